Source: an optimization exercise on an open RTL-to-GDS flow (aim: small area). Production flows keep margins and buffers that such runs may drop.
RTL that was checked went through simulation tests only; none was proved equivalent to the original.
Runs are listed by start time; runs that overlapped did not see each other's results, and the first one shown may already differ from the original design.
The series may have gaps, and a smaller design here may also do less where the tests do not look.
No functional check of the RTL was part of runs 2 to 4, 7 and 15.
The clock port is modelled as an ideal driver; clocking choices that lean on that would not hold on a real chip.
Power and IR drop assume default switching activity.

## design/flow/constraint.sdc

```tcl
create_clock -name core_clock -period 5.0 [get_ports {clk_50M}]
set_input_delay 1.0000 -clock core_clock [delete_from_list [all_inputs] [get_ports {clk_50M}]]
set_output_delay 1.0000 -clock core_clock [all_outputs]
set_load 0.01 [all_outputs]
```

## design/flow/design.v

```verilog
`timescale 1ns / 1ps
module Clock(clk, reset, en1);
input clk, reset;
output en1;
reg clk1;
reg [24:0] counter1;
assign en1 = (counter1 == 10) && (clk1 == 1'b0);
always@(posedge reset or posedge clk)
begin
    if (reset == 1'b1)
        begin
            clk1 <= 0;
            counter1 <= 0;
        end
    else
        begin
            counter1 <= counter1 + 1;
            if ( counter1 == 10)
                begin
                    counter1 <= 0;
                    clk1 <= ~clk1;
                end
        end
end
endmodule
`timescale 1ns / 1ps
module tm1638 (clk, en1, reset, stb, dio, sclk, data_check, light_chuc1, light_dv1, light_chuc2, light_dv2, light1, light2);
input clk, en1, reset;
output reg stb, dio, sclk;
output reg [7:0] data_check;
input [3:0] light_chuc1, light_dv1, light_chuc2, light_dv2;
input [1:0] light1, light2;
wire [7:0] sseg1, sseg2, sseg3, sseg4, sseg5, sseg6;
function [7:0] decode_sseg;
	input [3:0] hex;
		case(hex)
			4'd0: decode_sseg = 8'h3f;
			4'd1: decode_sseg = 8'h06;
			4'd2: decode_sseg = 8'h5b;
			4'd3: decode_sseg = 8'h4f;
			4'd4: decode_sseg = 8'h66;
			4'd5: decode_sseg = 8'h6d;
			4'd6: decode_sseg = 8'h7d;
			4'd7: decode_sseg = 8'h07;
			4'd8: decode_sseg = 8'h7f;
			4'd9: decode_sseg = 8'h6f;
			default: decode_sseg = 8'h00;
        endcase
endfunction
assign sseg1 = decode_sseg(light_chuc1);
assign sseg2 = decode_sseg(light_dv1);
assign sseg4 = decode_sseg(light_chuc2);
assign sseg5 = decode_sseg(light_dv2);
function [7:0] traffic_light;
	input [3:0] hex;
		case(hex)
			4'd1: traffic_light = 8'h01;
			4'd2: traffic_light = 8'h40;
			4'd3: traffic_light = 8'h08;
			default: traffic_light = 8'h00;
		endcase
endfunction
assign sseg3 = traffic_light(light1);
assign sseg6 = traffic_light(light2);
wire [47:0]data;
assign data[0*8+7:0*8+0]=sseg1;
assign data[1*8+7:1*8+0]=sseg2;
assign data[2*8+7:2*8+0]=sseg3;
assign data[3*8+7:3*8+0]=sseg4;
assign data[4*8+7:4*8+0]=sseg5;
assign data[5*8+7:5*8+0]=sseg6;
reg [47:0] data_hold;
reg [7:0] command_activate;  
reg [7:0] command_mode;  
reg [7:0] command_addr1;  
reg [7:0] command_addr2;  
reg [7:0] command_addr3;  
reg [7:0] command_addr4;  
reg [7:0] command_addr5;  
reg [7:0] command_addr6;  
integer cnt;
always @ (posedge clk or posedge reset) begin
if (reset) begin
	sclk = 1;
	stb = 1; 
	dio = 0;
	cnt = 0;
	data_check = 0;
	command_mode = 8'h44; command_activate = 8'h8f; command_addr1 = 8'hc0; command_addr2 = 8'hc2; command_addr3 = 8'hc4; command_addr4 = 8'hc6; command_addr5 = 8'hc8; command_addr6 = 8'hca;
	data_hold = 0;
end
else if (en1) begin
	if (cnt == 0) begin 
		command_mode = 8'h44; command_activate = 8'h8f; command_addr1 = 8'hc0; command_addr2 = 8'hc2; command_addr3 = 8'hc4; command_addr4 = 8'hc6; command_addr5 = 8'hc8; command_addr6 = 8'hca;
		data_hold = data;
		stb = 0;
	end
	else if ((cnt >= 1) && (cnt <= 16)) begin  
		data_check = 8'h44;
		dio = command_mode[0];
		sclk = ~sclk;
		if (sclk) begin command_mode=command_mode>>1; end
	end
	else if (cnt == 17) begin  
		data_check = 0;
		stb = 1;
	end
	else if (cnt == 18) begin  
		stb = 0;
	end
	else if ((cnt>=19) && (cnt<=34)) begin  
		data_check = 8'hc0;
		dio = command_addr1[0];
		sclk = ~sclk;
		if (sclk) begin command_addr1 = command_addr1>>1; end
	end
	else if ((cnt>=35) && (cnt<=50)) begin  
		data_check = sseg1;
		dio = data_hold[0];
		sclk = ~ sclk;
		if (sclk) begin data_hold = data_hold >>1; end
	end
	else if (cnt == 51) begin  
		data_check = 0;
		stb = 1;
	end
	else if (cnt == 52) begin  
		stb = 0;
	end
	else if ((cnt>=53) && (cnt<=68)) begin  
		data_check = 8'hc2;
		dio = command_addr2[0];
		sclk = ~sclk;
		if (sclk) begin command_addr2 = command_addr2>>1; end
	end
	else if ((cnt>=69) && (cnt<=84)) begin  
		data_check = sseg2;
		dio = data_hold[0];
		sclk = ~ sclk;
		if (sclk) begin data_hold = data_hold >>1; end
	end
	else if (cnt == 85) begin  
		data_check = 0;
		stb = 1;
	end
	else if (cnt == 86) begin  
		stb = 0;
	end
	else if ((cnt>=87) && (cnt<=102)) begin  
		data_check = 8'hc4;
		dio = command_addr3[0];
		sclk = ~sclk;
		if (sclk) begin command_addr3 = command_addr3>>1; end
	end
	else if ((cnt>=103) && (cnt<=118)) begin  
		data_check = sseg3;
		dio = data_hold[0];
		sclk = ~ sclk;
		if (sclk) begin data_hold = data_hold >>1; end
	end
	else if (cnt == 119) begin  
		data_check = 0;
		stb = 1;
	end
	else if (cnt == 120) begin  
		stb = 0;
	end
	else if ((cnt>=121) && (cnt<=136)) begin  
		data_check = 8'hc6;
		dio = command_addr4[0];
		sclk = ~sclk;
		if (sclk) begin command_addr4 = command_addr4>>1; end
	end
	else if ((cnt>=137) && (cnt<=152)) begin  
		data_check = sseg4;
		dio = data_hold[0];
		sclk = ~ sclk;
		if (sclk) begin data_hold = data_hold >>1; end
	end
	else if (cnt == 153) begin  
		data_check = 0;
		stb = 1;
	end
	else if (cnt == 154) begin  
		stb = 0;
	end
	else if ((cnt>=155) && (cnt<=170)) begin  
		data_check = 8'hc8;
		dio = command_addr5[0];
		sclk = ~sclk;
		if (sclk) begin command_addr5 = command_addr5>>1; end
	end
	else if ((cnt>=171) && (cnt<=186)) begin  
		data_check = sseg5;
		dio = data_hold[0];
		sclk = ~ sclk;
		if (sclk) begin data_hold = data_hold >>1; end
	end
	else if (cnt == 187) begin  
		data_check = 0;
		stb = 1;
	end
	else if (cnt == 188) begin  
		stb = 0;
	end
	else if ((cnt>=189) && (cnt<=204)) begin  
		data_check = 8'hca;
		dio = command_addr6[0];
		sclk = ~sclk;
		if (sclk) begin command_addr6 = command_addr6>>1; end
	end
	else if ((cnt>=205) && (cnt<=220)) begin  
		data_check = sseg6;
		dio = data_hold[0];
		sclk = ~ sclk;
		if (sclk) begin data_hold = data_hold >>1; end
	end
	else if (cnt == 221) begin  
		data_check = 0;
		stb = 1;
	end
	else if (cnt == 222) begin  
		stb = 0;
	end
	else if ((cnt>=223) && (cnt<=238)) begin  
		data_check = 8'h8f;
		dio = command_activate[0];
		sclk = ~sclk;
		if (sclk) begin command_activate = command_activate>>1; end
	end
	else if (cnt == 239) begin  
		data_check = 0;
		stb = 1;
	end
	else if (cnt == 240) begin  
		cnt = -1;
		sclk = 1;
		dio = 0;
	end
	cnt = cnt +1;
end
end
endmodule 
`timescale 1ns / 1ps
module mainblock(clk_50M, reset, dio, sclk, stb, data_check, light_chuc1, light_dv1, light_chuc2, light_dv2,light1, light2);
input clk_50M, reset;
wire en1;
input wire [3:0] light_chuc1, light_dv1, light_chuc2, light_dv2;
output wire dio, stb, sclk;
output wire [7:0] data_check;
input wire [1:0] light1, light2;
Clock Clock(clk_50M, reset, en1);
tm1638 tm1638(clk_50M, en1, reset, stb, dio, sclk, data_check, light_chuc1, light_dv1, light_chuc2, light_dv2, light1, light2);
endmodule
```

## design/flow/run.sh

```bash
#!/bin/bash
# synth_recipe.tcl (not shown) runs the flow's synth.tcl, then flattens the netlist and writes it again
# the make line also repeats each setting of config.mk as NAME=value (left out here)
make -C /OpenROAD-flow-scripts/flow DESIGN_CONFIG=/design/flow/config.mk WORK_HOME=/design/flow/orfs CLKGATE_MAP_FILE= SYNTH_SCRIPT=/design/flow/synth_recipe.tcl finish
```

## design/flow/config.mk

```make
export PLATFORM = sky130hd
export DESIGN_NAME = mainblock
export DESIGN_NICKNAME = mainblock
export VERILOG_FILES = /design/flow/design.v
export SDC_FILE = /design/flow/constraint.sdc
export NUM_CORES = 4
export LEC_CHECK = 0
export CAP_MARGIN = 20
export CORE_MARGIN = 2
export CORE_UTILIZATION = 40
export SLEW_MARGIN = 20
```

==> summary.txt, run 1 <==
clock share of power 0.456; clock root buffer clkbuf_16; Die H between 150 and 200 um; max incr delay on CP between 1 and 1.5 ns; YS warnings 2; post-synth cell types roughly 90; Final Slew Violations 0; # IOs 33; overall die area 28500 um2; FF+latch area ~4500 um2; post-synth net total approximately 1300; Leakage Power roughly 0.005 uW; pre-CTS setup slack 1.28 ns; Cells after Synth 1213; Max FO, Critical Path 31; WP data required roughly 5.4 ns; WL/cell between 15 and 20 um; Multi-input gate area 5760 um2; Routed WL between 20000 and 30000 um; Clk Latency, worst-skew pair between 0.4 and 0.5 ns; Worst Skew between 0.01 and 0.015 ns; GRT Util Overall 0.201; critical path's most frequent cell nand3_1; critical-path cell list nand4_1, nor2_1, nand3_1, buf_4, nand2b_1, ha_1, o21ai_1, or4b_1, or4_1, nand3_1; synthesized flop and latch total ~180; Die Span X between 150 and 200 um; Worst Tran Pin Value slightly above 1 ns; Rel. slew slack 0.319; hold_ws around 0.47 ns; core area about 27000 um2; vias in the first global route 8691; Final period util 0.758; GRT Residual Overflow 0; Row Count 60; Critical Path Source Type flip-flop; Detailed Routing Iterations Pass 1 5; Final WS setup approximately 1.2 ns; number of antenna repair diodes 0; Max clock buf depth 2; gp weighted congestion about 0.95; Setup Fix Bufs, Post-CTS 0; # clock sinks roughly 180; # H-tree levels 4; P&R area growth vs syn 10.4%; layout cells sized above 1 0.123; Final Hold Viols 0; Crit path arrival time about 4.2 ns; Starting Density 0.405; Avg Cell Area, Syn around 8.9 um2; P_sw roughly 760 uW; post-cts resize count 0; Reg power frac 0.494; Layout Nets between 1000 and 1500; peak supply drop around 0.00021 V; setup tns final 0 ns; Main synth FF type dfrtp_1; max_cap viols 0; Combinational Power Share 0.050; R2R Path Start tm1638.cnt[7]; initial detailed-routing violation count a little over 900; Post-route DRC 0; CTS tree yes; Cell Area, Placed between 10000 and 15000 um2; largest net degree at the start of global routing 93; initial antenna violation count 0; Buffers on Ports 32; origin of the worst min-delay path tm1638.command_addr2[1]; crit path from tm1638.cnt[7]; min-delay worst type reg -> reg; Seq/Total Area, Yosys 0.416; placed wire-length estimate slightly below 20000 um; number of buffers created by CTS 17; Sw Ratio 0.253; Int Power about 2200 uW; Buf/Inv on CP 1; Post-synth ARST share 1.00; global-route wire length before repair 46000 um; Layout fillers ~2600; power per cell area ~250 nW/um2; post-synthesis cell area 10900 um2; unrepaired setup endpoints after global routing no; Tmin final approximately 3.8 ns; CP max stage cell dfrtp_1; Vias ~9000; achievable frequency ~260 MHz; final instance area 12000 um2; DR vias/cell between 5 and 6; clock-pin slew on the worst setup and hold paths 0.08 ns; post-route ant nets 0; endpoint class of the critical path flip-flop; Post-synth EDFFs 0; # hold bufs at CTS 0; Setup Viol. Count Final 0; delay-heaviest family, CP simple AND/OR/NAND/NOR gates; critical path type reg -> reg; status complete, no violations
[kinds of logic after synthesis]
family          Yosys count  synth area share
compound gates          331             0.206
xor+xnor                 41            0.0331
fa+ha+maj                23            0.0265
buf+inv                 125            0.0550
flops                   179             0.416
mux                      33            0.0315
simple gates            481             0.232
[power by group through the flow]
stage	combinational (uW)	clock, uW	sequential (uW)
2_1_floorplan	96.3	0	1510
3_3_place_gp	150	0	1510
3_5_place_dp	153	0	1510
4_1_cts	153	1400	1480
5_1_grt	174	1460	1490
6_report	150	1370	1480
[final cells by class]
| cell class | instances | share of cell area |
|---|---|---|
| inverters | 49 | 0.0157 |
| well taps | 341 | 0.0356 |
| multi-input cells | 909 | 0.481 |
| clock buffers | 18 | 0.0358 |
| repair buffers | 54 | 0.0426 |
| flip-flops and latches | 179 | 0.377 |
| clock inverters | 14 | 0.0129 |
[metal layers]
| layer | part of all wire | wire length (um) | vias up | track usage |
|---|---|---|---|---|
| li1 | - | - | 4382 | - |
| met1 | 0.47 | 13100 | 4322 | 0.289 |
| met2 | 0.44 | 12200 | 270 | 0.301 |
| met3 | 0.057 | 1570 | 52 | 0.0379 |
| met4 | 0.028 | 778 | 0 | 0.0742 |
| met5 | 0 | 0 | - | 0 |
[synth_stat cells, drive strengths merged (6+ instances only)]
library cell / instances / share of area
o31ai: 10 / 0.0078
dfstp: 28 / 0.068
mux2i: 24 / 0.022
a21oi: 57 / 0.026
nor2: 88 / 0.030
o22a: 7 / 0.0056
ha: 23 / 0.027
or2: 10 / 0.0060
nand3: 40 / 0.018
a31oi: 12 / 0.0069
nand4: 20 / 0.012
a2111oi: 6 / 0.0067
nor3: 18 / 0.0088
a211oi: 8 / 0.0076
a211o: 10 / 0.0081
xor2: 11 / 0.0089
and2: 8 / 0.0046
nand2b: 18 / 0.010
dfrtp: 151 / 0.35
o21ai: 131 / 0.068
mux2: 9 / 0.0093
nor4: 27 / 0.021
clkbuf: 30 / 0.010
o22ai: 14 / 0.0081
xnor2: 30 / 0.024
buf: 46 / 0.028
nor2b: 7 / 0.0040
a21o: 9 / 0.0062
a22o: 16 / 0.013
inv: 49 / 0.017
or3: 15 / 0.0091
and4: 11 / 0.0089
or4: 6 / 0.0045
nand2: 165 / 0.057
and3: 20 / 0.012
[metrics by stage]
stage                     total power, uW  cells   util
after floorplan                      1600   1213      -
after global placement               1660   1532  0.425
after detailed placement             1660   1532  0.425
after CTS                            3040   1564  0.447
after global routing                 3120   1564  0.447
final                                3000   1564  0.447
[sequential cells by signal, summed over array words and instances, names as in the netlist]
register and flops:
tm1638.command_activate 8, tm1638.command_mode 7, tm1638.command_addr4 8, Clock.counter1 25, tm1638.stb 1, tm1638.command_addr2 8
tm1638.command_addr6 8, tm1638.data_check 8, tm1638.sclk 1, tm1638.command_addr5 8, tm1638.data_hold 47, tm1638.command_addr3 8
tm1638.command_addr1 8, tm1638.dio 1, Clock.clk1 1, tm1638.cnt 32
[worst register-to-register path: cells and delay by family (launching register included)]
family,cells,cell delay [ns]
AO/OA/AOI/OAI,1,0.12
flip-flops,1,1.02
buffers and inverters,1,0.23
AND/OR/NAND/NOR,7,2.14
adder cells (fa/ha/maj),1,0.21
[cells in the final DEF, fill, tap and decap left out, types with 6 or more instances in the layout]
master,instances
a21oi_1,57
a22o_1,16
nor3_1,17
o22ai_1,14
inv_1,48
or2_2,9
mux2i_1,24
nand2b_1,18
nand3_1,40
dfstp_2,28
and4_1,11
nor2_1,88
nand2_1,164
nor4_1,21
a21o_1,9
a211o_1,10
clkdlybuf4s50_1,32
a31oi_1,12
o22a_1,7
o21ai_2,21
o21ai_1,31
o31ai_1,7
o21ai_0,79
buf_4,20
or3_1,14
xor2_1,11
mux2_2,7
dfrtp_1,151
nand4_1,20
and3_1,20
nor2b_1,7
ha_1,23
inv_6,6
and2_1,8
clkbuf_16,17
xnor2_1,30
[final timing paths]
kind | slack (ns) | cells after the start | endpoint
setup / recovery | 1.21 | 10 | tm1638.cnt[28]
hold / removal | 0.47 | 2 | tm1638.command_addr2[1]
setup reg to reg | 1.21 | 10 | tm1638.cnt[28]
hold reg to reg | 0.47 | 2 | tm1638.command_addr2[1]
max in group asynchronous | 3.18 | 3 | tm1638.command_addr2[1]
min in group asynchronous | 0.94 | 2 | tm1638.cnt[25]
==> run 2, diff against run 1 <==
==> design/flow/design.v (replaced) <==
`timescale 1ns / 1ps
module Clock(clk, reset, en1);
input clk, reset;
output en1;
reg [4:0] p;
assign en1 = (p == 5'd10);
always @(posedge clk or posedge reset)
    if (reset)
        p <= 5'd0;
    else if (p == 5'd21)
        p <= 5'd0;
    else
        p <= p + 5'd1;
endmodule
`timescale 1ns / 1ps
module tm1638 (clk, en1, reset, stb, dio, sclk, data_check, light_chuc1, light_dv1, light_chuc2, light_dv2, light1, light2);
input clk, en1, reset;
output reg stb, dio, sclk;
output reg [7:0] data_check;
input [3:0] light_chuc1, light_dv1, light_chuc2, light_dv2;
input [1:0] light1, light2;
function [7:0] decode_sseg;
	input [3:0] hex;
	if (hex == 4'd0) decode_sseg = 8'h3f;
	else if (hex == 4'd1) decode_sseg = 8'h06;
	else if (hex == 4'd2) decode_sseg = 8'h5b;
	else if (hex == 4'd3) decode_sseg = 8'h4f;
	else if (hex == 4'd4) decode_sseg = 8'h66;
	else if (hex == 4'd5) decode_sseg = 8'h6d;
	else if (hex == 4'd6) decode_sseg = 8'h7d;
	else if (hex == 4'd7) decode_sseg = 8'h07;
	else if (hex == 4'd8) decode_sseg = 8'h7f;
	else if (hex == 4'd9) decode_sseg = 8'h6f;
	else decode_sseg = 8'h00;
endfunction
function [7:0] traffic_light;
	input [1:0] hex;
	if (hex == 2'd1) traffic_light = 8'h01;
	else if (hex == 2'd2) traffic_light = 8'h40;
	else if (hex == 2'd3) traffic_light = 8'h08;
	else traffic_light = 8'h00;
endfunction
reg [2:0] g;
reg [1:0] slot;
reg [3:0] i;
reg [19:0] hold;    
reg [3:0] cur;      
wire cmdg = g[2] & g[1];
wire byte_slot = (slot == 2'd1) | (slot == 2'd2 & ~cmdg);
always @(posedge clk or posedge reset)
	if (reset) begin
		g <= 3'd7;
		slot <= 2'd3;
		i <= 4'd0;
	end else if (en1) begin
		if (byte_slot)
			i <= i + 4'd1;
		if (~byte_slot | (i == 4'd15)) begin
			if (slot == 2'd3 | (slot == 2'd2 & g == 3'd6)) begin
				slot <= 2'd0;
				case (g)
					3'd5: g <= 3'd7;
					3'd6: g <= 3'd0;
					3'd7: g <= 3'd6;
					default: g <= g + 3'd1;
				endcase
			end else
				slot <= slot + 2'd1;
		end
	end
always @(posedge clk)
	if (en1 && g == 3'd7 && slot == 2'd3)
		hold <= {light2, light_dv2, light_chuc2, light1, light_dv1, light_chuc1};
always @(posedge clk)
	if (en1)
		case (g)
			3'd0: cur <= light_chuc1;
			3'd1: cur <= light_dv1;
			3'd2: cur <= {2'b00, light1};
			3'd3: cur <= light_chuc2;
			3'd4: cur <= light_dv2;
			default: cur <= {2'b00, light2};
		endcase
reg [3:0] hsel;
always @(*)
	case (g)
		3'd0: hsel = hold[3:0];
		3'd1: hsel = hold[7:4];
		3'd2: hsel = {2'b00, hold[9:8]};
		3'd3: hsel = hold[13:10];
		3'd4: hsel = hold[17:14];
		default: hsel = {2'b00, hold[19:18]};
	endcase
wire light_pos = (g == 3'd2) | (g == 3'd5);
wire [7:0] cur_b = light_pos ? traffic_light(cur[1:0]) : decode_sseg(cur);
wire [7:0] hold_b = light_pos ? traffic_light(hsel[1:0]) : decode_sseg(hsel);
reg [7:0] sbyte, hbyte;
always @(*) begin
	if (cmdg) begin
		sbyte = g[0] ? 8'h8f : 8'h44;
		hbyte = sbyte;
	end else if (slot == 2'd1) begin
		sbyte = {4'hc, g, 1'b0};
		hbyte = sbyte;
	end else begin
		sbyte = cur_b;
		hbyte = hold_b;
	end
	sclk = byte_slot ? i[0] : 1'b1;
	data_check = byte_slot ? sbyte : 8'h00;
	dio = byte_slot ? hbyte[i[3:1]] : (g == 3'd7 && slot == 2'd2);
	stb = (slot == 2'd3) | (slot == 2'd2 & cmdg);
end
endmodule
`timescale 1ns / 1ps
module mainblock(clk_50M, reset, dio, sclk, stb, data_check, light_chuc1, light_dv1, light_chuc2, light_dv2,light1, light2);
input clk_50M, reset;
wire en1;
input wire [3:0] light_chuc1, light_dv1, light_chuc2, light_dv2;
output wire dio, stb, sclk;
output wire [7:0] data_check;
input wire [1:0] light1, light2;
Clock Clock(clk_50M, reset, en1);
tm1638 tm1638(clk_50M, en1, reset, stb, dio, sclk, data_check, light_chuc1, light_dv1, light_chuc2, light_dv2, light1, light2);
endmodule
==> run 2 against run 1 <==
Hold slack better by 0.031 ns. Via count fell by 76%. Fmax decreased by 21%. Largest cell class unchanged. Final area decreased by 74%. Core utilization grew 4.8 points. Critical path depth rose by 1. Critical path type is now reg -> out. Still clean.
==> summary.txt, run 2 <==
Setup Viol. Count Final 0; initial detailed-routing violation count 104; cell taking the most area after synthesis edfxtp_1; final instance area a little over 3000 um2; # clock sinks 38; Final Slew Violations 0; Starting Density 0.407; commonest non-fill, non-tap cell in the layout clkdlybuf4s50_1; WL/cell between 15 and 20 um; min-delay worst type reg -> reg; most frequent cells in the layout clkdlybuf4s50_1 (32), edfxtp_1 (24), o21ai_0 (22); Seq/Total Area, Yosys 0.424; status complete, no violations; global-route wire length before repair around 9700 um; top cells by area, synth edfxtp_1 (28%), dfrtp_1 (8.9%), ha_1 (5.4%), dfstp_2 (5.2%), o21ai_0 (4.3%); Tmin final between 4 and 5 ns; Die H between 80 and 90 um; synthesized flop and latch total 38; overall die area ~7000 um2; clock root buffer clkbuf_8; core area between 6000 and 7000 um2; # hold bufs at CTS 0; achievable frequency around 210 MHz; flop2flop setup slack 2.40 ns; YS warnings 2; Cells after Synth ~260; Max clock buf depth 2; post-route ant nets 0; post-synth cell types 63; largest net degree at the start of global routing 33; DP Cell Count about 360; Buffers on Ports 32; Final Non-Filler Cells around 370; P&R area growth vs syn 21.5%; max_cap viols 0; Crit path arrival time between 3 and 4 ns; vias in the first global route between 2000 and 2500; pre-CTS setup slack about 0.35 ns; Routed WL 5780 um; Clk Latency, worst-skew pair approximately 0.29 ns; WP data required roughly 4.0 ns; Post-synth ARST share 0.368; layout cells sized above 1 0.141; Final Hold Viols 0; Detailed Routing Iterations Pass 1 5; CP max stage cell dfstp_2; endpoint class of the critical path primary output; Final WS setup ~0.17 ns; top cells by count, synth edfxtp_1 (24), o21ai_0 (22), nand2_1 (19); clock-pin slew on the worst setup and hold paths 0.08 ns; critical-path cell list clkinv_1, ha_2, nor4_4, o32ai_1, or2_1, maj3_2, mux2_2, o311ai_1, nand4b_1, nand2_1, clkdlybuf4s50_1; CTS tree yes; gp weighted congestion between 0.8 and 0.9; placed wire-length estimate ~4300 um; # H-tree levels 2; GRT Util Overall 0.169; area fraction of the dominant cell type after synthesis 0.283; number of buffers created by CTS 5; Vias around 2100; Final period util 0.966; most frequent cell after synthesis edfxtp_1; critical path type reg -> out; Critical Path Source Type flip-flop; Worst Skew approximately 0.0042 ns; Worst Tran Pin Value between 0.8 and 0.9 ns; Die Span X 83.7 um; Avg Cell Area, Syn 9.89 um2; GRT Residual Overflow 0; number of antenna repair diodes 0; Post-route DRC 0; Layout Nets between 300 and 400; hold_ws approximately 0.50 ns; initial antenna violation count 0; Rel. slew slack 0.423; Main synth FF type edfxtp_1; # IOs 33; max incr delay on CP roughly 0.65 ns; post-synthesis cell area 2540 um2; Cell Area, Placed around 2900 um2; post-synth net total 290; DR vias/cell slightly below 6; number of flip-flops in the largest register 20; Max FO, Critical Path 14; Post-synth EDFFs 24; Row Count 29
run 2: cell types whose count changed after synthesis, moves of 22 or more:
| cell | change |
|---|---|
| nand2_1 | -145 |
| dfrtp_1 | -142 |
| nor2_1 | -73 |
| o21ai_0 | -57 |
| a21oi_1 | -44 |
| inv_1 | -37 |
| nand3_1 | -30 |
| o21ai_1 | -30 |
| xnor2_1 | -26 |
| edfxtp_1 | +24 |
| buf_2 | -23 |
| dfstp_2 | -23 |
| clkbuf_1 | -22 |
run 2: layout make-up:
cell class              instances  area (um2)
fillers                       595        3150
multi-input cells             189        1350
flip-flops and latches         38        1080
repair buffers                 42         395
well taps                      77        96.3
clock buffers                   5        68.8
inverters                      14        56.3
clock inverters                 3        45.0
run 2: repair_timing:
| action | in CTS | in global routing |
|---|---|---|
| buffers inserted | 0 | 3 |
| resized for setup | 0 | 7 |
| setup endpoints to repair | 0 | 1 |
run 2: path summary, 6_finish.rpt:
path / start / to / cells past startpoint
worst min-delay path: tm1638.slot[1] / tm1638.slot[1] / 2
worst max register to register: flip-flop / tm1638.g[0] / 6
worst min register to register: tm1638.slot[1] / tm1638.slot[1] / 2
max in group asynchronous: reset / asynchronous set/reset pin / 2
min in group asynchronous: reset / Clock.p[4] / 2
worst max-delay path: tm1638.g[1] / dio / 11
run 2: cell families (layout without fill, tap and decap cells):
kind of cell	after synthesis	in the layout	share of synthesized area
AO/OA/AOI/OAI	93	93	0.259
AND/OR/NAND/NOR	71	71	0.148
flip-flops	38	38	0.424
buffers and inverters	30	64	0.0610
adder cells (fa/ha/maj)	12	12	0.0586
multiplexers	8	8	0.0330
XOR/XNOR	5	5	0.0172
run 2: worst max-delay path, delay by kind of cell, from the launching register on:
kind,cells,cell delay (ns)
AO/OA/AOI/OAI,2,0.45
adder cells (fa/ha/maj),2,0.62
buffers and inverters,2,0.72
flip-flops,1,0.65
multiplexers,1,0.26
AND/OR/NAND/NOR,4,0.84
run 2: metrics by stage:
stage,setup TNS (ns),utilization
2_1_floorplan,0,-
3_3_place_gp,0,0.467
3_5_place_dp,0,0.467
4_1_cts,0,0.485
5_1_grt,-0.0102,0.495
6_report,0,0.495
run 2: per-layer routing:
| metal | vias to the layer above | GRT usage | share of wire |
|---|---|---|---|
| met3 | 6 | 0.0218 | 0.042 |
| li1 | 1056 | - | - |
| met2 | 54 | 0.271 | 0.48 |
| met5 | - | 0 | 0 |
| met1 | 1027 | 0.233 | 0.47 |
| met4 | 0 | 0.0660 | 0.017 |
Power of run 2 is not shown: the default activity estimate is doubtful for this run.
==> run 3, diff against run 2 <==
==> design/flow/flow/run.sh (new file) <==
#!/bin/bash
# Standard synthesis, then the standard layout with small port buffers and
# a lighter clock tree.
set -euo pipefail
bash standard.sh synth > synth.log 2>&1
bash standard.sh \
  'BUFFER_PORTS_ARGS=-buffer_cell sky130_fd_sc_hd__buf_1' \
  finish > layout.log 2>&1
==> design/flow/standard.sh (new file) <==
#!/bin/bash
# synth_recipe.tcl (not shown) runs the flow's synth.tcl, then flattens the netlist and writes it again
# the make line also repeats each setting of config.mk as NAME=value (left out here)
make -C /OpenROAD-flow-scripts/flow DESIGN_CONFIG=/design/flow/config.mk WORK_HOME=/design/flow/orfs CLKGATE_MAP_FILE= SYNTH_SCRIPT=/design/flow/synth_recipe.tcl "${@:-finish}"
removed: design/flow/run.sh
==> run 3 against run 2 <==
Die area unchanged. Hold slack better by 0.0033 ns. Fmax up 3.8%.
==> summary.txt, run 3 <==
CP max stage cell dfstp_2; Layout fillers between 600 and 700; met3 usage 0.0326; Post-synth EDFFs 24; # hold bufs at CTS 0; initial antenna violation count 0; GRT Util Overall 0.169; Cells after Synth about 260; synthesized flop and latch total 38; Hold EP tm1638.slot[1]; commonest non-fill, non-tap cell in the layout buf_1; origin of the worst min-delay path tm1638.slot[1]; YS warnings 2; Tmin final approximately 4.7 ns; max_cap viols 0; post-synth net total a little under 300; most frequent cells in the layout buf_1 (32), edfxtp_1 (24), o21ai_0 (22); Die Span X ~84 um; # clock sinks 38; worst r2r path cells 6; Setup Viol. Count Final 0; Vias 2168; overall die area approximately 7000 um2; Final period util 0.931; post-cts resize count 0; Die H about 84 um; Worst Tran Pin Value approximately 0.85 ns; Crit path arrival time 3.66 ns; Layout Nets approximately 320; Avg Cell Area, Syn about 9.9 um2; Detailed Routing Iterations Pass 1 7; post-route ant nets 0; routing usage on met1 0.238; post-synth cell types 63; WL/cell approximately 16 um; endpoint class of the critical path primary output; P&R area growth vs syn 10.9%; initial detailed-routing violation count roughly 290; Buffers on Ports 32; unrepaired setup endpoints after global routing no; DR vias/cell 6.01; most frequent cell after synthesis edfxtp_1; global-route wire length before repair around 9600 um; core area 6240 um2; critical path type reg -> out; status complete, no violations; top cells by area, synth edfxtp_1 (28%), dfrtp_1 (8.9%), ha_1 (5.4%), dfstp_2 (5.2%), o21ai_0 (4.3%); Post-route DRC 0; achievable frequency about 210 MHz; CTS tree yes; # H-tree levels 2; min-delay worst type reg -> reg; Setup Fix Bufs, Post-CTS 0; placed wire-length estimate between 4000 and 5000 um; Worst Skew about 0.0075 ns; Max clock buf depth 2; Max FO, Critical Path 14; # IOs 33; clock-pin slew on the worst setup and hold paths around 0.070 ns; Row Count 29; WP data required 4.00 ns; Clk Latency, worst-skew pair 0.29 ns; clock root buffer clkbuf_8; flop2flop setup slack between 2 and 2.5 ns; Post-synth ARST share 0.368; max incr delay on CP between 0.6 and 0.7 ns; area fraction of the dominant cell type after synthesis 0.283; Critical Path Source Type flip-flop; Seq/Total Area, Yosys 0.424; number of flip-flops in the largest register 20; Routed WL 5780 um; top cells by count, synth edfxtp_1 (24), o21ai_0 (22), nand2_1 (19); vias in the first global route just under 2000; Final Slew Violations 0; met2 Use GR 0.265; largest net degree at the start of global routing 33; layout cells sized above 1 0.106; Rel. slew slack 0.435; Starting Density 0.407; Main synth FF type edfxtp_1; cell taking the most area after synthesis edfxtp_1; gp weighted congestion 0.842; number of buffers created by CTS 5; reg2reg end tm1638.g[0]; number of antenna repair diodes 0; post-synthesis cell area 2540 um2; GRT Residual Overflow 0; Final Hold Viols 0; critical-path cell list clkinv_1, ha_2, nor4_4, o32ai_1, or2_1, maj3_2, mux2_2, o311ai_1, nand4b_1, nand2_1, buf_1; setup tns final 0 ns; worst hold stages 2; GRT busiest layer met2
## run 3: worst max-delay path, delay by kind of cell, from the launching register on
kind                     cells  cell delay, ns
multiplexers                 1            0.25
flip-flops                   1            0.63
adder cells (fa/ha/maj)      2            0.71
AND/OR/NAND/NOR              4            0.93
buffers and inverters        2            0.40
AO/OA/AOI/OAI                2            0.44
## run 3: stage by stage
stage               setup WS, ns  std cells  area (um2)  hold WS, ns   util
finish                     0.345        361        2820        0.504  0.452
global route              0.0308        361        2820        0.547  0.452
CTS                        0.189        361        2810        0.509  0.450
detailed placement         0.508        353        2680        0.488  0.429
global placement           0.628        353        2680        0.488  0.429
floorplan                  0.845        257        2540        0.471      -
## run 3: area by class of cell
| class | instances | area (um2) | area share |
|---|---|---|---|
| clock inverters | 3 | 63.8 | 0.0226 |
| repair buffers | 35 | 143 | 0.0506 |
| well taps | 77 | 96.3 | 0.0342 |
| inverters | 14 | 56.3 | 0.0200 |
| clock buffers | 5 | 68.8 | 0.0244 |
| flip-flops and latches | 38 | 1080 | 0.382 |
| multi-input cells | 189 | 1320 | 0.466 |
## run 3: logic make-up (layout without fill, tap and decap cells)
family                   Yosys count  in the layout  share of synthesized area
multiplexers                       8              8                     0.0330
AND/OR/NAND/NOR                   71             71                      0.148
XOR/XNOR                           5              5                     0.0172
adder cells (fa/ha/maj)           12             12                     0.0586
flip-flops                        38             38                      0.424
buffers and inverters             30             57                     0.0610
AO/OA/AOI/OAI                     93             93                      0.259
## run 3: worst max-delay path by stage
stage,start,slack (ns),endpoint,depth (start not counted)
after detailed placement,tm1638.g[0],0.51,dio,11
after global placement,tm1638.g[1],0.63,dio,11
after CTS,tm1638.g[0],0.19,dio,11
after global routing,tm1638.g[0],0.03,dio,11
after floorplan,tm1638.g[1],0.84,dio,13
final,tm1638.g[1],0.34,dio,11
## run 3: per-layer routing
layer	routed length [um]	vias to the layer above	share of wire
li1	-	1050	-
met1	2730	1028	0.47
met2	2700	84	0.47
met3	280	6	0.048
met4	77	0	0.013
met5	0	-	0
Power of run 3 is not shown: the default activity estimate is doubtful for this run.
==> run 4, diff against run 3 <==
==> design/flow/flow/run.sh (replaced) <==
#!/bin/bash
# Standard synthesis and layout, except: the ports get the smallest buffer
# (buf_1), and the clock tree is a few clock buffers fed by the clock port,
# each driving a group of nearby registers (flow/clock.tcl).
set -euo pipefail
PORTBUF='BUFFER_PORTS_ARGS=-buffer_cell sky130_fd_sc_hd__buf_1'
bash standard.sh synth > synth.log 2>&1
bash standard.sh "$PORTBUF" place > place.log 2>&1
export RES=orfs/results/$FLOW_PLATFORM/mainblock/base
export LIB=$FLOW_HOME/platforms/sky130hd/lib/sky130_fd_sc_hd__tt_025C_1v80.lib
export SETRC=$FLOW_HOME/platforms/sky130hd/setRC.tcl
export CLKPORT=clk_50M
cp $RES/3_place.odb $RES/3_place_saved.odb
ok=0
for cfg in "2 clkbuf_8" "3 clkbuf_8" "4 clkbuf_8" "4 clkbuf_16"; do
  set -- $cfg
  CLK_GROUPS=$1 CLKBUF=sky130_fd_sc_hd__$2 openroad -no_init -exit flow/clock.tcl > clock_$1_$2.log 2>&1
  s=$(sed -n 's/^max clk slew //p' clock_$1_$2.log)
  if awk -v s="$s" 'BEGIN{exit !(s < 0.115)}'; then ok=1; break; fi
done
[[ $ok == 1 ]]
bash standard.sh "$PORTBUF" finish > finish.log 2>&1
==> design/flow/flow/clock.tcl (new file) <==
# Clock distribution: the register clock pins are split into K groups by
# position; one clock buffer, fed by the clock port, drives each group.
set res $::env(RES)
set K $::env(CLK_GROUPS)
set cell $::env(CLKBUF)
read_db $res/3_place.odb
read_liberty $::env(LIB)
read_sdc $res/3_place.sdc
source $::env(SETRC)
set block [ord::get_db_block]
set clknet [$block findNet $::env(CLKPORT)]
set pins {}
foreach it [$clknet getITerms] {
  set b [[$it getInst] getBBox]
  lappend pins [list $it [expr ([$b xMin]+[$b xMax])/2] [expr ([$b yMin]+[$b yMax])/2]]
}
set n [llength $pins]
# k-means, seeded with pins spread along the sort by x+y
set sorted [lsort -real -index 0 [lmap p $pins {list [expr [lindex $p 1]+[lindex $p 2]] $p}]]
set cx {}; set cy {}
for {set k 0} {$k < $K} {incr k} {
  set p [lindex [lindex $sorted [expr int(($k+0.5)*$n/$K)]] 1]
  lappend cx [lindex $p 1]; lappend cy [lindex $p 2]
}
for {set it 0} {$it < 50} {incr it} {
  set asg {}
  foreach p $pins {
    set best 0; set bd 1e30
    for {set k 0} {$k < $K} {incr k} {
      set d [expr abs([lindex $p 1]-[lindex $cx $k]) + abs([lindex $p 2]-[lindex $cy $k])]
      if {$d < $bd} {set bd $d; set best $k}
    }
    lappend asg $best
  }
  set sx [lrepeat $K 0.0]; set sy [lrepeat $K 0.0]; set sc [lrepeat $K 0]
  foreach p $pins a $asg {
    lset sx $a [expr [lindex $sx $a]+[lindex $p 1]]
    lset sy $a [expr [lindex $sy $a]+[lindex $p 2]]
    lset sc $a [expr [lindex $sc $a]+1]
  }
  for {set k 0} {$k < $K} {incr k} {
    if {[lindex $sc $k] > 0} {
      lset cx $k [expr [lindex $sx $k]/[lindex $sc $k]]
      lset cy $k [expr [lindex $sy $k]/[lindex $sc $k]]
    }
  }
}
for {set k 0} {$k < $K} {incr k} {
  set loads {}
  foreach p $pins a $asg {
    if {$a == $k} {
      set it [lindex $p 0]
      lappend loads [get_pins [[$it getInst] getName]/[[$it getMTerm] getName]]
    }
  }
  if {[llength $loads] == 0} continue
  insert_buffer -buffer_cell $cell -net $::env(CLKPORT) -load_pins $loads \
    -location [list [expr [lindex $cx $k]/1000.0] [expr [lindex $cy $k]/1000.0]] \
    -buffer_name clkbuf_g$k -net_name clknet_g$k
}
set_propagated_clock [all_clocks]
detailed_placement
check_placement -verbose
estimate_parasitics -placement
report_clock_skew
set m 0
foreach p [get_pins -hierarchical */CLK] { set s [get_property $p slew_max] ; if {$s > $m} {set m $s} }
puts "max clk slew $m"
report_checks -format end
report_worst_slack -max
report_worst_slack -min
write_db $res/4_1_cts.odb
write_sdc $res/4_cts.sdc
==> run 4 against run 3 <==
Still clean on timing, DRC and antenna. Synthesized cell count unchanged. Final area fell by 3.5%. Register-to-register slack hardly changed. Die area stayed put. Global-route usage down 1.1 points. Via count shrank 1.4%. Count of clock-buffer cells in the layout down 2. Core utilization down 1.6 points. Hold slack got worse by 0.0025 ns. Cell count is 1.4% lower. Worst setup slack better by 0.0093 ns. Largest cell class unchanged.
==> summary.txt, run 4 <==
status complete, no violations; YS warnings 2; post-route ant nets 0; Starting Density 0.407; Final WS setup around 0.35 ns; Crit path arrival time 3.65 ns; Worst Skew around 0.016 ns; crit path from tm1638.g[1]; Tmin final ~4.6 ns; largest net degree at the start of global routing 33; Setup Viol. Count Final 0; vias in the first global route roughly 1900; Cells after Synth 257; cell taking the most area after synthesis edfxtp_1; Final Hold Viols 0; adder and majority gate portion of the synthesized area 0.0586; post-synth net total just under 300; Max FO, Critical Path 14; Die H roughly 84 um; achievable frequency approximately 220 MHz; Buffers on Ports 32; Worst Tran Pin Value between 0.8 and 0.9 ns; Die Span X between 80 and 90 um; Final Slew Violations 0; Routed WL 5720 um; overall die area about 7000 um2; most frequent cell after synthesis edfxtp_1; simple-gate portion of the synthesized area 0.148; Compound-Gate Fraction of Synth Area 0.259; critical path type reg -> out; area fraction of the dominant cell type after synthesis 0.283; largest family of logic cells by synthesized area compound AO/OA/AOI/OAI gates; Layout fillers roughly 630; pre-CTS setup slack between 0.5 and 0.6 ns; Post-route DRC 0; global-route wire length before repair ~9400 um; setup tns final 0 ns; clock-pin slew on the worst setup and hold paths 0.09 ns; Rel. slew slack 0.434; post-synthesis cell area around 2500 um2; origin of the worst min-delay path tm1638.slot[1]; initial detailed-routing violation count roughly 230; Critical Path Source Type flip-flop; WL/cell approximately 16 um; Vias between 2000 and 2500; post-synth cell types 63; Layout Nets ~310; min-delay worst type reg -> reg; Detailed Routing Iterations Pass 1 5; Main synth FF type edfxtp_1; synthesized flop and latch total 38; Row Count 29; top cells by count, synth edfxtp_1 (24), o21ai_0 (22), nand2_1 (19); Post-synth EDFFs 24; Clk Latency, worst-skew pair 0.15 ns; GRT Residual Overflow 0; Final period util 0.929; unrepaired setup endpoints after global routing no; core area 6240 um2; initial antenna violation count 0; GRT Util Overall 0.158; commonest non-fill, non-tap cell in the layout buf_1; DR vias/cell between 6 and 7; max_cap viols 0; post-synthesis mux area share 0.0330; Seq/Total Area, Yosys 0.424; endpoint class of the critical path primary output; placed wire-length estimate 4280 um; number of flip-flops in the largest register 20; Post-synth ARST share 0.368; layout cells sized above 1 0.0860; WP data required ~4 ns; top cells by area, synth edfxtp_1 (28%), dfrtp_1 (8.9%), ha_1 (5.4%), dfstp_2 (5.2%), o21ai_0 (4.3%); gp weighted congestion 0.842; XOR/XNOR share of the synthesized area 0.0172; number of antenna repair diodes 0; Avg Cell Area, Syn roughly 9.9 um2; # IOs 33; most frequent cells in the layout buf_1 (32), edfxtp_1 (24), o21ai_0 (22); P&R area growth vs syn 7.09%
[run 4: logic make-up (layout without fill, tap and decap cells)]
group           Yosys count  after routing
flops                    38             38
buf+inv                  30             52
xor+xnor                  5              5
mux                       8              8
fa+ha+maj                12             12
compound gates           93             93
simple gates             71             71
[run 4: path summary, 6_finish.rpt]
check | slack (ns) | cells after the start | endpoint
max | 0.35 | 11 | dio
min | 0.50 | 2 | tm1638.slot[1]
max reg2reg | 2.39 | 6 | tm1638.g[0]
min reg2reg | 0.50 | 2 | tm1638.slot[1]
max in group asynchronous | 3.77 | 2 | Clock.p[0]
min in group asynchronous | 0.85 | 2 | Clock.p[3]
[run 4: worst max-delay path, cell delays in order, from the launching register on]
cell,delay [ns]
dfstp_2,0.64
clkinv_1,0.24
ha_1,0.45
nor4_4,0.35
o32ai_1,0.17
or2_1,0.38
maj3_2,0.35
mux2_2,0.25
o311ai_1,0.27
nand4b_1,0.14
nand2_1,0.10
buf_1,0.15
[run 4: metrics by stage]
step                std cells  area, um2   util  hold WS [ns]
floorplan                 257       2540      -         0.471
global placement          353       2680  0.429         0.488
detailed placement        353       2680  0.429         0.488
global route              356       2720  0.436         0.552
finish                    356       2720  0.436         0.501
[run 4: metal layers]
layer / routed length (um) / global-route usage / vias to the layer above / part of all wire
met3: 239 / 0.0119 / 3 / 0.042
met4: 55 / 0.0147 / 0 / 0.0096
li1: - / - / 1039 / -
met1: 2750 / 0.237 / 1039 / 0.48
met5: 0 / 0 / - / 0
met2: 2670 / 0.260 / 57 / 0.47
[run 4: final cells by class]
type	instances	area (um2)	area share
multi-input combinational	189	1310	0.482
inverter	14	52.6	0.0193
sequential	38	1080	0.396
timing repair buffer	35	143	0.0524
tap	77	96.3	0.0354
clock buffer	3	41.3	0.0152
Power of run 4 is not shown: the default activity estimate is doubtful for this run.
==> run 5, diff against run 4 <==
==> design/flow/design.v (replaced) <==
`timescale 1ns / 1ps
module Clock(clk, reset, en1);
input clk, reset;
output en1;
reg [4:0] p;
localparam [15:0] F = 16'b0010000011011111;
assign en1 = ~p[2] & ~p[3] & ~p[4];
always @(posedge clk or posedge reset)
    if (reset)
        p <= 5'b10010;
    else
        p <= {p[3:0], F[{p[4], p[2], p[1], p[0]}]};
endmodule
`timescale 1ns / 1ps
module tm1638 (clk, en1, reset, stb, dio, sclk, data_check, light_chuc1, light_dv1, light_chuc2, light_dv2, light1, light2);
input clk, en1, reset;
output reg stb, dio, sclk;
output reg [7:0] data_check;
input [3:0] light_chuc1, light_dv1, light_chuc2, light_dv2;
input [1:0] light1, light2;
localparam [127:0] SSEG = {48'h0, 8'h6f, 8'h7f, 8'h07, 8'h7d, 8'h6d, 8'h66, 8'h4f, 8'h5b, 8'h06, 8'h3f};
localparam [31:0] TLIGHT = {8'h08, 8'h40, 8'h01, 8'h00};
reg [2:0] g;
reg [1:0] slot;
reg [3:0] i;
reg [19:0] hold;    
reg [3:0] cur;      
wire cmdg = g[2] & g[1];
wire byte_slot = (slot == 2'd1) | (slot == 2'd2 & ~cmdg);
wire frame_end = (g == 3'd7) & (slot == 2'd3);
always @(posedge clk or posedge reset)
	if (reset) begin
		g <= 3'd7;
		slot <= 2'd3;
	end else if (en1 & (~byte_slot | (i == 4'd15))) begin
		if (slot == 2'd3 | (slot == 2'd2 & g == 3'd6)) begin
			slot <= 2'd0;
			case (g)
				3'd5: g <= 3'd7;
				3'd6: g <= 3'd0;
				3'd7: g <= 3'd6;
				default: g <= g + 3'd1;
			endcase
		end else
			slot <= slot + 2'd1;
	end
always @(posedge clk)
	if (frame_end)
		i <= 4'd0;
	else if (en1 & byte_slot)
		i <= i + 4'd1;
always @(posedge clk)
	if (en1 & frame_end)
		hold <= {light2, light_dv2, light_chuc2, light1, light_dv1, light_chuc1};
always @(posedge clk)
	if (en1)
		case (g)
			3'd0: cur <= light_chuc1;
			3'd1: cur <= light_dv1;
			3'd2: cur <= {2'b00, light1};
			3'd3: cur <= light_chuc2;
			3'd4: cur <= light_dv2;
			default: cur <= {2'b00, light2};
		endcase
reg [3:0] hsel;
always @(*)
	case (g)
		3'd0: hsel = hold[3:0];
		3'd1: hsel = hold[7:4];
		3'd2: hsel = {2'b00, hold[9:8]};
		3'd3: hsel = hold[13:10];
		3'd4: hsel = hold[17:14];
		default: hsel = {2'b00, hold[19:18]};
	endcase
wire light_pos = (g == 3'd2) | (g == 3'd5);
wire [7:0] cur_b;
genvar k;
generate for (k = 0; k < 8; k = k + 1) begin : dc
	assign cur_b[k] = light_pos ? TLIGHT[{cur[1:0], k[2:0]}] : SSEG[{cur, k[2:0]}];
end endgenerate
wire hold_bit = light_pos ? TLIGHT[{hsel[1:0], i[3:1]}] : SSEG[{hsel, i[3:1]}];
reg [7:0] cbyte;
always @(*) begin
	if (cmdg)
		cbyte = g[0] ? 8'h8f : 8'h44;
	else
		cbyte = {4'hc, g, 1'b0};
	sclk = byte_slot ? i[0] : 1'b1;
	data_check = ~byte_slot ? 8'h00 : (slot == 2'd1) ? cbyte : cur_b;
	dio = ~byte_slot ? (g == 3'd7 && slot == 2'd2) : (slot == 2'd1) ? cbyte[i[3:1]] : hold_bit;
	stb = (slot == 2'd3) | (slot == 2'd2 & cmdg);
end
endmodule
`timescale 1ns / 1ps
module mainblock(clk_50M, reset, dio, sclk, stb, data_check, light_chuc1, light_dv1, light_chuc2, light_dv2,light1, light2);
input clk_50M, reset;
wire en1;
input wire [3:0] light_chuc1, light_dv1, light_chuc2, light_dv2;
output wire dio, stb, sclk;
output wire [7:0] data_check;
input wire [1:0] light1, light2;
Clock Clock(clk_50M, reset, en1);
tm1638 tm1638(clk_50M, en1, reset, stb, dio, sclk, data_check, light_chuc1, light_dv1, light_chuc2, light_dv2, light1, light2);
endmodule
==> design/flow/flow/run.sh (replaced) <==
#!/bin/bash
# Layout flow:
#  1. the standard synthesis, then a second synthesis (flow/synth.tcl) that
#     differs only in its combinational mapping; the second is kept only if
#     it has exactly the same registers (names and cell types).
#  2. the standard placement, with the smallest buffer (buf_1) on the ports.
#  3. clock tree: a few clock buffers fed by the clock port, each driving a
#     group of nearby registers (flow/clock.tcl).
#  4. the standard routing and finishing.
set -euo pipefail
RES=orfs/results/$FLOW_PLATFORM/mainblock/base
PORTBUF='BUFFER_PORTS_ARGS=-buffer_cell sky130_fd_sc_hd__buf_1'
bash standard.sh synth > synth_standard.log 2>&1
mkdir -p keep
cp $RES/1_2_yosys.v $RES/1_2_yosys.sdc $RES/1_synth.odb $RES/1_synth.sdc keep/
python3 flow/regs.py keep/1_2_yosys.v > regs_standard.txt
rm -f $RES/1_2_yosys.v $RES/1_2_yosys.sdc $RES/1_synth.odb $RES/1_synth.sdc
if bash standard.sh SYNTH_SCRIPT=$PWD/flow/synth.tcl synth > synth_own.log 2>&1 \
   && python3 flow/regs.py $RES/1_2_yosys.v > regs_own.txt \
   && cmp -s regs_standard.txt regs_own.txt; then
  echo "own synthesis kept" > synth_choice.log
else
  echo "own synthesis dropped, standard synthesis used" > synth_choice.log
  cp keep/* $RES/
fi
bash standard.sh "$PORTBUF" place > place.log 2>&1
export RES
export LIB=$FLOW_HOME/platforms/sky130hd/lib/sky130_fd_sc_hd__tt_025C_1v80.lib
export SETRC=$FLOW_HOME/platforms/sky130hd/setRC.tcl
export CLKPORT=clk_50M
ok=0
for cfg in "2 clkbuf_8" "3 clkbuf_8" "4 clkbuf_8" "4 clkbuf_16"; do
  set -- $cfg
  CLK_GROUPS=$1 CLKBUF=sky130_fd_sc_hd__$2 openroad -no_init -exit flow/clock.tcl > clock_$1_$2.log 2>&1
  s=$(sed -n 's/^max clk slew //p' clock_$1_$2.log)
  if awk -v s="$s" 'BEGIN{exit !(s < 0.115)}'; then ok=1; break; fi
done
[[ $ok == 1 ]]
bash standard.sh "$PORTBUF" finish > finish.log 2>&1
==> design/flow/flow/abc.script (new file) <==
strash
&get -n
&deepsyn -T 20
&put
dch -f
map -a
topo
stime -c
==> design/flow/flow/regs.py (new file) <==
# print "name type" of every flip-flop in a Yosys netlist, sorted
import re, sys
t = open(sys.argv[1]).read()
out = []
for m in re.finditer(r'^\s*(sky130_fd_sc_hd__(\w+?)_\d+)\s+(\\\S+|\S+)\s*\(', t, re.M):
    base = m.group(2)
    if re.match(r'(e|s|se)?df', base):
        out.append('%s %s' % (m.group(3), base))
print('\n'.join(sorted(out)))
==> design/flow/flow/synth.tcl (new file) <==
# The standard flow's synthesis (synth_recipe.tcl) with two changes: no adder extraction
# (extract_fa), and an area-oriented ABC script (flow/abc.script). Registers
# are mapped exactly as in the standard synthesis.
set flowdir [file dirname [file normalize [info script]]]
proc synth {args} { yosys synth -nofsm -noshare {*}$args }
proc extract_fa {args} { puts "extract_fa skipped" }
proc abc {args} {
  set i [lsearch -exact $args -script]
  if { $i >= 0 } {
    set args [lreplace $args [expr {$i + 1}] [expr {$i + 1}] $::flowdir/abc.script]
  }
  yosys abc {*}$args
}
source $::env(SCRIPTS_DIR)/synth.tcl
# left out here: clear keep_hierarchy, flatten, clean up, hide names made inside functions, write 1_2_yosys.v
==> run 5 against run 4 <==
Count of clock-buffer cells in the layout unchanged. Synthesized cell count shrank 9.3%. Clock skew down 0.00087 ns. Worst setup slack improved by 0.45 ns. Synthesized area shrank 5.8%. Via count shrank 13%. Routed wire length is 7.3% lower. Cell count down 6.2%. First-iteration DRC count is 46% lower. Flip-flop and latch count unchanged. Register-to-register slack lost 0.02 ns. Hold slack lost 0.12 ns. Critical path type unchanged.
==> summary.txt, run 5 <==
commonest non-fill, non-tap cell in the layout buf_1; Avg Cell Area, Syn slightly above 10 um2; Rel. slew slack 0.333; met3 usage 0.0111; GRT Util Overall 0.164; Vias around 1900; Buffers on Ports 32; GRT Residual Overflow 0; P&R area growth vs syn 8.83%; overall die area ~6600 um2; vias in the first global route ~1700; Die H around 81 um; WL/cell between 15 and 20 um; post-synthesis cell area between 2000 and 2500 um2; Worst Skew 0.0146 ns; endpoint class of the critical path primary output; WP data required 4.00 ns; max_cap viols 0; Tmin final ~4.2 ns; critical path type reg -> out; Final Hold Viols 0; Row Count 28; YS warnings 2; unrepaired setup endpoints after global routing no; placed wire-length estimate a little over 4000 um; DR vias/cell approximately 5.6; Detailed Routing Iterations Pass 1 4; Die Span X roughly 81 um; number of flip-flops in the largest register 20; Cell Area, Placed ~2600 um2; Cells after Synth 233; Starting Density 0.410; Routed WL around 5300 um; layout cells sized above 1 0.0695; clock-pin slew on the worst setup and hold paths about 0.090 ns; Final Slew Violations 0; routing usage on met1 0.243; Setup Viol. Count Final 0; Worst Tran Pin Value approximately 1 ns; post-route ant nets 0; worst hold stages 0; setup tns final 0 ns; Max FO, Critical Path 18; pre-CTS setup slack between 0.9 and 1 ns; worst r2r path cells 3; Layout Nets around 300; Clk Latency, worst-skew pair around 0.15 ns; final instance area between 2000 and 3000 um2; Final WS setup approximately 0.81 ns; # IOs 33; post-synth net total between 200 and 300; core area 5850 um2; most frequent cells in the layout buf_1 (32), edfxtp_1 (24), nand2_1 (23); achievable frequency around 240 MHz; Critical Path Source Type flip-flop; initial detailed-routing violation count ~130; global-route wire length before repair between 8000 and 9000 um; Crit path arrival time 3.19 ns; Final period util 0.838; min-delay worst type reg -> reg; gp weighted congestion roughly 0.82; Post-route DRC 0; GRT busiest layer met2; number of antenna repair diodes 0; initial antenna violation count 0; largest net degree at the start of global routing 28; status complete, no violations; met2 Use GR 0.267
## run 5: cell types whose count changed in the layout (fill, tap and decap cells not counted), moves of 4 or more
cell / previous run / this run
o21ai_0: 22 / 15
ha_1: 10 / 21
dfrtp_1: 9 / 3
a21oi_1: 13 / 8
inv_1: 12 / 19
a221oi_1: 4 / 0
nand2_1: 19 / 23
nand3_1: 10 / 6
dfxtp_1: 0 / 4
## run 5: final cells by class
class | instances | area, um2
clock buffers | 3 | 41.3
repair buffers | 32 | 120
well taps | 75 | 93.8
flip-flops and latches | 38 | 1060
inverters | 19 | 71.3
multi-input cells | 167 | 1220
fillers | 569 | 3240
## run 5: final timing paths
check | endpoint | slack, ns | from
max | dio | 0.81 | tm1638.g[0]
max reg2reg | tm1638.hold[16] | 2.37 | tm1638.g[1]
max in group asynchronous | tm1638.slot[0] | 3.92 | reset
min reg2reg | Clock.p[1] | 0.38 | Clock.p[0]
min | Clock.p[1] | 0.38 | Clock.p[0]
min in group asynchronous | Clock.p[3] | 0.78 | reset
## run 5: per-layer routing
metal  wire, um  vias to the layer above
li1           -                      922
met1       2600                      909
met2       2500                       29
met3        143                        3
met4         54                        0
met5          0                        -
## run 5: worst max-delay path: stages (launching register included)
cell      delay, ns
dfstp_2        0.62
inv_1          0.13
ha_1           0.42
or4_4          0.51
a32oi_1        0.48
mux2_2         0.40
a211oi_1       0.28
a221oi_2       0.06
buf_1          0.15
## run 5: through the flow
stage	std cells	util	hold WS, ns
detailed placement	331	0.439	0.365
global route	334	0.446	0.407
floorplan	233	-	0.355
finish	334	0.446	0.382
global placement	331	0.439	0.363
Power of run 5 is not shown: the default activity estimate is doubtful for this run.
==> run 6, diff against run 5 <==
--- a/design/flow/flow/run.sh
+++ b/design/flow/flow/run.sh
@@ -13,10 +13,13 @@
 bash standard.sh synth > synth_standard.log 2>&1
 mkdir -p keep
 cp $RES/1_2_yosys.v $RES/1_2_yosys.sdc $RES/1_synth.odb $RES/1_synth.sdc keep/
-python3 flow/regs.py keep/1_2_yosys.v > regs_standard.txt
+python3 flow/regs.py list keep/1_2_yosys.v > regs_standard.txt
 rm -f $RES/1_2_yosys.v $RES/1_2_yosys.sdc $RES/1_synth.odb $RES/1_synth.sdc
 if bash standard.sh SYNTH_SCRIPT=$PWD/flow/synth.tcl synth > synth_own.log 2>&1 \
-   && python3 flow/regs.py $RES/1_2_yosys.v > regs_own.txt \
+   && python3 flow/regs.py rename keep/1_2_yosys.v $RES/1_2_yosys.v own_renamed.v \
+   && cp own_renamed.v $RES/1_2_yosys.v && rm -f $RES/1_synth.odb $RES/1_synth.sdc \
+   && bash standard.sh synth > synth_own_odb.log 2>&1 \
+   && python3 flow/regs.py list $RES/1_2_yosys.v > regs_own.txt \
    && cmp -s regs_standard.txt regs_own.txt; then
   echo "own synthesis kept" > synth_choice.log
 else
==> design/flow/flow/regs.py (replaced) <==
# Flip-flops of a Yosys netlist.
#   regs.py list NETLIST          print "name type" of every flip-flop, sorted
#   regs.py rename STD OWN OUT    write OWN to OUT with each flip-flop named as
#                                 the flip-flop of STD that drives the same Q net
import re, sys

INST = re.compile(r'^(\s*)(sky130_fd_sc_hd__(\w+?)_\d+)\s+(\\\S+|\S+)(\s*\()', re.M)

def is_ff(base):
    return re.match(r'(e|s|se)?df', base) is not None

def flops(text):
    out = {}
    for m in INST.finditer(text):
        if not is_ff(m.group(3)):
            continue
        body = text[m.end():text.index(');', m.end())]
        q = re.search(r'\.Q\(\s*(\\\S+|[^\s)]+)\s*\)', body)
        out[m.group(4)] = (m.group(3), q.group(1) if q else None)
    return out

if sys.argv[1] == 'list':
    f = flops(open(sys.argv[2]).read())
    print('\n'.join(sorted('%s %s' % (n, t) for n, (t, q) in f.items())))
else:
    std = flops(open(sys.argv[2]).read())
    text = open(sys.argv[3]).read()
    own = flops(text)
    want = {}
    byq = {q: n for n, (t, q) in std.items()}
    for n, (t, q) in own.items():
        if q in byq and byq[q] != n:
            want[n] = byq[q]
    names = set(m.group(4) for m in INST.finditer(text))
    taken = set(want.values())
    def sub(m):
        n = m.group(4)
        if n in want:
            n = want[n]
        elif n in taken:
            k = 0
            while '%s_%d' % (n.rstrip(), k) in names:
                k += 1
            n = '%s_%d' % (n.rstrip(), k)
            names.add(n)
        sep = ' ' if n.startswith('\\') else ''
        return m.group(1) + m.group(2) + ' ' + n + sep + m.group(5)
    open(sys.argv[4], 'w').write(INST.sub(sub, text))
==> run 6 against run 5 <==
Count of clock-buffer cells in the layout unchanged. Routed wire length shrank 15%. Sequential share of layout area up 8.0 points. Final area decreased by 16%. Hold slack improved by 0.0020 ns. Non-clock buffer count is 1 higher. Fmax up 6.6%. Synthesized cell count decreased by 5.2%. Critical path type unchanged.
==> summary.txt, run 6 <==
largest net degree at the start of global routing 21; post-synth cell types 26; layout cells sized above 1 0.0700; Hold EP Clock.p[4]; origin of the worst min-delay path Clock.p[3]; reg2reg end tm1638.i[2]; synthesized flop and latch total 38; Crit path arrival time 2.93 ns; post-synthesis cell area ~2000 um2; Setup Viol. Count Final 0; placed wire-length estimate ~3400 um; Die Span X about 74 um; Clk Latency, worst-skew pair 0.15 ns; Post-synth EDFFs 24; P&R area growth vs syn 12.2%; Final Hold Viols 0; initial detailed-routing violation count 74; flop2flop setup slack between 2 and 2.5 ns; worst hold stages 0; Post-synth ARST share 0.263; overall die area between 5000 and 6000 um2; unrepaired setup endpoints after global routing no; achievable frequency around 250 MHz; GRT Util Overall 0.179; crit path from tm1638.g[0]; Final period util 0.787; most frequent cells in the layout nor2_1 (37), clkinv_1 (36), nand2_1 (33); post-synth net total 243; Avg Cell Area, Syn between 8 and 9 um2; max_cap viols 0; WP data required 4.00 ns; gp weighted congestion around 0.86; final instance area ~2200 um2; vias in the first global route 1648; Cells after Synth roughly 220; endpoint class of the critical path primary output; Seq/Total Area, Yosys 0.545; core area 4690 um2; Layout Nets 281; cell taking the most area after synthesis edfxtp_1; # IOs 33; YS warnings 2; GRT Residual Overflow 0; area fraction of the dominant cell type after synthesis 0.371; critical path type reg -> out; critical path's most frequent cell clkinv_1; post-route ant nets 0; Post-route DRC 0; Starting Density 0.414; Tmin final 3.93 ns; Worst Skew 0.0181 ns; Die H 73.7 um; number of flip-flops in the largest register 20; status complete, no violations; critical-path cell list clkinv_1, a221o_2, o21ai_0, clkinv_1, o31ai_1, a21oi_1, a211oi_1, o22ai_1, buf_1; Final Slew Violations 0; Main synth FF type edfxtp_1; top cells by area, synth edfxtp_1 (37%), dfstp_2 (9.5%), nor2_1 (7.1%), clkinv_1 (7.0%), nand2_1 (6.4%); initial antenna violation count 0; max incr delay on CP 0.57 ns; top cells by count, synth nor2_1 (37), clkinv_1 (36), nand2_1 (33); setup tns final 0 ns; DR vias/cell 5.50; Critical Path Source Type flip-flop; Detailed Routing Iterations Pass 1 4; Vias approximately 1700; Worst Tran Pin Value 0.869 ns; commonest non-fill, non-tap cell in the layout nor2_1; Buffers on Ports 32; min-delay worst type reg -> reg; CP max stage cell dfstp_2; Cell Area, Placed around 2100 um2; global-route wire length before repair ~7700 um; most frequent cell after synthesis nor2_1; number of antenna repair diodes 0; Rel. slew slack 0.416; WL/cell 14.4 um; Row Count 25; clock-pin slew on the worst setup and hold paths approximately 0.09 ns; Routed WL roughly 4500 um; Max FO, Critical Path 15; worst r2r path cells 10; Layout fillers about 480
[run 6: cell count changes in the layout (fill, tap and decap cells not counted), sizes merged, moves of 5 or more]
cell and delta:
clkinv +36, nor2 +22, ha -21, inv -19
nand2 +10, nor3 +7, a222oi -5, o21ai -5
o22ai +5
[run 6: per-stage QoR]
stage                     hold slack, ns   util  worst slack, ns  instances
after floorplan                    0.355      -             1.65        221
after global placement             0.360  0.456             1.34        308
after detailed placement           0.368  0.456             1.23        308
after global routing               0.403  0.465            0.734        311
final                              0.384  0.465             1.07        311
[run 6: final cells by class]
class | instances | area (um2) | area share
clock buffer | 3 | 41.3 | 0.0189
timing repair buffer | 33 | 128 | 0.0586
sequential | 38 | 1060 | 0.486
tap | 54 | 67.6 | 0.0310
inverter | 36 | 135 | 0.0620
multi-input combinational | 147 | 748 | 0.343
[run 6: cells by family after synthesis]
logic type             after synthesis  synth area share
AND/OR/NAND/NOR                     90             0.187
AO/OA/AOI/OAI                       56             0.193
flip-flops                          38             0.545
buffers and inverters               36            0.0695
XOR/XNOR                             1           0.00451
[run 6: how the worst max path moves through the flow]
stage / end / slack, ns / cells past startpoint
after floorplan: dio / 1.65 / 8
after global placement: dio / 1.34 / 9
after detailed placement: dio / 1.23 / 9
after global routing: dio / 0.73 / 9
final: dio / 1.07 / 9
[run 6: worst max-delay path: cells and delay by family (launching register included)]
kind            cells  cell delay, ns
compound gates      6            1.58
buf+inv             3            0.65
flops               1            0.57
[run 6: layer usage]
metal	routed length (um)	vias to the layer above	track usage
met4	53	0	0.0242
li1	-	850	-
met5	0	-	0
met3	191	6	0.0137
met1	2010	814	0.253
met2	2230	40	0.310
Power of run 6 is not shown: the default activity estimate is doubtful for this run.
==> run 7, diff against run 6 <==
--- a/design/flow/design.v
+++ b/design/flow/design.v
@@ -20,8 +20,10 @@
 input [1:0] light1, light2;
 localparam [127:0] SSEG = {48'h0, 8'h6f, 8'h7f, 8'h07, 8'h7d, 8'h6d, 8'h66, 8'h4f, 8'h5b, 8'h06, 8'h3f};
 localparam [31:0] TLIGHT = {8'h08, 8'h40, 8'h01, 8'h00};
-reg [2:0] g;
-reg [1:0] slot;
+reg [2:0] ng;       
+reg [1:0] nslot;    
+wire [2:0] g = ~ng;
+wire [1:0] slot = ~nslot;
 reg [3:0] i;
 reg [19:0] hold;    
 reg [3:0] cur;      
@@ -30,19 +32,19 @@
 wire frame_end = (g == 3'd7) & (slot == 2'd3);
 always @(posedge clk or posedge reset)
 	if (reset) begin
-		g <= 3'd7;
-		slot <= 2'd3;
+		ng <= 3'd0;
+		nslot <= 2'd0;
 	end else if (en1 & (~byte_slot | (i == 4'd15))) begin
 		if (slot == 2'd3 | (slot == 2'd2 & g == 3'd6)) begin
-			slot <= 2'd0;
+			nslot <= 2'd3;
 			case (g)
-				3'd5: g <= 3'd7;
-				3'd6: g <= 3'd0;
-				3'd7: g <= 3'd6;
-				default: g <= g + 3'd1;
+				3'd5: ng <= 3'd0;
+				3'd6: ng <= 3'd7;
+				3'd7: ng <= 3'd1;
+				default: ng <= ~(g + 3'd1);
 			endcase
 		end else
-			slot <= slot + 2'd1;
+			nslot <= ~(slot + 2'd1);
 	end
 always @(posedge clk)
 	if (frame_end)
--- a/design/flow/flow/run.sh
+++ b/design/flow/flow/run.sh
@@ -32,11 +32,11 @@
 export SETRC=$FLOW_HOME/platforms/sky130hd/setRC.tcl
 export CLKPORT=clk_50M
 ok=0
-for cfg in "2 clkbuf_8" "3 clkbuf_8" "4 clkbuf_8" "4 clkbuf_16"; do
+for cfg in "3 clkbuf_4" "1 clkbuf_16" "2 clkbuf_8" "4 clkbuf_4" "3 clkbuf_8" "4 clkbuf_8" "4 clkbuf_16"; do
   set -- $cfg
   CLK_GROUPS=$1 CLKBUF=sky130_fd_sc_hd__$2 openroad -no_init -exit flow/clock.tcl > clock_$1_$2.log 2>&1
   s=$(sed -n 's/^max clk slew //p' clock_$1_$2.log)
-  if awk -v s="$s" 'BEGIN{exit !(s < 0.115)}'; then ok=1; break; fi
+  if awk -v s="$s" 'BEGIN{exit !(s < 0.118)}'; then ok=1; break; fi
 done
 [[ $ok == 1 ]]
 bash standard.sh "$PORTBUF" finish > finish.log 2>&1
==> design/flow/flow/abc.script (replaced) <==
strash
&get -n
&deepsyn -T 20
&put
dch -f
amap
topo
stime -c
--- a/design/flow/config.mk
+++ b/design/flow/config.mk
@@ -7,5 +7,5 @@
 export LEC_CHECK = 0
 export CAP_MARGIN = 20
 export CORE_MARGIN = 2
-export CORE_UTILIZATION = 40
+export CORE_UTILIZATION = 70
 export SLEW_MARGIN = 20
==> run 7 against run 6 <==
Still clean on timing, DRC and antenna. Via count up 4.6%. Final area decreased by 0.98%. Hold slack hardly changed. Fmax decreased by 13%. Synthesized area fell by 0.64%. Highest routed layer unchanged.
==> summary.txt, run 7 <==
worst hold stages 0; Setup Viol. Count Final 0; max_cap viols 0; Rel. slew slack 0.575; post-route ant nets 0; initial detailed-routing violation count roughly 190; Clk Latency, worst-skew pair roughly 0.15 ns; placed wire-length estimate approximately 3500 um; origin of the worst min-delay path Clock.p[3]; endpoint class of the critical path primary output; Post-synth EDFFs 24; most frequent cell after synthesis nor2_1; Max FO, Critical Path 7; GRT Util Overall 0.298; Die H roughly 57 um; number of flip-flops in the largest register 20; post-synth cell types 36; Layout fillers ~180; cell taking the most area after synthesis edfxtp_1; Routed WL 4540 um; top cells by count, synth nor2_1 (38), clkinv_1 (32), edfxtp_1 (24); unrepaired setup endpoints after global routing no; Setup crit end dio; Final Hold Viols 0; WP data required around 4.0 ns; Main synth FF type edfxtp_1; number of antenna repair diodes 0; Tmin final roughly 4.5 ns; FF+latch area about 1100 um2; Cells after Synth about 200; area fraction of the dominant cell type after synthesis 0.373; Buffers on Ports 32; commonest non-fill, non-tap cell in the layout nor2_1; min-delay worst type reg -> reg; Seq/Total Area, Yosys 0.546; flop2flop setup slack 2.77 ns; WL/cell roughly 17 um; most frequent cells in the layout nor2_1 (38), clkinv_1 (32), buf_1 (32); critical path type reg -> out; setup tns final 0 ns; Critical Path Source Type flip-flop; Row Count 19; Detailed Routing Iterations Pass 1 5; Crit path arrival time ~3.5 ns; Final period util 0.900; core area around 2700 um2; gp weighted congestion ~1.1; Post-route DRC 0; top cells by area, synth edfxtp_1 (37%), dfrtp_1 (10%), nor2_1 (7.4%), clkinv_1 (6.2%), dfxtp_1 (4.1%); DR vias/cell roughly 6.6; Worst Skew approximately 0.014 ns; # IOs 33; overall die area 3190 um2; status complete, no violations; R2R Path Start tm1638.i[1]; largest net degree at the start of global routing 21; post-synthesis cell area between 1500 and 2000 um2; global-route wire length before repair roughly 7700 um; GRT Residual Overflow 0; P&R area growth vs syn 11.8%; worst r2r path cells 7; final instance area 2160 um2; Avg Cell Area, Syn 9.51 um2; Worst Tran Pin Value about 0.63 ns; Starting Density 0.719; Layout Nets about 270; synthesized flop and latch total 38; Vias 1788; Final Slew Violations 0; Cell Area, Placed about 2100 um2; Post-synth ARST share 0.263; initial antenna violation count 0; YS warnings 2; Die Span X between 50 and 60 um; layout cells sized above 1 0.0373; clock-pin slew on the worst setup and hold paths about 0.080 ns; crit path from tm1638.ng[0]; vias in the first global route about 1700; Multi-input gate area about 760 um2; achievable frequency 222 MHz; post-synth net total around 230
-- run 7: layer usage --
| metal | track usage | wire [um] | share of wire | vias to the layer above |
|---|---|---|---|---|
| met5 | 0 | 0 | 0 | - |
| li1 | - | - | - | 837 |
| met1 | 0.415 | 1870 | 0.41 | 833 |
| met4 | 0.0748 | 110 | 0.024 | 0 |
| met3 | 0.0138 | 297 | 0.065 | 13 |
| met2 | 0.517 | 2260 | 0.50 | 105 |
-- run 7: layout make-up --
cell class / count / area share
multi-input cells: 133 / 0.353
well taps: 31 / 0.0180
flip-flops and latches: 38 / 0.488
inverters: 32 / 0.0557
clock buffers: 3 / 0.0191
repair buffers: 35 / 0.0661
-- run 7: worst max-delay path, stage by stage (launching register included) --
cell	delay, ns
dfrtp_1	0.46
clkinv_1	0.17
nor2_1	0.40
clkinv_1	0.22
nand2_1	0.19
o21ai_0	0.12
o32ai_1	0.60
clkinv_1	0.21
o221a_1	0.16
a31oi_1	0.16
o2111ai_1	0.12
o311ai_0	0.14
nand3_1	0.14
o211ai_1	0.10
buf_1	0.17
-- run 7: worst min path at each step --
stage | endpoint | slack [ns]
after global routing | Clock.p[4] | 0.40
final | Clock.p[4] | 0.38
after detailed placement | Clock.p[4] | 0.36
after global placement | Clock.p[4] | 0.36
after floorplan | Clock.p[1] | 0.35
-- run 7: logic make-up (layout without fill, tap and decap cells) --
| kind of cell | Yosys count | in the layout | share of synthesized area |
|---|---|---|---|
| AOI/OAI and AO/OA | 58 | 58 | 0.224 |
| buffers and inverters | 32 | 70 | 0.0622 |
| DFF | 38 | 38 | 0.546 |
| and+or+nand+nor | 75 | 75 | 0.169 |
-- run 7: through the flow --
step	setup slack (ns)	hold WS (ns)	instances	util
floorplan	1.44	0.355	203	-
global placement	1.05	0.364	269	0.788
detailed placement	0.780	0.361	269	0.788
global route	0.143	0.401	272	0.803
finish	0.502	0.384	272	0.803
Power of run 7 is not shown: the default activity estimate is doubtful for this run.
==> run 8, diff against run 7 <==
--- a/design/flow/design.v
+++ b/design/flow/design.v
@@ -47,9 +47,9 @@
 			nslot <= ~(slot + 2'd1);
 	end
 always @(posedge clk)
-	if (frame_end)
+	if (~byte_slot)
 		i <= 4'd0;
-	else if (en1 & byte_slot)
+	else if (en1)
 		i <= i + 4'd1;
 always @(posedge clk)
 	if (en1 & frame_end)
==> design/flow/flow/abc.script (replaced) <==
strash
&get -n
&deepsyn -T 10 -S @SEED@
&put
dch -f
amap
topo
stime -c
==> design/flow/flow/synth.tcl (replaced) <==
# The standard flow's synthesis (synth_recipe.tcl) with two changes: no adder extraction
# (extract_fa), and an area-oriented ABC script (flow/abc.script, run with a
# few random seeds; the smallest result is kept). Registers are mapped exactly
# as in the standard synthesis.
set flowdir [file dirname [file normalize [info script]]]
proc synth {args} { yosys synth -nofsm -noshare {*}$args }
proc extract_fa {args} { puts "extract_fa skipped" }
proc design_area {} {
  set s [tee -q -s result.string stat {*}$::lib_args]
  regexp {Chip area for module[^:]*:\s*([0-9.]+)} $s -> a
  return $a
}
proc abc {args} {
  set i [lsearch -exact $args -script]
  if { $i < 0 } {
    yosys abc {*}$args
    return
  }
  set f [open $::flowdir/abc.script]
  set script [read $f]
  close $f
  yosys design -save abc_in
  set best -1
  foreach seed {0 1 2 3} {
    set fn $::env(OBJECTS_DIR)/abc_seed$seed.script
    set f [open $fn w]
    puts $f [string map [list @SEED@ $seed] $script]
    close $f
    yosys design -load abc_in
    yosys abc {*}[lreplace $args [expr {$i + 1}] [expr {$i + 1}] $fn]
    set a [design_area]
    puts "abc seed $seed: area $a"
    if { $best < 0 || $a < $best } {
      set best $a
      yosys design -save abc_best
    }
  }
  yosys design -load abc_best
  puts "abc kept area $best"
}
source $::env(SCRIPTS_DIR)/synth.tcl
# left out here: clear keep_hierarchy, flatten, clean up, hide names made inside functions, write 1_2_yosys.v
--- a/design/flow/config.mk
+++ b/design/flow/config.mk
@@ -7,5 +7,5 @@
 export LEC_CHECK = 0
 export CAP_MARGIN = 20
 export CORE_MARGIN = 2
-export CORE_UTILIZATION = 70
+export CORE_UTILIZATION = 40
 export SLEW_MARGIN = 20
==> run 8 against run 7 <==
Still clean. Critical path type unchanged. Register-to-register slack improved by 0.05 ns. Final area fell by 1.9%. Critical path depth fell by 2.
==> summary.txt, run 8 <==
status complete, no violations; initial detailed-routing violation count ~200; Final period util 0.837; Crit path arrival time between 3 and 4 ns; gp weighted congestion between 0.8 and 0.9; Worst Tran Pin Value around 0.68 ns; P&R area growth vs syn 13.1%; Avg Cell Area, Syn 9.36 um2; overall die area approximately 5200 um2; YS warnings 2; layout cells sized above 1 0.0417; WL met1 2220 um; Setup Viol. Count Final 0; core area ~4400 um2; Setup crit end dio; Post-synth ARST share 0.263; Rel. slew slack 0.543; Tmin final 4.18 ns; area fraction of the dominant cell type after synthesis 0.385; top cells by area, synth edfxtp_1 (39%), dfrtp_1 (11%), nor2_1 (7.2%), clkinv_1 (6.4%), a21oi_1 (4.3%); DR vias/cell 5.62; commonest non-fill, non-tap cell in the layout nor2_1; met3 WL roughly 230 um; Final Hold Viols 0; met2 WL 1810 um; Row Count 24; max incr delay on CP 0.56 ns; CP max stage cell dfrtp_1; critical path type reg -> out; number of flip-flops in the largest register 20; global-route wire length before repair roughly 7300 um; # IOs 33; Routed WL between 4000 and 5000 um; Die H 72.4 um; number of antenna repair diodes 0; Vias 1641; post-synthesis cell area 1870 um2; max_cap viols 0; R2R Path Start tm1638.ng[0]; initial antenna violation count 0; setup tns final 0 ns; vias in the first global route 1540; most frequent cell after synthesis nor2_1; clock-pin slew on the worst setup and hold paths around 0.11 ns; Max FO, Critical Path 11; Starting Density 0.421; reg2reg end tm1638.nslot[0]; post-route ant nets 0; most frequent cells in the layout nor2_1 (36), clkinv_1 (32), buf_1 (32); Buffers on Ports 32; Critical Path Source Type flip-flop; Final Slew Violations 0; Cells after Synth 200; synthesized flop and latch total 38; WL/cell between 10 and 15 um; endpoint class of the critical path primary output; Main synth FF type edfxtp_1; Clk Latency, worst-skew pair approximately 0.17 ns; top cells by count, synth nor2_1 (36), clkinv_1 (32), edfxtp_1 (24); Die Span X 72.4 um; Multi-input gate area ~700 um2; Detailed Routing Iterations Pass 1 4; GRT Util Overall 0.171; largest net degree at the start of global routing 13; achievable frequency around 240 MHz; Worst Skew roughly 0.030 ns; FF+latch area 1050 um2; min-delay worst type reg -> reg; Seq/Total Area, Yosys 0.563; cell taking the most area after synthesis edfxtp_1; post-synth net total between 200 and 250; critical path's most frequent cell clkinv_1; uppermost layer routed met4; Post-route DRC 0; WP data required approximately 4.0 ns; post-synth cell types 30; flop2flop setup slack 2.82 ns; unrepaired setup endpoints after global routing no; critical-path cell list clkinv_1, nor3_1, clkinv_1, o221ai_1, clkinv_1, nor2_1, or4_1, o221ai_1, o21ai_0, o211ai_1, o211ai_1, buf_1; Layout Nets around 260; worst r2r path cells 7; placed wire-length estimate 3460 um; GRT Residual Overflow 0; Post-synth EDFFs 24; Layout fillers 447
==> run 8: cells by family after synthesis <==
family	after synthesis	synth area share
AOI/OAI and AO/OA	64	0.220
buffers and inverters	32	0.0642
DFF	38	0.563
and+or+nand+nor	66	0.153
==> run 8: worst min path at each step <==
stage | endpoint | cells past startpoint | start
floorplan | Clock.p[1] | 0 | Clock.p[0]
detailed placement | Clock.p[4] | 0 | Clock.p[3]
global route | Clock.p[1] | 0 | Clock.p[0]
global placement | Clock.p[4] | 0 | Clock.p[3]
finish | Clock.p[1] | 0 | Clock.p[0]
==> run 8: final cells by class <==
| type | count | area share |
|---|---|---|
| Sequential cell | 38 | 0.498 |
| Multi-Input combinational cell | 130 | 0.330 |
| Timing Repair Buffer | 36 | 0.0709 |
| Inverter | 32 | 0.0567 |
| Tap cell | 52 | 0.0307 |
| Clock buffer | 4 | 0.0142 |
==> run 8: stage by stage <==
| stage | util | instance area [um2] | instances | worst slack, ns | hold slack, ns |
|---|---|---|---|---|---|
| 2_1_floorplan | - | 1870 | 200 | 1.70 | 0.355 |
| 3_3_place_gp | 0.470 | 2090 | 288 | 1.17 | 0.361 |
| 3_5_place_dp | 0.470 | 2090 | 288 | 1.00 | 0.363 |
| 5_1_grt | 0.476 | 2120 | 292 | 0.472 | 0.406 |
| 6_report | 0.476 | 2120 | 292 | 0.816 | 0.390 |
==> run 8: per-layer routing <==
layer / global-route usage / up-vias
met5: 0 / -
met4: 0.0206 / 0
met3: 0.0181 / 5
met2: 0.272 / 49
met1: 0.263 / 759
li1: - / 828
==> run 8: critical path, delay by kind of cell (launching register included) <==
kind / cells / cell delay (ns)
and+or+nand+nor: 3 / 0.66
AOI/OAI and AO/OA: 5 / 0.92
DFF: 1 / 0.56
buffers and inverters: 4 / 0.88
Power of run 8 is not shown: the default activity estimate is doubtful for this run.
==> run 9, diff against run 8 <==
--- a/design/flow/flow/run.sh
+++ b/design/flow/flow/run.sh
@@ -36,7 +36,7 @@
   set -- $cfg
   CLK_GROUPS=$1 CLKBUF=sky130_fd_sc_hd__$2 openroad -no_init -exit flow/clock.tcl > clock_$1_$2.log 2>&1
   s=$(sed -n 's/^max clk slew //p' clock_$1_$2.log)
-  if awk -v s="$s" 'BEGIN{exit !(s < 0.118)}'; then ok=1; break; fi
+  if awk -v s="$s" 'BEGIN{exit !(s < 0.112)}'; then ok=1; break; fi
 done
 [[ $ok == 1 ]]
 bash standard.sh "$PORTBUF" finish > finish.log 2>&1
==> design/flow/flow/abc.script (replaced) <==
strash
&get -n
&deepsyn -T 10 -S @SEED@
&put
@MAP@
topo
stime -c
==> design/flow/flow/clock.tcl (replaced) <==
# Clock distribution: the register clock pins are split into K groups of
# nearly equal size by position; one clock buffer, fed by the clock port,
# drives each group.
set res $::env(RES)
set K $::env(CLK_GROUPS)
set cell $::env(CLKBUF)
read_db $res/3_place.odb
read_liberty $::env(LIB)
read_sdc $res/3_place.sdc
source $::env(SETRC)
set block [ord::get_db_block]
set clknet [$block findNet $::env(CLKPORT)]
set pins {}
foreach it [$clknet getITerms] {
  set b [[$it getInst] getBBox]
  lappend pins [list $it [expr ([$b xMin]+[$b xMax])/2] [expr ([$b yMin]+[$b yMax])/2]]
}
set n [llength $pins]
# balanced groups: sort the pins along the longer side of their bounding
# box and cut the sorted list into K runs of (nearly) equal size
proc split_pins {pins K} {
  if {$K <= 1} { return [list $pins] }
  set xs [lmap p $pins {lindex $p 1}]; set ys [lmap p $pins {lindex $p 2}]
  set w [expr [tcl::mathfunc::max {*}$xs] - [tcl::mathfunc::min {*}$xs]]
  set h [expr [tcl::mathfunc::max {*}$ys] - [tcl::mathfunc::min {*}$ys]]
  set idx [expr {$w >= $h ? 1 : 2}]
  set s [lsort -real -index $idx $pins]
  set K1 [expr {$K / 2}]
  set n1 [expr {int(round([llength $s] * double($K1) / $K))}]
  return [concat [split_pins [lrange $s 0 [expr $n1-1]] $K1] [split_pins [lrange $s $n1 end] [expr $K-$K1]]]
}
set groups [split_pins $pins $K]
set asg {}
set cx {}; set cy {}
set k 0
set pins {}
foreach grp $groups {
  set sx 0.0; set sy 0.0
  foreach p $grp { lappend pins $p; lappend asg $k; set sx [expr $sx+[lindex $p 1]]; set sy [expr $sy+[lindex $p 2]] }
  lappend cx [expr $sx/[llength $grp]]; lappend cy [expr $sy/[llength $grp]]
  incr k
}
for {set k 0} {$k < $K} {incr k} {
  set loads {}
  foreach p $pins a $asg {
    if {$a == $k} {
      set it [lindex $p 0]
      lappend loads [get_pins [[$it getInst] getName]/[[$it getMTerm] getName]]
    }
  }
  if {[llength $loads] == 0} continue
  insert_buffer -buffer_cell $cell -net $::env(CLKPORT) -load_pins $loads \
    -location [list [expr [lindex $cx $k]/1000.0] [expr [lindex $cy $k]/1000.0]] \
    -buffer_name clkbuf_g$k -net_name clknet_g$k
}
set_propagated_clock [all_clocks]
detailed_placement
check_placement -verbose
estimate_parasitics -placement
report_clock_skew
set m 0
foreach p [get_pins -hierarchical */CLK] { set s [get_property $p slew_max] ; if {$s > $m} {set m $s} }
puts "max clk slew $m"
report_checks -format end
report_worst_slack -max
report_worst_slack -min
write_db $res/4_1_cts.odb
write_sdc $res/4_cts.sdc
==> design/flow/flow/synth.tcl (replaced) <==
# The standard flow's synthesis (synth_recipe.tcl) with two changes: no adder extraction
# (extract_fa), and an area-oriented ABC script (flow/abc.script, run with a
# few random seeds and two mappings; the smallest result is kept). Registers are mapped exactly
# as in the standard synthesis.
set flowdir [file dirname [file normalize [info script]]]
proc synth {args} { yosys synth -nofsm -noshare {*}$args }
proc extract_fa {args} { puts "extract_fa skipped" }
proc design_area {} {
  set s [tee -q -s result.string stat {*}$::lib_args]
  regexp {Chip area for module[^:]*:\s*([0-9.]+)} $s -> a
  return $a
}
proc abc {args} {
  set i [lsearch -exact $args -script]
  if { $i < 0 } {
    yosys abc {*}$args
    return
  }
  set f [open $::flowdir/abc.script]
  set script [read $f]
  close $f
  yosys design -save abc_in
  set best -1
  foreach seed {0 1 2 3 4 5 6 7} {
    foreach map {{dch -f; amap} {dch -f; amap; strash; dch -f; amap}} {
      set fn $::env(OBJECTS_DIR)/abc_run.script
      set f [open $fn w]
      puts $f [string map [list @SEED@ $seed @MAP@ $map] $script]
      close $f
      yosys design -load abc_in
      yosys abc {*}[lreplace $args [expr {$i + 1}] [expr {$i + 1}] $fn]
      set a [design_area]
      puts "abc seed $seed, mapping '$map': area $a"
      if { $best < 0 || $a < $best } {
        set best $a
        yosys design -save abc_best
      }
    }
  }
  yosys design -load abc_best
  puts "abc kept area $best"
}
source $::env(SCRIPTS_DIR)/synth.tcl
# left out here: clear keep_hierarchy, flatten, clean up, hide names made inside functions, write 1_2_yosys.v
--- a/design/flow/config.mk
+++ b/design/flow/config.mk
@@ -8,4 +8,5 @@
 export CAP_MARGIN = 20
 export CORE_MARGIN = 2
 export CORE_UTILIZATION = 40
+export GPL_TIMING_DRIVEN = 0
 export SLEW_MARGIN = 20
==> run 9 against run 8 <==
Still clean. Via count decreased by 1.3%. Clock skew down 0.016 ns. Sequential share of layout area up 0.69 points. First-iteration DRC count is 31% lower. Global-route usage is 0.43 points higher. Hold slack lost 0.0011 ns. Register-to-register slack worse by 1.2 ns. Cell count is 4.8% lower. Critical path type unchanged. Critical endpoint unchanged. Largest cell class unchanged.
==> summary.txt, run 9 <==
placed wire-length estimate between 3000 and 4000 um; Routed WL between 4000 and 5000 um; initial antenna violation count 0; Critical Path Source Type flip-flop; Detailed Routing Iterations Pass 1 4; global-route wire length before repair 7300 um; status complete, no violations; Die Span X slightly above 70 um; Final Slew Violations 0; setup tns final 0 ns; cell taking the most area after synthesis edfxtp_1; P&R area growth vs syn 12.5%; Layout fillers between 400 and 500; core area roughly 4400 um2; Worst Tran Pin Value 1.04 ns; worst r2r path cells 9; initial detailed-routing violation count approximately 140; max_cap viols 0; GRT Util Overall 0.176; YS warnings 2; Max FO, Critical Path 13; Final period util 0.905; post-synthesis cell area between 1500 and 2000 um2; worst hold stages 0; layout cells sized above 1 0.0398; top cells by count, synth nor2_1 (34), edfxtp_1 (24), clkinv_1 (19); largest net degree at the start of global routing 14; most frequent cell after synthesis nor2_1; area fraction of the dominant cell type after synthesis 0.388; Avg Cell Area, Syn a little under 10 um2; Buffers on Ports 32; Worst Skew between 0.01 and 0.015 ns; unrepaired setup endpoints after global routing no; Row Count 24; Tmin final between 4 and 5 ns; DR vias/cell between 5 and 6; post-route ant nets 0; Die H between 70 and 80 um; most frequent cells in the layout nor2_1 (32), buf_1 (32), edfxtp_1 (24); Post-route DRC 0; Rel. slew slack 0.302; overall die area 5200 um2; origin of the worst min-delay path Clock.p[3]; Layout Nets 250; Post-synth ARST share 0.263; endpoint class of the critical path primary output; Vias around 1600; Setup Viol. Count Final 0; Seq/Total Area, Yosys 0.567; achievable frequency between 200 and 250 MHz; GRT Residual Overflow 0; Starting Density 0.421; clock-pin slew on the worst setup and hold paths around 0.1 ns; post-synth net total ~210; Cell Area, Placed a little over 2000 um2; number of antenna repair diodes 0; Post-synth EDFFs 24; hold_ws ~0.4 ns; critical path type reg -> out; WP data required about 4.0 ns; post-synth cell types 34; Clk Latency, worst-skew pair approximately 0.16 ns; Hold EP Clock.p[4]; flop2flop setup slack approximately 1.6 ns; min-delay worst type reg -> reg; Crit path arrival time about 3.5 ns; number of flip-flops in the largest register 20; Main synth FF type edfxtp_1; WL/cell 16.1 um; # IOs 33; Cells after Synth 189; R2R Path Start tm1638.ng[0]; reg2reg end tm1638.hold[12]; Final Hold Viols 0; synthesized flop and latch total 38; vias in the first global route about 1500; top cells by area, synth edfxtp_1 (39%), dfrtp_1 (11%), nor2_1 (6.9%), dfxtp_1 (4.3%), o21ai_0 (4.0%); gp weighted congestion about 0.95; final instance area around 2100 um2
-- run 9: cell count changes in the layout (fill, tap and decap cells not counted), moves of 3 or more --
cell,before,now
a21oi_1,16,9
buf_4,4,0
o211ai_1,3,0
a22o_1,0,3
nor3_1,11,7
o22ai_1,10,4
nand2_1,9,16
nor2_1,36,32
clkinv_1,32,19
a211oi_1,2,5
-- run 9: worst max-delay path, stage by stage (launching register included) --
cell and delay (ns):
dfrtp_1 0.66, clkinv_1 0.40, nor2_2 0.40, a22oi_1 0.13, o21ai_0 0.49, nand2_1 0.19
nand4_1 0.13, nor4bb_1 0.27, nor2_1 0.07, o21a_1 0.19, a211oi_1 0.24, buf_1 0.18
-- run 9: how the worst max path moves through the flow --
stage / slack [ns] / end / startpoint / cells past startpoint
floorplan: 1.41 / dio / flip-flop / 10
global placement: 0.53 / dio / tm1638.ng[1] / 11
detailed placement: 0.51 / dio / tm1638.ng[1] / 11
global route: 0.12 / dio / tm1638.ng[1] / 11
finish: 0.48 / dio / tm1638.ng[1] / 11
-- run 9: through the flow --
step | setup WS (ns) | utilization | std cells
finish | 0.475 | 0.473 | 278
floorplan | 1.41 | - | 189
detailed placement | 0.512 | 0.466 | 274
global route | 0.123 | 0.473 | 278
global placement | 0.530 | 0.463 | 273
-- run 9: cell families (layout without fill, tap and decap cells) --
logic type      Yosys count  in the layout  synth area share
buf+inv                  19             56            0.0384
flops                    38             38             0.567
compound gates           61             61             0.227
simple gates             71             71             0.167
-- run 9: area by class of cell --
class	count	area [um2]	share of cell area
inverter	19	71.3	0.0342
multi-input combinational	132	737	0.353
clock buffer	4	30.0	0.0144
sequential	38	1050	0.504
tap	52	65.1	0.0312
timing repair buffer	33	131	0.0629
-- run 9: routing by layer --
layer | GRT usage | vias to the layer above | routed length (um)
met3 | 0.0153 | 6 | 189
met2 | 0.303 | 42 | 2070
met1 | 0.253 | 778 | 2170
met4 | 0.0126 | 0 | 45
li1 | - | 794 | -
met5 | 0 | - | 0
Power of run 9 is not shown: the default activity estimate is doubtful for this run.
==> run 10, diff against run 9 <==
--- a/design/flow/config.mk
+++ b/design/flow/config.mk
@@ -8,5 +8,4 @@
 export CAP_MARGIN = 20
 export CORE_MARGIN = 2
 export CORE_UTILIZATION = 40
-export GPL_TIMING_DRIVEN = 0
 export SLEW_MARGIN = 20
==> run 10 against run 9 <==
Worst setup slack improved by 0.21 ns. Core utilization rose by 0.057 points. Cell count fell by 0.36%. Sequential share of layout area fell by 0.061 points. Routed wire length fell by 2.3%. Die area did not move. Final area rose by 0.12%. Register-to-register slack improved by 0.31 ns. Highest routed layer unchanged.
==> summary.txt, run 10 <==
status complete, no violations; Die H a little over 70 um; P&R area growth vs syn 12.6%; Worst Skew around 0.0054 ns; post-synth net total 211; DR vias/cell about 5.7; Critical Path Source Type flip-flop; Pwr Total roughly 480 uW; synthesized flop and latch total 38; WP data required 4.00 ns; initial antenna violation count 0; CP max stage cell dfrtp_1; Worst Tran Pin Value 0.930 ns; max incr delay on CP 0.60 ns; vias in the first global route ~1500; Layout Nets between 200 and 250; YS warnings 2; Setup Viol. Count Final 0; delay-heaviest family, CP simple AND/OR/NAND/NOR gates; endpoint class of the critical path primary output; number of antenna repair diodes 0; core area 4410 um2; critical path type reg -> out; Layout fillers ~430; Buf/Inv on CP 2; Final Slew Violations 0; Avg Cell Area, Syn 9.82 um2; WL/cell 15.8 um; Leakage Power ~0.00069 uW; min-delay worst type reg -> reg; area fraction of the dominant cell type after synthesis 0.388; Post-synth ARST share 0.263; Post-route DRC 0; Buffers on Ports 32; crit path from tm1638.ng[1]; Starting Density 0.421; Post-synth EDFFs 24; post-synth cell types 34; peak supply drop 0.000188 V; setup tns final 0 ns; largest net degree at the start of global routing 21; post-synthesis cell area ~1900 um2; critical path's most frequent cell nor2_1; power per cell area between 200 and 250 nW/um2; Main synth FF type edfxtp_1; commonest non-fill, non-tap cell in the layout nor2_1; post-route ant nets 0; Final period util 0.864; placed wire-length estimate 3410 um; origin of the worst min-delay path Clock.p[3]; Final Hold Viols 0; number of flip-flops in the largest register 20; gp weighted congestion a little over 0.9; Clk Latency, worst-skew pair roughly 0.14 ns; layout cells sized above 1 0.0267; Routed WL 4380 um; initial detailed-routing violation count approximately 100; # IOs 33; cell taking the most area after synthesis edfxtp_1; global-route wire length before repair a little over 7000 um; Cells after Synth 189; max_cap viols 0; achievable frequency ~230 MHz; Crit path arrival time 3.32 ns; R2R Path Start tm1638.ng[0]; Max FO, Critical Path 13; top cells by area, synth edfxtp_1 (39%), dfrtp_1 (11%), nor2_1 (6.9%), dfxtp_1 (4.3%), o21ai_0 (4.0%); most frequent cell after synthesis nor2_1; Seq/Total Area, Yosys 0.567; unrepaired setup endpoints after global routing no; GRT Util Overall 0.171; clock-pin slew on the worst setup and hold paths ~0.08 ns; critical-path cell list clkinv_1, nor2_1, a22oi_1, o21ai_0, nand2_1, nand4_1, nor4bb_1, nor2_1, o21a_1, a211oi_1, buf_1; most frequent cells in the layout nor2_1 (34), buf_1 (32), edfxtp_1 (24); top cells by count, synth nor2_1 (34), edfxtp_1 (24), clkinv_1 (19); Tmin final ~4.3 ns; Rel. slew slack 0.376; Vias around 1600; Detailed Routing Iterations Pass 1 4; overall die area 5200 um2; Row Count 24; GRT Residual Overflow 0; Die Span X ~72 um
-- run 10: routing by layer --
metal,wire length (um),GRT usage
met1,2120,0.268
met2,2040,0.262
met3,196,0.00972
met4,16,0.0398
met5,0,0
-- run 10: worst paths after layout --
kind	end	slack, ns	depth (start not counted)
max in group asynchronous	Clock.p[1]	3.99	2
min reg2reg	Clock.p[4]	0.39	0
max	dio	0.68	11
min in group asynchronous	tm1638.nslot[0]	0.74	2
min	Clock.p[4]	0.39	0
max reg2reg	tm1638.hold[13]	1.91	9
-- run 10: cells by family after synthesis --
| kind of cell | synth area share |
|---|---|
| DFF | 0.567 |
| AOI/OAI and AO/OA | 0.227 |
| buffers and inverters | 0.0384 |
| and+or+nand+nor | 0.167 |
-- run 10: area by class of cell --
class | instances | area, um2 | area share
Inverter | 19 | 71.3 | 0.0341
Timing Repair Buffer | 33 | 128 | 0.0610
Clock buffer | 3 | 41.3 | 0.0197
Sequential cell | 38 | 1050 | 0.504
Multi-Input combinational cell | 132 | 732 | 0.350
Tap cell | 52 | 65.1 | 0.0311
-- run 10: through the flow --
stage | area (um2) | utilization | hold WS [ns] | setup slack (ns) | instances
2_1_floorplan | 1860 | - | 0.355 | 1.41 | 189
5_1_grt | 2090 | 0.474 | 0.396 | 0.456 | 277
3_5_place_dp | 2050 | 0.464 | 0.369 | 0.908 | 274
6_report | 2090 | 0.474 | 0.386 | 0.681 | 277
3_3_place_gp | 2050 | 0.464 | 0.365 | 1.06 | 274
-- run 10: power breakdown --
part | leakage [uW] | total, uW | switching [uW] | internal [uW]
registers | 0.000366 | 333 | 0 | 333
clock network | 0.0000216 | 130 | 75.4 | 55.1
logic | 0.000303 | 13.2 | 7.81 | 5.36
total | 0.000690 | 477 | 83.2 | 394
==> run 11, diff against run 10 <==
--- a/design/flow/config.mk
+++ b/design/flow/config.mk
@@ -8,4 +8,5 @@
 export CAP_MARGIN = 20
 export CORE_MARGIN = 2
 export CORE_UTILIZATION = 40
+export PLACE_DENSITY = 0.85
 export SLEW_MARGIN = 20
==> run 11 against run 10 <==
Count of clock-buffer cells in the layout grew 1. Global-route usage rose by 0.089 points. Largest power group unchanged. Register-to-register slack worse by 0.11 ns. Clock power fell by 12%. Critical endpoint unchanged. Worst setup slack lost 0.073 ns. Via count up 6.0%. Still clean.
==> summary.txt, run 11 <==
Cell Area, Placed approximately 2000 um2; setup tns final 0 ns; Buffers on Ports 32; final instance area roughly 2100 um2; P_sw roughly 84 uW; largest net degree at the start of global routing 21; most frequent cells in the layout nor2_1 (34), buf_1 (32), edfxtp_1 (24); Tmin final approximately 4.4 ns; origin of the worst min-delay path Clock.p[0]; R2R Path Start tm1638.ng[0]; post-synthesis cell area ~1900 um2; top cells by count, synth nor2_1 (34), edfxtp_1 (24), clkinv_1 (19); initial antenna violation count 0; peak supply drop 0.0000984 V; Worst Skew approximately 0.0084 ns; synthesized flop and latch total 38; GRT Residual Overflow 0; Final Hold Viols 0; initial detailed-routing violation count roughly 160; endpoint class of the critical path primary output; area fraction of the dominant cell type after synthesis 0.388; WP data required about 4 ns; Seq/Total Area, Yosys 0.567; gp weighted congestion around 0.94; post-route ant nets 0; Post-synth ARST share 0.263; Max FO, Critical Path 13; overall die area approximately 5200 um2; GRT Util Overall 0.172; commonest non-fill, non-tap cell in the layout nor2_1; crit path from tm1638.ng[1]; Row Count 24; Starting Density 0.421; Avg Cell Area, Syn slightly below 10 um2; Post-synth EDFFs 24; core area about 4400 um2; hold_ws 0.388 ns; clock share of power 0.248; cell taking the most area after synthesis edfxtp_1; Die Span X a little over 70 um; layout cells sized above 1 0.0310; Int Power around 380 uW; Critical Path Source Type flip-flop; max_cap viols 0; clock-pin slew on the worst setup and hold paths 0.10 ns; unrepaired setup endpoints after global routing no; Leakage Power roughly 0.00069 uW; number of antenna repair diodes 0; post-synth cell types 34; Layout Nets 250; Worst Tran Pin Value 0.976 ns; # IOs 33; placed wire-length estimate around 3400 um; Cells after Synth around 190; Crit path arrival time around 3.4 ns; Combinational Power Share 0.029; P&R area growth vs syn 12.0%; most frequent cell after synthesis nor2_1; Main synth FF type edfxtp_1; global-route wire length before repair about 7300 um; power per cell area 222 nW/um2; Reg power frac 0.723; Rel. slew slack 0.344; min-delay worst type reg -> reg; Final Core Density 0.471; Post-route DRC 0; achievable frequency around 230 MHz; Pwr Total 461 uW; number of flip-flops in the largest register 20; Detailed Routing Iterations Pass 1 6; Final period util 0.878; Die H roughly 72 um; Multi-input gate area roughly 730 um2; FF+latch area ~1100 um2; WL/cell 16.1 um; DR vias/cell ~6; Routed WL approximately 4500 um; status complete, no violations; Clk Latency, worst-skew pair between 0.15 and 0.2 ns; top cells by area, synth edfxtp_1 (39%), dfrtp_1 (11%), nor2_1 (6.9%), dfxtp_1 (4.3%), o21ai_0 (4.0%); YS warnings 2; Setup Viol. Count Final 0; vias in the first global route 1558; post-synth net total 211; Final Slew Violations 0; Vias ~1700; Sw Ratio 0.182; critical path type reg -> out; Layout fillers around 420
-- run 11: routing by layer --
| metal | GRT usage | share of wire | vias up |
|---|---|---|---|
| met3 | 0.0167 | 0.085 | 5 |
| met1 | 0.248 | 0.43 | 775 |
| met4 | 0.0314 | 0.011 | 0 |
| met5 | 0 | 0 | - |
| li1 | - | - | 788 |
| met2 | 0.286 | 0.47 | 101 |
-- run 11: critical path, stage by stage, from the launching register on --
cell and delay [ns]:
dfrtp_1 0.61, clkinv_1 0.30, nor2_1 0.41, a22oi_1 0.13, o21ai_0 0.45, nand2_1 0.19
nand4_1 0.14, nor4bb_1 0.30, nor2_1 0.08, o21a_1 0.19, a211oi_1 0.24, buf_1 0.18
-- run 11: worst paths after layout --
| check | endpoint | slack, ns | cells past startpoint |
|---|---|---|---|
| setup / recovery | dio | 0.61 | 11 |
| hold / removal | Clock.p[1] | 0.39 | 0 |
| setup reg to reg | tm1638.hold[9] | 1.80 | 9 |
| hold reg to reg | Clock.p[1] | 0.39 | 0 |
| max in group asynchronous | Clock.p[4] | 4.01 | 2 |
| min in group asynchronous | tm1638.nslot[0] | 0.72 | 2 |
-- run 11: cell type report --
| cell class | instances | share of cell area |
|---|---|---|
| sequential | 38 | 0.507 |
| multi-input combinational | 132 | 0.352 |
| timing repair buffer | 33 | 0.0614 |
| inverter | 19 | 0.0343 |
| tap | 52 | 0.0313 |
| clock buffer | 4 | 0.0144 |
-- run 11: through the flow --
| stage | setup slack (ns) | cells |
|---|---|---|
| 6_report | 0.608 | 278 |
| 5_1_grt | 0.381 | 278 |
| 3_5_place_dp | 0.921 | 274 |
| 3_3_place_gp | 1.10 | 274 |
| 2_1_floorplan | 1.41 | 189 |
-- run 11: cell families (layout without fill, tap and decap cells) --
kind of cell	after synthesis	in the layout	share of synthesized area
and+or+nand+nor	71	71	0.167
DFF	38	38	0.567
AOI/OAI and AO/OA	61	61	0.227
buffers and inverters	19	56	0.0384
-- run 11: power groups by stage --
stage,clock network [uW],registers [uW],logic [uW]
floorplan,0,340,3.71
global placement,0,340,13.2
detailed placement,0,340,13.4
global route,129,333,14.7
finish,114,333,13.4
==> run 12, diff against run 11 <==
==> design/flow/flow/abc.script (replaced) <==
strash
&get -n
&deepsyn -J 100 -T 120 -S @SEED@
&put
@MAP@
topo
stime -c
--- a/design/flow/flow/synth.tcl
+++ b/design/flow/flow/synth.tcl
@@ -21,7 +21,7 @@
   close $f
   yosys design -save abc_in
   set best -1
-  foreach seed {0 1 2 3 4 5 6 7} {
+  foreach seed {0 1 2 3 4 5} {
     foreach map {{dch -f; amap} {dch -f; amap; strash; dch -f; amap}} {
       set fn $::env(OBJECTS_DIR)/abc_run.script
       set f [open $fn w]
==> design/flow/config.mk (replaced) <==
export PLATFORM = sky130hd
export DESIGN_NAME = mainblock
export DESIGN_NICKNAME = mainblock
export VERILOG_FILES = /design/flow/design.v
export SDC_FILE = /design/flow/constraint.sdc
export NUM_CORES = 4
export LEC_CHECK = 0
export CAP_MARGIN = 0
export CORE_MARGIN = 2
export CORE_UTILIZATION = 40
export GPL_TIMING_DRIVEN = 0
export SLEW_MARGIN = 0
==> run 12 against run 11 <==
Sequential share of layout area is 0.27 points lower. Routed wire length is 1.5% lower. Cell count is 2.5% higher. Critical path depth is 3 higher. Fmax is 3.1% lower. Non-clock buffer count is 1 higher. Clock skew hardly changed. Global-route usage is 0.55 points higher. Hold slack hardly changed. Count of clock-buffer cells in the layout stayed put. Critical path type unchanged. Critical endpoint unchanged. Largest cell class unchanged. Highest routed layer unchanged.
==> summary.txt, run 12 <==
initial detailed-routing violation count between 150 and 200; status complete, no violations; Vias approximately 1600; Avg Cell Area, Syn 9.51 um2; vias in the first global route 1484; final instance area 2090 um2; GRT Util Overall 0.178; # IOs 33; unrepaired setup endpoints after global routing no; max_cap viols 0; largest family of logic cells by synthesized area simple AND/OR/NAND/NOR gates; Final period util 0.907; commonest non-fill, non-tap cell in the layout nor2_1; Routed WL roughly 4400 um; Cell Area, Placed 2060 um2; area fraction of the dominant cell type after synthesis 0.389; post-synthesis cell area roughly 1900 um2; Max FO, Critical Path 9; number of antenna repair diodes 0; gp weighted congestion between 0.8 and 0.9; Post-route DRC 0; Final Slew Violations 0; Clk Latency, worst-skew pair 0.16 ns; Rel. slew slack 0.353; P&R area growth vs syn 12.8%; Row Count 24; post-synth net total approximately 220; Compound-Gate Fraction of Synth Area 0.192; YS warnings 2; XOR/XNOR share of the synthesized area 0; Die Span X 72.1 um; post-route ant nets 0; simple-gate portion of the synthesized area 0.196; WP data required 4.00 ns; post-synth cell types 31; number of flip-flops in the largest register 20; placed wire-length estimate 3400 um; GRT Residual Overflow 0; clock-pin slew on the worst setup and hold paths around 0.10 ns; synthesized flop and latch total 38; DR vias/cell about 5.8; Multi-input gate area 724 um2; Final Hold Viols 0; Cells after Synth around 200; Critical Path Source Type flip-flop; cell taking the most area after synthesis edfxtp_1; Post-synth EDFFs 24; global-route wire length before repair ~7400 um; Die H between 70 and 80 um; layout cells sized above 1 0.0386; Worst Skew approximately 0.0083 ns; critical path type reg -> out; Crit path arrival time 3.53 ns; Tmin final ~4.5 ns; Seq/Total Area, Yosys 0.568; most frequent cells in the layout nor2_1 (34), buf_1 (32), nand2_1 (27); Layout fillers between 400 and 500; Detailed Routing Iterations Pass 1 6; core area ~4400 um2; Post-synth ARST share 0.263; most frequent cell after synthesis nor2_1; endpoint class of the critical path primary output; post-synthesis mux area share 0; achievable frequency approximately 220 MHz; overall die area approximately 5200 um2; Main synth FF type edfxtp_1; FF+latch area 1050 um2; Buffers on Ports 32; min-delay worst type reg -> reg; top cells by area, synth edfxtp_1 (39%), dfrtp_1 (11%), nor2_1 (6.9%), nand2_1 (5.5%), clkinv_1 (4.5%); Starting Density 0.420; top cells by count, synth nor2_1 (34), nand2_1 (27), edfxtp_1 (24); Worst Tran Pin Value 0.963 ns; Layout Nets between 200 and 300; WL/cell between 15 and 20 um; initial antenna violation count 0; adder and majority gate portion of the synthesized area 0; hold_ws 0.389 ns; Setup Viol. Count Final 0; largest net degree at the start of global routing 13
-- run 12: cell count changes after synthesis, moves of 3 or more --
cell / change
nand2_1: +11
a211oi_1: -3
clkinv_1: +3
a222oi_1: +3
nor3_1: +6
o21ai_0: -7
-- run 12: final timing paths --
path	start	endpoint	slack [ns]	cells after the start
worst max-delay path	flip-flop	dio	0.47	14
worst min-delay path	Clock.p[0]	Clock.p[1]	0.39	0
worst max register to register	Clock.p[4]	tm1638.hold[16]	1.88	6
worst min register to register	Clock.p[0]	Clock.p[1]	0.39	0
max in group asynchronous	reset	Clock.p[1]	4.03	2
min in group asynchronous	reset	Clock.p[3]	0.71	2
-- run 12: metal layers --
metal  GRT usage  wire, um  up-vias
met2       0.270      1950       72
met3      0.0167       342        2
met4      0.0147        34        0
li1            -         -      805
met5           0         0        -
met1       0.287      2080      762
-- run 12: through the flow --
| stage | instances | setup slack (ns) | setup TNS (ns) | util |
|---|---|---|---|---|
| after floorplan | 195 | 0.923 | 0 | - |
| after global placement | 279 | -0.250 | -4.98 | 0.462 |
| after detailed placement | 281 | 0.749 | 0 | 0.467 |
| after global routing | 285 | 0.0506 | 0 | 0.474 |
| final | 285 | 0.466 | 0 | 0.474 |
-- run 12: final cells by class --
type                       instances  share of cell area
sequential                        38               0.504
multi-input combinational        135               0.346
timing repair buffer              34              0.0646
inverter                          22              0.0395
tap                               52              0.0311
clock buffer                       4              0.0144
-- run 12: kinds of logic after synthesis --
logic type             after synthesis
AO/OA/AOI/OAI                       49
buffers and inverters               22
AND/OR/NAND/NOR                     86
flip-flops                          38
-- run 12: worst max-delay path, cell delays in order (launching register included) --
cell,delay (ns)
dfrtp_1,0.56
clkinv_1,0.30
nor2_1,0.44
clkinv_1,0.23
nor2_1,0.34
a222oi_1,0.12
o2111ai_1,0.27
clkinv_1,0.24
o221ai_1,0.23
a21oi_1,0.09
nand2_1,0.07
o311ai_0,0.13
nand3_1,0.12
o21ai_0,0.10
buf_1,0.14
Power of run 12 is not shown: the default activity estimate is doubtful for this run.
==> run 13, diff against run 12 <==
==> design/flow/config.mk (replaced) <==
export PLATFORM = sky130hd
export DESIGN_NAME = mainblock
export DESIGN_NICKNAME = mainblock
export VERILOG_FILES = /design/flow/design.v
export SDC_FILE = /design/flow/constraint.sdc
export NUM_CORES = 4
export LEC_CHECK = 0
export CAP_MARGIN = 20
export CORE_MARGIN = 2
export CORE_UTILIZATION = 40
export PLACE_DENSITY = 0.95
export SLEW_MARGIN = 20
==> run 13 against run 12 <==
Critical endpoint unchanged. Core utilization down 0.23 points. Highest routed layer unchanged. Final area down 0.48%. Cell count down 1.1%. First-iteration DRC count down 2.4%. Critical path depth unchanged. Still clean on timing, DRC and antenna.
==> summary.txt, run 13 <==
overall die area between 5000 and 6000 um2; Int Power 375 uW; peak supply drop approximately 0.0001 V; Die H 72.1 um; placed wire-length estimate about 3400 um; Clk Latency, worst-skew pair 0.16 ns; Final Slew Violations 0; FF+latch area 1050 um2; critical-path cell list clkinv_1, nor2_1, nand2_1, clkinv_1, a222oi_1, o2111ai_1, o21ai_0, o221ai_1, a21oi_1, nand2_1, o311ai_0, nand3_1, o21ai_0, buf_1; Worst Skew 0.00528 ns; clock-pin slew on the worst setup and hold paths between 0.1 and 0.15 ns; Row Count 24; Tmin final 4.39 ns; Multi-input gate area slightly above 700 um2; max_cap viols 0; initial detailed-routing violation count ~160; unrepaired setup endpoints after global routing no; GRT Util Overall 0.161; Post-synth ARST share 0.263; top cells by count, synth nor2_1 (34), nand2_1 (27), edfxtp_1 (24); Cells after Synth 195; Setup Viol. Count Final 0; global-route wire length before repair between 6000 and 7000 um; Main synth FF type edfxtp_1; CP max stage cell dfrtp_1; synthesized flop and latch total 38; YS warnings 2; most frequent cell after synthesis nor2_1; post-synth net total approximately 220; Final period util 0.878; max incr delay on CP ~0.53 ns; top cells by area, synth edfxtp_1 (39%), dfrtp_1 (11%), nor2_1 (6.9%), nand2_1 (5.5%), clkinv_1 (4.5%); WL/cell 15.3 um; Final Core Density 0.471; setup tns final 0 ns; power per cell area roughly 220 nW/um2; post-synthesis cell area 1850 um2; Critical Path Source Type flip-flop; Die Span X around 72 um; Vias 1657; critical path type reg -> out; GRT Residual Overflow 0; clock share of power 0.240; number of flip-flops in the largest register 20; Post-synth EDFFs 24; number of antenna repair diodes 0; Final Hold Viols 0; Worst Tran Pin Value around 0.86 ns; commonest non-fill, non-tap cell in the layout nor2_1; cell taking the most area after synthesis edfxtp_1; WP data required ~4 ns; Layout Nets 254; most frequent cells in the layout nor2_1 (34), buf_1 (32), nand2_1 (27); core area around 4400 um2; P_sw roughly 80 uW; Final Non-Filler Cells about 280; worst hold stages 0; worst r2r path cells 6; gp weighted congestion a little under 1; Layout fillers ~430; Avg Cell Area, Syn 9.51 um2; initial antenna violation count 0; Detailed Routing Iterations Pass 1 5; Buffers on Ports 32; Sw Ratio 0.175; Max FO, Critical Path 12; status complete, no violations; Rel. slew slack 0.425; Starting Density 0.420; vias in the first global route between 1500 and 2000; area fraction of the dominant cell type after synthesis 0.389; post-synth cell types 31; Combinational Power Share 0.027; Leakage Power approximately 0.00069 uW; layout cells sized above 1 0.0261; Seq/Total Area, Yosys 0.568; largest net degree at the start of global routing 21; post-route ant nets 0; endpoint class of the critical path primary output; # IOs 33; P&R area growth vs syn 12.2%; Reg power frac 0.733; Post-route DRC 0; Routed WL around 4300 um; Crit path arrival time 3.39 ns; DP Cell Count 280; achievable frequency about 230 MHz; DR vias/cell slightly below 6; min-delay worst type reg -> reg
run 13: worst paths after layout:
path | from | to | slack, ns
min in group asynchronous | reset | tm1638.ng[1] | 0.71
setup / recovery | tm1638.ng[1] | dio | 0.61
hold reg to reg | Clock.p[0] | Clock.p[1] | 0.40
max in group asynchronous | reset | Clock.p[4] | 4.03
hold / removal | Clock.p[0] | Clock.p[1] | 0.40
setup reg to reg | Clock.p[3] | tm1638.hold[6] | 2.09
run 13: power groups by stage:
| stage | clock network (uW) | registers (uW) | logic [uW] |
|---|---|---|---|
| after floorplan | 0 | 340 | 2.43 |
| after global placement | 0 | 340 | 11.9 |
| after detailed placement | 0 | 340 | 12.1 |
| after global routing | 121 | 333 | 13.4 |
| final | 109 | 333 | 12.2 |
run 13: stage by stage:
stage | cell area, um2 | power, uW | worst slack (ns) | hold slack (ns)
final | 2080 | 455 | 0.611 | 0.398
after global routing | 2080 | 468 | 0.389 | 0.409
after detailed placement | 2050 | 352 | 0.918 | 0.381
after global placement | 2050 | 352 | 1.14 | 0.360
after floorplan | 1850 | 343 | 0.923 | 0.355
run 13: kinds of logic after synthesis:
logic type             count (synthesis)  synth area share
buffers and inverters                 22            0.0445
DFF                                   38             0.568
AOI/OAI and AO/OA                     49             0.192
and+or+nand+nor                       86             0.196
run 13: cell type report:
class / count / share of cell area
Sequential cell: 38 / 0.506
Tap cell: 52 / 0.0313
Inverter: 22 / 0.0397
Multi-Input combinational cell: 135 / 0.348
Clock buffer: 2 / 0.0132
Timing Repair Buffer: 33 / 0.0613
run 13: per-layer routing:
metal  vias up  wire length (um)  global-route usage
met5         -                 0                   0
met4         0                80              0.0273
met3         8               438             0.00972
met2       107              1990               0.263
met1       746              1810               0.243
li1        796                 -                   -
run 13: worst max-delay path: cells and delay by family, from the launching register on:
| kind | cells | cell delay [ns] |
|---|---|---|
| buf+inv | 3 | 0.57 |
| compound gates | 7 | 1.67 |
| flops | 1 | 0.53 |
| simple gates | 4 | 0.43 |
==> run 14, diff against run 13 <==
--- a/design/flow/config.mk
+++ b/design/flow/config.mk
@@ -8,5 +8,5 @@
 export CAP_MARGIN = 20
 export CORE_MARGIN = 2
 export CORE_UTILIZATION = 40
-export PLACE_DENSITY = 0.95
+export PLACE_DENSITY = 0.85
 export SLEW_MARGIN = 20
==> run 14 against run 13 <==
Core utilization grew 0.057 points. Still clean on timing, DRC and antenna. Cell count is 0.71% higher. Critical path type unchanged. Sequential share of layout area decreased by 0.061 points. Final area is 0.12% higher. Highest routed layer unchanged. Global-route usage is 0.40 points higher.
==> summary.txt, run 14 <==
status complete, no violations; area fraction of the dominant cell type after synthesis 0.389; endpoint class of the critical path primary output; pre-CTS setup slack ~1 ns; largest net degree at the start of global routing 21; global-route wire length before repair around 7000 um; clock-pin slew on the worst setup and hold paths ~0.1 ns; Tmin final between 4 and 5 ns; XOR/XNOR share of the synthesized area 0; vias in the first global route 1540; DR vias/cell around 5.9; Final Hold Viols 0; synthesized flop and latch total 38; Main synth FF type edfxtp_1; commonest non-fill, non-tap cell in the layout nor2_1; Post-synth ARST share 0.263; number of antenna repair diodes 0; setup tns final 0 ns; reg2reg end tm1638.hold[0]; gp weighted congestion approximately 0.97; placed wire-length estimate between 3000 and 4000 um; number of flip-flops in the largest register 20; initial detailed-routing violation count between 150 and 200; adder and majority gate portion of the synthesized area 0; Vias 1671; Starting Density 0.420; post-synthesis mux area share 0; achievable frequency roughly 230 MHz; most frequent cells in the layout nor2_1 (34), buf_1 (32), nand2_1 (27); Max FO, Critical Path 9; Compound-Gate Fraction of Synth Area 0.192; max_cap viols 0; WL/cell 15.3 um; Setup Viol. Count Final 0; flop2flop setup slack 2.09 ns; Worst Skew between 0.006 and 0.007 ns; post-synth net total ~220; Rel. slew slack 0.363; Routed WL 4340 um; overall die area 5200 um2; Post-synth EDFFs 24; Seq/Total Area, Yosys 0.568; R2R Path Start Clock.p[4]; Avg Cell Area, Syn between 9 and 10 um2; simple-gate portion of the synthesized area 0.196; largest family of logic cells by synthesized area simple AND/OR/NAND/NOR gates; most frequent cell after synthesis nor2_1; GRT Residual Overflow 0; core area 4410 um2; Setup crit end dio; unrepaired setup endpoints after global routing no; hold_ws between 0.3 and 0.4 ns; post-synth cell types 31; post-route ant nets 0; Die Span X roughly 72 um; Detailed Routing Iterations Pass 1 5; cell taking the most area after synthesis edfxtp_1; P&R area growth vs syn 12.3%; YS warnings 2; Final WS setup just over 0.7 ns; min-delay worst type reg -> reg; Critical Path Source Type flip-flop; Crit path arrival time between 3 and 4 ns; WP data required approximately 4.0 ns; layout cells sized above 1 0.0345; Final period util 0.859; Post-route DRC 0; Final Slew Violations 0; GRT Util Overall 0.165; Buffers on Ports 32; Layout Nets between 200 and 300; initial antenna violation count 0; Cells after Synth a little under 200; Layout fillers 422; top cells by area, synth edfxtp_1 (39%), dfrtp_1 (11%), nor2_1 (6.9%), nand2_1 (5.5%), clkinv_1 (4.5%); top cells by count, synth nor2_1 (34), nand2_1 (27), edfxtp_1 (24); critical path type reg -> out; Row Count 24; post-synthesis cell area roughly 1900 um2; worst r2r path cells 6; # IOs 33; Clk Latency, worst-skew pair approximately 0.16 ns; Die H a little over 70 um; Worst Tran Pin Value 0.949 ns
run 14: cell types whose count changed in the layout (fill, tap and decap cells not counted), sizes merged:
| cell | change |
|---|---|
| clkbuf | +2 |
run 14: cell type report:
cell class | count | area, um2 | share of cell area
well taps | 52 | 65.1 | 0.0312
clock buffers | 4 | 30.0 | 0.0144
flip-flops and latches | 38 | 1050 | 0.506
multi-input cells | 135 | 724 | 0.348
repair buffers | 33 | 128 | 0.0613
inverters | 22 | 82.6 | 0.0396
run 14: worst min path at each step:
stage	start	endpoint	slack, ns	cells past startpoint
floorplan	Clock.p[0]	Clock.p[1]	0.35	0
global placement	Clock.p[3]	Clock.p[4]	0.36	0
detailed placement	Clock.p[3]	Clock.p[4]	0.37	0
global route	Clock.p[0]	Clock.p[1]	0.41	0
finish	Clock.p[3]	Clock.p[4]	0.39	0
run 14: stage by stage:
step	std cells	utilization	instance area [um2]
2_1_floorplan	195	-	1850
3_3_place_gp	280	0.465	2050
3_5_place_dp	280	0.465	2050
5_1_grt	284	0.472	2080
6_report	284	0.472	2080
run 14: worst max-delay path: stages, from the launching register on:
cell and delay, ns:
dfrtp_1 0.55, clkinv_1 0.25, nor2_1 0.33, clkinv_1 0.21
nor2_1 0.30, a222oi_1 0.12, o2111ai_1 0.26, clkinv_1 0.23
o221ai_1 0.26, a21oi_1 0.11, nand2_1 0.07, o311ai_0 0.11
nand3_1 0.11, o21ai_0 0.09, buf_1 0.13
run 14: per-layer routing:
| layer | vias up | global-route usage | wire [um] |
|---|---|---|---|
| li1 | 802 | - | - |
| met1 | 761 | 0.249 | 1990 |
| met2 | 94 | 0.258 | 1890 |
| met3 | 14 | 0.0181 | 371 |
| met4 | 0 | 0.0377 | 89 |
| met5 | - | 0 | 0 |
run 14: logic make-up after synthesis:
logic type             Yosys count
buffers and inverters           22
AOI/OAI and AO/OA               49
DFF                             38
and+or+nand+nor                 86
Power of run 14 is not shown: the default activity estimate is doubtful for this run.
==> run 15, diff against run 14 <==
--- a/design/flow/design.v
+++ b/design/flow/design.v
@@ -52,28 +52,22 @@
 	else if (en1)
 		i <= i + 4'd1;
 always @(posedge clk)
-	if (en1 & frame_end)
+	if (frame_end)
 		hold <= {light2, light_dv2, light_chuc2, light1, light_dv1, light_chuc1};
 always @(posedge clk)
-	if (en1)
-		case (g)
-			3'd0: cur <= light_chuc1;
-			3'd1: cur <= light_dv1;
-			3'd2: cur <= {2'b00, light1};
-			3'd3: cur <= light_chuc2;
-			3'd4: cur <= light_dv2;
-			default: cur <= {2'b00, light2};
-		endcase
-reg [3:0] hsel;
-always @(*)
-	case (g)
-		3'd0: hsel = hold[3:0];
-		3'd1: hsel = hold[7:4];
-		3'd2: hsel = {2'b00, hold[9:8]};
-		3'd3: hsel = hold[13:10];
-		3'd4: hsel = hold[17:14];
-		default: hsel = {2'b00, hold[19:18]};
-	endcase
+	if (en1) begin
+		cur[1:0] <= g[2] ? (g[0] ? light2 : light_dv2[1:0]) :
+		            g[1] ? (g[0] ? light_chuc2[1:0] : light1) :
+		                   (g[0] ? light_dv1[1:0] : light_chuc1[1:0]);
+		cur[3:2] <= g[2] ? light_dv2[3:2] : g[1] ? light_chuc2[3:2] :
+		            g[0] ? light_dv1[3:2] : light_chuc1[3:2];
+	end
+wire [3:0] hsel;
+assign hsel[1:0] = g[2] ? (g[0] ? hold[19:18] : hold[15:14]) :
+                   g[1] ? (g[0] ? hold[11:10] : hold[9:8]) :
+                          (g[0] ? hold[5:4] : hold[1:0]);
+assign hsel[3:2] = g[2] ? hold[17:16] : g[1] ? hold[13:12] :
+                   g[0] ? hold[7:6] : hold[3:2];
 wire light_pos = (g == 3'd2) | (g == 3'd5);
 wire [7:0] cur_b;
 genvar k;
--- a/design/flow/config.mk
+++ b/design/flow/config.mk
@@ -8,5 +8,5 @@
 export CAP_MARGIN = 20
 export CORE_MARGIN = 2
 export CORE_UTILIZATION = 40
-export PLACE_DENSITY = 0.85
+export PLACE_DENSITY = 0.95
 export SLEW_MARGIN = 20
==> run 15 against run 14 <==
Hold slack worse by 0.0019 ns. Die area fell by 0.76%. Highest routed layer unchanged. Critical path type unchanged. Critical endpoint is now data_check[0]. Worst setup slack got worse by 0.14 ns.
==> summary.txt, run 15 <==
routing usage on met1 0.249; Crit path arrival time approximately 3.4 ns; most frequent cells in the layout buf_1 (32), nor2_1 (31), edfxtp_1 (24); Final Non-Filler Cells 270; status complete, no violations; core area 4380 um2; Hold EP Clock.p[1]; met3 usage 0.0169; top cells by area, synth edfxtp_1 (39%), dfrtp_1 (11%), nor2_1 (6.3%), dfxtp_1 (4.4%), clkinv_1 (3.3%); pre-CTS setup slack roughly 0.69 ns; commonest non-fill, non-tap cell in the layout buf_1; unrepaired setup endpoints after global routing no; worst hold stages 0; Final WS setup approximately 0.56 ns; Layout Nets between 200 and 250; placed wire-length estimate ~3200 um; Post-synth EDFFs 24; gp weighted congestion ~0.92; Routed WL 4160 um; Cells after Synth around 180; global-route wire length before repair roughly 7000 um; GRT busiest layer met2; YS warnings 2; setup tns final 0 ns; Detailed Routing Iterations Pass 1 5; Reg power frac 0.730; WL/cell 15.4 um; cell taking the most area after synthesis edfxtp_1; initial detailed-routing violation count approximately 180; min-delay worst type reg -> reg; post-route ant nets 0; area fraction of the dominant cell type after synthesis 0.392; endpoint class of the critical path primary output; clock share of power 0.241; Post-route DRC 0; Row Count 24; Post-synth ARST share 0.263; Worst Skew about 0.0096 ns; layout cells sized above 1 0.0505; peak supply drop a little under 0.00009 V; vias in the first global route 1497; clock-pin slew on the worst setup and hold paths around 0.10 ns; overall die area 5160 um2; synthesized flop and latch total 38; Cell Area, Placed 2050 um2; Tmin final roughly 4.4 ns; critical path's most frequent cell nor2_1; flop2flop setup slack between 2 and 2.5 ns; Main synth FF type edfxtp_1; Combinational Power Share 0.029; CP max stage cell a211oi_2; Leakage Power 0.000709 uW; final instance area about 2100 um2; max incr delay on CP ~0.51 ns; critical-path cell list clkinv_1, a211oi_2, nand2_1, nor2_1, clkinv_1, a21oi_1, nor2_1, nor2_1, o22ai_1, a31oi_1, o31a_1, o21ai_0, buf_1; Int Power between 300 and 400 uW; R2R Path Start Clock.p[4]; WP data required around 4 ns; met2 Use GR 0.266; # IOs 33; Vias about 1600; Clk Latency, worst-skew pair 0.16 ns; Max FO, Critical Path 16; critical path type reg -> out; post-synth cell types 38; post-synth net total 200; Layout fillers 423; worst r2r path cells 8; GRT Residual Overflow 0; Sw Ratio 0.174; max_cap viols 0; Final period util 0.888; DP Cell Count about 270; P&R area growth vs syn 13.6%; Starting Density 0.420; Seq/Total Area, Yosys 0.573; most frequent cell after synthesis nor2_1; achievable frequency between 200 and 250 MHz; Final Slew Violations 0; top cells by count, synth nor2_1 (31), edfxtp_1 (24), clkinv_1 (16); origin of the worst min-delay path Clock.p[0]; power per cell area approximately 220 nW/um2; GRT Util Overall 0.165; Avg Cell Area, Syn slightly above 10 um2; DR vias/cell ~6.0; Die Span X roughly 72 um; number of flip-flops in the largest register 20; hold_ws 0.391 ns; Die H between 70 and 80 um; Worst Tran Pin Value just over 0.9 ns; post-synthesis cell area approximately 1800 um2; initial antenna violation count 0; largest net degree at the start of global routing 21; Critical Path Source Type flip-flop; Final Hold Viols 0; P_sw 79.2 uW; Buffers on Ports 32; Setup Viol. Count Final 0; number of antenna repair diodes 0; Rel. slew slack 0.379
==> run 15: changes by cell type in the layout (fill, tap and decap cells not counted), moves of 3 or more <==
cell | before | now
nor2_1 | 34 | 31
clkinv_1 | 22 | 16
nand2_1 | 27 | 13
buf_4 | 1 | 4
==> run 15: routing by layer <==
| layer | wire length, um | vias up |
|---|---|---|
| li1 | - | 774 |
| met1 | 1800 | 751 |
| met2 | 1950 | 81 |
| met3 | 358 | 4 |
| met4 | 55 | 0 |
| met5 | 0 | - |
==> run 15: kinds of logic (layout without fill, tap and decap cells) <==
| group | after synthesis | after routing | synth area share |
|---|---|---|---|
| AO/OA/AOI/OAI | 54 | 54 | 0.227 |
| buffers and inverters | 16 | 56 | 0.0327 |
| flip-flops | 38 | 38 | 0.573 |
| AND/OR/NAND/NOR | 70 | 70 | 0.167 |
==> run 15: worst max path at each step <==
| stage | endpoint | slack (ns) | depth (start not counted) | start |
|---|---|---|---|---|
| after floorplan | data_check[0] | 1.38 | 12 | flip-flop |
| after global placement | data_check[0] | 0.79 | 13 | flip-flop |
| after detailed placement | data_check[0] | 0.69 | 13 | flip-flop |
| after global routing | data_check[0] | 0.20 | 13 | flip-flop |
| final | data_check[0] | 0.56 | 13 | flip-flop |
==> run 15: final cells by class <==
cell class | count | area [um2] | area share
flip-flops and latches | 38 | 1050 | 0.504
multi-input cells | 124 | 731 | 0.350
repair buffers | 36 | 150 | 0.0719
well taps | 52 | 65.1 | 0.0311
inverters | 16 | 60.1 | 0.0287
clock buffers | 4 | 30.0 | 0.0144
==> run 15: power by group through the flow <==
stage / combinational (uW) / clock, uW / sequential (uW)
after floorplan: 3.67 / 0 / 341
after global placement: 13.2 / 0 / 340
after detailed placement: 13.4 / 0 / 340
after global routing: 15.1 / 124 / 334
final: 13.1 / 110 / 334
==> run 15: through the flow <==
step,utilization,power (uW)
floorplan,-,344
global placement,0.469,354
detailed placement,0.469,354
global route,0.477,472
finish,0.477,457
==> run 15: worst max-delay path: cells and delay by family (launching register included) <==
family          cells  cell delay, ns
compound gates      6            1.28
buf+inv             3            0.77
flops               1            0.49
simple gates        4            0.73
==> run 16, diff against run 15 <==
--- a/design/flow/design.v
+++ b/design/flow/design.v
@@ -29,7 +29,6 @@
 reg [3:0] cur;      
 wire cmdg = g[2] & g[1];
 wire byte_slot = (slot == 2'd1) | (slot == 2'd2 & ~cmdg);
-wire frame_end = (g == 3'd7) & (slot == 2'd3);
 always @(posedge clk or posedge reset)
 	if (reset) begin
 		ng <= 3'd0;
@@ -52,8 +51,11 @@
 	else if (en1)
 		i <= i + 4'd1;
 always @(posedge clk)
-	if (frame_end)
-		hold <= {light2, light_dv2, light_chuc2, light1, light_dv1, light_chuc1};
+	if (g[2] & g[0])
+		hold[9:0] <= {light1, light_dv1, light_chuc1};
+always @(posedge clk)
+	if (g == 3'd7)
+		hold[19:10] <= {light2, light_dv2, light_chuc2};
 always @(posedge clk)
 	if (en1) begin
 		cur[1:0] <= g[2] ? (g[0] ? light2 : light_dv2[1:0]) :
--- a/design/flow/flow/run.sh
+++ b/design/flow/flow/run.sh
@@ -1,12 +1,16 @@
 #!/bin/bash
 # Layout flow:
 #  1. the standard synthesis, then a second synthesis (flow/synth.tcl) that
-#     differs only in its combinational mapping; the second is kept only if
-#     it has exactly the same registers (names and cell types).
+#     differs only in its combinational mapping. Its registers are renamed to
+#     the standard synthesis's names (flow/regs.py, matched by the net each
+#     drives), and it is kept only if it then has exactly the same registers
+#     (names and cell types); otherwise the standard netlist is used.
 #  2. the standard placement, with the smallest buffer (buf_1) on the ports.
-#  3. clock tree: a few clock buffers fed by the clock port, each driving a
-#     group of nearby registers (flow/clock.tcl).
+#  3. clock tree (flow/clock.tcl): one to four clock buffers fed by the clock
+#     port, each driving a group of nearby registers; the smallest choice
+#     whose estimated clock-pin slew is under 112 ps is kept.
 #  4. the standard routing and finishing.
+# Each step's output goes to its own log file in this folder.
 set -euo pipefail
 RES=orfs/results/$FLOW_PLATFORM/mainblock/base
 PORTBUF='BUFFER_PORTS_ARGS=-buffer_cell sky130_fd_sc_hd__buf_1'
--- a/design/flow/flow/synth.tcl
+++ b/design/flow/flow/synth.tcl
@@ -1,7 +1,7 @@
 # The standard flow's synthesis (synth_recipe.tcl) with two changes: no adder extraction
-# (extract_fa), and an area-oriented ABC script (flow/abc.script, run with a
-# few random seeds and two mappings; the smallest result is kept). Registers are mapped exactly
-# as in the standard synthesis.
+# (extract_fa), and an area-oriented ABC script (flow/abc.script), run with a
+# few random seeds and two mappings, keeping the smallest result. Registers
+# are mapped exactly as in the standard synthesis.
 set flowdir [file dirname [file normalize [info script]]]
 proc synth {args} { yosys synth -nofsm -noshare {*}$args }
 proc extract_fa {args} { puts "extract_fa skipped" }
==> run 16 against run 15 <==
Combinational power grew 4%. Via count shrank 1.9%. Synthesized area shrank 0.20%. Hold slack gained 0.0032 ns. Clock skew shrank 0.0024 ns. Routed wire length grew 0.29%. Sequential share of layout area grew 0.58 points. Critical path depth shrank 1. Synthesized cell count grew 6.2%. Core utilization shrank 0.54 points.
==> summary.txt, run 16 <==
overall die area slightly above 5000 um2; flop2flop setup slack 2.51 ns; Crit path depth 12; most frequent cell after synthesis nor2_1; Combinational Power Share 0.030; Main synth FF type edfxtp_1; YS warnings 2; WL/cell 15.0 um; vias in the first global route between 1000 and 1500; Worst Skew slightly above 0.007 ns; Starting Density 0.419; post-synth net total about 210; DP Cell Count roughly 280; Clk Latency, worst-skew pair between 0.15 and 0.2 ns; Final period util 0.871; Seq/Total Area, Yosys 0.574; Cells after Synth about 190; P&R area growth vs syn 12.5%; post-synth cell types 33; Routed WL 4170 um; cell taking the most area after synthesis edfxtp_1; DR vias/cell about 5.7; clock share of power 0.240; Buffers on Ports 32; Die Span X 71.7 um; peak supply drop approximately 0.00008 V; P_sw 79.1 uW; worst hold stages 0; CP max stage cell dfrtp_1; Detailed Routing Iterations Pass 1 4; Post-synth ARST share 0.263; layout cells sized above 1 0.0352; global-route wire length before repair a little over 7000 um; Avg Cell Area, Syn 9.71 um2; Layout Nets between 200 and 300; Die H 71.7 um; critical path type reg -> out; Row Count 24; top cells by count, synth nor2_1 (32), edfxtp_1 (24), clkinv_1 (23); Max FO, Critical Path 13; placed wire-length estimate ~3300 um; initial antenna violation count 0; Critical Path Source Type flip-flop; max incr delay on CP 0.62 ns; core area roughly 4400 um2; delay-heaviest family, CP simple AND/OR/NAND/NOR gates; post-synthesis cell area around 1800 um2; Setup Viol. Count Final 0; Post-route DRC 0; achievable frequency about 230 MHz; max_cap viols 0; top cells by area, synth edfxtp_1 (39%), dfrtp_1 (11%), nor2_1 (6.5%), clkinv_1 (4.7%), dfxtp_1 (4.4%); Worst Tran Pin Value about 1.1 ns; GRT Util Overall 0.166; final instance area a little over 2000 um2; Final Slew Violations 0; endpoint class of the critical path primary output; Pwr Total 457 uW; GRT Residual Overflow 0; initial detailed-routing violation count roughly 180; Vias 1580; min-delay worst type reg -> reg; Final Hold Viols 0; number of antenna repair diodes 0; most frequent cells in the layout nor2_1 (32), buf_1 (32), edfxtp_1 (24); Post-synth EDFFs 24; largest net degree at the start of global routing 14; Final Non-Filler Cells about 280; clock-pin slew on the worst setup and hold paths about 0.10 ns; Crit path arrival time 3.35 ns; Leakage Power around 0.0007 uW; post-route ant nets 0; number of flip-flops in the largest register 20; worst r2r path cells 11; Cell Area, Placed between 2000 and 2500 um2; Tmin final between 4 and 5 ns; WP data required 4.00 ns; # IOs 33; setup tns final 0 ns; critical path's most frequent cell clkinv_1; synthesized flop and latch total 38; Rel. slew slack 0.296; area fraction of the dominant cell type after synthesis 0.393; Reg power frac 0.730; power per cell area approximately 220 nW/um2; status complete, no violations; Sw Ratio 0.173; Int Power around 380 uW; critical-path cell list clkinv_1, nor3_1, clkinv_1, o22ai_1, nor3_1, clkinv_1, nand2_1, o21a_1, or3_1, a31oi_1, o221ai_1, buf_1; Buf/Inv on CP 4; gp weighted congestion between 0.9 and 1; unrepaired setup endpoints after global routing no
run 16: cell types whose count changed in the layout (fill, tap and decap cells not counted), moves of 2 or more:
cell,change
nor4_1,+3
o22ai_1,+7
a22o_1,-4
a222oi_1,-4
a221oi_1,-2
nand2_1,-2
o221ai_1,-2
and3_1,-2
o21ai_0,+10
nand3_1,-3
buf_4,-2
clkinv_1,+7
run 16: worst register-to-register path: stages (launching register included):
cell and delay [ns]:
dfstp_2 0.39, nor3_1 0.18, buf_4 0.19, nand2_1 0.10, nor3_1 0.27, a21oi_1 0.14
nand2b_1 0.20, nor2_1 0.13, clkinv_1 0.10, nor2_1 0.21, a21oi_1 0.12, or3_1 0.35
run 16: worst paths after layout:
check,from,endpoint
setup / recovery,flip-flop,dio
hold / removal,Clock.p[3],Clock.p[4]
setup reg to reg,Clock.p[4],tm1638.ng[1]
hold reg to reg,Clock.p[3],Clock.p[4]
max in group asynchronous,reset,Clock.p[4]
min in group asynchronous,reset,Clock.p[3]
run 16: power groups by stage:
stage          clock network (uW)  logic [uW]  registers, uW
2_1_floorplan                   0        3.91            341
3_3_place_gp                    0        13.3            340
3_5_place_dp                    0        13.7            340
5_1_grt                       123        15.4            334
6_report                      110        13.6            334
run 16: stage by stage:
step / hold WS, ns / setup WS (ns) / utilization
finish: 0.395 / 0.646 / 0.471
global route: 0.410 / 0.264 / 0.471
detailed placement: 0.368 / 0.877 / 0.464
global placement: 0.366 / 0.924 / 0.464
floorplan: 0.355 / 1.54 / -
run 16: kinds of logic (layout without fill, tap and decap cells):
family	Yosys count	after routing	synth area share
AOI/OAI and AO/OA	60	60	0.215
buffers and inverters	23	61	0.0470
DFF	38	38	0.574
and+or+nand+nor	68	68	0.164
run 16: metal layers:
metal,global-route usage,vias up,wire [um]
met4,0.0252,0,57
met3,0.0183,6,336
met2,0.290,66,2040
met1,0.230,724,1740
li1,-,784,-
met5,0,-,0
run 16: area by class of cell:
type,count,area [um2]
Fill cell,413,2320
Sequential cell,38,1050
Multi-Input combinational cell,128,696
Timing Repair Buffer,34,135
Inverter,23,86.3
Tap cell,52,65.1
Clock buffer,4,30.0
==> run 17, diff against run 16 <==
--- a/design/flow/config.mk
+++ b/design/flow/config.mk
@@ -8,5 +8,6 @@
 export CAP_MARGIN = 20
 export CORE_MARGIN = 2
 export CORE_UTILIZATION = 40
+export GPL_TIMING_DRIVEN = 0
 export PLACE_DENSITY = 0.95
 export SLEW_MARGIN = 20
==> run 17 against run 16 <==
Clock power about the same. Die area unchanged. Critical path depth unchanged. Sequential share of layout area increased by 0.25 points. Cell count decreased by 0.72%. Still clean. Worst setup slack got worse by 0.096 ns. Synthesized area unchanged.
==> summary.txt, run 17 <==
worst r2r path cells 10; Max FO, Critical Path 13; power per cell area 223 nW/um2; cell taking the most area after synthesis edfxtp_1; GRT busiest layer met2; P&R area growth vs syn 12.0%; largest net degree at the start of global routing 14; critical path type reg -> out; number of antenna repair diodes 0; area fraction of the dominant cell type after synthesis 0.393; met3 usage 0.0253; clock-pin slew on the worst setup and hold paths approximately 0.1 ns; Post-route DRC 0; DR vias/cell between 5 and 6; Die Span X slightly above 70 um; Leakage Power approximately 0.00067 uW; hold_ws 0.399 ns; Layout fillers 400; Main synth FF type edfxtp_1; Crit path arrival time between 3 and 4 ns; GRT Util Overall 0.165; initial antenna violation count 0; Worst Tran Pin Value a little under 1 ns; min-delay worst type reg -> reg; synthesized flop and latch total 38; initial detailed-routing violation count 91; peak supply drop between 0.0001 and 0.00015 V; Critical Path Source Type flip-flop; Post-synth EDFFs 24; YS warnings 2; Setup Viol. Count Final 0; max_cap viols 0; WL/cell 15.6 um; most frequent cell after synthesis nor2_1; unrepaired setup endpoints after global routing no; number of flip-flops in the largest register 20; met2 Use GR 0.275; Die H between 70 and 80 um; post-synth net total 211; WP data required 4.00 ns; flop2flop setup slack 2.19 ns; top cells by area, synth edfxtp_1 (39%), dfrtp_1 (11%), nor2_1 (6.5%), clkinv_1 (4.7%), dfxtp_1 (4.4%); core area 4380 um2; Avg Cell Area, Syn ~9.7 um2; Clk Latency, worst-skew pair 0.16 ns; achievable frequency 225 MHz; Routed WL ~4300 um; Rel. slew slack 0.336; post-synthesis cell area between 1500 and 2000 um2; Detailed Routing Iterations Pass 1 4; setup tns final 0 ns; post-synth cell types 33; GRT Residual Overflow 0; Starting Density 0.419; reg2reg end tm1638.ng[1]; Pwr Total between 400 and 500 uW; Cells after Synth ~190; most frequent cells in the layout nor2_1 (32), buf_1 (32), edfxtp_1 (24); Tmin final between 4 and 5 ns; Vias 1582; routing usage on met1 0.229; Final period util 0.890; global-route wire length before repair between 6000 and 7000 um; Seq/Total Area, Yosys 0.574; gp weighted congestion approximately 0.94; status complete, no violations; Buffers on Ports 32; vias in the first global route 1477; Final Slew Violations 0; endpoint class of the critical path primary output; R2R Path Start Clock.p[3]; layout cells sized above 1 0.0311; post-route ant nets 0; Worst Skew about 0.0054 ns; Final Hold Viols 0; # IOs 33; Row Count 24; Layout Nets approximately 250; top cells by count, synth nor2_1 (32), edfxtp_1 (24), clkinv_1 (23); overall die area approximately 5100 um2; Setup crit end dio; placed wire-length estimate 3340 um; Post-synth ARST share 0.263
## run 17: worst min-delay path by stage
stage / startpoint / end / slack [ns] / cells past startpoint
global route: Clock.p[0] / Clock.p[1] / 0.41 / 0
detailed placement: Clock.p[3] / Clock.p[4] / 0.37 / 0
finish: Clock.p[0] / Clock.p[1] / 0.40 / 0
global placement: Clock.p[3] / Clock.p[4] / 0.36 / 0
floorplan: Clock.p[0] / Clock.p[1] / 0.35 / 0
## run 17: layout make-up
class	count	area (um2)	share of cell area
clock buffers	4	30.0	0.0146
inverters	23	86.3	0.0420
multi-input cells	128	701	0.341
flip-flops and latches	38	1050	0.512
well taps	52	65.1	0.0316
repair buffers	32	120	0.0584
## run 17: worst max-delay path, stage by stage, from the launching register on
cell      delay [ns]
dfrtp_1         0.61
clkinv_1        0.44
nor3_1          0.50
clkinv_1        0.23
o22ai_1         0.19
nor3_1          0.14
clkinv_1        0.10
nand2_1         0.08
o21a_1          0.21
or3_1           0.31
a31oi_1         0.19
o221ai_1        0.14
buf_1           0.15
## run 17: metrics by stage
stage               setup WS [ns]  instances  area (um2)  utilization
detailed placement          0.771        273        2020        0.461
floorplan                    1.54        189        1840            -
global placement            0.935        273        2020        0.461
finish                      0.549        277        2060        0.469
global route                0.221        277        2060        0.469
## run 17: logic make-up (layout without fill, tap and decap cells)
family                 count (synthesis)  after routing  synth area share
AOI/OAI and AO/OA                     60             60             0.215
buffers and inverters                 23             59            0.0470
DFF                                   38             38             0.574
and+or+nand+nor                       68             68             0.164
## run 17: report_power, final
part           internal [uW]  leakage [uW]  switching [uW]  total (uW)
clock network           38.3     0.0000184            72.8         111
logic                   5.79      0.000283            7.65        13.4
registers                334      0.000370               0         334
total                    378      0.000672            80.5         458
## run 17: metal layers
layer / vias up / wire length [um]
li1: 777 / -
met4: 0 / 104
met5: - / 0
met2: 73 / 2070
met1: 719 / 1790
met3: 13 / 360
==> run 18, diff against run 17 <==
--- a/design/flow/design.v
+++ b/design/flow/design.v
@@ -50,33 +50,32 @@
 		i <= 4'd0;
 	else if (en1)
 		i <= i + 4'd1;
-always @(posedge clk)
-	if (g[2] & g[0])
-		hold[9:0] <= {light1, light_dv1, light_chuc1};
-always @(posedge clk)
-	if (g == 3'd7)
-		hold[19:10] <= {light2, light_dv2, light_chuc2};
-always @(posedge clk)
-	if (en1) begin
-		cur[1:0] <= g[2] ? (g[0] ? light2 : light_dv2[1:0]) :
-		            g[1] ? (g[0] ? light_chuc2[1:0] : light1) :
-		                   (g[0] ? light_dv1[1:0] : light_chuc1[1:0]);
-		cur[3:2] <= g[2] ? light_dv2[3:2] : g[1] ? light_chuc2[3:2] :
-		            g[0] ? light_dv1[3:2] : light_chuc1[3:2];
-	end
+wire [5:0] pos = {g == 3'd5, g == 3'd4, g == 3'd3, g == 3'd2, g == 3'd1, g == 3'd0};
+wire live = en1 & byte_slot;
+wire win02 = g[2] & g[0];
+wire win35 = g == 3'd7;
+always @(posedge clk) if (win02 | live & pos[0]) hold[3:0] <= light_chuc1;
+always @(posedge clk) if (win02 | live & pos[1]) hold[7:4] <= light_dv1;
+always @(posedge clk) if (win02 | live & pos[2]) hold[9:8] <= light1;
+always @(posedge clk) if (win35 | live & pos[3]) hold[13:10] <= light_chuc2;
+always @(posedge clk) if (win35 | live & pos[4]) hold[17:14] <= light_dv2;
+always @(posedge clk) if (win35 | live & pos[5]) hold[19:18] <= light2;
 wire [3:0] hsel;
 assign hsel[1:0] = g[2] ? (g[0] ? hold[19:18] : hold[15:14]) :
                    g[1] ? (g[0] ? hold[11:10] : hold[9:8]) :
                           (g[0] ? hold[5:4] : hold[1:0]);
 assign hsel[3:2] = g[2] ? hold[17:16] : g[1] ? hold[13:12] :
                    g[0] ? hold[7:6] : hold[3:2];
+always @(posedge clk)
+	if (en1 & (slot == 2'd0))
+		cur <= hsel;
 wire light_pos = (g == 3'd2) | (g == 3'd5);
-wire [7:0] cur_b;
+wire [7:0] live_b;
 genvar k;
 generate for (k = 0; k < 8; k = k + 1) begin : dc
-	assign cur_b[k] = light_pos ? TLIGHT[{cur[1:0], k[2:0]}] : SSEG[{cur, k[2:0]}];
+	assign live_b[k] = light_pos ? TLIGHT[{hsel[1:0], k[2:0]}] : SSEG[{hsel, k[2:0]}];
 end endgenerate
-wire hold_bit = light_pos ? TLIGHT[{hsel[1:0], i[3:1]}] : SSEG[{hsel, i[3:1]}];
+wire hold_bit = light_pos ? TLIGHT[{cur[1:0], i[3:1]}] : SSEG[{cur, i[3:1]}];
 reg [7:0] cbyte;
 always @(*) begin
 	if (cmdg)
@@ -84,7 +83,7 @@
 	else
 		cbyte = {4'hc, g, 1'b0};
 	sclk = byte_slot ? i[0] : 1'b1;
-	data_check = ~byte_slot ? 8'h00 : (slot == 2'd1) ? cbyte : cur_b;
+	data_check = ~byte_slot ? 8'h00 : (slot == 2'd1) ? cbyte : live_b;
 	dio = ~byte_slot ? (g == 3'd7 && slot == 2'd2) : (slot == 2'd1) ? cbyte[i[3:1]] : hold_bit;
 	stb = (slot == 2'd3) | (slot == 2'd2 & cmdg);
 end
==> run 18 against run 17 <==
Via count is 4.2% lower. Die area is 2.3% lower. Core utilization is 0.51 points lower. Synthesized area is 2.5% lower. Global-route usage down 2.6 points. Critical path type unchanged. Highest routed layer unchanged.
==> summary.txt, run 18 <==
P&R area growth vs syn 12.0%; DR vias/cell 5.49; # IOs 33; Starting Density 0.414; number of flip-flops in the largest register 20; GRT Util Overall 0.140; Crit path arrival time between 3 and 4 ns; flop2flop setup slack about 2.6 ns; WL/cell between 10 and 15 um; most frequent cell after synthesis nor2_1; Routed WL about 3500 um; setup tns final 0 ns; synthesized flop and latch total 38; DP Cell Count about 270; Post-synth EDFFs 24; Die Span X between 70 and 80 um; Detailed Routing Iterations Pass 1 5; Avg Cell Area, Syn ~9.5 um2; core area 4320 um2; vias in the first global route around 1400; achievable frequency between 200 and 250 MHz; most frequent cells in the layout nor2_1 (45), buf_1 (32), edfxtp_1 (24); Final Hold Viols 0; Vias ~1500; top cells by area, synth edfxtp_1 (40%), dfrtp_1 (11%), nor2_1 (9.4%), clkinv_1 (4.8%), dfxtp_1 (4.5%); post-synthesis cell area 1790 um2; final instance area 2010 um2; commonest non-fill, non-tap cell in the layout nor2_1; Cells after Synth between 150 and 200; clock-pin slew on the worst setup and hold paths ~0.1 ns; status complete, no violations; Die H between 70 and 80 um; YS warnings 2; initial detailed-routing violation count between 100 and 150; Row Count 24; Rel. slew slack 0.595; Final Non-Filler Cells 276; max_cap viols 0; Max FO, Critical Path 7; initial antenna violation count 0; largest net degree at the start of global routing 15; Final period util 0.908; Post-synth ARST share 0.263; post-route ant nets 0; Worst Tran Pin Value ~0.6 ns; number of antenna repair diodes 0; GRT Residual Overflow 0; cell taking the most area after synthesis edfxtp_1; post-synth cell types 27; Seq/Total Area, Yosys 0.588; min-delay worst type reg -> reg; area fraction of the dominant cell type after synthesis 0.403; Clk Latency, worst-skew pair between 0.15 and 0.2 ns; gp weighted congestion between 0.9 and 1; Final WS setup between 0.4 and 0.5 ns; global-route wire length before repair 5860 um; placed wire-length estimate approximately 2900 um; Layout fillers 425; pre-CTS setup slack about 0.71 ns; Tmin final 4.54 ns; WL met1 around 1400 um; Cell Area, Placed a little under 2000 um2; endpoint class of the critical path primary output; overall die area approximately 5000 um2; met2 WL between 1500 and 2000 um; Critical Path Source Type flip-flop; layout cells sized above 1 0.0268; Setup Viol. Count Final 0; Worst Skew around 0.015 ns; Post-route DRC 0; top cells by count, synth nor2_1 (45), edfxtp_1 (24), clkinv_1 (23); critical path type reg -> out; Final Slew Violations 0; unrepaired setup endpoints after global routing no; uppermost layer routed met4; WP data required approximately 4 ns; Layout Nets between 200 and 250; Buffers on Ports 32; met3 WL around 220 um; post-synth net total 210; Main synth FF type edfxtp_1
==> run 18: changes by cell type after synthesis, moves of 3 or more <==
cell,previous run,this run
o21ai_0,16,13
a21oi_1,9,13
nand2_1,11,14
nor2_1,32,45
o22ai_1,10,3
nor4_1,3,0
==> run 18: per-stage QoR <==
step                 util  hold slack [ns]
global placement    0.457            0.362
global route        0.464            0.410
detailed placement  0.457            0.367
finish              0.464            0.390
floorplan               -            0.355
==> run 18: metal layers <==
metal | GRT usage | vias to the layer above
li1 | - | 757
met1 | 0.155 | 689
met2 | 0.285 | 59
met3 | 0.00855 | 10
met4 | 0.0356 | 0
met5 | 0 | -
==> run 18: final timing paths <==
path | depth (start not counted) | start | end
max in group asynchronous | 2 | reset | Clock.p[1]
worst max register to register | 10 | Clock.p[4] | flip-flop
worst min-delay path | 0 | Clock.p[0] | Clock.p[1]
worst min register to register | 0 | Clock.p[0] | Clock.p[1]
min in group asynchronous | 2 | reset | tm1638.ng[1]
worst max-delay path | 15 | flip-flop | data_check[0]
==> run 18: worst max-delay path: stages (launching register included) <==
cell,delay [ns]
dfrtp_1,0.49
clkinv_1,0.23
nor2_1,0.23
clkinv_1,0.18
o32ai_1,0.29
nor3_1,0.09
o21ai_0,0.25
clkinv_1,0.24
nor3_1,0.37
nand2_1,0.08
o21ai_0,0.13
nor2_1,0.10
o22a_1,0.22
nor2_1,0.16
o221ai_1,0.15
buf_1,0.16
==> run 18: area by class of cell <==
cell class	count	area [um2]	area share
Sequential cell	38	1050	0.525
Clock buffer	4	30.0	0.0150
Multi-Input combinational cell	127	651	0.324
Tap cell	52	65.1	0.0324
Timing Repair Buffer	32	120	0.0599
Inverter	23	86.3	0.0430
==> run 18: cells by family after synthesis <==
group                  after synthesis  synth area share
buffers and inverters               23            0.0482
AOI/OAI and AO/OA                   52             0.191
and+or+nand+nor                     75             0.172
DFF                                 38             0.588
Power of run 18 is not shown: the default activity estimate is doubtful for this run.
==> run 19, diff against run 18 <==
--- a/design/flow/design.v
+++ b/design/flow/design.v
@@ -51,15 +51,15 @@
 	else if (en1)
 		i <= i + 4'd1;
 wire [5:0] pos = {g == 3'd5, g == 3'd4, g == 3'd3, g == 3'd2, g == 3'd1, g == 3'd0};
-wire live = en1 & byte_slot;
-wire win02 = g[2] & g[0];
-wire win35 = g == 3'd7;
-always @(posedge clk) if (win02 | live & pos[0]) hold[3:0] <= light_chuc1;
-always @(posedge clk) if (win02 | live & pos[1]) hold[7:4] <= light_dv1;
-always @(posedge clk) if (win02 | live & pos[2]) hold[9:8] <= light1;
-always @(posedge clk) if (win35 | live & pos[3]) hold[13:10] <= light_chuc2;
-always @(posedge clk) if (win35 | live & pos[4]) hold[17:14] <= light_dv2;
-always @(posedge clk) if (win35 | live & pos[5]) hold[19:18] <= light2;
+wire live = en1;
+wire win04 = g[2] & g[0];
+wire win5 = g == 3'd7;
+always @(posedge clk) if (win04 | live & pos[0]) hold[3:0] <= light_chuc1;
+always @(posedge clk) if (win04 | live & pos[1]) hold[7:4] <= light_dv1;
+always @(posedge clk) if (win04 | live & pos[2]) hold[9:8] <= light1;
+always @(posedge clk) if (win04 | live & pos[3]) hold[13:10] <= light_chuc2;
+always @(posedge clk) if (win04 | live & pos[4]) hold[17:14] <= light_dv2;
+always @(posedge clk) if (win5 | live & pos[5]) hold[19:18] <= light2;
 wire [3:0] hsel;
 assign hsel[1:0] = g[2] ? (g[0] ? hold[19:18] : hold[15:14]) :
                    g[1] ? (g[0] ? hold[11:10] : hold[9:8]) :
@@ -67,7 +67,7 @@
 assign hsel[3:2] = g[2] ? hold[17:16] : g[1] ? hold[13:12] :
                    g[0] ? hold[7:6] : hold[3:2];
 always @(posedge clk)
-	if (en1 & (slot == 2'd0))
+	if (slot == 2'd0)
 		cur <= hsel;
 wire light_pos = (g == 3'd2) | (g == 3'd5);
 wire [7:0] live_b;
==> run 19 against run 18 <==
Flip-flop and latch count did not move. Critical endpoint is now data_check[2]. Global-route usage rose by 0.48 points. First-iteration DRC count rose by 21%. Register-to-register slack improved by 0.07 ns. Via count rose by 0.66%. Non-clock buffer count rose by 1.
==> summary.txt, run 19 <==
status complete, no violations; global-route wire length before repair between 6000 and 7000 um; min-delay worst type reg -> reg; commonest non-fill, non-tap cell in the layout nor2_1; top cells by count, synth nor2_1 (43), edfxtp_1 (24), clkinv_1 (22); Cells after Synth about 180; Seq/Total Area, Yosys 0.591; P&R area growth vs syn 13.3%; synthesized flop and latch total 38; Avg Cell Area, Syn between 9 and 10 um2; Multi-input gate area ~650 um2; unrepaired setup endpoints after global routing no; DR vias/cell 5.67; Die H approximately 71 um; Setup Viol. Count Final 0; Tmin final roughly 4.6 ns; Worst Tran Pin Value about 0.74 ns; overall die area approximately 5000 um2; GRT Residual Overflow 0; Rel. slew slack 0.502; Post-route DRC 0; WP data required approximately 4 ns; YS warnings 2; FF+latch area approximately 1100 um2; Vias between 1500 and 2000; WL/cell 13.6 um; Critical Path Source Type flip-flop; Detailed Routing Iterations Pass 1 4; max_cap viols 0; most frequent cell after synthesis nor2_1; number of flip-flops in the largest register 20; # IOs 33; post-synthesis cell area 1780 um2; post-synth net total between 200 and 250; endpoint class of the critical path primary output; Row Count 24; Main synth FF type edfxtp_1; vias in the first global route about 1400; Clk Latency, worst-skew pair 0.17 ns; placed wire-length estimate approximately 2800 um; Post-synth ARST share 0.263; area fraction of the dominant cell type after synthesis 0.404; number of antenna repair diodes 0; critical path type reg -> out; Final Slew Violations 0; initial detailed-routing violation count between 100 and 150; post-synth cell types 35; Starting Density 0.412; layout cells sized above 1 0.0461; Post-synth EDFFs 24; Die Span X approximately 71 um; Final Hold Viols 0; Worst Skew 0.0141 ns; top cells by area, synth edfxtp_1 (40%), dfrtp_1 (11%), nor2_1 (9.1%), clkinv_1 (4.6%), dfxtp_1 (4.5%); cell taking the most area after synthesis edfxtp_1; core area roughly 4300 um2; gp weighted congestion roughly 0.89; Crit path arrival time 3.60 ns; Layout Nets about 240; Buffers on Ports 32; GRT Util Overall 0.145; largest net degree at the start of global routing 20; post-route ant nets 0; initial antenna violation count 0; Final period util 0.920; Max FO, Critical Path 12; setup tns final 0 ns; most frequent cells in the layout nor2_1 (43), buf_1 (32), edfxtp_1 (24); Routed WL ~3700 um; Layout fillers 411; achievable frequency between 200 and 250 MHz; clock-pin slew on the worst setup and hold paths ~0.11 ns
run 19: final timing paths:
path                            start         endpoint  slack [ns]  cells after the start
max in group asynchronous       reset       Clock.p[1]        4.02                      2
max reg2reg                 flip-flop  tm1638.nslot[1]        2.64                      7
min                        Clock.p[1]       Clock.p[2]        0.39                      0
min in group asynchronous       reset       Clock.p[2]        0.70                      2
min reg2reg                Clock.p[1]       Clock.p[2]        0.39                      0
max                         flip-flop    data_check[2]        0.40                     11
run 19: cell families (layout without fill, tap and decap cells):
| group | after synthesis | count (layout) | share of synthesized area |
|---|---|---|---|
| AO/OA/AOI/OAI | 52 | 52 | 0.197 |
| buffers and inverters | 22 | 57 | 0.0463 |
| flip-flops | 38 | 38 | 0.591 |
| AND/OR/NAND/NOR | 70 | 70 | 0.165 |
run 19: layout make-up:
cell class | instances | area share
Timing Repair Buffer | 33 | 0.0632
Tap cell | 52 | 0.0322
Multi-Input combinational cell | 122 | 0.323
Inverter | 22 | 0.0446
Sequential cell | 38 | 0.523
Clock buffer | 2 | 0.0136
run 19: worst max-delay path, cell delays in order (launching register included):
cell	delay, ns
dfrtp_1	0.59
nor2_1	0.20
nor3_1	0.61
clkinv_1	0.20
nor2_1	0.33
o221ai_1	0.23
o21ai_0	0.44
o22ai_1	0.20
clkinv_1	0.11
o221ai_1	0.11
o21ai_0	0.25
buf_1	0.18
run 19: per-layer routing:
layer	global-route usage	share of wire	wire length [um]	vias to the layer above
li1	-	-	-	740
met1	0.191	0.41	1490	692
met2	0.261	0.49	1790	77
met3	0.00855	0.076	278	16
met4	0.0356	0.028	102	0
met5	0	0	0	-
run 19: stage by stage:
| stage | utilization | worst slack (ns) | hold WS (ns) | instances | area (um2) |
|---|---|---|---|---|---|
| after global routing | 0.467 | 0.000805 | 0.411 | 269 | 2020 |
| after floorplan | - | 0.851 | 0.355 | 182 | 1780 |
| final | 0.467 | 0.398 | 0.389 | 269 | 2020 |
| after global placement | 0.455 | 0.427 | 0.364 | 266 | 1970 |
| after detailed placement | 0.455 | 0.469 | 0.381 | 266 | 1970 |
Power of run 19 is not shown: the default activity estimate is doubtful for this run.
==> run 20, diff against run 19 <==
--- a/design/flow/design.v
+++ b/design/flow/design.v
@@ -51,15 +51,15 @@
 	else if (en1)
 		i <= i + 4'd1;
 wire [5:0] pos = {g == 3'd5, g == 3'd4, g == 3'd3, g == 3'd2, g == 3'd1, g == 3'd0};
-wire live = en1;
-wire win04 = g[2] & g[0];
-wire win5 = g == 3'd7;
-always @(posedge clk) if (win04 | live & pos[0]) hold[3:0] <= light_chuc1;
-always @(posedge clk) if (win04 | live & pos[1]) hold[7:4] <= light_dv1;
-always @(posedge clk) if (win04 | live & pos[2]) hold[9:8] <= light1;
-always @(posedge clk) if (win04 | live & pos[3]) hold[13:10] <= light_chuc2;
-always @(posedge clk) if (win04 | live & pos[4]) hold[17:14] <= light_dv2;
-always @(posedge clk) if (win5 | live & pos[5]) hold[19:18] <= light2;
+wire live = en1 & byte_slot;
+wire win02 = g[2] & g[0];
+wire win35 = g == 3'd7;
+always @(posedge clk) if (win02 | live & pos[0]) hold[3:0] <= light_chuc1;
+always @(posedge clk) if (win02 | live & pos[1]) hold[7:4] <= light_dv1;
+always @(posedge clk) if (win02 | live & pos[2]) hold[9:8] <= light1;
+always @(posedge clk) if (win35 | live & pos[3]) hold[13:10] <= light_chuc2;
+always @(posedge clk) if (win35 | live & pos[4]) hold[17:14] <= light_dv2;
+always @(posedge clk) if (win35 | live & pos[5]) hold[19:18] <= light2;
 wire [3:0] hsel;
 assign hsel[1:0] = g[2] ? (g[0] ? hold[19:18] : hold[15:14]) :
                    g[1] ? (g[0] ? hold[11:10] : hold[9:8]) :
@@ -67,7 +67,7 @@
 assign hsel[3:2] = g[2] ? hold[17:16] : g[1] ? hold[13:12] :
                    g[0] ? hold[7:6] : hold[3:2];
 always @(posedge clk)
-	if (slot == 2'd0)
+	if (en1 & (slot == 2'd0))
 		cur <= hsel;
 wire light_pos = (g == 3'd2) | (g == 3'd5);
 wire [7:0] live_b;
--- a/design/flow/flow/synth.tcl
+++ b/design/flow/flow/synth.tcl
@@ -1,8 +1,10 @@
 # The standard flow's synthesis (synth_recipe.tcl) with two changes: no adder extraction
 # (extract_fa), and an area-oriented ABC script (flow/abc.script), run with a
-# few random seeds and two mappings, keeping the smallest result. Registers
-# are mapped exactly as in the standard synthesis.
+# few random seeds and two mappings, keeping the smallest result whose delay
+# (ABC's estimate) is at most max_delay. Registers are mapped exactly as in
+# the standard synthesis.
 set flowdir [file dirname [file normalize [info script]]]
+set max_delay 1850
 proc synth {args} { yosys synth -nofsm -noshare {*}$args }
 proc extract_fa {args} { puts "extract_fa skipped" }
 proc design_area {} {
@@ -21,6 +23,7 @@
   close $f
   yosys design -save abc_in
   set best -1
+  set best_fast 0
   foreach seed {0 1 2 3 4 5} {
     foreach map {{dch -f; amap} {dch -f; amap; strash; dch -f; amap}} {
       set fn $::env(OBJECTS_DIR)/abc_run.script
@@ -28,11 +31,15 @@
       puts $f [string map [list @SEED@ $seed @MAP@ $map] $script]
       close $f
       yosys design -load abc_in
-      yosys abc {*}[lreplace $args [expr {$i + 1}] [expr {$i + 1}] $fn]
+      set log [tee -q -s result.string abc {*}[lreplace $args [expr {$i + 1}] [expr {$i + 1}] $fn]]
       set a [design_area]
-      puts "abc seed $seed, mapping '$map': area $a"
-      if { $best < 0 || $a < $best } {
+      set d 0
+      regexp {Delay =\s*([0-9.]+) ps} $log -> d
+      puts "abc seed $seed, mapping '$map': area $a, delay $d ps"
+      set fast [expr {$d > 0 && $d <= $::max_delay}]
+      if { $best < 0 || ($fast && !$best_fast) || ($fast == $best_fast && $a < $best) } {
         set best $a
+        set best_fast $fast
         yosys design -save abc_best
       }
     }
==> run 20 against run 19 <==
Still clean on timing, DRC and antenna. Cell count rose by 2.6%. Non-clock buffer count fell by 1. First-iteration DRC count shrank 17%. Synthesized cell count up 3.3%. Sequential share of layout area grew 0.20 points. Count of clock-buffer cells in the layout increased by 2. Die area up 0.47%. Clock skew is 0.0011 ns higher. Fmax up 1.4%. Critical path depth increased by 4. Final area shrank 0.62%. Hold slack gained 0.0011 ns. Largest cell class unchanged.
==> summary.txt, run 20 <==
status complete, no violations; achievable frequency 220 MHz; largest net degree at the start of global routing 15; WL/cell between 10 and 15 um; Final period util 0.908; initial detailed-routing violation count 123; Worst Tran Pin Value approximately 0.60 ns; Main synth FF type edfxtp_1; Max FO, Critical Path 7; GRT Util Overall 0.140; Worst Skew 0.0153 ns; area fraction of the dominant cell type after synthesis 0.403; Setup Viol. Count Final 0; initial antenna violation count 0; DR vias/cell between 5 and 6; Buffers on Ports 32; # IOs 33; Clk Latency, worst-skew pair between 0.15 and 0.2 ns; top cells by count, synth nor2_1 (45), edfxtp_1 (24), clkinv_1 (23); max incr delay on CP 0.49 ns; Post-synth EDFFs 24; critical-path cell list clkinv_1, nor2_1, clkinv_1, o32ai_1, nor3_1, o21ai_0, clkinv_1, nor3_1, nand2_1, o21ai_0, nor2_1, o22a_1, nor2_1, o221ai_1, buf_1; R2R Path Start Clock.p[4]; synthesized flop and latch total 38; endpoint class of the critical path primary output; GRT Residual Overflow 0; P&R area growth vs syn 12.0%; flop2flop setup slack 2.57 ns; max_cap viols 0; Rel. slew slack 0.595; min-delay worst type reg -> reg; global-route wire length before repair ~5900 um; Critical Path Source Type flip-flop; YS warnings 2; most frequent cells in the layout nor2_1 (45), buf_1 (32), edfxtp_1 (24); Final Hold Viols 0; post-synth cell types 27; post-synthesis cell area 1790 um2; top cells by area, synth edfxtp_1 (40%), dfrtp_1 (11%), nor2_1 (9.4%), clkinv_1 (4.8%), dfxtp_1 (4.5%); number of antenna repair diodes 0; Post-route DRC 0; Die H around 71 um; Starting Density 0.414; overall die area slightly above 5000 um2; Hold EP Clock.p[1]; Row Count 24; gp weighted congestion 0.906; clock-pin slew on the worst setup and hold paths ~0.1 ns; cell taking the most area after synthesis edfxtp_1; Crit path arrival time around 3.5 ns; number of flip-flops in the largest register 20; unrepaired setup endpoints after global routing no; layout cells sized above 1 0.0268; Final Slew Violations 0; CP max stage cell dfrtp_1; Avg Cell Area, Syn between 9 and 10 um2; vias in the first global route about 1400; Tmin final ~4.5 ns; Die Span X roughly 70 um; critical path type reg -> out; Routed WL between 3000 and 4000 um; post-synth net total between 200 and 250; Vias around 1500; setup tns final 0 ns; placed wire-length estimate 2860 um; commonest non-fill, non-tap cell in the layout nor2_1; Layout fillers 425; Detailed Routing Iterations Pass 1 5; Seq/Total Area, Yosys 0.588; Buf/Inv on CP 4; worst r2r path cells 10; core area ~4300 um2; Post-synth ARST share 0.263; post-route ant nets 0; origin of the worst min-delay path Clock.p[0]; WP data required approximately 4.0 ns; delay-heaviest family, CP compound AO/OA/AOI/OAI gates; Cells after Synth 188; Layout Nets 248; most frequent cell after synthesis nor2_1; worst hold stages 0
[run 20: per-layer routing]
metal | global-route usage | part of all wire | up-vias
li1 | - | - | 757
met1 | 0.155 | 0.39 | 689
met4 | 0.0356 | 0.029 | 0
met5 | 0 | 0 | -
met3 | 0.00855 | 0.063 | 10
met2 | 0.285 | 0.51 | 59
[run 20: worst max path at each step]
stage                   start       endpoint  slack (ns)  cells after the start
floorplan           flip-flop  data_check[0]        1.09                     15
global placement    flip-flop  data_check[0]        0.78                     15
detailed placement  flip-flop  data_check[0]        0.71                     15
global route        flip-flop  data_check[0]        0.12                     15
finish              flip-flop  data_check[0]        0.46                     15
[run 20: cell type report]
type	instances	area [um2]	area share
well taps	52	65.1	0.0324
clock buffers	4	30.0	0.0150
flip-flops and latches	38	1050	0.525
multi-input cells	127	651	0.324
repair buffers	32	120	0.0599
inverters	23	86.3	0.0430
[run 20: cells by family (layout without fill, tap and decap cells)]
kind of cell | count (synthesis) | count (layout) | synth area share
AOI/OAI and AO/OA | 52 | 52 | 0.191
DFF | 38 | 38 | 0.588
buffers and inverters | 23 | 59 | 0.0482
and+or+nand+nor | 75 | 75 | 0.172
[run 20: through the flow]
step / setup WS [ns] / instance area (um2) / cells / util / hold slack, ns
3_3_place_gp: 0.781 / 1980 / 272 / 0.457 / 0.362
6_report: 0.460 / 2010 / 276 / 0.464 / 0.390
5_1_grt: 0.118 / 2010 / 276 / 0.464 / 0.410
2_1_floorplan: 1.09 / 1790 / 188 / - / 0.355
3_5_place_dp: 0.706 / 1980 / 272 / 0.457 / 0.367
[run 20: worst reg2reg max path: stages, from the launching register on]
cell and delay, ns:
dfstp_2 0.39, nor3_1 0.33, nand2_1 0.18, nor3_1 0.34, a21oi_1 0.16, nor2_1 0.14, o21ai_0 0.15, nor2_1 0.16
clkinv_1 0.15, o21ai_0 0.23, o21a_1 0.16
Power of run 20 is not shown: the default activity estimate is doubtful for this run.
==> run 21, diff against run 20 <==
--- a/design/flow/design.v
+++ b/design/flow/design.v
@@ -51,15 +51,15 @@
 	else if (en1)
 		i <= i + 4'd1;
 wire [5:0] pos = {g == 3'd5, g == 3'd4, g == 3'd3, g == 3'd2, g == 3'd1, g == 3'd0};
-wire live = en1 & byte_slot;
-wire win02 = g[2] & g[0];
-wire win35 = g == 3'd7;
-always @(posedge clk) if (win02 | live & pos[0]) hold[3:0] <= light_chuc1;
-always @(posedge clk) if (win02 | live & pos[1]) hold[7:4] <= light_dv1;
-always @(posedge clk) if (win02 | live & pos[2]) hold[9:8] <= light1;
-always @(posedge clk) if (win35 | live & pos[3]) hold[13:10] <= light_chuc2;
-always @(posedge clk) if (win35 | live & pos[4]) hold[17:14] <= light_dv2;
-always @(posedge clk) if (win35 | live & pos[5]) hold[19:18] <= light2;
+wire live = en1;
+wire win04 = g[2] & g[0];
+wire win5 = g == 3'd7;
+always @(posedge clk) if (win04 | live & pos[0]) hold[3:0] <= light_chuc1;
+always @(posedge clk) if (win04 | live & pos[1]) hold[7:4] <= light_dv1;
+always @(posedge clk) if (win04 | live & pos[2]) hold[9:8] <= light1;
+always @(posedge clk) if (win04 | live & pos[3]) hold[13:10] <= light_chuc2;
+always @(posedge clk) if (win04 | live & pos[4]) hold[17:14] <= light_dv2;
+always @(posedge clk) if (win5 | live & pos[5]) hold[19:18] <= light2;
 wire [3:0] hsel;
 assign hsel[1:0] = g[2] ? (g[0] ? hold[19:18] : hold[15:14]) :
                    g[1] ? (g[0] ? hold[11:10] : hold[9:8]) :
@@ -67,7 +67,7 @@
 assign hsel[3:2] = g[2] ? hold[17:16] : g[1] ? hold[13:12] :
                    g[0] ? hold[7:6] : hold[3:2];
 always @(posedge clk)
-	if (en1 & (slot == 2'd0))
+	if (slot == 2'd0)
 		cur <= hsel;
 wire light_pos = (g == 3'd2) | (g == 3'd5);
 wire [7:0] live_b;
==> run 21 against run 20 <==
Still clean on timing, DRC and antenna. Die area fell by 0.46%. First-iteration DRC count up 21%. Critical path depth decreased by 4. Synthesized area shrank 0.49%. Fmax is 1.3% lower. Cell count is 2.5% lower. Hold slack worse by 0.0011 ns. Count of clock-buffer cells in the layout down 2. Via count rose by 0.66%. Flip-flop and latch count unchanged. Core utilization up 0.29 points. Highest routed layer unchanged.
==> summary.txt, run 21 <==
status complete, no violations; P&R area growth vs syn 13.3%; commonest non-fill, non-tap cell in the layout nor2_1; Avg Cell Area, Syn about 9.8 um2; post-synth cell types 35; Final Hold Viols 0; endpoint class of the critical path primary output; top cells by area, synth edfxtp_1 (40%), dfrtp_1 (11%), nor2_1 (9.1%), clkinv_1 (4.6%), dfxtp_1 (4.5%); Rel. slew slack 0.502; achievable frequency between 200 and 250 MHz; Post-synth ARST share 0.263; DR vias/cell about 5.7; Die Span X between 70 and 80 um; largest net degree at the start of global routing 20; pre-CTS setup slack roughly 0.47 ns; WL/cell approximately 14 um; number of antenna repair diodes 0; Vias between 1500 and 2000; Final WS setup 0.398 ns; Post-route DRC 0; initial detailed-routing violation count between 100 and 150; post-route ant nets 0; post-synth net total around 200; vias in the first global route approximately 1400; Seq/Total Area, Yosys 0.591; critical path type reg -> out; area fraction of the dominant cell type after synthesis 0.404; Layout Nets ~240; max incr delay on CP 0.61 ns; Starting Density 0.412; Buffers on Ports 32; Worst Tran Pin Value 0.742 ns; WP data required 4.00 ns; Layout fillers a little over 400; Crit path arrival time roughly 3.6 ns; Final Slew Violations 0; GRT Residual Overflow 0; synthesized flop and latch total 38; number of flip-flops in the largest register 20; Clk Latency, worst-skew pair about 0.17 ns; most frequent cells in the layout nor2_1 (43), buf_1 (32), edfxtp_1 (24); Buf/Inv on CP 3; core area 4320 um2; Die H ~71 um; overall die area 5000 um2; setup tns final 0 ns; critical-path cell list nor2_1, nor3_1, clkinv_1, nor2_1, o221ai_1, o21ai_0, o22ai_1, clkinv_1, o221ai_1, o21ai_0, buf_1; Row Count 24; placed wire-length estimate 2790 um; Critical Path Source Type flip-flop; clock-pin slew on the worst setup and hold paths 0.11 ns; post-synthesis cell area between 1500 and 2000 um2; top cells by count, synth nor2_1 (43), edfxtp_1 (24), clkinv_1 (22); max_cap viols 0; initial antenna violation count 0; Main synth FF type edfxtp_1; gp weighted congestion between 0.8 and 0.9; worst hold stages 0; YS warnings 2; Routed WL 3660 um; global-route wire length before repair 6120 um; GRT Util Overall 0.145; most frequent cell after synthesis nor2_1; # IOs 33; Final period util 0.920; Post-synth EDFFs 24; min-delay worst type reg -> reg; layout cells sized above 1 0.0461; Tmin final around 4.6 ns; Setup Viol. Count Final 0; Max FO, Critical Path 12; Crit path depth 11; unrepaired setup endpoints after global routing no; Worst Skew roughly 0.014 ns; delay-heaviest family, CP compound AO/OA/AOI/OAI gates; Detailed Routing Iterations Pass 1 4; Cells after Synth between 150 and 200; CP max stage cell nor3_1; cell taking the most area after synthesis edfxtp_1; worst r2r path cells 7
==> run 21: logic make-up (layout without fill, tap and decap cells) <==
| group | after synthesis | after routing | share of synthesized area |
|---|---|---|---|
| AO/OA/AOI/OAI | 52 | 52 | 0.197 |
| buffers and inverters | 22 | 57 | 0.0463 |
| flip-flops | 38 | 38 | 0.591 |
| AND/OR/NAND/NOR | 70 | 70 | 0.165 |
==> run 21: metal layers <==
layer  part of all wire  global-route usage  vias to the layer above  wire, um
met5                  0                   0                        -         0
met4              0.028              0.0356                        0       102
met3              0.076             0.00855                       16       278
met2               0.49               0.261                       77      1790
met1               0.41               0.191                      692      1490
li1                   -                   -                      740         -
==> run 21: final timing paths <==
path / start / end / slack (ns)
max: flip-flop / data_check[2] / 0.40
min: Clock.p[1] / Clock.p[2] / 0.39
max reg2reg: flip-flop / tm1638.nslot[1] / 2.64
min reg2reg: Clock.p[1] / Clock.p[2] / 0.39
max in group asynchronous: reset / Clock.p[1] / 4.02
min in group asynchronous: reset / Clock.p[2] / 0.70
==> run 21: stage by stage <==
stage	hold WS, ns	util	instance area [um2]	instances
floorplan	0.355	-	1780	182
global placement	0.364	0.455	1970	266
detailed placement	0.381	0.455	1970	266
global route	0.411	0.467	2020	269
finish	0.389	0.467	2020	269
==> run 21: cell type report <==
| class | count | area (um2) | area share |
|---|---|---|---|
| multi-input cells | 122 | 652 | 0.323 |
| well taps | 52 | 65.1 | 0.0322 |
| repair buffers | 33 | 128 | 0.0632 |
| clock buffers | 2 | 27.5 | 0.0136 |
| flip-flops and latches | 38 | 1060 | 0.523 |
| inverters | 22 | 90.1 | 0.0446 |
Power of run 21 is not shown: the default activity estimate is doubtful for this run.
==> run 22, diff against run 21 <==
--- a/design/flow/flow/synth.tcl
+++ b/design/flow/flow/synth.tcl
@@ -4,7 +4,7 @@
 # (ABC's estimate) is at most max_delay. Registers are mapped exactly as in
 # the standard synthesis.
 set flowdir [file dirname [file normalize [info script]]]
-set max_delay 1850
+set max_delay 2800
 proc synth {args} { yosys synth -nofsm -noshare {*}$args }
 proc extract_fa {args} { puts "extract_fa skipped" }
 proc design_area {} {
==> run 22 against run 21 <==
Still clean. Register-to-register slack hardly changed. Flip-flop and latch count stayed put. Non-clock buffer count is 1 lower. Sequential share of layout area is 0.26 points higher. Final area is 0.37% lower. Synthesized area stayed put.
==> summary.txt, run 22 <==
status complete, no violations; Row Count 24; Multi-input gate area about 650 um2; Layout fillers between 400 and 500; Final Slew Violations 0; Avg Cell Area, Syn roughly 9.5 um2; cell taking the most area after synthesis edfxtp_1; Layout Nets 245; delay-heaviest family, CP compound AO/OA/AOI/OAI gates; hold_ws about 0.39 ns; critical path type reg -> out; Clk Latency, worst-skew pair about 0.17 ns; Final period util 0.931; initial antenna violation count 0; Worst Skew 0.00740 ns; top cells by area, synth edfxtp_1 (40%), dfrtp_1 (11%), nor2_1 (8.8%), o21ai_0 (5.3%), clkinv_1 (4.6%); synthesized flop and latch total 38; Detailed Routing Iterations Pass 1 4; Max FO, Critical Path 11; GRT Residual Overflow 0; XOR/XNOR share of the synthesized area 0; final instance area 2010 um2; placed wire-length estimate between 2000 and 3000 um; overall die area ~5000 um2; min-delay worst type reg -> reg; Buffers on Ports 32; worst r2r path cells 7; DR vias/cell around 5.4; number of antenna repair diodes 0; global-route wire length before repair approximately 6100 um; layout cells sized above 1 0.0498; Post-route DRC 0; flop2flop setup slack roughly 2.7 ns; post-route ant nets 0; reg2reg end tm1638.nslot[1]; Hold EP Clock.p[1]; number of flip-flops in the largest register 20; GRT Util Overall 0.144; initial detailed-routing violation count 84; WL/cell 13.3 um; origin of the worst min-delay path Clock.p[0]; critical-path cell list clkinv_1, nor2_1, o21ai_0, o211ai_1, o22ai_1, nand2_1, o21ai_0, nand2_1, nor2_1, o21ai_0, nand2_1, o22ai_1, clkinv_1, a221oi_1, a221o_1, buf_1; Compound-Gate Fraction of Synth Area 0.188; adder and majority gate portion of the synthesized area 0; Post-synth EDFFs 24; post-synthesis mux area share 0; # IOs 33; max incr delay on CP about 0.5 ns; Setup Viol. Count Final 0; Worst Tran Pin Value approximately 0.65 ns; Routed WL 3620 um; most frequent cells in the layout nor2_1 (42), buf_1 (32), edfxtp_1 (24); Final Non-Filler Cells 273; area fraction of the dominant cell type after synthesis 0.404; simple-gate portion of the synthesized area 0.175; Rel. slew slack 0.566; P&R area growth vs syn 12.9%; top cells by count, synth nor2_1 (42), edfxtp_1 (24), clkinv_1 (22); core area around 4300 um2; Final Hold Viols 0; WP data required 4.00 ns; Tmin final 4.65 ns; DP Cell Count ~270; Main synth FF type edfxtp_1; CP max stage cell dfrtp_2; largest family of logic cells by synthesized area compound AO/OA/AOI/OAI gates; post-synth cell types 30; FF+latch area around 1100 um2; vias in the first global route about 1400; Starting Density 0.412; largest net degree at the start of global routing 20; post-synth net total between 200 and 250; setup tns final 0 ns; Vias 1473; most frequent cell after synthesis nor2_1; endpoint class of the critical path primary output; post-synthesis cell area ~1800 um2; Buf/Inv on CP 3; Critical Path Source Type flip-flop; Post-synth ARST share 0.263; achievable frequency around 210 MHz; Die Span X between 70 and 80 um; Seq/Total Area, Yosys 0.591; worst hold stages 0; Crit path arrival time between 3 and 4 ns; YS warnings 2; max_cap viols 0; gp weighted congestion 0.936; unrepaired setup endpoints after global routing no; R2R Path Start Clock.p[3]; Cells after Synth roughly 190; Cell Area, Placed approximately 2000 um2; commonest non-fill, non-tap cell in the layout nor2_1; Die H 70.7 um; clock-pin slew on the worst setup and hold paths around 0.1 ns
[run 22: logic make-up (layout without fill, tap and decap cells)]
logic type,count (synthesis),after routing
AOI/OAI and AO/OA,51,51
buffers and inverters,22,56
DFF,38,38
and+or+nand+nor,76,76
[run 22: area by class of cell]
class,count,share of cell area
sequential,38,0.526
multi-input combinational,127,0.324
timing repair buffer,32,0.0597
inverter,22,0.0448
tap,52,0.0324
clock buffer,2,0.0137
[run 22: worst max path at each step]
| stage | slack, ns | to | startpoint | depth (start not counted) |
|---|---|---|---|---|
| finish | 0.35 | data_check[2] | flip-flop | 16 |
| global route | 0.12 | data_check[2] | tm1638.ng[0] | 16 |
| detailed placement | 0.38 | data_check[2] | tm1638.ng[0] | 16 |
| global placement | 0.49 | data_check[2] | tm1638.ng[0] | 16 |
| floorplan | 1.04 | data_check[2] | tm1638.ng[0] | 16 |
[run 22: worst register-to-register path: cells and delay by family, from the launching register on]
kind / cells / cell delay, ns
AOI/OAI and AO/OA: 3 / 0.59
DFF: 1 / 0.40
and+or+nand+nor: 4 / 1.29
[run 22: stage by stage]
| step | utilization | worst slack (ns) |
|---|---|---|
| 2_1_floorplan | - | 1.04 |
| 3_3_place_gp | 0.455 | 0.491 |
| 3_5_place_dp | 0.455 | 0.381 |
| 5_1_grt | 0.465 | 0.117 |
| 6_report | 0.465 | 0.345 |
[run 22: routing by layer]
metal	wire (um)	up-vias	global-route usage
met2	1870	58	0.271
met3	231	7	0.0114
met1	1450	668	0.180
li1	-	740	-
met5	0	-	0
met4	61	0	0.0335
Power of run 22 is not shown: the default activity estimate is doubtful for this run.

what the ideal ports hide:
No port has a modelled driver above. Below, the same layouts with a new extraction and two added sets of constraints. Step 1 sets driving cells, clkbuf_16 on the clock port and buf_2 on the other inputs (assumed; they add their load-dependent delay and slew). Step 2, shift: input delay + t, output delay - t, t = (earliest + latest rising clock arrival at the registers) / 2. This alone moves slack from input paths to output paths. Three values: no drivers, after step 1, after step 2; two values: the first two.
run | shift t [ns] | setup slack, ns | slew at the worst register clock pin (ns)
run 1 | 0.489 | 1.208 / 1.208 / 1.208 | 0.08 / 0.08
run 2 | 0.314 | 0.169 / 0.139 / 0.453 | 0.08 / 0.08
run 3 | 0.319 | 0.345 / 0.315 / 0.633 | 0.08 / 0.08
run 4 | 0.187 | 0.354 / 0.306 / 0.493 | 0.09 / 0.09
run 5 | 0.181 | 0.808 / 0.765 / 0.946 | 0.09 / 0.09
run 6 | 0.189 | 1.067 / 1.019 / 1.208 | 0.09 / 0.09
run 7 | 0.185 | 0.502 / 0.456 / 0.641 | 0.08 / 0.08
run 8 | 0.201 | 0.816 / 0.773 / 0.974 | 0.12 / 0.12
run 9 | 0.202 | 0.475 / 0.431 / 0.633 | 0.11 / 0.10
run 10 | 0.188 | 0.681 / 0.634 / 0.822 | 0.08 / 0.08
run 11 | 0.207 | 0.608 / 0.561 / 0.768 | 0.10 / 0.10
run 12 | 0.203 | 0.466 / 0.421 / 0.624 | 0.10 / 0.10
run 13 | 0.199 | 0.611 / 0.573 / 0.772 | 0.11 / 0.11
run 14 | 0.199 | 0.705 / 0.661 / 0.860 | 0.10 / 0.10
run 15 | 0.202 | 0.562 / 0.516 / 0.718 | 0.10 / 0.10
run 16 | 0.198 | 0.646 / 0.604 / 0.801 | 0.10 / 0.10
run 17 | 0.200 | 0.549 / 0.506 / 0.706 | 0.10 / 0.10
run 18 | 0.202 | 0.460 / 0.414 / 0.616 | 0.10 / 0.10
run 19 | 0.198 | 0.398 / 0.360 / 0.558 | 0.11 / 0.11
run 20 | 0.202 | 0.460 / 0.414 / 0.616 | 0.10 / 0.10
run 21 | 0.198 | 0.398 / 0.360 / 0.558 | 0.11 / 0.11
run 22 | 0.197 | 0.345 / 0.311 / 0.507 | 0.11 / 0.11
After both steps every run listed still meets setup and hold.
